From an optimization exercise on the open Yosys and OpenROAD flow, aimed at a short achievable clock period and few clock cycles; shortcuts taken in it are not production practice.
The RTL was checked by simulation tests, not by an equivalence proof against the original design.
Runs are listed by start time; runs that overlapped did not see each other's results, and the first one shown may already differ from the original design.
Some runs may be left out. An edit can pass the tests and still lose a function that they never use.
No activity file was given, so power comes from the tool's default toggle rates.

<file path="flow/run.sh">
#!/bin/bash
# synth_recipe.tcl (not shown) runs the flow's synth.tcl, then flattens the netlist and writes it again
# the make line also repeats each setting of config.mk as NAME=value (left out here)
make -C /OpenROAD-flow-scripts/flow DESIGN_CONFIG=/design/flow/config.mk WORK_HOME=/design/flow/orfs CLKGATE_MAP_FILE= SYNTH_SCRIPT=/design/flow/synth_recipe.tcl finish
</file>
<file path="flow/config.mk">
export PLATFORM = sky130hd
export DESIGN_NAME = simplecore
export DESIGN_NICKNAME = simplecore
export VERILOG_FILES = /design/flow/design.v
export SDC_FILE = /design/flow/constraint.sdc
export NUM_CORES = 4
export LEC_CHECK = 0
export CAP_MARGIN = 20
export CORE_MARGIN = 2
export CORE_UTILIZATION = 40
export SLEW_MARGIN = 20
</file>
<file path="flow/constraint.sdc">
create_clock -name core_clock -period 11.5 [get_ports {clk}]
set_input_delay 2.3000 -clock core_clock [delete_from_list [all_inputs] [get_ports {clk}]]
set_output_delay 2.3000 -clock core_clock [all_outputs]
set_load 0.01 [all_outputs]
</file>
<file path="flow/design.v">
module	alu(
	aluAIn,
	aluBIn,
	aluCtl,
	aluOut,
	condFlag
);
input	[15:0]	aluAIn;    
input	[15:0]	aluBIn;    
input	[ 2:0]	aluCtl;    
output	[15:0]	aluOut;    
output	[ 3:0]	condFlag;  
reg	[15:0]	aluOut;
reg		aluCarry;
always @ (*)
begin
	casex(aluCtl)
		3'b000:  
			{aluCarry, aluOut} = {1'b0, aluAIn};
		3'b001:  
			{aluCarry, aluOut} = {1'b0, aluBIn};
		3'b010:  
			{aluCarry, aluOut} = {1'b0, aluAIn & aluBIn};
		3'b011:  
			{aluCarry, aluOut} = {1'b0, aluAIn | aluBIn};
		3'b10?:  
			{aluCarry, aluOut} = aluAIn + aluBIn;
		3'b11?:  
			{aluCarry, aluOut} = aluAIn - aluBIn;
	endcase
end
wire	aluOverflow;
assign	aluOverflow = (aluAIn[15] == aluBIn[15])&&(aluAIn[15] != aluOut[15]);
assign	condFlag[3] = aluOut[15];			 
assign	condFlag[2] = ~|aluOut;				 
assign	condFlag[1] = aluCtl[2] ? aluCarry    : 1'b0;	 
assign	condFlag[0] = aluCtl[2] ? aluOverflow : 1'b0;	 
endmodule
module	shifter(
	shiftIn,
	shiftAmt, 
	shiftCtl,
	shiftOut
);
input	[15:0]	shiftIn;   
input	[ 3:0]	shiftAmt;  
input	[ 2:0]	shiftCtl;  
output	[15:0]	shiftOut;  
reg	[15:0]	shiftOut;
always @ (*)
begin
	casex(shiftCtl)
		3'b0?? :  
			shiftOut = shiftIn << shiftAmt; 
		3'b100 :  
			shiftOut = shiftIn >> shiftAmt; 
		3'b101 :  
			shiftOut = ({16{shiftIn[15]}}<<(16-shiftAmt)) | (shiftIn >> shiftAmt); 
		3'b11? :  
			shiftOut = (shiftIn >> shiftAmt) | (shiftIn << (16-shiftAmt)); 
	endcase
end
endmodule
module	mul(
	mulAIn,
	mulBIn,
	mulOut
);
input	[15:0]	mulAIn;  
input	[15:0]	mulBIn;  
output	[15:0]	mulOut;  
assign	mulOut = mulAIn * mulBIn;
endmodule
module	incr (
	iAddr,
	incrOut
);
input	[15:0]	iAddr;
output	[15:0]	incrOut;
assign	incrOut = iAddr + 2;
endmodule
module	iAreg (
	clk,
	nreset,
	incrOut,
	aluOut,
	iAregCtl,
	iAddr
);
input		clk;
input		nreset;
input	[15:0]	incrOut;
input	[15:0]	aluOut;
input		iAregCtl;
output	[15:0]	iAddr;
reg	[15:0]	iAddr;
always@(posedge clk)
begin
	if(~nreset)
		iAddr <= 16'b0;
	else
		if(iAregCtl)
			iAddr <= aluOut;
		else
			iAddr <= incrOut;
end
endmodule
module	gpr (
	clk,
	wbEn,
	wbData,
	rdData
);
input		clk;
input		wbEn;
input	[15:0]	wbData;
output	[15:0]	rdData;
reg	[15:0]	rdData;
always	@(posedge clk)
	if(wbEn)
		rdData <= wbData;
endmodule
module	regSel (
	rdIdx,
	gpr0 , gpr1 , gpr2 , gpr3 , gpr4 , gpr5 , gpr6 , gpr7,
	gpr8 , gpr9 , gpr10, gpr11, gpr12, gpr13, gpr14, gpr15,
	rdData
);
input	[ 3:0]	rdIdx;
input	[15:0]	gpr0 , gpr1 , gpr2 , gpr3 , gpr4 , gpr5 , gpr6 , gpr7;
input	[15:0]	gpr8 , gpr9 , gpr10, gpr11, gpr12, gpr13, gpr14, gpr15;
output	[15:0]	rdData;
reg	[15:0]	rdData;
always @ (*)
begin
	case(rdIdx)
		4'd0 :	rdData = gpr0 ;
		4'd1 :	rdData = gpr1 ;
		4'd2 :	rdData = gpr2 ;
		4'd3 :	rdData = gpr3 ;
		4'd4 :	rdData = gpr4 ;
		4'd5 :	rdData = gpr5 ;
		4'd6 :	rdData = gpr6 ;
		4'd7 :	rdData = gpr7 ;
		4'd8 :	rdData = gpr8 ;
		4'd9 :	rdData = gpr9 ;
		4'd10:	rdData = gpr10;
		4'd11:	rdData = gpr11;
		4'd12:	rdData = gpr12;
		4'd13:	rdData = gpr13;
		4'd14:	rdData = gpr14;
		4'd15:	rdData = gpr15;
	endcase
end
endmodule
module	regFile (
	clk,
	rdAIdx,
	rdBIdx,
	rdAOEn,
	rdBOEn,
	wbIdx,
	wbData,
	wbEn,
	pc,
	rdAData,
	rdBData
);
input		clk;
input	[ 3:0]	rdAIdx;    
input	[ 3:0]	rdBIdx;    
input		rdAOEn;    
input		rdBOEn;    
input	[ 3:0]	wbIdx;     
input	[15:0]	wbData;    
input		wbEn;	   
input	[15:0]	pc;
output	[15:0]	rdAData;   
output	[15:0]	rdBData;   
wire	[15:0]	gpr0 , gpr1 , gpr2 , gpr3 , gpr4 , gpr5 , gpr6 , gpr7;
wire	[15:0]	gpr8 , gpr9 , gpr10, gpr11, gpr12, gpr13, gpr14;
wire	[15:0]	rdADataTmp, rdBDataTmp;
gpr	Igpr0 (.clk(clk), .wbEn(wbEn && wbIdx == 4'd0),  .wbData(wbData), .rdData(gpr0 ));
gpr	Igpr1 (.clk(clk), .wbEn(wbEn && wbIdx == 4'd1),  .wbData(wbData), .rdData(gpr1 ));
gpr	Igpr2 (.clk(clk), .wbEn(wbEn && wbIdx == 4'd2),  .wbData(wbData), .rdData(gpr2 ));
gpr	Igpr3 (.clk(clk), .wbEn(wbEn && wbIdx == 4'd3),  .wbData(wbData), .rdData(gpr3 ));
gpr	Igpr4 (.clk(clk), .wbEn(wbEn && wbIdx == 4'd4),  .wbData(wbData), .rdData(gpr4 ));
gpr	Igpr5 (.clk(clk), .wbEn(wbEn && wbIdx == 4'd5),  .wbData(wbData), .rdData(gpr5 ));
gpr	Igpr6 (.clk(clk), .wbEn(wbEn && wbIdx == 4'd6),  .wbData(wbData), .rdData(gpr6 ));
gpr	Igpr7 (.clk(clk), .wbEn(wbEn && wbIdx == 4'd7),  .wbData(wbData), .rdData(gpr7 ));
gpr	Igpr8 (.clk(clk), .wbEn(wbEn && wbIdx == 4'd8),  .wbData(wbData), .rdData(gpr8 ));
gpr	Igpr9 (.clk(clk), .wbEn(wbEn && wbIdx == 4'd9),  .wbData(wbData), .rdData(gpr9 ));
gpr	Igpr10(.clk(clk), .wbEn(wbEn && wbIdx == 4'd10), .wbData(wbData), .rdData(gpr10));
gpr	Igpr11(.clk(clk), .wbEn(wbEn && wbIdx == 4'd11), .wbData(wbData), .rdData(gpr11));
gpr	Igpr12(.clk(clk), .wbEn(wbEn && wbIdx == 4'd12), .wbData(wbData), .rdData(gpr12));
gpr	Igpr13(.clk(clk), .wbEn(wbEn && wbIdx == 4'd13), .wbData(wbData), .rdData(gpr13));
gpr	Igpr14(.clk(clk), .wbEn(wbEn && wbIdx == 4'd14), .wbData(wbData), .rdData(gpr14));
regSel	regASel (
	rdAIdx,
	gpr0 , gpr1 , gpr2 , gpr3 , gpr4 , gpr5 , gpr6 , gpr7,
	gpr8 , gpr9 , gpr10, gpr11, gpr12, gpr13, gpr14, pc,
	rdADataTmp
);
regSel	regBSel (
	rdBIdx,
	gpr0 , gpr1 , gpr2 , gpr3 , gpr4 , gpr5 , gpr6 , gpr7,
	gpr8 , gpr9 , gpr10, gpr11, gpr12, gpr13, gpr14, pc,
	rdBDataTmp
);
assign	rdAData = rdADataTmp;
assign	rdBData = rdBDataTmp;
endmodule
module sr (
	clk,
	nreset,
	condFlag,
	wbData,
	wbSel,
	srOEn,
	srWbEn,
	zFlag,
	rdData
);
input		clk;
input		nreset;
input	[ 3:0]	condFlag;
input	[ 3:0]	wbData;
input		wbSel;
input		srOEn;
input		srWbEn;
output		zFlag;
output	[ 3:0]	rdData;
reg	[3:0]	srData;
always@(posedge clk)
begin
	if(~nreset)
		srData <= 4'b0;
	else if(srWbEn == 1'b1)
		if(wbSel)
			srData <= condFlag;
		else
			srData <= wbData;
end
assign	zFlag = srData[2];
assign	rdData = srData;
endmodule
module	fetch (
	clk,
	dIn,
	fInst
	);
input		clk;	 
input	[15:0]	dIn;	 
output	[15:0]	fInst;	 
reg	[15:0]	fInst;
always@(posedge clk)
begin
	fInst <= dIn;
end
endmodule
module	decode (
	clk,
	nreset,
	fInst,
	flush,
	refill,
	instId,
	cond,
	opcode,
	shift,
	rs1Idx,
	rs2Idx,
	rdIdx,
	imm,
	immFlag,
	cmpFlag,
	branchFlag,
	exitFlag,
	srOEn,
	srWbEn
	);
input		clk;		 
input		nreset;		 
input	[15:0]	fInst;		 
input		flush;		 
output		refill;		 
output	[ 2:0]	instId;		 
output	[ 1:0]	cond;		 
output	[ 2:0]	opcode;		 
output	[ 1:0]	shift;		 
output	[ 3:0]	rs1Idx;		 
output	[ 3:0]	rs2Idx;		 
output	[ 3:0]	rdIdx;		 
output	[15:0]	imm;		 
output		immFlag;	 
output		cmpFlag;	 
output		branchFlag;	 
output		exitFlag;	 
output		srOEn, srWbEn;	 
reg	[ 2:0]	instId;
reg		refillTmp, refill;
reg	[ 1:0]	cond;
always@(posedge clk)
begin
	if(~nreset)
	begin
		refillTmp <= 1'b1;
		refill    <= 1'b1;
	end
	else
	begin
		if(flush)
		begin
			refillTmp <= 1'b1;
			refill    <= 1'b1;
		end
		else
		begin
			refillTmp <= 1'b0;
			refill    <= refillTmp;
		end
	end
end
always@(*)
begin
	instId = 3'd0;
	casex(fInst[15:12])
		4'b00?? : instId = 3'd0; 	 
		4'b01?? : instId = 3'd1; 	 
		4'b100? : instId = 3'd2; 	 
		4'b1010 : instId = 3'd3; 	 
		4'b1011 : instId = 3'd4; 	 
		4'b110? : instId = 3'd5; 	 
		4'b11?0 : instId = 3'd5; 	 
		4'b1111 : instId = 3'd6;		 
	endcase
end
always@(*)
begin
	casex({instId, refill})
	{3'd5, 1'b0} : cond = fInst[13:12];
	{      3'b???, 1'b0} : cond = 2'd2;
	default              : cond = 2'd2;
	endcase
end
assign	opcode     = fInst[13:11];
assign	shift      = fInst[12:11];
assign	rs1Idx     = fInst[ 3: 0];
assign	rs2Idx     = {1'b0, fInst[ 6: 4]};
assign	rdIdx      = fInst[10: 7];
assign	imm        = (instId == 3'd5) ? 
			{{4{fInst[11]}}, fInst[11:0]} :   
			{9'b0, fInst[6:0]};		  
assign	immFlag    = (instId == 3'd0);
assign	cmpFlag    = (fInst[15:11] == 5'b00101);
assign	branchFlag = (instId == 3'd5); 
assign	exitFlag   = (fInst[15:11] == 5'b00111);	  
assign	srWbEn     = (fInst[15:11] == 5'b00110) || (fInst[15:11] == 5'b00101);  
assign	srOEn      = (fInst[15:11] == 5'b00111);  
endmodule
module	execute (
	clk,
	instId,
	cond,
	opcode,
	shift,
	rs1Idx,
	rs2Idx,
	rdIdx,
	imm,
	immFlag,
	cmpFlag,
	srOEn,
	srWbEn,
	aluCtl,
	aluOEn,
	shiftCtl,
	shiftOEn,
	mulOEn,
	opAIdx,
	opBIdx,
	rdAOEn,
	rdBOEn,
	wbIdx,
	wbEn,
	immOEn,
	iAregCtl,
	dAregCtl,
	dInCtl,
	dOutCtl
	);
input		clk;		 
input	[ 2:0]	instId;		 
input	[ 1:0]	cond;		 
input	[ 2:0]	opcode;		 
input	[ 1:0]	shift;		 
input	[ 3:0]	rs1Idx;		 
input	[ 3:0]	rs2Idx;		 
input	[ 3:0]	rdIdx;		 
input	[15:0]	imm;		 
input		immFlag;	 
input		cmpFlag;	 
input		srOEn, srWbEn;	 
output	[ 2:0]	aluCtl;		 
output		aluOEn;		 
output	[ 2:0]	shiftCtl;	 
output		shiftOEn;	 
output		mulOEn;		 
output	[ 3:0]	opAIdx;		 
output	[ 3:0]	opBIdx;		 
output		rdAOEn;		 
output		rdBOEn;		 
output	[ 3:0]	wbIdx;		 
output		wbEn;		 
output		immOEn;		 
output		iAregCtl;	 
output		dAregCtl;	 
output		dInCtl;		 
output		dOutCtl;	 
reg	[16:0]	control;
reg	[ 2:0]	aluCtl;
reg	[ 2:0]	shiftCtl;
reg	[ 3:0]	opAIdx;
reg	[ 3:0]	opBIdx;
always@(*)
begin
	control = 17'b0;
	case(instId)
		3'd0   : control = { opcode,  1'b1,    1'b0,  1'b0,2'b00 ,2'b00 ,1'b1, 1'b0, 1'b0,  1'b0,   1'b0};
		3'd1   : control = { opcode,  1'b1,    1'b0,  1'b0,2'b01,2'b01,1'b1, 1'b0, 1'b0,  1'b0,   1'b0};
		3'd2   : control = {   3'b0,  1'b0,    1'b1,  1'b0,2'b01,2'b01,1'b1, 1'b0, 1'b0,  1'b0,   1'b0};
		3'd3   : control = {3'd0,  1'b0,    1'b0,  1'b0,2'b01,2'b00 ,1'b1, 1'b0, 1'b1,  1'b1,   1'b0};
		3'd4  : control = {3'd0,  1'b0,    1'b0,  1'b0,2'b01,2'b10 ,1'b0, 1'b0, 1'b1,  1'b0,   1'b1};
		3'd5 : control = {3'd1,  1'b1,    1'b0,  1'b0,2'b10 ,2'b00 ,1'b0, 1'b1, 1'b0,  1'b0,   1'b0};
		3'd6    : control = {   3'b0,  1'b0,    1'b0,  1'b1,2'b01,2'b01,1'b1, 1'b0, 1'b0,  1'b0,   1'b0};
	endcase
end
wire	[ 2:0]	opcodeTmp;
wire	[ 1:0]	opA;
wire	[ 1:0]	opB;
wire		wbEnTmp; 
assign	{opcodeTmp, aluOEn, shiftOEn, mulOEn, opA, opB, wbEnTmp, iAregCtl, dAregCtl,dInCtl, dOutCtl} = control;
assign	rdAOEn = ~srOEn;
assign	rdBOEn = (opB != 2'b00);
assign	wbEn   = (cmpFlag == 1'b0 && wbEnTmp == 1'b1);	 
assign	immOEn = (opB == 2'b00);
always@(*)
begin
	case(opA)
		2'b00   : opAIdx = rdIdx;
		2'b01  : opAIdx = rs1Idx;
		2'b10   : opAIdx = 4'b1111;
		default: opAIdx = 4'b0;
	endcase
end
always@(*)
begin
	case(opB)
		2'b00   : opBIdx = 4'b0;
		2'b01  : opBIdx = rs2Idx;
		2'b10   : opBIdx = rdIdx;
		default: opBIdx = 4'b0;
	endcase
end
assign	wbIdx = rdIdx;
always@(*)
begin
	casex({opcodeTmp, immFlag})
		{3'd0,1'b0}	: aluCtl = 3'b000;
		{3'd0,1'b1}	: aluCtl = 3'b001;
		{3'd1,1'b?}	: aluCtl = 3'b100;
		{3'd2,1'b?}	: aluCtl = 3'b110;
		{3'd3,1'b?}	: aluCtl = 3'b010;
		{3'd4 ,1'b?}	: aluCtl = 3'b011;
		{3'd5,1'b?}	: aluCtl = 3'b110;
		{3'd6,1'b?}	: aluCtl = 3'b000;
		{3'd7,1'b?}	: aluCtl = 3'b000;
	endcase
end
always@(*)
begin
	case(shift)
		2'd0	: shiftCtl = 3'b000;
		2'd1	: shiftCtl = 3'b100;
		2'd2	: shiftCtl = 3'b101;
		2'd3	: shiftCtl = 3'b110;
	endcase
end
endmodule
module	control (
	clk,
	nreset,
	dIn,
	zFlag,
	imm,
	cmpFlag,
	srOEn, 
	srWbEn,
	aluCtl,
	aluOEn,
	shiftCtl,
	shiftOEn,
	mulOEn,
	opAIdx,
	opBIdx,
	rdAOEn,
	rdBOEn,
	wbIdx,
	wbEn,
	immOEn,
	iAregCtl,
	dAregCtl,
	dInCtl,
	dOutCtl
);
input		clk;		 
input		nreset;		 
input	[15:0]	dIn;		 
input		zFlag; 		 
output	[15:0]	imm;		 
output		cmpFlag;	 
output		srOEn, srWbEn;	 
output	[ 2:0]	aluCtl;		 
output		aluOEn;		 
output	[ 2:0]	shiftCtl;	 
output		shiftOEn;	 
output		mulOEn;		 
output	[ 3:0]	opAIdx;		 
output	[ 3:0]	opBIdx;		 
output		rdAOEn;		 
output		rdBOEn;		 
output	[ 3:0]	wbIdx;		 
output		wbEn;		 
output		immOEn;		 
output		iAregCtl;	 
output		dAregCtl;	 
output		dInCtl;		 
output		dOutCtl;	 
wire	[15:0]	fInst;
fetch	Ifetch (
	.clk		(clk		),
	.dIn		(dIn		),
	.fInst		(fInst		)
	);
wire		flush;		 
wire		refill;		 
wire	[ 2:0]	dInstId;	 
wire	[ 1:0]	dCond;		 
wire	[ 2:0]	opcode;		 
wire	[ 1:0]	shift;		 
wire	[ 3:0]	rs1Idx;		 
wire	[ 3:0]	rs2Idx;		 
wire	[ 3:0]	rdIdx;		 
wire	[15:0]	dImm;		 
wire		immFlag;	 
wire		dCmpFlag;	 
wire		dBranchFlag;	 
wire		dExitFlag;	 
wire		dSrOEn, dSrWbEn; 
decode	Idecode (
	.clk		(clk		),
	.nreset		(nreset		),
	.fInst		(fInst		),
	.flush		(flush		),
	.refill		(refill		),
	.instId		(dInstId	),
	.cond		(dCond		),
	.opcode		(opcode		),
	.shift		(shift		),
	.rs1Idx		(rs1Idx		),
	.rs2Idx		(rs2Idx		),
	.rdIdx		(rdIdx		),
	.imm		(dImm		),
	.immFlag	(immFlag	),
	.cmpFlag	(dCmpFlag	),
	.branchFlag	(dBranchFlag	),
	.exitFlag	(dExitFlag	),
	.srOEn		(dSrOEn		),
	.srWbEn		(dSrWbEn	)	
	);
wire	[ 2:0]	dAluCtl;	 
wire		dAluOEn;	 
wire	[ 2:0]	dShiftCtl;	 
wire		dShiftOEn;	 
wire		dMulOEn;	 
wire	[ 3:0]	dOpAIdx;	 
wire	[ 3:0]	dOpBIdx;	 
wire		dRdAOEn;	 
wire		dRdBOEn;	 
wire	[ 3:0]	dWbIdx;		 
wire		dWbEn;		 
wire		dImmOEn;	 
wire		dIAregCtl;	 
wire		dDAregCtl;	 
wire		dDInCtl;	 
wire		dDOutCtl;	 
reg	[ 2:0]	instId;		 
reg	[ 1:0]	cond;		 
reg		cmpFlag;	 
reg		branchFlag;	 
reg		eExitFlag;
reg		srOEn, eSrWbEn;	 
reg	[ 2:0]	aluCtl;		 
reg		aluOEn;		 
reg	[ 2:0]	shiftCtl;	 
reg		shiftOEn;	 
reg		mulOEn;		 
reg	[ 3:0]	opAIdx;		 
reg	[ 3:0]	opBIdx;		 
reg		rdAOEn;		 
reg		rdBOEn;		 
reg	[ 3:0]	wbIdx;		 
reg		eWbEn;		 
reg	[15:0]	imm;		 
reg		immOEn;		 
reg		eIAregCtl;	 
reg		dAregCtl;	 
reg		dInCtl;		 
reg		eDOutCtl;	 
execute	Iexecute (
	.clk		(clk		),
	.instId		(dInstId	),
	.cond		(dCond		),
	.opcode		(opcode		),
	.shift		(shift		),
	.rs1Idx		(rs1Idx		),
	.rs2Idx		(rs2Idx		),
	.rdIdx		(rdIdx		),
	.imm		(dImm		),
	.immFlag	(immFlag	),
	.cmpFlag	(dCmpFlag	),
	.srOEn		(dSrOEn		),
	.srWbEn		(dSrWbEn	),
	.aluCtl		(dAluCtl	),
	.aluOEn		(dAluOEn	),
	.shiftCtl	(dShiftCtl	),
	.shiftOEn	(dShiftOEn	),
	.mulOEn		(dMulOEn	),
	.opAIdx		(dOpAIdx	),
	.opBIdx		(dOpBIdx	),
	.rdAOEn		(dRdAOEn	),
	.rdBOEn		(dRdBOEn	),
	.wbIdx		(dWbIdx		),
	.wbEn		(dWbEn		),
	.immOEn		(dImmOEn	),
	.iAregCtl	(dIAregCtl	),
	.dAregCtl	(dDAregCtl	),
	.dInCtl		(dDInCtl	),
	.dOutCtl	(dDOutCtl	)
	);
always@(posedge clk)
begin
	if(~nreset)
	begin
		cond		<= 2'b10;
		eSrWbEn		<= 1'b0;
		eWbEn		<= 1'b0;	
		eIAregCtl	<= 1'b0;
		branchFlag	<= 1'b0;
		eExitFlag	<= 1'b0;
	end
	else
	begin
		instId		<= dInstId;
		cond		<= dCond;
		cmpFlag		<= dCmpFlag;
		branchFlag	<= dBranchFlag;
		eExitFlag	<= dExitFlag;
		srOEn  		<= dSrOEn;
		eSrWbEn		<= dSrWbEn;
		aluCtl		<= dAluCtl;
		aluOEn		<= dAluOEn;
		shiftCtl	<= dShiftCtl;
		shiftOEn	<= dShiftOEn;
		mulOEn		<= dMulOEn;
		opAIdx		<= dOpAIdx;
		opBIdx		<= dOpBIdx;
		rdAOEn		<= dRdAOEn;
		rdBOEn		<= dRdBOEn;
		wbIdx		<= dWbIdx;
		eWbEn		<= dWbEn;
		immOEn		<= dImmOEn;
		imm		<= dImm;
		eIAregCtl	<= dIAregCtl;
		dAregCtl	<= dDAregCtl;
		dInCtl		<= dDInCtl;
		eDOutCtl	<= dDOutCtl;
	end
end
wire		execFlag;	 
assign	execFlag = (cond == 2'd2) || (cond == 2'd0 && zFlag) || (cond == 2'd1 && ~zFlag);
assign	flush    = branchFlag & execFlag & ~refill;
assign	wbEn     = (execFlag && ~refill) ? eWbEn    : 1'b0;
assign	srWbEn   = (execFlag && ~refill) ? eSrWbEn  : 1'b0;
assign	iAregCtl = (execFlag && ~refill) ? eIAregCtl: 1'b0;
assign	dOutCtl  = (execFlag && ~refill) ? eDOutCtl : 1'b0;
endmodule
module	datapath (
	clk,
	nreset,
	imm,
	cmpFlag,
	srOEn,
	srWbEn,
	aluCtl,
	shiftCtl,
	aluOEn,
	shiftOEn,
	mulOEn,
	opAIdx,
	opBIdx,
	rdAOEn,
	rdBOEn,
	immOEn,
	wbIdx,
	wbEn,
	iAregCtl,
	dAregCtl,
	dInCtl,
	dOutCtl,
	dIn,
	zFlag,
	iAddr,
	dAddr,
	dOut
);
input		clk;
input		nreset;
input	[15:0]	imm;		 
input		cmpFlag;	 
input		srOEn, srWbEn;	 
input	[ 2:0]	aluCtl;		 
input		aluOEn;		 
input	[ 2:0]	shiftCtl;	 
input		shiftOEn;	 
input		mulOEn;		 
input	[ 3:0]	opAIdx;		 
input	[ 3:0]	opBIdx;		 
input		rdAOEn;		 
input		rdBOEn;		 
input	[ 3:0]	wbIdx;		 
input		wbEn;		 
input		immOEn;		 
input		iAregCtl;	 
input		dAregCtl;	 
input		dInCtl;		 
input		dOutCtl;	 
input	[15:0]	dIn;
output		zFlag;     
output	[15:0]	iAddr;     
output	[15:0]	dAddr;     
output	[15:0]	dOut;
wire	[15:0]	busA, busB, busW;
wire	[15:0]	rdA, rdB;    
wire	[ 3:0]	srRd;        
wire	[15:0]	aluOut;    
wire	[ 3:0]	condFlag;  
wire	[15:0]	shiftOut;  
wire	[15:0]	mulOut;    
wire	[15:0]	incrOut;   
regFile	IregFile (
	.clk		(clk		),
	.rdAIdx		(opAIdx		),
	.rdBIdx		(opBIdx		),
	.rdAOEn		(rdAOEn		),
	.rdBOEn		(rdBOEn		),
	.wbIdx		(wbIdx		),
	.wbData		(busW		),
	.wbEn		(wbEn		),
	.pc		(iAddr		),
	.rdAData	(rdA		),
	.rdBData	(rdB		)
);
assign	busA = srOEn  ? {srRd, 12'b0} : rdA;
assign	busB = immOEn ? imm : rdB;
sr Isr(
	.clk		(clk		),
	.nreset		(nreset		),
	.condFlag	(condFlag	),
	.wbData		(busW[15:12]	),
	.wbSel		(cmpFlag	),
	.srOEn		(srOEn		),
	.srWbEn		(srWbEn		),
	.zFlag		(zFlag		),
	.rdData		(srRd		)
);
alu	Ialu(
	.aluAIn		(busA		),
	.aluBIn		(busB		),
	.aluCtl		(aluCtl		),
	.aluOut		(aluOut		),
	.condFlag	(condFlag	)
);
shifter	Ishifter(
	.shiftIn	(busA		),
	.shiftAmt	(busB[3:0]	), 
	.shiftCtl	(shiftCtl	),
	.shiftOut	(shiftOut	)
);
mul	Imul(
	.mulAIn		(busA		),
	.mulBIn		(busB		),
	.mulOut		(mulOut		)
);
incr	Iincr (
	.iAddr		(iAddr		),
	.incrOut	(incrOut	)
);
iAreg	IiAreg (
	.clk		(clk		),
	.nreset		(nreset		),
	.incrOut	(incrOut	),
	.aluOut		(aluOut		),
	.iAregCtl	(iAregCtl	),
	.iAddr		(iAddr		)
);
assign	dAddr = aluOut;
assign	dOut  = busB;
assign	busW = aluOEn   ? aluOut   :
	       shiftOEn ? shiftOut :
	       mulOEn   ? mulOut   :
	       dInCtl   ? dIn      : 16'b0;
endmodule
module	simplecore (
	clk,
	nreset,
	iAddr,
	iData,
	dAddr,
	dIn,
	dOut,
	nRW
);
input		clk;
input		nreset;
output	[15:0]	iAddr;     
input	[15:0]	iData;     
output	[15:0]	dAddr;     
input	[15:0]	dIn;       
output	[15:0]	dOut;      
output		nRW;
wire	[15:0]	imm;
wire		cmpFlag;	 
wire		srOEn, srWbEn;	 
wire	[ 2:0]	aluCtl;    
wire	[ 2:0]	shiftCtl;  
wire		aluOEn;
wire		shiftOEn;
wire		mulOEn;
wire	[ 3:0]	opAIdx;
wire	[ 3:0]	opBIdx;
wire		rdAOEn;
wire		rdBOEn;
wire	[ 3:0]	wbIdx;
wire		wbEn;
wire		immOEn;
wire		iAregCtl;
wire		dAregCtl;
wire		dInCtl;
wire		dOutCtl;
wire		zFlag;
control	Icontrol (
	clk,
	nreset,
	iData,
	zFlag,
	imm,
	cmpFlag,
	srOEn, 
	srWbEn,
	aluCtl,
	aluOEn,
	shiftCtl,
	shiftOEn,
	mulOEn,
	opAIdx,
	opBIdx,
	rdAOEn,
	rdBOEn,
	wbIdx,
	wbEn,
	immOEn,
	iAregCtl,
	dAregCtl,
	dInCtl,
	dOutCtl
);
assign	nRW = dOutCtl;
datapath Idatapath (
	clk,
	nreset,
	imm,
	cmpFlag,
	srOEn, 
	srWbEn,
	aluCtl,
	shiftCtl,
	aluOEn,
	shiftOEn,
	mulOEn,
	opAIdx,
	opBIdx,
	rdAOEn,
	rdBOEn,
	immOEn,
	wbIdx,
	wbEn,
	iAregCtl,
	dAregCtl,
	dInCtl,
	dOutCtl,
	dIn,
	zFlag,
	iAddr,
	dAddr,
	dOut
);
endmodule
</file>
==> results.toml, run 1 <==
[status]
outcome = "finished clean"

[power]
p_clk_share_pct = 21.5
p_switching_mw = 2.543
switching_share_pct = 44.56
p_leak_nw = 10.00
vdd_drop_max_mv = 0.7480
power_density_nw_per_um2 = 215.5
seqPwrFrac_pct = 24.9
combPwrFrac_pct = 53.5
p_int_mw = 3.163

[detailed_routing]
drc = 0
wirelength_um = 107300
drt_iter0_drc = 3208
vias = 21206
drtAntennaViolNets = 0
first_pass_iters = 8
wl_per_cell_um = 33.76
viasPerCell = 6.673

[floorplanning]
ios = 83
die_y_um = 246.6
rows = 88
core-area_um2 = 57920
die_w_um = 246.6
die-area_um2 = 60790
start_util_pct = 40.64

[worst_setup_path]
worstPathArrival_ns = 8.03
path_max_fanout = 30
cp-end-kind = "primary output"
cp-start-kind = "flop"
rr_startpoint = "Icontrol.opAIdx[1]$_DFFE_PP_"
reg2regPathDepth = 27
r2r_slack_ns = 1.65
crit_required_ns = 9.20
r2r-end = "Idatapath.IregFile.Igpr2.rdData[15]$_DFFE_PP_"
crit_type = "reg2out"

[run]
maxCapViolations = 0

[timing]
hold_viol = 0
min_period_over_period_pct = 89.82
skew_ns = 0.04493
tns_ns = 0
rsz0062_at_grt = "false"
finalMaxSlewViolations = 0
timing.fmax_mhz = 96.81
setup_viol = 0
fin_ws_ns = 1.171
slew_headroom_pct = 17.64
tightest_slew_ns = 1.230
period_minus_slack_ns = 10.33

[clock_network]
cts_setup_buffers = 0
h-tree-depth = 2
clkSlewWorstSetupHoldPaths_ns = 0.06
insertion_delay_ns = 0.59
cts_tree = "built"
clk_path_buf_depth = 3
ctsHoldBuffers = 0
numCtsBuffers = 37
clock-sinks = 322
cts-resized-gates = 0
cts_root_buf = "clkbuf_16"

[placed_design]
port_buffers = 82
hpwl_um = 79490
post-place-ws_ns = 1.875
globalplace.congestion = 1.050

[synthesis]
synth_top_flop_cell = "edfxtp_1"
yosys_warnings = 10
yosysTopAreaCell = "edfxtp_1"
synth_edf_count = 278
yosysSeqAreaShare_pct = 39.21
synth_nets = 2526
async_reset_ff_share_pct = 0
synthesis.area_um2 = 23540
synth_cell_types = 116
avgSynthCellArea_um2 = 10.07
ys_seq_elements = 322
synthTopCellsByArea = "edfxtp_1, fa_1, ha_1, dfxtp_1, nand2_1"
synth.top_cell.area_share_pct = 35.47
postSynthCellCount = 2336

[global_routing]
grt_overflow = 0
grt_pass1_vias = 19812
antenna_found_initial = 2
grt_pass1_wl_um = 150100
grt_max_degree = 65
grt_util_all_layers_pct = 34.89

[worst_hold_path]
whs_endpoint = "Icontrol.Idecode.refill$_SDFF_PP1_"
hp-class = "reg2reg"
min_from = "Icontrol.Idecode.refillTmp$_SDFF_PN1_"
whs_path_depth = 1

[final_layout]
syn_to_final_growth_pct = 12.49
drive_gt1_share_pct = 12.19
final_common_cell = "edfxtp_1"
final_cell_mix = "edfxtp_1, nand2_1, nor2_1, inv_1, a21oi_1"
nets = 2573
==> power by group through the flow <==
stage          logic (mW)  registers (mW)  clock network [mW]
3_3_place_gp         2.93            1.45                   0
2_1_floorplan        1.84            1.43                   0
6_report             3.05            1.42                1.23
3_5_place_dp         2.96            1.45                   0
5_1_grt              3.28            1.42                1.28
4_1_cts              2.97            1.42                1.23
==> cells by family after synthesis <==
kind of cell | count (synthesis) | share of synthesized area, %
buffers and inverters | 334 | 6.619
adder cells (fa/ha/maj) | 156 | 10.88
AND/OR/NAND/NOR | 720 | 15.05
multiplexers | 105 | 5.167
flip-flops | 322 | 39.21
XOR/XNOR | 83 | 3.631
AO/OA/AOI/OAI | 616 | 19.44
==> through the flow <==
stage | hold slack, ns | power, mW | instance area (um^2) | instances | util (%)
5_1_grt | 0.4523 | 5.980 | 26470 | 3177 | 45.71
3_5_place_dp | 0.4054 | 4.402 | 25240 | 3109 | 43.57
2_1_floorplan | 0.3925 | 3.270 | 23540 | 2336 | -
3_3_place_gp | 0.4028 | 4.377 | 25220 | 3108 | 43.54
6_report | 0.4259 | 5.706 | 26470 | 3178 | 45.71
4_1_cts | 0.4295 | 5.627 | 26470 | 3177 | 45.70
==> sequential cells by signal (all words and copies together) (netlist names), 12 cells and up <==
register and count:
Icontrol.Ifetch.fInst 16, Icontrol.imm 12, Idatapath.IiAreg.iAddr 16, Idatapath.IregFile.Igpr0.rdData 16
Idatapath.IregFile.Igpr1.rdData 16, Idatapath.IregFile.Igpr10.rdData 16, Idatapath.IregFile.Igpr11.rdData 16, Idatapath.IregFile.Igpr12.rdData 16
Idatapath.IregFile.Igpr13.rdData 16, Idatapath.IregFile.Igpr14.rdData 16, Idatapath.IregFile.Igpr2.rdData 16, Idatapath.IregFile.Igpr3.rdData 16
Idatapath.IregFile.Igpr4.rdData 16, Idatapath.IregFile.Igpr5.rdData 16, Idatapath.IregFile.Igpr6.rdData 16, Idatapath.IregFile.Igpr7.rdData 16
Idatapath.IregFile.Igpr8.rdData 16, Idatapath.IregFile.Igpr9.rdData 16
==> final cells by class <==
cell class / count / area (um^2)
Tap cell: 765 / 957.2
Fill cell: 5526 / 31440
Timing Repair Buffer: 170 / 1501
Multi-Input combinational cell: 1680 / 12900
Clock buffer: 48 / 987.2
Clock inverter: 20 / 246.5
Sequential cell: 322 / 9229
Inverter: 172 / 651.9
Antenna cell: 1 / 2.502
==> worst max-delay path by stage <==
| stage | cells past startpoint | to | startpoint | slack, ns |
|---|---|---|---|---|
| after floorplan | 28 | dAddr[14] | Icontrol.opBIdx[1]$_DFFE_PP_ | 3.00 |
| after CTS | 22 | dAddr[14] | Icontrol.opBIdx[1]$_DFFE_PP_ | 1.37 |
| after global routing | 22 | dAddr[14] | Icontrol.opBIdx[1]$_DFFE_PP_ | 0.78 |
| final | 22 | dAddr[14] | Icontrol.opBIdx[1]$_DFFE_PP_ | 1.17 |
| after detailed placement | 28 | Idatapath.IregFile.Igpr12.rdData[15]$_DFFE_PP_ | Icontrol.opBIdx[0]$_DFFE_PP_ | 1.87 |
| after global placement | 29 | Idatapath.IregFile.Igpr2.rdData[15]$_DFFE_PP_ | Icontrol.opAIdx[0]$_DFFE_PP_ | 1.91 |
==> Yosys cell counts, types with 15 or more instances <==
master / count
a21o_1: 15
a21oi_1: 98
a221oi_1: 50
a22o_1: 32
a22oi_1: 48
a31oi_1: 25
a32oi_1: 29
and2_1: 35
and3_1: 23
buf_2: 39
buf_4: 24
buf_6: 21
clkbuf_1: 71
dfxtp_1: 44
edfxtp_1: 278
fa_1: 81
ha_1: 75
inv_1: 157
mux2_2: 35
mux2i_1: 53
nand2_1: 216
nand2b_1: 32
nand3_1: 52
nor2_1: 192
nor2b_1: 47
nor3_1: 27
o211ai_1: 22
o21ai_0: 96
o31ai_1: 16
xnor2_1: 55
xor2_1: 19
==> metal layers <==
| metal | global-route usage, % | part of all wire, % | wire [um] |
|---|---|---|---|
| met5 | 0 | 0.011 | 12 |
| met1 | 51.03 | 42 | 45560 |
| met4 | 12.42 | 4.2 | 4496 |
| met2 | 49.00 | 41 | 43740 |
| met3 | 9.455 | 13 | 13480 |
==> critical path: stages (launching register included) <==
cell	delay, ns
edfxtp_1	0.79
buf_4	0.47
nor2b_1	0.63
a311oi_1	0.19
a21oi_1	0.26
o31a_1	0.34
clkinv_4	0.29
ha_1	0.76
a21oi_1	0.22
fa_1	0.48
a21o_1	0.18
a21oi_1	0.18
nand2b_1	0.17
a21oi_1	0.10
o21a_1	0.20
a311o_1	0.39
a21o_1	0.18
a21o_1	0.21
a31oi_1	0.26
xnor2_1	0.10
mux2i_1	0.34
inv_1	0.18
clkdlybuf4s50_1	0.52
Testbench counts, summed over its fixed seeds: cycles 54,356.
==> run 2: changes to the inputs <==
==> flow/design.v (replaced) <==
module	csa16 (
	x,
	y,
	z,
	s,
	c
);
input	[15:0]	x, y, z;
output	[15:0]	s, c;
wire	[15:0]	maj = (x & y) | (x & z) | (y & z);
assign	s = x ^ y ^ z;
assign	c = {maj[14:0], 1'b0};
endmodule
module	simplecore (
	clk,
	nreset,
	iAddr,
	iData,
	dAddr,
	dIn,
	dOut,
	nRW
);
input		clk;
input		nreset;
output	[15:0]	iAddr;     
input	[15:0]	iData;     
output	[15:0]	dAddr;     
input	[15:0]	dIn;       
output	[15:0]	dOut;      
output		nRW;
reg	[15:0]	pc;		 
reg	[15:0]	fInst;		 
reg		refillTmp, refill;
reg	[ 1:0]	cond;
reg		cmpFlag;
reg		branchFlag;
reg		srOEn, eSrWbEn;
reg	[ 2:0]	aluCtl;
reg		aluOEn;
reg	[ 2:0]	shiftCtl;
reg		shiftOEn;
reg		mulOEn;
reg	[ 3:0]	wbIdx;
reg		eWbEn;
reg		eIAregCtl;
reg		dInCtl;
reg		eDOutCtl;
reg	[15:0]	opA, opB;	 
reg	[ 3:0]	sr;		 
reg	[16*15-1:0]	rf;		 
wire	zFlag = sr[2];
wire	execFlag = (cond == 2'd2) || (cond == 2'd0 && zFlag) ||
		   (cond == 2'd1 && ~zFlag);
wire	live     = execFlag & ~refill;
wire	flush    = branchFlag & live;
wire	wbEn     = eWbEn & live;
wire	srWbEn   = eSrWbEn & live;
wire	iAregCtl = eIAregCtl & live;
wire	[15:0]	aluA = srOEn ? {sr, 12'b0} : opA;
reg	[15:0]	aluOut;
reg		aluCarry;
always @(*)
begin
	casex (aluCtl)
		3'b000:	{aluCarry, aluOut} = {1'b0, aluA};
		3'b001:	{aluCarry, aluOut} = {1'b0, opB};
		3'b010:	{aluCarry, aluOut} = {1'b0, aluA & opB};
		3'b011:	{aluCarry, aluOut} = {1'b0, aluA | opB};
		3'b10?:	{aluCarry, aluOut} = aluA + opB;
		default: {aluCarry, aluOut} = aluA - opB;
	endcase
end
wire	aluOverflow = (aluA[15] == opB[15]) && (aluA[15] != aluOut[15]);
wire	[ 3:0]	condFlag = {aluOut[15], ~|aluOut,
			    aluCtl[2] ? aluCarry : 1'b0,
			    aluCtl[2] ? aluOverflow : 1'b0};
wire	[ 3:0]	amt = opB[3:0];
wire	[31:0]	rot = {opA, opA} >> amt;
wire	[31:0]	asr = {{16{opA[15]}}, opA} >> amt;
reg	[15:0]	shiftOut;
always @(*)
begin
	casex (shiftCtl)
		3'b0??:	shiftOut = opA << amt;
		3'b100:	shiftOut = opA >> amt;
		3'b101:	shiftOut = asr[15:0];
		default: shiftOut = rot[15:0];
	endcase
end
wire	[15:0]	mulOut = opA * opB;
wire	[15:0]	busW = aluOEn   ? aluOut   :
		       shiftOEn ? shiftOut :
		       mulOEn   ? mulOut   :
		       dInCtl   ? dIn      : 16'b0;
assign	dAddr = opA;
assign	dOut  = opB;
assign	nRW   = eDOutCtl & live;
assign	iAddr = pc;
reg	[ 2:0]	instId;
always @(*)
begin
	casex (fInst[15:12])
		4'b00??: instId = 3'd0;
		4'b01??: instId = 3'd1;
		4'b100?: instId = 3'd2;
		4'b1010: instId = 3'd3;
		4'b1011: instId = 3'd4;
		4'b1111: instId = 3'd6;
		default: instId = 3'd5;
	endcase
end
wire	[ 2:0]	opcode = fInst[13:11];
wire	[ 3:0]	rs1Idx = fInst[ 3: 0];
wire	[ 3:0]	rs2Idx = {1'b0, fInst[ 6: 4]};
wire	[ 3:0]	rdIdx  = fInst[10: 7];
wire	isBranch = (instId == 3'd5);
wire	immFlag  = (instId == 3'd0);
wire	[15:0]	dImm = isBranch ? {{4{fInst[11]}}, fInst[11:0]} : {9'b0, fInst[6:0]};
wire	[ 1:0]	dCond = (isBranch && ~refill) ? fInst[13:12] : 2'd2;
wire	dCmpFlag = (fInst[15:11] == 5'b00101);
wire	dSrWbEn  = (fInst[15:11] == 5'b00110) || (fInst[15:11] == 5'b00101);
wire	dSrOEn   = (fInst[15:11] == 5'b00111);
reg	[ 2:0]	opTmp;
reg		dAluOEn, dShiftOEn, dMulOEn, dWbTmp, dIAreg, dDIn, dDOut;
always @(*)
begin
	{opTmp, dAluOEn, dShiftOEn, dMulOEn, dWbTmp, dIAreg, dDIn, dDOut} = 10'b0;
	case (instId)
		3'd0:   {opTmp, dAluOEn, dShiftOEn, dMulOEn, dWbTmp, dIAreg, dDIn, dDOut} = {opcode,  7'b1001000};
		3'd1:   {opTmp, dAluOEn, dShiftOEn, dMulOEn, dWbTmp, dIAreg, dDIn, dDOut} = {opcode,  7'b1001000};
		3'd2:   {opTmp, dAluOEn, dShiftOEn, dMulOEn, dWbTmp, dIAreg, dDIn, dDOut} = {3'b0,    7'b0101000};
		3'd3:   {opTmp, dAluOEn, dShiftOEn, dMulOEn, dWbTmp, dIAreg, dDIn, dDOut} = {3'd0, 7'b0001010};
		3'd4:  {opTmp, dAluOEn, dShiftOEn, dMulOEn, dWbTmp, dIAreg, dDIn, dDOut} = {3'd0, 7'b0000001};
		3'd5: {opTmp, dAluOEn, dShiftOEn, dMulOEn, dWbTmp, dIAreg, dDIn, dDOut} = {3'd1, 7'b1000100};
		3'd6:    {opTmp, dAluOEn, dShiftOEn, dMulOEn, dWbTmp, dIAreg, dDIn, dDOut} = {3'b0,    7'b0011000};
		default: ;
	endcase
end
reg	[ 2:0]	dAluCtl;
always @(*)
begin
	case (opTmp)
		3'd0: dAluCtl = immFlag ? 3'b001 : 3'b000;
		3'd1: dAluCtl = 3'b100;
		3'd2: dAluCtl = 3'b110;
		3'd3: dAluCtl = 3'b010;
		3'd4:  dAluCtl = 3'b011;
		3'd5: dAluCtl = 3'b110;
		default: dAluCtl = 3'b000;
	endcase
end
reg	[ 2:0]	dShiftCtl;
always @(*)
begin
	case (fInst[12:11])
		2'd0: dShiftCtl = 3'b000;
		2'd1: dShiftCtl = 3'b100;
		2'd2: dShiftCtl = 3'b101;
		default: dShiftCtl = 3'b110;
	endcase
end
wire	[ 3:0]	aIdx = immFlag ? rdIdx : (isBranch ? 4'd15 : rs1Idx);
wire	immOEn = immFlag | isBranch | (instId == 3'd3);
wire	[ 3:0]	bIdx = (instId == 3'd4) ? rdIdx : rs2Idx;
wire	[15:0]	pcInc = pc + 16'd2;
reg	[15:0]	rfA, rfB;
integer	k;
always @(*)
begin
	rfA = pcInc;
	rfB = pcInc;
	for (k = 0; k < 15; k = k + 1)
	begin
		if (aIdx == k)
			rfA = rf[k*16 +: 16];
		if (bIdx == k)
			rfB = rf[k*16 +: 16];
	end
end
wire	fwdA = wbEn && (wbIdx == aIdx) && (aIdx != 4'd15);
wire	fwdB = wbEn && (wbIdx == bIdx) && (bIdx != 4'd15);
wire	[15:0]	dOpA = fwdA ? busW : rfA;
wire	[15:0]	dOpB = immOEn ? dImm : (fwdB ? busW : rfB);
always @(posedge clk)
	fInst <= iData;
always @(posedge clk)
begin
	if (~nreset)
	begin
		pc		<= 16'b0;
		refillTmp	<= 1'b1;
		refill		<= 1'b1;
		cond		<= 2'd2;
		eSrWbEn		<= 1'b0;
		eWbEn		<= 1'b0;
		eIAregCtl	<= 1'b0;
		branchFlag	<= 1'b0;
		eDOutCtl	<= 1'b0;
		sr		<= 4'b0;
	end
	else
	begin
		pc <= iAregCtl ? aluOut : pcInc;
		if (flush)
		begin
			refillTmp <= 1'b1;
			refill    <= 1'b1;
		end
		else
		begin
			refillTmp <= 1'b0;
			refill    <= refillTmp;
		end
		cond		<= dCond;
		cmpFlag		<= dCmpFlag;
		branchFlag	<= isBranch;
		srOEn		<= dSrOEn;
		eSrWbEn		<= dSrWbEn;
		aluCtl		<= dAluCtl;
		aluOEn		<= dAluOEn;
		shiftCtl	<= dShiftCtl;
		shiftOEn	<= dShiftOEn;
		mulOEn		<= dMulOEn;
		wbIdx		<= rdIdx;
		eWbEn		<= dWbTmp & ~dCmpFlag;
		eIAregCtl	<= dIAreg;
		dInCtl		<= dDIn;
		eDOutCtl	<= dDOut;
		opA		<= dOpA;
		opB		<= dOpB;
		if (srWbEn)
			sr <= cmpFlag ? condFlag : busW[15:12];
	end
end
integer	w;
always @(posedge clk)
	for (w = 0; w < 15; w = w + 1)
		if (wbEn && wbIdx == w)
			rf[w*16 +: 16] <= busW;
endmodule
==> run 2 against run 1 <==
Effect of this change: still clean; clock skew is 0.022 ns lower; first-iteration DRC count shrank 7.5%; sequential power increased by 7%; combinational power rose by 4%; register-to-register slack better by 2.4 ns; synthesized cell count increased by 7.1%; cell area grew 2.3%; largest cell class unchanged; largest power group unchanged; highest routed layer unchanged.
==> results.toml, run 2 <==
[final_layout]
multi_input_area_um2 = 13290
regMostFlops = "rf"
syn_to_final_growth_pct = 12.83
regArea_um2 = 9530
n_fill_cell = 5658
final_cell_mix = "edfxtp_1, nand2_1, nor2_1, a21oi_1, inv_1"
diodes = 0
nets = 2719
final_common_cell = "edfxtp_1"
largest_reg_flops = 240
final_cell_area_um2 = 27090
drive_gt1_share_pct = 9.208

[floorplanning]
die-area_um2 = 62010
die_w_um = 249.0
core-area_um2 = 59240
die_y_um = 249.0
rows = 89
ios = 83
start_util_pct = 40.54

[worst_setup_path]
critPathTopFamily = "adder cells"
reg2regPathDepth = 20
worstPathArrival_ns = 7.77
slowest_stage = "edfxtp_1"
path_max_fanout = 21
critPathMostFrequentCell = "fa_1"
crit_buf_inv = 5
cp-start-kind = "flop"
cp-end-kind = "flop"
crit_chain = "and2_1 > fa_1 > inv_1 > fa_1 > fa_1 > fa_1 > inv_1 > fa_1 > inv_1 > fa_1 > inv_1 > ha_1 > nand2_1 > a21boi_0 > a31oi_1 > a21oi_1 > xnor2_1 > a2111oi_0 > a21oi_1 > inv_1"
crit_required_ns = 11.81
cp.depth = 20
critPathMaxStageDelay_ns = 1.04
crit_type = "reg2reg"

[global_routing]
grt_max_degree = 58
grt_util_all_layers_pct = 32.86
grt_pass1_wl_um = 150800
antenna_found_initial = 2
grt_pass1_vias = 20976
grt_overflow = 0

[power]
p_leak_nw = 9.997
power_density_nw_per_um2 = 220.6
vdd_drop_max_mv = 0.2917

[detailed_routing]
wirelength_um = 104300
vias = 22103
first_pass_iters = 6
drc = 0
drtAntennaViolNets = 0
drt_iter0_drc = 2968
wl_per_cell_um = 31.26
viasPerCell = 6.626

[timing]
slew_headroom_pct = 21.64
hold_viol = 0
setup_viol = 0
timing.fmax_mhz = 134.0
skew_ns = 0.02320
tns_ns = 0
rsz0062_at_grt = "false"
tightest_slew_ns = 1.146
period_minus_slack_ns = 7.463
min_period_over_period_pct = 64.90
finalMaxSlewViolations = 0

[placed_design]
placedInstanceArea_um2 = 25820
globalplace.congestion = 0.9855
hpwl_um = 73180
port_buffers = 82

[clock_network]
cts_root_buf = "clkbuf_16"
cts-resized-gates = 0
clock-sinks = 332
h-tree-depth = 2
clkSlewWorstSetupHoldPaths_ns = 0.06
insertion_delay_ns = 0.59
clk_path_buf_depth = 3
numCtsBuffers = 38
cts_setup_buffers = 0
cts_tree = "built"
ctsHoldBuffers = 0

[synthesis]
synthesis.area_um2 = 24010
synth_cell_types = 94
synth_edf_count = 288
yosysSeqAreaShare_pct = 39.68
ys_seq_elements = 332
yosys-top-cells-count = "edfxtp_1, nand2_1, nor2_1, a21oi_1, inv_1"
avgSynthCellArea_um2 = 9.594
synth_nets = 2688
synth.top_cell.area_share_pct = 36.01
synth_top_flop_cell = "edfxtp_1"
synthMostInstantiatedCell = "edfxtp_1"
synthTopCellsByArea = "edfxtp_1, fa_1, nand2_1, dfxtp_1, ha_1"
async_reset_ff_share_pct = 0
postSynthCellCount = 2503
yosys_warnings = 1
yosysTopAreaCell = "edfxtp_1"

[worst_hold_path]
whs_path_depth = 1
hp-class = "reg2reg"

[run]
maxCapViolations = 0

[status]
outcome = "finished clean"
## run 2: cells by family (layout without fill, tap and decap cells)
logic type | Yosys count | count (layout) | share of synthesized area [%]
and+or+nand+nor | 786 | 786 | 15.45
adders and majority gates | 151 | 151 | 10.40
DFF | 332 | 332 | 39.68
muxes | 100 | 100 | 5.617
buffers and inverters | 325 | 385 | 5.570
AOI/OAI and AO/OA | 728 | 728 | 20.27
xor gates and xnor gates | 81 | 81 | 3.011
## run 2: path summary, 6_finish.rpt
| kind | startpoint | to | slack [ns] |
|---|---|---|---|
| max | opA[5]$_DFFE_PP_ | rf[143]$_DFFE_PP_ | 4.04 |
| min | refillTmp$_SDFF_PN1_ | refill$_SDFF_PP1_ | 0.41 |
| max reg2reg | opA[5]$_DFFE_PP_ | rf[143]$_DFFE_PP_ | 4.04 |
| min reg2reg | refillTmp$_SDFF_PN1_ | refill$_SDFF_PP1_ | 0.41 |
## run 2: final cells by class
| cell class | instances | area share, % |
|---|---|---|
| inverter | 149 | 2.064 |
| sequential | 332 | 35.17 |
| clock inverter | 18 | 0.9651 |
| tap | 773 | 3.570 |
| multi-input combinational | 1846 | 49.03 |
| timing repair buffer | 167 | 5.440 |
| clock buffer | 51 | 3.754 |
## run 2: report_power, final
group | switching (mW) | leakage [nW] | internal, mW
logic | 1.93 | 6.37 | 1.25
clock network | 0.536 | 0.614 | 0.741
registers | 0.0793 | 3.01 | 1.44
total | 2.54 | 10.0 | 3.43
## run 2: through the flow
step / std cells / util [%] / hold slack (ns) / worst slack, ns / total power [mW]
after CTS: 3336 / 45.74 / 0.4101 / 4.087 / 5.945
after detailed placement: 3267 / 43.58 / 0.3972 / 4.111 / 4.668
after global placement: 3266 / 43.51 / 0.3944 / 4.314 / 4.639
after global routing: 3336 / 45.74 / 0.4253 / 3.789 / 6.358
final: 3336 / 45.74 / 0.4084 / 4.037 / 5.976
after floorplan: 2503 / - / 0.3863 / 4.903 / 3.662
## run 2: metal layers
metal  routed length, um  track usage, %  vias to the layer above
met2               45750           49.91                     1514
met3               11650           6.928                      265
met1               42290           45.79                    11020
met5                 141           1.390                        -
met4                4437           12.77                        6
li1                    -               -                     9298
## run 2: worst reg2reg max path, stage by stage (launching register included)
cell and delay [ns]:
edfxtp_1 1.04, and2_1 0.26, fa_1 0.40, inv_1 0.08, fa_1 0.43, fa_1 0.51, fa_1 0.55, inv_1 0.06
fa_1 0.49, inv_1 0.05, fa_1 0.48, inv_1 0.04, ha_1 0.33, nand2_1 0.10, a21boi_0 0.08, a31oi_1 0.23
a21oi_1 0.13, xnor2_1 0.15, a2111oi_0 1.01, a21oi_1 0.28, inv_1 0.48
Testbench counts for the RTL of run 2, summed over its fixed seeds: cycles 54,356.
==> run 3: changes to the inputs <==
--- a/flow/design.v
+++ b/flow/design.v
@@ -10,6 +10,50 @@
 wire	[15:0]	maj = (x & y) | (x & z) | (y & z);
 assign	s = x ^ y ^ z;
 assign	c = {maj[14:0], 1'b0};
+endmodule
+module	mul (
+	mulAIn,
+	mulBIn,
+	mulOut
+);
+input	[15:0]	mulAIn;	 
+input	[15:0]	mulBIn;	 
+output	[15:0]	mulOut;
+wire	[16:0]	b = {mulBIn, 1'b0};
+wire	[15:0]	row [0:7];
+wire	[ 7:0]	neg;
+genvar	k, i;
+generate
+	for (k = 0; k < 8; k = k + 1) begin : gbooth
+		wire	one = b[2*k+1] ^ b[2*k];
+		wire	two = (b[2*k+2] & ~b[2*k+1] & ~b[2*k]) |
+			      (~b[2*k+2] & b[2*k+1] & b[2*k]);
+		assign	neg[k] = b[2*k+2];
+		for (i = 0; i < 16; i = i + 1) begin : gbit
+			if (i < 2*k) begin : glo
+				assign row[k][i] = (k > 0 && i == 2*k-2) ? neg[k-1] : 1'b0;
+			end else if (i == 2*k) begin : gfirst
+				assign row[k][i] = (one & mulAIn[0]) ^ neg[k];
+			end else begin : grest
+				assign row[k][i] = ((one & mulAIn[i-2*k]) |
+						    (two & mulAIn[i-2*k-1])) ^ neg[k];
+			end
+		end
+	end
+endgenerate
+wire	[15:0]	row8 = {1'b0, neg[7], 14'b0};
+wire	[15:0]	a0, a1, a2, a3, a4, a5;
+csa16	Ia0 (row[0], row[1], row[2], a0, a1);
+csa16	Ia1 (row[3], row[4], row[5], a2, a3);
+csa16	Ia2 (row[6], row[7], row8,   a4, a5);
+wire	[15:0]	b0, b1, b2, b3;
+csa16	Ib0 (a0, a1, a2, b0, b1);
+csa16	Ib1 (a3, a4, a5, b2, b3);
+wire	[15:0]	c0, c1;
+csa16	Ic0 (b0, b1, b2, c0, c1);
+wire	[15:0]	d0, d1;
+csa16	Id0 (c0, c1, b3, d0, d1);
+assign	mulOut = d0 + d1;
 endmodule
 module	simplecore (
 	clk,
@@ -47,6 +91,12 @@
 reg		dInCtl;
 reg		eDOutCtl;
 reg	[15:0]	opA, opB;	 
+reg	[15:0]	mulA, mulB;	 
+reg	[15:0]	dAddrR, dOutR;	 
+reg		nRWR;
+reg		wEn;
+reg	[ 3:0]	wIdx;
+reg	[15:0]	wVal;
 reg	[ 3:0]	sr;		 
 reg	[16*15-1:0]	rf;		 
 wire	zFlag = sr[2];
@@ -88,14 +138,19 @@
 		default: shiftOut = rot[15:0];
 	endcase
 end
-wire	[15:0]	mulOut = opA * opB;
-wire	[15:0]	busW = aluOEn   ? aluOut   :
-		       shiftOEn ? shiftOut :
-		       mulOEn   ? mulOut   :
-		       dInCtl   ? dIn      : 16'b0;
-assign	dAddr = opA;
-assign	dOut  = opB;
-assign	nRW   = eDOutCtl & live;
+wire	[15:0]	mulOut;
+mul	Imul (
+	.mulAIn		(mulA		),
+	.mulBIn		(mulB		),
+	.mulOut		(mulOut		)
+);
+wire	[15:0]	busW = (aluOEn   ? aluOut   : 16'b0) |
+		       (shiftOEn ? shiftOut : 16'b0) |
+		       mulOut |
+		       (dInCtl   ? dIn      : 16'b0);
+assign	dAddr = dAddrR;
+assign	dOut  = dOutR;
+assign	nRW   = nRWR;
 assign	iAddr = pc;
 reg	[ 2:0]	instId;
 always @(*)
@@ -178,12 +233,37 @@
 			rfB = rf[k*16 +: 16];
 	end
 end
-wire	fwdA = wbEn && (wbIdx == aIdx) && (aIdx != 4'd15);
-wire	fwdB = wbEn && (wbIdx == bIdx) && (bIdx != 4'd15);
-wire	[15:0]	dOpA = fwdA ? busW : rfA;
-wire	[15:0]	dOpB = immOEn ? dImm : (fwdB ? busW : rfB);
+wire	fwdA  = wbEn && (wbIdx == aIdx) && (aIdx != 4'd15);
+wire	fwdB  = wbEn && (wbIdx == bIdx) && (bIdx != 4'd15);
+wire	fwdWA = wEn && (wIdx == aIdx);
+wire	fwdWB = wEn && (wIdx == bIdx);
+wire	[15:0]	regA = fwdWA ? wVal : rfA;
+wire	[15:0]	regB = fwdWB ? wVal : rfB;
+wire	[15:0]	dOpA = fwdA ? busW : regA;
+wire	[15:0]	dOpB = immOEn ? dImm : (fwdB ? busW : regB);
+wire	isMem  = (instId == 3'd3) || (instId == 3'd4);
 always @(posedge clk)
-	fInst <= iData;
+begin
+	fInst	<= iData;
+	opA	<= dOpA;
+	opB	<= dOpB;
+	mulA	<= dMulOEn ? dOpA : 16'b0;
+	mulB	<= dMulOEn ? dOpB : 16'b0;
+	dAddrR	<= isMem ? dOpA : 16'b0;
+	dOutR	<= isMem ? dOpB : 16'b0;
+	wEn	<= wbEn && (wbIdx != 4'd15);
+	wIdx	<= wbIdx;
+	wVal	<= busW;
+	cmpFlag	<= dCmpFlag;
+	srOEn	<= dSrOEn;
+	aluCtl	<= dAluCtl;
+	aluOEn	<= dAluOEn;
+	shiftCtl <= dShiftCtl;
+	shiftOEn <= dShiftOEn;
+	mulOEn	<= dMulOEn;
+	wbIdx	<= rdIdx;
+	dInCtl	<= dDIn;
+end
 always @(posedge clk)
 begin
 	if (~nreset)
@@ -197,6 +277,7 @@
 		eIAregCtl	<= 1'b0;
 		branchFlag	<= 1'b0;
 		eDOutCtl	<= 1'b0;
+		nRWR		<= 1'b0;
 		sr		<= 4'b0;
 	end
 	else
@@ -213,22 +294,12 @@
 			refill    <= refillTmp;
 		end
 		cond		<= dCond;
-		cmpFlag		<= dCmpFlag;
 		branchFlag	<= isBranch;
-		srOEn		<= dSrOEn;
 		eSrWbEn		<= dSrWbEn;
-		aluCtl		<= dAluCtl;
-		aluOEn		<= dAluOEn;
-		shiftCtl	<= dShiftCtl;
-		shiftOEn	<= dShiftOEn;
-		mulOEn		<= dMulOEn;
-		wbIdx		<= rdIdx;
 		eWbEn		<= dWbTmp & ~dCmpFlag;
 		eIAregCtl	<= dIAreg;
-		dInCtl		<= dDIn;
 		eDOutCtl	<= dDOut;
-		opA		<= dOpA;
-		opB		<= dOpB;
+		nRWR		<= dDOut & ~flush & ~refillTmp;
 		if (srWbEn)
 			sr <= cmpFlag ? condFlag : busW[15:12];
 	end
@@ -236,6 +307,6 @@
 integer	w;
 always @(posedge clk)
 	for (w = 0; w < 15; w = w + 1)
-		if (wbEn && wbIdx == w)
-			rf[w*16 +: 16] <= busW;
+		if (wEn && wIdx == w)
+			rf[w*16 +: 16] <= wVal;
 endmodule
==> run 3 against run 2 <==
Effect of this change: synthesized cell count is 20% higher; non-clock buffer count is 4 higher; utilization is 0.39 points lower.
==> results.toml, run 3 <==
[global_routing]
met2_usage_pct = 53.30
grt_pass1_vias = 23929
grt_pass1_wl_um = 173200
grt_util_all_layers_pct = 33.72
grt_overflow = 0
grt_util_met1_pct = 43.52
grt_max_degree = 73
busiest_layer = "met2"
antenna_found_initial = 2
use_met3_pct = 7.078

[clock_network]
clk_path_buf_depth = 3
cts-resized-gates = 0
cts_root_buf = "clkbuf_16"
clock-sinks = 416
cts_setup_buffers = 0
h-tree-depth = 2
cts_tree = "built"
ctsHoldBuffers = 0
clkSlewWorstSetupHoldPaths_ns = 0.07
insertion_delay_ns = 0.61
numCtsBuffers = 45

[synthesis]
synth_nets = 3141
synthesis.area_um2 = 27230
synth_top_flop_cell = "edfxtp_1"
postSynthCellCount = 3013
ys_seq_elements = 416
yosys-top-cells-count = "nand2_1, edfxtp_1, nor2_1, a21oi_1, o21ai_0"
async_reset_ff_share_pct = 0
synthTopCellsByArea = "edfxtp_1, dfxtp_1, nand2_1, a21oi_1, o21ai_0"
synthMostInstantiatedCell = "nand2_1"
synth_cell_types = 106
yosysTopAreaCell = "edfxtp_1"
avgSynthCellArea_um2 = 9.038
synth_edf_count = 240
yosys_warnings = 2
yosysSeqAreaShare_pct = 39.40
synth.top_cell.area_share_pct = 26.46

[run]
maxCapViolations = 0

[final_layout]
drive_gt1_share_pct = 9.142
largest_reg_flops = 240
final_cells = 3915
regMostFlops = "rf"
regArea_um2 = 10740
multi_input_area_um2 = 15140
post-route-util_pct = 45.35
final_cell_mix = "nand2_1, edfxtp_1, nor2_1, a21oi_1, o21ai_0"
final_common_cell = "nand2_1"
nets = 3132
n_fill_cell = 6510
syn_to_final_growth_pct = 12.03

[timing]
rsz0062_at_grt = "false"
fin_ws_ns = 5.367
hold_viol = 0
period_minus_slack_ns = 6.133
timing.fmax_mhz = 163.1
setup_viol = 0
finalMaxSlewViolations = 0
skew_ns = 0.02880
tightest_slew_ns = 1.387
min_period_over_period_pct = 53.33
slew_headroom_pct = 7.508
tns_ns = 0

[worst_setup_path]
slowest_stage = "fa_1"
crit_chain = "buf_4 > clkinv_1 > nand2_1 > o21ai_0 > nand2_1 > o221ai_1 > fa_1 > fa_1 > fa_1 > inv_1 > fa_1 > xnor2_1 > xnor3_1 > xnor3_1 > xnor2_1 > xnor3_1 > xor2_1 > a211o_1 > o21ai_1 > o21ai_1"
cp-start-kind = "flop"
crit_required_ns = 11.98
reg2regPathDepth = 20
worstPathArrival_ns = 6.61
r2r_slack_ns = 5.37
critPathMaxStageDelay_ns = 0.60
critPathMostFrequentCell = "fa_1"
path_max_fanout = 54
crit_type = "reg2reg"
cp-end-kind = "flop"

[floorplanning]
core-area_um2 = 67280
ios = 83
start_util_pct = 40.48
die-area_um2 = 70190
rows = 95
die_y_um = 264.9
die_w_um = 264.9

[detailed_routing]
first_pass_iters = 8
wl_per_cell_um = 31.01
viasPerCell = 6.527
vias = 25555
wirelength_um = 121400
drtAntennaViolNets = 0
drc = 0
drt_iter0_drc = 3626

[placed_design]
dp.cells = 3829
hpwl_um = 87390
post-place-ws_ns = 5.439
port_buffers = 82
globalplace.congestion = 1.012

[power]
power_density_nw_per_um2 = 163.2
p_leak_nw = 10.90
vdd_drop_max_mv = 0.1140

[status]
outcome = "finished clean"

[worst_hold_path]
hp-class = "reg2reg"
whs_path_depth = 0
==> run 3: cell types whose count changed in the layout (fill, tap and decap cells not counted), sizes merged, moves of 52 or more <==
cell | previous run | this run
dfxtp | 44 | 176
o21ai | 157 | 239
nand2 | 286 | 364
nor2 | 176 | 240
a21oi | 167 | 220
and2 | 76 | 24
==> run 3: final cells by class <==
type	instances	share of cell area, %
multi-input cells	2259	49.64
flip-flops and latches	416	35.21
repair buffers	171	4.917
clock buffers	51	3.937
well taps	873	3.580
inverters	111	1.366
clock inverters	33	1.341
diodes	1	0.008202
==> run 3: layer usage <==
| metal | up-vias | part of all wire [%] |
|---|---|---|
| li1 | 11123 | - |
| met1 | 12607 | 39 |
| met2 | 1526 | 45 |
| met3 | 297 | 9.4 |
| met4 | 2 | 6.0 |
| met5 | - | 0.011 |
==> run 3: cells by family after synthesis <==
family / Yosys count / synth area share (%)
AO/OA/AOI/OAI: 931 / 22.45
XOR/XNOR: 105 / 3.529
adder cells (fa/ha/maj): 132 / 6.763
buffers and inverters: 338 / 5.196
flip-flops: 416 / 39.40
multiplexers: 116 / 5.665
AND/OR/NAND/NOR: 975 / 16.99
==> run 3: critical path: cells and delay by family (launching register included) <==
family                     cells  cell delay [ns]
AOI/OAI and AO/OA              5             0.89
xor gates and xnor gates       6             1.62
adders and majority gates      4             1.89
buffers and inverters          3             0.97
DFF                            1             0.31
and+or+nand+nor                2             0.29
==> run 3: where the power goes <==
group,leakage (nW),internal (mW),total (mW),switching (mW)
sequential,3.62,1.75,1.99,0.235
clock,0.784,0.922,1.59,0.666
combinational,6.49,0.463,1.41,0.943
==> run 3: metrics by stage <==
step	cell area, um^2	hold WS [ns]	total power [mW]
5_1_grt	30510	0.4165	5.112
3_5_place_dp	28880	0.4107	3.369
2_1_floorplan	27230	0.3559	2.693
3_3_place_gp	28860	0.4024	3.352
4_1_cts	30490	0.4137	4.936
6_report	30510	0.4141	4.979
==> run 3: final timing paths <==
| kind | startpoint | to |
|---|---|---|
| setup / recovery | mulB[5]$_SDFF_PP0_ | opB[15]$_DFF_P_ |
| hold / removal | wbIdx[2]$_DFF_P_ | wIdx[2]$_DFF_P_ |
| setup reg to reg | mulB[5]$_SDFF_PP0_ | opB[15]$_DFF_P_ |
| hold reg to reg | wbIdx[2]$_DFF_P_ | wIdx[2]$_DFF_P_ |
Testbench counts for the RTL of run 3, summed over its fixed seeds: cycles 54,356.
==> run 4: changes to the inputs <==
--- a/flow/config.mk
+++ b/flow/config.mk
@@ -5,7 +5,9 @@
 export SDC_FILE = /design/flow/constraint.sdc
 export NUM_CORES = 4
 export LEC_CHECK = 0
+export ABC_CLOCK_PERIOD_IN_PS = 3000
 export CAP_MARGIN = 20
 export CORE_MARGIN = 2
 export CORE_UTILIZATION = 40
+export SETUP_SLACK_MARGIN = 5
 export SLEW_MARGIN = 20
==> run 4 against run 3 <==
Effect of this change: non-clock buffer count did not move; setup slack improved by 0.079 ns; maximum frequency rose by 1.3%; cell area barely moved; synthesized cell count did not move; sequential power barely moved; sequential share of layout area barely moved; utilization barely moved; clock power barely moved; combinational power barely moved; worst hold slack improved by 0.0034 ns; critical endpoint is now opB[14]$_DFF_P_; largest cell class unchanged; highest routed layer unchanged.
==> results.toml, run 4 <==
[power]
power_mw = 4.984
power_density_nw_per_um2 = 163.3
p_int_mw = 3.136
combPwrFrac_pct = 28.3
p_leak_nw = 10.90
p_clk_share_pct = 31.9
vdd_drop_max_mv = 0.1145
seqPwrFrac_pct = 39.9
switching_share_pct = 37.08
p_switching_mw = 1.848

[placed_design]
port_buffers = 82
placedInstanceArea_um2 = 28880
globalplace.congestion = 1.012
hpwl_um = 87390
post-place-ws_ns = 5.439

[synthesis]
synth_top_family_by_area = "compound AO/OA/AOI/OAI gates"
synth_edf_count = 240
muxShareOfSynthArea_pct = 5.665
postSynthCellCount = 3013
ys_seq_elements = 416
synthTopCellsByArea = "edfxtp_1, dfxtp_1, nand2_1, a21oi_1, o21ai_0"
synthesis.area_um2 = 27230
synthAdderAreaFrac_pct = 6.763
synth_compound_area_share_pct = 22.45
yosys-top-cells-count = "nand2_1, edfxtp_1, nor2_1, a21oi_1, o21ai_0"
synth_nets = 3141
synth_xor_area_share_pct = 3.529
synthMostInstantiatedCell = "nand2_1"
synth_top_flop_cell = "edfxtp_1"
yosysSeqAreaShare_pct = 39.40
avgSynthCellArea_um2 = 9.038
async_reset_ff_share_pct = 0
yosysTopAreaCell = "edfxtp_1"
yosys_warnings = 2
synth.top_cell.area_share_pct = 26.46
synth_simple_gate_area_share_pct = 16.99
synth_cell_types = 106

[worst_setup_path]
r2r-end = "opB[14]$_DFF_P_"
cp-end-kind = "flop"
path_max_fanout = 38
r2r_slack_ns = 5.45
reg2regPathDepth = 18
cp-start-kind = "flop"
crit_type = "reg2reg"
worstPathArrival_ns = 6.53
crit_required_ns = 11.98
rr_startpoint = "mulB[1]$_SDFF_PP0_"

[timing]
fin_ws_ns = 5.446
finalMaxSlewViolations = 0
period_minus_slack_ns = 6.054
tightest_slew_ns = 1.295
min_period_over_period_pct = 52.64
setup_viol = 0
hold_viol = 0
timing.fmax_mhz = 165.2
slew_headroom_pct = 13.68
skew_ns = 0.02884
tns_ns = 0
rsz0062_at_grt = "false"

[clock_network]
clkSlewWorstSetupHoldPaths_ns = 0.07
clk_path_buf_depth = 3
cts_tree = "built"
clock-sinks = 416
numCtsBuffers = 45
insertion_delay_ns = 0.61
h-tree-depth = 2
cts_root_buf = "clkbuf_16"
ctsHoldBuffers = 0

[run]
maxCapViolations = 0

[floorplanning]
die_w_um = 264.9
ios = 83
start_util_pct = 40.48
rows = 95
die-area_um2 = 70190
die_y_um = 264.9
core-area_um2 = 67280

[final_layout]
syn_to_final_growth_pct = 12.06
post-route-util_pct = 45.36
drive_gt1_share_pct = 9.207
final_cell_mix = "nand2_1, edfxtp_1, nor2_1, a21oi_1, o21ai_0"
largest_reg_flops = 240
final_common_cell = "nand2_1"
final_cell_area_um2 = 30520
nets = 3132
diodes = 0
regMostFlops = "rf"

[global_routing]
grt_max_degree = 73
grt_pass1_vias = 23929
grt_pass1_wl_um = 173200
grt_util_all_layers_pct = 33.72
grt_overflow = 0
antenna_found_initial = 2

[detailed_routing]
drc = 0
first_pass_iters = 7
viasPerCell = 6.501
wirelength_um = 121500
drtAntennaViolNets = 0
wl_per_cell_um = 31.03
drt_iter0_drc = 3689
vias = 25443

[status]
outcome = "finished clean"

[worst_hold_path]
whs_path_depth = 0
hp-class = "reg2reg"
min_from = "wbIdx[2]$_DFF_P_"
whs_endpoint = "wIdx[2]$_DFF_P_"
[run 4: power by group through the flow]
| stage | Sequential (mW) | Combinational (mW) | Clock, mW |
|---|---|---|---|
| after global placement | 2.00 | 1.35 | 0 |
| after floorplan | 1.88 | 0.815 | 0 |
| after global routing | 1.99 | 1.47 | 1.66 |
| after detailed placement | 2.01 | 1.36 | 0 |
| after CTS | 1.97 | 1.37 | 1.59 |
| final | 1.99 | 1.41 | 1.59 |
[run 4: kinds of logic after synthesis]
kind of cell / after synthesis
xor+xnor: 105
fa+ha+maj: 132
simple gates: 975
mux: 116
flops: 416
buf+inv: 338
compound gates: 931
[run 4: layout make-up]
cell class | count | area [um^2]
well taps | 873 | 1092
inverters | 111 | 420.4
flip-flops and latches | 416 | 10740
clock buffers | 51 | 1201
multi-input cells | 2259 | 15150
fillers | 6508 | 36760
repair buffers | 171 | 1500
clock inverters | 33 | 409.1
[run 4: metal layers]
metal / GRT usage [%] / up-vias / part of all wire [%]
li1: - / 11125 / -
met1: 43.52 / 12548 / 40
met2: 53.30 / 1458 / 45
met3: 7.078 / 310 / 9.2
met4: 17.58 / 2 / 6.0
met5: 0 / - / 0.011
[run 4: metrics by stage]
stage	instances	hold WS [ns]
2_1_floorplan	3013	0.3559
3_3_place_gp	3828	0.4024
4_1_cts	3913	0.4137
5_1_grt	3914	0.4165
6_report	3914	0.4175
3_5_place_dp	3829	0.4107
[run 4: worst max-delay path by stage]
stage,startpoint,cells after the start,end
2_1_floorplan,mulB[1]$_SDFF_PP0_,19,opB[15]$_DFF_P_
3_3_place_gp,mulB[5]$_SDFF_PP0_,20,mulB[15]$_SDFF_PP0_
3_5_place_dp,mulB[9]$_SDFF_PP0_,19,opB[15]$_DFF_P_
4_1_cts,mulB[9]$_SDFF_PP0_,19,opB[15]$_DFF_P_
5_1_grt,mulB[5]$_SDFF_PP0_,20,opB[15]$_DFF_P_
6_report,mulB[1]$_SDFF_PP0_,18,opB[14]$_DFF_P_
[run 4: critical path: stages (launching register included)]
cell and delay, ns:
dfxtp_2 0.82, buf_4 0.48, maj3_1 0.23, o22ai_1 0.08, a21oi_1 0.21, fa_1 0.47
fa_1 0.54, fa_1 0.43, ha_1 0.30, ha_1 0.38, o21a_1 0.16, a21oi_1 0.09
o31ai_1 0.39, a21oi_1 0.13, a31oi_1 0.17, a221oi_1 0.09, a311o_1 0.42, a221oi_2 0.41
o21ai_1 0.11
[run 4: what timing repair did]
item	CTS	global route
setup buffers	0	0
setup endpoints to repair	0	2
gates resized for setup	0	2
endpoints found under the hold margin	0	0
==> run 5: changes to the inputs <==
==> flow/flow/run.sh (new file) <==
#!/bin/bash
# The standard layout (standard.sh: the standard synthesis and the
# ORFS steps) with timing repair aimed well below the clock period: every
# repair_timing step works until the setup slack is SETUP_SLACK_MARGIN ns.
# The clock, constraints and all other settings are the design's.
set -euo pipefail
bash standard.sh SETUP_SLACK_MARGIN=8 finish > standard.log 2>&1
==> flow/standard.sh (new file) <==
#!/bin/bash
# synth_recipe.tcl (not shown) runs the flow's synth.tcl, then flattens the netlist and writes it again
# the make line also repeats each setting of config.mk as NAME=value (left out here)
make -C /OpenROAD-flow-scripts/flow DESIGN_CONFIG=/design/flow/config.mk WORK_HOME=/design/flow/orfs CLKGATE_MAP_FILE= SYNTH_SCRIPT=/design/flow/synth_recipe.tcl "${@:-finish}"
removed: flow/run.sh
==> run 5 against run 4 <==
Effect of this change: global-route usage up 2.4 points; critical path depth is 2 higher; sequential cell count unchanged; worst hold slack lost 0.0053 ns; combinational power rose by 29%; critical endpoint is now dOutR[14]$_SDFF_PN0_; largest cell class unchanged.
==> results.toml, run 5 <==
[clock_network]
ctsHoldBuffers = 0
clk_path_buf_depth = 3
clkSlewWorstSetupHoldPaths_ns = 0.07
insertion_delay_ns = 0.60
clock-sinks = 416
cts_tree = "built"
numCtsBuffers = 46
cts_root_buf = "clkbuf_16"
h-tree-depth = 2

[worst_setup_path]
cp.depth = 20
cp-end-kind = "flop"
slowest_stage = "fa_1"
crit_type = "reg2reg"
crit_required_ns = 11.94
cp-start-kind = "flop"
crit_path_start = "mulB[3]$_SDFF_PP0_"
r2r_slack_ns = 6.39
reg2regPathDepth = 20
critPathTopFamily = "adder cells"
path_max_fanout = 7
worstPathArrival_ns = 5.56
crit_buf_inv = 6
critPathMostFrequentCell = "fa_1"
rr_startpoint = "mulB[3]$_SDFF_PP0_"
critPathMaxStageDelay_ns = 0.55
crit_chain = "buf_12 > buf_16 > buf_8 > buf_6 > o22ai_2 > a21oi_2 > fa_1 > inv_2 > fa_2 > fa_1 > fa_1 > inv_2 > ha_4 > a2111oi_4 > a21oi_1 > a31oi_1 > a221oi_2 > a311o_1 > a221oi_2 > nor3_1"

[timing]
timing.fmax_mhz = 195.5
period_minus_slack_ns = 5.114
setup_viol = 0
skew_ns = 0.02957
min_period_over_period_pct = 44.47
slew_headroom_pct = 15.00
tns_ns = 0
hold_viol = 0
finalMaxSlewViolations = 0
rsz0062_at_grt = "true"
tightest_slew_ns = 1.272

[synthesis]
yosys_warnings = 2
postSynthCellCount = 3013
synth_top_flop_cell = "edfxtp_1"
ys_seq_elements = 416
avgSynthCellArea_um2 = 9.038
synth_nets = 3141
synth_edf_count = 240
synthesis.area_um2 = 27230
synth_cell_types = 106
synthTopCellsByArea = "edfxtp_1, dfxtp_1, nand2_1, a21oi_1, o21ai_0"
yosysTopAreaCell = "edfxtp_1"
yosys-top-cells-count = "nand2_1, edfxtp_1, nor2_1, a21oi_1, o21ai_0"
yosysSeqAreaShare_pct = 39.40
synth.top_cell.area_share_pct = 26.46
synthMostInstantiatedCell = "nand2_1"
async_reset_ff_share_pct = 0

[final_layout]
nets = 3328
largest_reg_flops = 240
final_cell_mix = "nand2_1, edfxtp_1, nor2_1, a21oi_1, o21ai_0"
syn_to_final_growth_pct = 28.79
diodes = 0
drive_gt1_share_pct = 26.43
n_fill_cell = 5954
final_common_cell = "nand2_1"
regMostFlops = "rf"

[placed_design]
globalplace.congestion = 1.019
hpwl_um = 87080
port_buffers = 82

[global_routing]
grt_util_all_layers_pct = 36.16
antenna_found_initial = 3
grt_pass1_wl_um = 185600
grt_pass1_vias = 25644
grt_max_degree = 48
grt_overflow = 0

[floorplanning]
core-area_um2 = 67280
die_w_um = 264.9
start_util_pct = 40.48
die_y_um = 264.9
rows = 95
die-area_um2 = 70190
ios = 83

[power]
switching_share_pct = 37.84
power_mw = 5.340
seqPwrFrac_pct = 38.0
p_int_mw = 3.320
combPwrFrac_pct = 34.1
power_density_nw_per_um2 = 152.3
p_clk_share_pct = 27.9
p_switching_mw = 2.020
p_leak_nw = 12.62
vdd_drop_max_mv = 0.1084

[worst_hold_path]
hp-class = "reg2reg"
min_from = "wbIdx[3]$_DFF_P_"
whs_path_depth = 0

[status]
outcome = "finished clean"

[run]
maxCapViolations = 0

[detailed_routing]
viasPerCell = 6.677
wirelength_um = 132700
drtAntennaViolNets = 0
drc = 0
drt_iter0_drc = 3812
vias = 27429
wl_per_cell_um = 32.30
first_pass_iters = 6
run 5: area by class of cell:
cell class | instances | area, um^2 | area share, %
repair buffers | 364 | 4084 | 11.64
clock buffers | 58 | 1291 | 3.682
inverters | 111 | 470.5 | 1.341
flip-flops and latches | 416 | 10910 | 31.11
multi-input cells | 2260 | 17030 | 48.54
repair inverters | 1 | 5.005 | 0.01427
well taps | 873 | 1092 | 3.114
clock inverters | 25 | 193.9 | 0.5529
run 5: cell families after synthesis:
kind of cell | share of synthesized area (%)
AO/OA/AOI/OAI | 22.45
XOR/XNOR | 3.529
adder cells (fa/ha/maj) | 6.763
buffers and inverters | 5.196
flip-flops | 39.40
multiplexers | 5.665
AND/OR/NAND/NOR | 16.99
run 5: path summary, 6_finish.rpt:
kind / to
setup reg to reg: dOutR[14]$_SDFF_PN0_
setup / recovery: dOutR[14]$_SDFF_PN0_
hold / removal: wIdx[3]$_DFF_P_
hold reg to reg: wIdx[3]$_DFF_P_
run 5: timing repair:
item,CTS,global route
buffers inserted,111,63
pin swaps,119,99
hold endpoints to repair,0,0
gates cloned,23,4
resized for setup,575,175
endpoints found under the setup margin,176,127
run 5: per-stage QoR:
step	hold WS, ns	instances	util, %	cell area (um^2)	worst slack [ns]
2_1_floorplan	0.3559	3013	-	27610	6.629
5_1_grt	0.4347	4108	52.13	35070	6.266
4_1_cts	0.4125	4040	50.28	33820	6.499
6_report	0.4122	4108	52.13	35070	6.386
3_5_place_dp	0.4091	3823	43.17	29040	5.437
3_3_place_gp	0.3993	3823	43.15	29030	5.536
run 5: power groups by stage:
stage | sequential, mW | combinational [mW] | clock, mW
3_3_place_gp | 2.04 | 1.33 | 0
2_1_floorplan | 1.88 | 0.833 | 0
3_5_place_dp | 2.04 | 1.34 | 0
5_1_grt | 2.02 | 1.88 | 1.55
6_report | 2.03 | 1.82 | 1.49
4_1_cts | 2.01 | 1.64 | 1.49
run 5: routing by layer:
metal	vias to the layer above	wire length (um)	share of wire (%)	track usage, %
li1	11554	-	-	-
met1	13591	50310	38	46.87
met3	428	14020	11	7.144
met4	6	9776	7.4	21.18
met2	1850	58570	44	56.19
met5	-	30	0.023	0
==> run 6: changes to the inputs <==
--- a/flow/flow/run.sh
+++ b/flow/flow/run.sh
@@ -4,4 +4,4 @@
 # repair_timing step works until the setup slack is SETUP_SLACK_MARGIN ns.
 # The clock, constraints and all other settings are the design's.
 set -euo pipefail
-bash standard.sh SETUP_SLACK_MARGIN=8 finish > standard.log 2>&1
+bash standard.sh SETUP_SLACK_MARGIN=10 finish > standard.log 2>&1
==> flow/config.mk (replaced) <==
export PLATFORM = sky130hd
export DESIGN_NAME = simplecore
export DESIGN_NICKNAME = simplecore
export VERILOG_FILES = /design/flow/design.v
export SDC_FILE = /design/flow/constraint.sdc
export NUM_CORES = 4
export LEC_CHECK = 0
export ABC_CLOCK_PERIOD_IN_PS = 2000
export CAP_MARGIN = 20
export CORE_MARGIN = 2
export CORE_UTILIZATION = 55
export SLEW_MARGIN = 20
==> run 6 against run 5 <==
Effect of this change: cell area rose by 4.1%; global-route usage rose by 14 points; still clean; clock power barely moved; via count rose by 9.0%; power rose by 5.4%; register-to-register slack got worse by 0.25 ns; sequential share of layout area fell by 1.0 points; critical endpoint is now mulA[13]$_SDFF_PP0_; cell count fell by 3.2%; first-iteration DRC count rose by 52%; sequential cell count did not move; utilization rose by 22 points; largest power group is now combinational logic.
==> results.toml, run 6 <==
[status]
outcome = "finished clean"

[worst_setup_path]
worstPathArrival_ns = 5.82
cp-start-kind = "flop"
crit_type = "reg2reg"
r2r_slack_ns = 6.13
r2r-end = "mulA[13]$_SDFF_PP0_"
crit_path_start = "mulB[3]$_SDFF_PP0_"
rr_startpoint = "mulB[3]$_SDFF_PP0_"
crit_required_ns = 11.95
path_max_fanout = 5
reg2regPathDepth = 21
cp-end-kind = "flop"
worstSetupEndpoint = "mulA[13]$_SDFF_PP0_"

[clock_network]
insertion_delay_ns = 0.63
cts_tree = "built"
numCtsBuffers = 45
h-tree-depth = 2
cts_root_buf = "clkbuf_16"
clk_path_buf_depth = 3
clkSlewWorstSetupHoldPaths_ns = 0.07
clock-sinks = 416

[timing]
tightest_slew_ns = 1.274
period_minus_slack_ns = 5.367
min_period_over_period_pct = 46.67
tns_ns = 0
finalMaxSlewViolations = 0
hold_viol = 0
timing.fmax_mhz = 186.3
rsz0062_at_grt = "true"
slew_headroom_pct = 14.84
skew_ns = 0.02813
setup_viol = 0

[global_routing]
grt_overflow = 0
grt_util_all_layers_pct = 50.64
antenna_found_initial = 10
grt_max_degree = 51
grt_pass1_wl_um = 187200
grt_pass1_vias = 27321

[synthesis]
ys_seq_elements = 416
synthMostInstantiatedCell = "nand2_1"
synth_nets = 3141
synthTopCellsByArea = "edfxtp_1, dfxtp_1, nand2_1, a21oi_1, o21ai_0"
postSynthCellCount = 3013
synth_cell_types = 106
synth.top_cell.area_share_pct = 26.46
avgSynthCellArea_um2 = 9.038
yosys_warnings = 2
synth_edf_count = 240
async_reset_ff_share_pct = 0
synth_top_flop_cell = "edfxtp_1"
yosysSeqAreaShare_pct = 39.40
synthesis.area_um2 = 27230
yosysTopAreaCell = "edfxtp_1"
yosys-top-cells-count = "nand2_1, edfxtp_1, nor2_1, a21oi_1, o21ai_0"

[final_layout]
final_cell_mix = "nand2_1, edfxtp_1, buf_4, nor2_1, a21oi_1"
largest_reg_flops = 240
final_common_cell = "nand2_1"
regMostFlops = "rf"
drive_gt1_share_pct = 31.53
nets = 3398
final_cells = 3975
syn_to_final_growth_pct = 34.04

[placed_design]
globalplace.congestion = 1.022
hpwl_um = 80860
port_buffers = 82
dp.cells = 3596

[power]
p_leak_nw = 13.35
seqPwrFrac_pct = 36.5
p_clk_share_pct = 26.5
power_density_nw_per_um2 = 154.2
switching_share_pct = 39.21
vdd_drop_max_mv = 0.1429
p_int_mw = 3.422
power_mw = 5.630
combPwrFrac_pct = 37.1
p_switching_mw = 2.207

[floorplanning]
core-area_um2 = 48950
die-area_um2 = 51310
rows = 81
start_util_pct = 55.63
ios = 83
die_y_um = 226.5
die_w_um = 226.5

[detailed_routing]
drtAntennaViolNets = 0
vias = 29888
wl_per_cell_um = 35.24
viasPerCell = 7.519
drc = 0
drt_iter0_drc = 5803
wirelength_um = 140100
first_pass_iters = 10

[run]
maxCapViolations = 0

[worst_hold_path]
hp-class = "reg2reg"
## run 6: final cells by class
class	instances	area, um^2
Clock buffer	59	1261
Multi-Input combinational cell	2263	17650
Clock inverter	23	196.4
Fill cell	3218	12450
Timing Repair inverter	1	5.005
Timing Repair Buffer	432	5082
Sequential cell	416	10980
Inverter	111	479.2
Tap cell	664	830.8
Antenna cell	6	15.01
## run 6: worst min path at each step
stage                           from               end  slack (ns)  cells past startpoint
floorplan           fInst[9]$_DFF_P_  wbIdx[2]$_DFF_P_        0.36                      0
global placement    wbIdx[1]$_DFF_P_   wIdx[1]$_DFF_P_        0.41                      0
CTS                 wbIdx[3]$_DFF_P_   wIdx[3]$_DFF_P_        0.42                      0
detailed placement  wbIdx[2]$_DFF_P_   wIdx[2]$_DFF_P_        0.41                      0
finish              wbIdx[2]$_DFF_P_   wIdx[2]$_DFF_P_        0.43                      0
global route        wbIdx[2]$_DFF_P_   wIdx[2]$_DFF_P_        0.42                      0
## run 6: what timing repair did
action | CTS | global route
hold buffers | 0 | 0
pin swaps | 118 | 131
endpoints found under the setup margin | 447 | 305
resized for setup | 722 | 243
gates cloned | 29 | 7
buffers inserted | 165 | 90
## run 6: power groups by stage
| stage | Combinational, mW | Clock, mW | Sequential (mW) |
|---|---|---|---|
| CTS | 1.67 | 1.46 | 2.01 |
| global route | 2.11 | 1.53 | 2.03 |
| floorplan | 0.869 | 0 | 1.88 |
| global placement | 1.29 | 0 | 2.04 |
| finish | 2.09 | 1.49 | 2.05 |
| detailed placement | 1.31 | 0 | 2.04 |
## run 6: metal layers
metal,vias to the layer above,routed length (um),track usage [%],share of wire (%)
met4,2,16060,39.43,11
li1,11725,-,-,-
met3,1090,21200,16.42,15
met1,14037,43850,58.76,31
met2,3034,58950,77.57,42
met5,-,13,0,0.0093
## run 6: critical path, cell delays in order (launching register included)
cell and delay (ns):
dfxtp_4 0.40, buf_4 0.16, buf_16 0.13, maj3_2 0.30, o22ai_2 0.18, a21oi_2 0.06, fa_1 0.55, inv_1 0.05
fa_1 0.49, inv_2 0.06, fa_2 0.56, ha_4 0.21, ha_4 0.29, a21oi_1 0.09, nor2_2 0.20, nor2_1 0.08
a211o_1 0.31, xor2_2 0.23, nand3_2 0.14, a31o_4 0.33, o22ai_4 0.23, nor3_1 0.12
## run 6: metrics by stage
| step | area, um^2 | setup WS, ns | hold slack (ns) | utilization [%] |
|---|---|---|---|---|
| after global routing | 36490 | 6.079 | 0.4247 | 74.55 |
| after global placement | 29000 | 5.575 | 0.4076 | 59.24 |
| after detailed placement | 29000 | 5.361 | 0.4144 | 59.24 |
| after floorplan | 28160 | 6.629 | 0.3559 | - |
| final | 36500 | 6.133 | 0.4264 | 74.57 |
| after CTS | 34540 | 6.430 | 0.4239 | 70.55 |
## run 6: cells by family after synthesis
| family | Yosys count | synth area share, % |
|---|---|---|
| compound gates | 931 | 22.45 |
| xor+xnor | 105 | 3.529 |
| fa+ha+maj | 132 | 6.763 |
| buf+inv | 338 | 5.196 |
| flops | 416 | 39.40 |
| mux | 116 | 5.665 |
| simple gates | 975 | 16.99 |
==> run 7: changes to the inputs <==
--- a/flow/design.v
+++ b/flow/design.v
@@ -11,32 +11,51 @@
 assign	s = x ^ y ^ z;
 assign	c = {maj[14:0], 1'b0};
 endmodule
+module	boothDigits (
+	b,
+	digits
+);
+input	[15:0]	b;
+output	[23:0]	digits;
+wire	[16:0]	bx = {b, 1'b0};
+genvar	k;
+generate
+	for (k = 0; k < 8; k = k + 1) begin : gdig
+		assign	digits[3*k]   = bx[2*k+1] ^ bx[2*k];
+		assign	digits[3*k+1] = (bx[2*k+2] & ~bx[2*k+1] & ~bx[2*k]) |
+					(~bx[2*k+2] & bx[2*k+1] & bx[2*k]);
+		assign	digits[3*k+2] = bx[2*k+2];
+	end
+endgenerate
+endmodule
 module	mul (
-	mulAIn,
-	mulBIn,
+	aL,
+	aH,
+	dL,
+	dH,
 	mulOut
 );
-input	[15:0]	mulAIn;	 
-input	[15:0]	mulBIn;	 
+input	[15:0]	aL;
+input	[ 7:0]	aH;
+input	[11:0]	dL;
+input	[23:0]	dH;
 output	[15:0]	mulOut;
-wire	[16:0]	b = {mulBIn, 1'b0};
 wire	[15:0]	row [0:7];
-wire	[ 7:0]	neg;
+wire	[ 7:0]	neg = {dH[23], dH[20], dH[17], dH[14], dH[11], dH[8], dH[5], dH[2]};
 genvar	k, i;
 generate
 	for (k = 0; k < 8; k = k + 1) begin : gbooth
-		wire	one = b[2*k+1] ^ b[2*k];
-		wire	two = (b[2*k+2] & ~b[2*k+1] & ~b[2*k]) |
-			      (~b[2*k+2] & b[2*k+1] & b[2*k]);
-		assign	neg[k] = b[2*k+2];
 		for (i = 0; i < 16; i = i + 1) begin : gbit
+			wire	one = (i < 8 && k < 4) ? dL[3*k]   : dH[3*k];
+			wire	two = (i < 8 && k < 4) ? dL[3*k+1] : dH[3*k+1];
+			wire	ng  = (i < 8 && k < 4) ? dL[3*k+2] : dH[3*k+2];
 			if (i < 2*k) begin : glo
 				assign row[k][i] = (k > 0 && i == 2*k-2) ? neg[k-1] : 1'b0;
 			end else if (i == 2*k) begin : gfirst
-				assign row[k][i] = (one & mulAIn[0]) ^ neg[k];
+				assign row[k][i] = (one & (k < 4 ? aL[0] : aH[0])) ^ ng;
 			end else begin : grest
-				assign row[k][i] = ((one & mulAIn[i-2*k]) |
-						    (two & mulAIn[i-2*k-1])) ^ neg[k];
+				assign row[k][i] = ((one & (k < 4 ? aL[i-2*k] : aH[(i-2*k) % 8])) |
+						    (two & (k < 4 ? aL[i-2*k-1] : aH[(i-2*k-1) % 8]))) ^ ng;
 			end
 		end
 	end
@@ -91,7 +110,10 @@
 reg		dInCtl;
 reg		eDOutCtl;
 reg	[15:0]	opA, opB;	 
-reg	[15:0]	mulA, mulB;	 
+reg	[15:0]	mulAL;
+reg	[ 7:0]	mulAH;
+reg	[11:0]	digL;
+reg	[23:0]	digH;
 reg	[15:0]	dAddrR, dOutR;	 
 reg		nRWR;
 reg		wEn;
@@ -140,14 +162,16 @@
 end
 wire	[15:0]	mulOut;
 mul	Imul (
-	.mulAIn		(mulA		),
-	.mulBIn		(mulB		),
+	.aL		(mulAL		),
+	.aH		(mulAH		),
+	.dL		(digL		),
+	.dH		(digH		),
 	.mulOut		(mulOut		)
 );
-wire	[15:0]	busW = (aluOEn   ? aluOut   : 16'b0) |
-		       (shiftOEn ? shiftOut : 16'b0) |
-		       mulOut |
-		       (dInCtl   ? dIn      : 16'b0);
+wire	[15:0]	busWo = (aluOEn   ? aluOut   : 16'b0) |
+			(shiftOEn ? shiftOut : 16'b0) |
+			(dInCtl   ? dIn      : 16'b0);
+wire	[15:0]	busW = busWo | mulOut;
 assign	dAddr = dAddrR;
 assign	dOut  = dOutR;
 assign	nRW   = nRWR;
@@ -239,16 +263,23 @@
 wire	fwdWB = wEn && (wIdx == bIdx);
 wire	[15:0]	regA = fwdWA ? wVal : rfA;
 wire	[15:0]	regB = fwdWB ? wVal : rfB;
-wire	[15:0]	dOpA = fwdA ? busW : regA;
-wire	[15:0]	dOpB = immOEn ? dImm : (fwdB ? busW : regB);
+wire	[15:0]	dOpAo = fwdA ? busWo : regA;
+wire	[15:0]	dOpBo = immOEn ? dImm : (fwdB ? busWo : regB);
+wire	[15:0]	dOpA = (fwdA & mulOEn) ? mulOut : dOpAo;
+wire	[15:0]	dOpB = (fwdB & mulOEn & ~immOEn) ? mulOut : dOpBo;
+wire	[23:0]	dDig;
+boothDigits	IboothDigits (
+	.b		(dMulOEn ? dOpB : 16'b0),
+	.digits		(dDig		)
+);
 wire	isMem  = (instId == 3'd3) || (instId == 3'd4);
 always @(posedge clk)
 begin
 	fInst	<= iData;
 	opA	<= dOpA;
 	opB	<= dOpB;
-	mulA	<= dMulOEn ? dOpA : 16'b0;
-	mulB	<= dMulOEn ? dOpB : 16'b0;
+	mulAL	<= dMulOEn ? dOpA : 16'b0;
+	digL	<= dDig[11:0];
 	dAddrR	<= isMem ? dOpA : 16'b0;
 	dOutR	<= isMem ? dOpB : 16'b0;
 	wEn	<= wbEn && (wbIdx != 4'd15);
@@ -279,6 +310,8 @@
 		eDOutCtl	<= 1'b0;
 		nRWR		<= 1'b0;
 		sr		<= 4'b0;
+		mulAH		<= 8'b0;
+		digH		<= 24'b0;
 	end
 	else
 	begin
@@ -300,6 +333,8 @@
 		eIAregCtl	<= dIAreg;
 		eDOutCtl	<= dDOut;
 		nRWR		<= dDOut & ~flush & ~refillTmp;
+		mulAH		<= dMulOEn ? dOpA[7:0] : 8'b0;
+		digH		<= dDig;
 		if (srWbEn)
 			sr <= cmpFlag ? condFlag : busW[15:12];
 	end
--- a/flow/flow/run.sh
+++ b/flow/flow/run.sh
@@ -4,4 +4,4 @@
 # repair_timing step works until the setup slack is SETUP_SLACK_MARGIN ns.
 # The clock, constraints and all other settings are the design's.
 set -euo pipefail
-bash standard.sh SETUP_SLACK_MARGIN=10 finish > standard.log 2>&1
+bash standard.sh SETUP_SLACK_MARGIN=8 finish > standard.log 2>&1
--- a/flow/config.mk
+++ b/flow/config.mk
@@ -5,8 +5,9 @@
 export SDC_FILE = /design/flow/constraint.sdc
 export NUM_CORES = 4
 export LEC_CHECK = 0
-export ABC_CLOCK_PERIOD_IN_PS = 2000
+export ABC_CLOCK_PERIOD_IN_PS = 3000
 export CAP_MARGIN = 20
 export CORE_MARGIN = 2
-export CORE_UTILIZATION = 55
+export CORE_UTILIZATION = 40
+export SETUP_SLACK_MARGIN = 5
 export SLEW_MARGIN = 20
==> run 7 against run 6 <==
Effect of this change: sequential share of layout area rose by 2.4 points; critical path depth decreased by 1; setup slack improved by 0.15 ns; cell count rose by 1.1%; maximum frequency rose by 2.8%; wire length up 1.8%; area after synthesis shrank 0.61%; clock power increased by 9%; clock skew up 0.012 ns; cell area fell by 3.0%; first-iteration DRC count is 27% lower.
==> results.toml, run 7 <==
[power]
p_clk_share_pct = 27.8
power_mw = 5.843
seqPwrFrac_pct = 35.9
vdd_drop_max_mv = 0.1169
p_switching_mw = 2.235
p_leak_nw = 13.19
switching_share_pct = 38.25
p_int_mw = 3.608
combPwrFrac_pct = 36.3
power_density_nw_per_um2 = 165.1

[final_layout]
multi_input_area_um2 = 16710
n_fill_cell = 6154
regArea_um2 = 11510
final_cell_mix = "edfxtp_1, nor2_1, buf_4, nand2_1, a21oi_1"
top_regs = "rf (240), digH (24)"
largest_reg_flops = 240
final_common_cell = "edfxtp_1"
syn_to_final_growth_pct = 30.76
drive_gt1_share_pct = 28.71
nets = 3230
regMostFlops = "rf"
post-route-util_pct = 52.80

[floorplanning]
ios = 83
die_y_um = 264.1
core-area_um2 = 67040
rows = 95
start_util_pct = 40.38
die_w_um = 264.1
die-area_um2 = 69760

[synthesis]
ys_seq_elements = 445
synthMostInstantiatedCell = "nor2_1"
synth.top_cell.area_share_pct = 26.63
postSynthCellCount = 2832
synth_nets = 2961
avgSynthCellArea_um2 = 9.558
yosys-top-cells-count = "nor2_1, edfxtp_1, nand2_1, dfxtp_1, a21oi_1"
yosys_warnings = 2
synthTopCellsByArea = "edfxtp_1, dfxtp_1, nor2_1, xnor2_1, mux2i_1"
synth_top_flop_cell = "edfxtp_1"
synthesis.area_um2 = 27070
yosysSeqAreaShare_pct = 41.79
async_reset_ff_share_pct = 0
synth_cell_types = 108
synth_edf_count = 240
yosysTopAreaCell = "edfxtp_1"

[worst_setup_path]
r2r_slack_ns = 6.28
crit_chain = "buf_4 > a22oi_2 > xor2_1 > fa_1 > fa_1 > inv_1 > fa_1 > ha_4 > ha_4 > and3_4 > a2111o_1 > buf_4 > buf_6 > a21oi_4 > or3_4 > nand2_4 > o2bb2ai_4 > buf_4 > nor3b_2 > o21ba_2"
crit_type = "reg2reg"
crit_required_ns = 12.00
cp-end-kind = "flop"
path_max_fanout = 6
crit_buf_inv = 5
critPathTopFamily = "adder cells"
cp-start-kind = "flop"
r2r-end = "digH[22]$_SDFF_PN0_"
rr_startpoint = "digH[12]$_SDFF_PN0_"
reg2regPathDepth = 20
worstPathArrival_ns = 5.73
critPathMaxStageDelay_ns = 0.56
slowest_stage = "fa_1"

[clock_network]
clk_path_buf_depth = 3
cts_root_buf = "clkbuf_16"
numCtsBuffers = 51
cts_tree = "built"
insertion_delay_ns = 0.64
clkSlewWorstSetupHoldPaths_ns = 0.06
clock-sinks = 445
ctsHoldBuffers = 0
h-tree-depth = 2

[placed_design]
globalplace.congestion = 1.024
port_buffers = 82
post-place-ws_ns = 5.986
hpwl_um = 97990

[timing]
tightest_slew_ns = 1.269
slew_headroom_pct = 14.91
tns_ns = 0
fin_ws_ns = 6.278
min_period_over_period_pct = 45.41
skew_ns = 0.04037
rsz0062_at_grt = "true"
timing.fmax_mhz = 191.5
period_minus_slack_ns = 5.222
hold_viol = 0
finalMaxSlewViolations = 0
setup_viol = 0

[detailed_routing]
drtAntennaViolNets = 0
drc = 0
viasPerCell = 6.738
vias = 27082
wirelength_um = 142600
first_pass_iters = 7
drt_iter0_drc = 4239
wl_per_cell_um = 35.48

[worst_hold_path]
whs_endpoint = "wIdx[3]$_DFF_P_"
min_from = "wbIdx[3]$_DFF_P_"
hp-class = "reg2reg"
whs_path_depth = 0

[global_routing]
antenna_found_initial = 7
grt_pass1_vias = 25247
grt_max_degree = 49
grt_overflow = 0
grt_pass1_wl_um = 194200
grt_util_all_layers_pct = 38.84

[status]
outcome = "finished clean"

[run]
maxCapViolations = 0
-- run 7: per-layer routing --
layer	track usage (%)	vias to the layer above	share of wire (%)	wire length, um
met5	0	-	0.013	19
met4	15.99	4	5.3	7527
met3	11.36	421	13	18050
met2	56.59	1953	42	59380
met1	53.75	13553	40	57610
li1	-	11151	-	-
-- run 7: kinds of logic (layout without fill, tap and decap cells) --
| family | count (synthesis) | count (layout) | share of synthesized area (%) |
|---|---|---|---|
| multiplexers | 147 | 148 | 6.555 |
| flip-flops | 445 | 445 | 41.79 |
| adder cells (fa/ha/maj) | 95 | 95 | 5.473 |
| buffers and inverters | 301 | 609 | 4.609 |
| other | 0 | 4 | 0 |
| AND/OR/NAND/NOR | 881 | 881 | 15.87 |
| AO/OA/AOI/OAI | 812 | 813 | 20.77 |
| XOR/XNOR | 151 | 151 | 4.937 |
-- run 7: cell type report --
type	instances	share of cell area, %
Timing Repair Buffer	397	11.16
Tap cell	873	3.086
Inverter	118	1.372
Antenna cell	4	0.02828
Multi-Input combinational cell	2088	47.23
Clock buffer	76	4.097
Sequential cell	445	32.52
Clock inverter	18	0.5091
-- run 7: worst max-delay path by stage --
| stage | startpoint | to | slack (ns) | cells after the start |
|---|---|---|---|---|
| floorplan | mulAL[7]$_SDFF_PN0_ | digH[19]$_SDFF_PN0_ | 6.75 | 18 |
| finish | digH[12]$_SDFF_PN0_ | digH[22]$_SDFF_PN0_ | 6.28 | 20 |
| detailed placement | mulAL[7]$_SDFF_PN0_ | digH[22]$_SDFF_PN0_ | 5.99 | 18 |
| global placement | fInst[14]$_DFF_P_ | dAddrR[8]$_SDFF_PN0_ | 5.92 | 9 |
| global route | mulAH[3]$_SDFF_PN0_ | digH[22]$_SDFF_PN0_ | 6.18 | 21 |
| CTS | mulAH[1]$_SDFF_PN0_ | digH[22]$_SDFF_PN0_ | 6.41 | 20 |
-- run 7: power groups by stage --
stage	clock network, mW	registers [mW]	logic (mW)
2_1_floorplan	0	2.00	0.904
3_3_place_gp	0	2.11	1.55
3_5_place_dp	0	2.11	1.55
4_1_cts	1.63	2.08	1.84
5_1_grt	1.69	2.09	2.18
6_report	1.63	2.10	2.12
-- run 7: repair_timing --
item,CTS,global route
setup endpoints to repair,209,153
gates cloned,12,9
pin swaps,82,81
setup buffers,122,98
gates resized for setup,570,200
-- run 7: stage by stage --
step	instance area (um^2)	hold slack, ns	cells
after CTS	33640	0.4241	3908
after floorplan	27540	0.3686	2832
final	35390	0.4287	4019
after global routing	35390	0.4361	4018
after global placement	29210	0.4176	3679
after detailed placement	29230	0.4159	3680
Testbench counts for the RTL of run 7, summed over its fixed seeds: cycles 54,356.
==> run 8: changes to the inputs <==
--- a/flow/design.v
+++ b/flow/design.v
@@ -1,16 +1,3 @@
-module	csa16 (
-	x,
-	y,
-	z,
-	s,
-	c
-);
-input	[15:0]	x, y, z;
-output	[15:0]	s, c;
-wire	[15:0]	maj = (x & y) | (x & z) | (y & z);
-assign	s = x ^ y ^ z;
-assign	c = {maj[14:0], 1'b0};
-endmodule
 module	boothDigits (
 	b,
 	digits
@@ -28,6 +15,24 @@
 	end
 endgenerate
 endmodule
+module	cmp42 (
+	x1,
+	x2,
+	x3,
+	x4,
+	s,
+	c
+);
+input	[15:0]	x1, x2, x3, x4;
+output	[15:0]	s, c;
+wire	[15:0]	p12 = x1 ^ x2;
+wire	[15:0]	p   = p12 ^ (x3 ^ x4);
+wire	[15:0]	co  = (p12 & x3) | (~p12 & x1);
+wire	[15:0]	ci  = {co[14:0], 1'b0};
+wire	[15:0]	cc  = (p & ci) | (~p & x4);
+assign	s = p ^ ci;
+assign	c = {cc[14:0], 1'b0};
+endmodule
 module	mul (
 	aL,
 	aH,
@@ -44,7 +49,7 @@
 wire	[ 7:0]	neg = {dH[23], dH[20], dH[17], dH[14], dH[11], dH[8], dH[5], dH[2]};
 genvar	k, i;
 generate
-	for (k = 0; k < 8; k = k + 1) begin : gbooth
+	for (k = 0; k < 7; k = k + 1) begin : gbooth
 		for (i = 0; i < 16; i = i + 1) begin : gbit
 			wire	one = (i < 8 && k < 4) ? dL[3*k]   : dH[3*k];
 			wire	two = (i < 8 && k < 4) ? dL[3*k+1] : dH[3*k+1];
@@ -60,19 +65,15 @@
 		end
 	end
 endgenerate
-wire	[15:0]	row8 = {1'b0, neg[7], 14'b0};
-wire	[15:0]	a0, a1, a2, a3, a4, a5;
-csa16	Ia0 (row[0], row[1], row[2], a0, a1);
-csa16	Ia1 (row[3], row[4], row[5], a2, a3);
-csa16	Ia2 (row[6], row[7], row8,   a4, a5);
-wire	[15:0]	b0, b1, b2, b3;
-csa16	Ib0 (a0, a1, a2, b0, b1);
-csa16	Ib1 (a3, a4, a5, b2, b3);
-wire	[15:0]	c0, c1;
-csa16	Ic0 (b0, b1, b2, c0, c1);
-wire	[15:0]	d0, d1;
-csa16	Id0 (c0, c1, b3, d0, d1);
-assign	mulOut = d0 + d1;
+wire	m0 = dH[21] & aH[0];
+wire	m1 = (dH[21] & aH[1]) | (dH[22] & aH[0]);
+assign	row[7] = {m1 ^ (dH[23] & m0), m0, 1'b0, neg[6], 12'b0};
+wire	[15:0]	s0, c0, s1, c1;
+cmp42	Ic0 (row[0], row[1], row[2], row[3], s0, c0);
+cmp42	Ic1 (row[4], row[5], row[6], row[7], s1, c1);
+wire	[15:0]	s2, c2;
+cmp42	Ic2 (s0, c0, s1, c1, s2, c2);
+assign	mulOut = s2 + c2;
 endmodule
 module	simplecore (
 	clk,
@@ -336,7 +337,7 @@
 		mulAH		<= dMulOEn ? dOpA[7:0] : 8'b0;
 		digH		<= dDig;
 		if (srWbEn)
-			sr <= cmpFlag ? condFlag : busW[15:12];
+			sr <= cmpFlag ? condFlag : aluOut[15:12];
 	end
 end
 integer	w;
==> run 8 against run 7 <==
Effect of this change: cell count up 0.60%; clock-buffer cell count shrank 14; maximum frequency rose by 16%; power rose by 0.91%; sequential power is 2% lower; synthesized cell count is 0.42% lower; clock skew rose by 0.0016 ns; via count hardly changed; sequential cell count unchanged; non-clock buffer count up 44; critical endpoint unchanged.
==> results.toml, run 8 <==
[final_layout]
regMostFlops = "rf"
largest_reg_flops = 240
drive_gt1_share_pct = 33.10
final_cell_area_um2 = 36110
top_regs = "rf (240), digH (24)"
syn_to_final_growth_pct = 36.79
final_cell_mix = "nor2_1, buf_4, nand2_1, edfxtp_1, a21oi_1"
final_common_cell = "nor2_1"
final_cells = 4043
nets = 3225

[worst_hold_path]
whs_endpoint = "wIdx[3]$_DFF_P_"
whs_path_depth = 0
hp-class = "reg2reg"
min_from = "wbIdx[3]$_DFF_P_"

[clock_network]
cts_root_buf = "clkbuf_16"
clock-sinks = 445
clkSlewWorstSetupHoldPaths_ns = 0.07
insertion_delay_ns = 0.63
ctsHoldBuffers = 0
cts_tree = "built"
clk_path_buf_depth = 3
numCtsBuffers = 51
h-tree-depth = 2

[placed_design]
placedInstanceArea_um2 = 28580
port_buffers = 82
hpwl_um = 88760
globalplace.congestion = 1.074
dp.cells = 3653

[worst_setup_path]
crit_chain = "a22oi_2 > xnor2_2 > maj3_2 > xnor2_2 > xnor2_2 > xnor2_2 > ha_4 > ha_4 > a31oi_4 > o21bai_4 > a21oi_2 > o21bai_2 > a21oi_2 > o2bb2ai_2 > xor2_2 > and2_1 > a2111o_1 > inv_2 > buf_6 > nand3_1 > mux2i_1"
worstPathArrival_ns = 5.01
crit_required_ns = 12.02
r2r_slack_ns = 7.01
crit_type = "reg2reg"
r2r-end = "digH[22]$_SDFF_PN0_"
reg2regPathDepth = 21
crit_path_start = "mulAL[5]$_SDFF_PN0_"
slowest_stage = "a2111o_1"
critPathMaxStageDelay_ns = 0.47
rr_startpoint = "mulAL[5]$_SDFF_PN0_"
critPathMostFrequentCell = "xnor2_2"
cp-end-kind = "flop"
cp-start-kind = "flop"
path_max_fanout = 8

[detailed_routing]
first_pass_iters = 10
viasPerCell = 6.701
vias = 27094
drc = 0
wl_per_cell_um = 32.90
drtAntennaViolNets = 0
drt_iter0_drc = 4543
wirelength_um = 133000

[floorplanning]
start_util_pct = 40.30
ios = 83
core-area_um2 = 65510
die-area_um2 = 68070
rows = 94
die_w_um = 260.9
die_y_um = 260.9

[timing]
period_minus_slack_ns = 4.491
tightest_slew_ns = 1.181
min_period_over_period_pct = 39.06
hold_viol = 0
slew_headroom_pct = 21.09
setup_viol = 0
timing.fmax_mhz = 222.6
skew_ns = 0.04192
rsz0062_at_grt = "true"
tns_ns = 0
finalMaxSlewViolations = 0

[synthesis]
synthMostInstantiatedCell = "nor2_1"
synth_nets = 2908
synthesis.area_um2 = 26400
postSynthCellCount = 2820
synth_edf_count = 240
yosysSeqAreaShare_pct = 42.84
yosysTopAreaCell = "edfxtp_1"
synth.top_cell.area_share_pct = 27.30
synth_top_flop_cell = "edfxtp_1"
synthTopCellsByArea = "edfxtp_1, dfxtp_1, xnor2_1, nor2_1, nand2_1"
yosys-top-cells-count = "nor2_1, nand2_1, edfxtp_1, dfxtp_1, xnor2_1"
avgSynthCellArea_um2 = 9.362
yosys_warnings = 2
synth_cell_types = 100
async_reset_ff_share_pct = 0
ys_seq_elements = 445

[power]
power_density_nw_per_um2 = 163.3
p_clk_share_pct = 28.4
vdd_drop_max_mv = 0.1405
power_mw = 5.896
combPwrFrac_pct = 36.7
p_switching_mw = 2.213
p_leak_nw = 13.20
p_int_mw = 3.682
seqPwrFrac_pct = 34.9
switching_share_pct = 37.54

[global_routing]
grt_max_degree = 40
antenna_found_initial = 2
grt_util_all_layers_pct = 37.04
grt_pass1_vias = 24843
grt_pass1_wl_um = 181700
grt_overflow = 0

[run]
maxCapViolations = 0

[status]
outcome = "finished clean"
-- run 8: layout make-up --
cell class / count / area [um^2]
clock buffer: 62 / 1384
timing repair buffer: 441 / 4478
fill: 5620 / 29400
sequential: 445 / 11510
timing repair inverter: 2 / 10.01
tap: 864 / 1081
clock inverter: 32 / 314.1
multi-input combinational: 2128 / 17040
antenna: 1 / 2.502
inverter: 68 / 290.3
-- run 8: critical path: cells and delay by family, from the launching register on --
family,cells,cell delay [ns]
compound gates,8,1.66
xor+xnor,5,0.82
fa+ha+maj,3,0.83
buf+inv,2,0.25
flops,1,0.38
mux,1,0.17
simple gates,2,0.27
-- run 8: kinds of logic (layout without fill, tap and decap cells) --
group,count (synthesis),count (layout),synth area share [%]
muxes,125,125,5.986
AOI/OAI and AO/OA,823,823,21.08
other,0,1,0
DFF,445,445,42.84
and+or+nand+nor,870,871,15.17
xor gates and xnor gates,226,226,7.498
buffers and inverters,248,605,3.744
adders and majority gates,83,83,3.687
-- run 8: worst max path at each step --
stage	endpoint	slack, ns	depth (start not counted)
2_1_floorplan	digH[19]$_SDFF_PN0_	7.47	18
3_5_place_dp	digH[16]$_SDFF_PN0_	5.87	15
5_1_grt	digH[22]$_SDFF_PN0_	6.93	21
3_3_place_gp	digL[10]$_DFF_P_	5.54	10
4_1_cts	digH[19]$_SDFF_PN0_	7.17	20
6_report	digH[22]$_SDFF_PN0_	7.01	21
-- run 8: metrics by stage --
step           setup WS (ns)  util [%]  hold WS [ns]
3_3_place_gp           5.536     43.59        0.4059
4_1_cts                7.173     51.20        0.3979
5_1_grt                6.928     55.12        0.4158
6_report               7.009     55.12        0.4123
3_5_place_dp           5.872     43.63        0.4050
2_1_floorplan          7.473         -        0.3290
-- run 8: layer usage --
metal	track usage [%]	wire (um)	vias to the layer above
met4	17.95	8344	2
met3	9.645	17460	518
li1	-	-	11117
met1	50.33	51060	13335
met2	54.68	56120	2122
met5	0	31	-
-- run 8: repair_timing --
item	in CTS	in global routing
pin swaps	114	134
cloned	17	5
endpoints found under the setup margin	209	153
resized for setup	584	319
setup buffers	139	134
-- run 8: power by group through the flow --
stage / Clock (mW) / Sequential [mW] / Combinational [mW]
floorplan: 0 / 1.99 / 0.865
global placement: 0 / 2.08 / 1.45
detailed placement: 0 / 2.08 / 1.45
CTS: 1.68 / 2.05 / 1.82
global route: 1.74 / 2.05 / 2.22
finish: 1.67 / 2.06 / 2.17
Testbench counts for the RTL of run 8, summed over its fixed seeds: cycles 54,356.
==> run 9: changes to the inputs <==
--- a/flow/design.v
+++ b/flow/design.v
@@ -33,18 +33,19 @@
 assign	s = p ^ ci;
 assign	c = {cc[14:0], 1'b0};
 endmodule
-module	mul (
+module	boothTree (
 	aL,
 	aH,
 	dL,
 	dH,
-	mulOut
+	s,
+	c
 );
 input	[15:0]	aL;
 input	[ 7:0]	aH;
 input	[11:0]	dL;
 input	[23:0]	dH;
-output	[15:0]	mulOut;
+output	[15:0]	s, c;
 wire	[15:0]	row [0:7];
 wire	[ 7:0]	neg = {dH[23], dH[20], dH[17], dH[14], dH[11], dH[8], dH[5], dH[2]};
 genvar	k, i;
@@ -73,7 +74,29 @@
 cmp42	Ic1 (row[4], row[5], row[6], row[7], s1, c1);
 wire	[15:0]	s2, c2;
 cmp42	Ic2 (s0, c0, s1, c1, s2, c2);
-assign	mulOut = s2 + c2;
+assign	s = s2;
+assign	c = c2;
+endmodule
+module	sqTree (
+	x,
+	s,
+	c
+);
+input	[15:0]	x;
+output	[15:0]	s, c;
+wire	[15:0]	q0, q1, q2, q3, q4, q5, q6, q7;
+assign	q0 = {(x[0] & x[14]), x[7], (x[0] & x[12]), x[6], (x[0] & x[10]), x[5], (x[0] & x[8]), x[4], (x[0] & x[6]), x[3], (x[0] & x[4]), x[2], (x[0] & x[2]), x[1], 1'b0, x[0]};
+assign	q1 = {(x[1] & x[13]), (x[0] & x[13]), (x[1] & x[11]), (x[0] & x[11]), (x[1] & x[9]), (x[0] & x[9]), (x[1] & x[7]), (x[0] & x[7]), (x[1] & x[5]), (x[0] & x[5]), (x[1] & x[3]), (x[0] & x[3]), 1'b0, (x[0] & x[1]), 1'b0, 1'b0};
+assign	q2 = {(x[2] & x[12]), (x[1] & x[12]), (x[2] & x[10]), (x[1] & x[10]), (x[2] & x[8]), (x[1] & x[8]), (x[2] & x[6]), (x[1] & x[6]), (x[2] & x[4]), (x[1] & x[4]), 1'b0, (x[1] & x[2]), 1'b0, 1'b0, 1'b0, 1'b0};
+assign	q3 = {(x[3] & x[11]), (x[2] & x[11]), (x[3] & x[9]), (x[2] & x[9]), (x[3] & x[7]), (x[2] & x[7]), (x[3] & x[5]), (x[2] & x[5]), 1'b0, (x[2] & x[3]), 1'b0, 1'b0, 1'b0, 1'b0, 1'b0, 1'b0};
+assign	q4 = {(x[4] & x[10]), (x[3] & x[10]), (x[4] & x[8]), (x[3] & x[8]), (x[4] & x[6]), (x[3] & x[6]), 1'b0, (x[3] & x[4]), 1'b0, 1'b0, 1'b0, 1'b0, 1'b0, 1'b0, 1'b0, 1'b0};
+assign	q5 = {(x[5] & x[9]), (x[4] & x[9]), (x[5] & x[7]), (x[4] & x[7]), 1'b0, (x[4] & x[5]), 1'b0, 1'b0, 1'b0, 1'b0, 1'b0, 1'b0, 1'b0, 1'b0, 1'b0, 1'b0};
+assign	q6 = {(x[6] & x[8]), (x[5] & x[8]), 1'b0, (x[5] & x[6]), 1'b0, 1'b0, 1'b0, 1'b0, 1'b0, 1'b0, 1'b0, 1'b0, 1'b0, 1'b0, 1'b0, 1'b0};
+assign	q7 = {1'b0, (x[6] & x[7]), 1'b0, 1'b0, 1'b0, 1'b0, 1'b0, 1'b0, 1'b0, 1'b0, 1'b0, 1'b0, 1'b0, 1'b0, 1'b0, 1'b0};
+wire	[15:0]	s0, c0, s1, c1;
+cmp42	Ic0 (q0, q1, q2, q3, s0, c0);
+cmp42	Ic1 (q4, q5, q6, q7, s1, c1);
+cmp42	Ic2 (s0, c0, s1, c1, s, c);
 endmodule
 module	simplecore (
 	clk,
@@ -116,6 +139,10 @@
 reg	[11:0]	digL;
 reg	[23:0]	digH;
 reg	[15:0]	dAddrR, dOutR;	 
+reg	[15:0]	mulRes;
+reg		selMA, selMB;
+reg		mcSel, sqSel;
+reg		wMul;		 
 reg		nRWR;
 reg		wEn;
 reg	[ 3:0]	wIdx;
@@ -130,51 +157,59 @@
 wire	wbEn     = eWbEn & live;
 wire	srWbEn   = eSrWbEn & live;
 wire	iAregCtl = eIAregCtl & live;
-wire	[15:0]	aluA = srOEn ? {sr, 12'b0} : opA;
+wire	[15:0]	A = selMA ? mulRes : opA;
+wire	[15:0]	B = selMB ? mulRes : opB;
+wire	[15:0]	aluA = srOEn ? {sr, 12'b0} : A;
 reg	[15:0]	aluOut;
 reg		aluCarry;
 always @(*)
 begin
 	casex (aluCtl)
 		3'b000:	{aluCarry, aluOut} = {1'b0, aluA};
-		3'b001:	{aluCarry, aluOut} = {1'b0, opB};
-		3'b010:	{aluCarry, aluOut} = {1'b0, aluA & opB};
-		3'b011:	{aluCarry, aluOut} = {1'b0, aluA | opB};
-		3'b10?:	{aluCarry, aluOut} = aluA + opB;
-		default: {aluCarry, aluOut} = aluA - opB;
+		3'b001:	{aluCarry, aluOut} = {1'b0, B};
+		3'b010:	{aluCarry, aluOut} = {1'b0, aluA & B};
+		3'b011:	{aluCarry, aluOut} = {1'b0, aluA | B};
+		3'b10?:	{aluCarry, aluOut} = aluA + B;
+		default: {aluCarry, aluOut} = aluA - B;
 	endcase
 end
-wire	aluOverflow = (aluA[15] == opB[15]) && (aluA[15] != aluOut[15]);
+wire	aluOverflow = (aluA[15] == B[15]) && (aluA[15] != aluOut[15]);
 wire	[ 3:0]	condFlag = {aluOut[15], ~|aluOut,
 			    aluCtl[2] ? aluCarry : 1'b0,
 			    aluCtl[2] ? aluOverflow : 1'b0};
-wire	[ 3:0]	amt = opB[3:0];
-wire	[31:0]	rot = {opA, opA} >> amt;
-wire	[31:0]	asr = {{16{opA[15]}}, opA} >> amt;
+wire	[ 3:0]	amt = B[3:0];
+wire	[31:0]	rot = {A, A} >> amt;
+wire	[31:0]	asr = {{16{A[15]}}, A} >> amt;
 reg	[15:0]	shiftOut;
 always @(*)
 begin
 	casex (shiftCtl)
-		3'b0??:	shiftOut = opA << amt;
-		3'b100:	shiftOut = opA >> amt;
+		3'b0??:	shiftOut = A << amt;
+		3'b100:	shiftOut = A >> amt;
 		3'b101:	shiftOut = asr[15:0];
 		default: shiftOut = rot[15:0];
 	endcase
 end
-wire	[15:0]	mulOut;
-mul	Imul (
-	.aL		(mulAL		),
-	.aH		(mulAH		),
+wire	[15:0]	bS, bC, qS, qC;
+boothTree	IboothTree (
+	.aL		(mcSel ? mulRes : mulAL),
+	.aH		(mcSel ? mulRes[7:0] : mulAH),
 	.dL		(digL		),
 	.dH		(digH		),
-	.mulOut		(mulOut		)
+	.s		(bS		),
+	.c		(bC		)
+);
+sqTree	IsqTree (
+	.x		(mulRes		),
+	.s		(qS		),
+	.c		(qC		)
 );
+wire	[15:0]	mulOut = (sqSel ? qS : bS) + (sqSel ? qC : bC);
 wire	[15:0]	busWo = (aluOEn   ? aluOut   : 16'b0) |
 			(shiftOEn ? shiftOut : 16'b0) |
 			(dInCtl   ? dIn      : 16'b0);
-wire	[15:0]	busW = busWo | mulOut;
-assign	dAddr = dAddrR;
-assign	dOut  = dOutR;
+assign	dAddr = selMA ? mulRes : dAddrR;
+assign	dOut  = selMB ? mulRes : dOutR;
 assign	nRW   = nRWR;
 assign	iAddr = pc;
 reg	[ 2:0]	instId;
@@ -262,15 +297,16 @@
 wire	fwdB  = wbEn && (wbIdx == bIdx) && (bIdx != 4'd15);
 wire	fwdWA = wEn && (wIdx == aIdx);
 wire	fwdWB = wEn && (wIdx == bIdx);
-wire	[15:0]	regA = fwdWA ? wVal : rfA;
-wire	[15:0]	regB = fwdWB ? wVal : rfB;
-wire	[15:0]	dOpAo = fwdA ? busWo : regA;
-wire	[15:0]	dOpBo = immOEn ? dImm : (fwdB ? busWo : regB);
-wire	[15:0]	dOpA = (fwdA & mulOEn) ? mulOut : dOpAo;
-wire	[15:0]	dOpB = (fwdB & mulOEn & ~immOEn) ? mulOut : dOpBo;
+wire	[15:0]	wV   = wMul ? mulRes : wVal;
+wire	[15:0]	regA = fwdWA ? wV : rfA;
+wire	[15:0]	regB = fwdWB ? wV : rfB;
+wire	fwdMA = fwdA & mulOEn;
+wire	fwdMB = fwdB & mulOEn & ~immOEn;
+wire	[15:0]	dOpA = (fwdA & ~mulOEn) ? busWo : regA;
+wire	[15:0]	dOpB = immOEn ? dImm : ((fwdB & ~mulOEn) ? busWo : regB);
 wire	[23:0]	dDig;
 boothDigits	IboothDigits (
-	.b		(dMulOEn ? dOpB : 16'b0),
+	.b		(dMulOEn ? ((fwdMB & ~fwdMA) ? dOpA : dOpB) : 16'b0),
 	.digits		(dDig		)
 );
 wire	isMem  = (instId == 3'd3) || (instId == 3'd4);
@@ -285,7 +321,13 @@
 	dOutR	<= isMem ? dOpB : 16'b0;
 	wEn	<= wbEn && (wbIdx != 4'd15);
 	wIdx	<= wbIdx;
-	wVal	<= busW;
+	wVal	<= busWo;
+	wMul	<= mulOEn;
+	mulRes	<= mulOut;
+	selMA	<= fwdMA;
+	selMB	<= fwdMB;
+	mcSel	<= dMulOEn & (fwdMA | fwdMB);
+	sqSel	<= dMulOEn & fwdMA & fwdMB;
 	cmpFlag	<= dCmpFlag;
 	srOEn	<= dSrOEn;
 	aluCtl	<= dAluCtl;
@@ -344,5 +386,5 @@
 always @(posedge clk)
 	for (w = 0; w < 15; w = w + 1)
 		if (wEn && wIdx == w)
-			rf[w*16 +: 16] <= wVal;
+			rf[w*16 +: 16] <= wV;
 endmodule
==> run 9 against run 8 <==
Effect of this change: via count is 12% higher; largest power group unchanged; area after synthesis rose by 15%; non-clock buffer count rose by 146.
==> results.toml, run 9 <==
[timing]
setup_viol = 0
timing.fmax_mhz = 221.3
period_minus_slack_ns = 4.518
hold_viol = 0
tightest_slew_ns = 1.075
tns_ns = 0
slew_headroom_pct = 28.08
rsz0062_at_grt = "true"
min_period_over_period_pct = 39.29
skew_ns = 0.04993
finalMaxSlewViolations = 0

[global_routing]
use_met3_pct = 8.123
busiest_layer = "met2"
grt_util_met1_pct = 44.92
grt_util_all_layers_pct = 34.82
grt_overflow = 0
grt_max_degree = 53
antenna_found_initial = 5
grt_pass1_wl_um = 199900
met2_usage_pct = 52.83
grt_pass1_vias = 28369

[placed_design]
globalplace.congestion = 1.032
port_buffers = 82
dp.cells = 4130
hpwl_um = 92580

[power]
p_switching_mw = 2.466
seqPwrFrac_pct = 30.3
vdd_drop_max_mv = 0.1151
switching_share_pct = 37.36
combPwrFrac_pct = 41.6
power_mw = 6.600
p_clk_share_pct = 28.2
power_density_nw_per_um2 = 158.1
p_leak_nw = 15.65
p_int_mw = 4.134

[synthesis]
synthTopCellsByArea = "edfxtp_1, dfxtp_1, xnor2_1, mux2i_1, nand2_1"
synthesis.area_um2 = 30390
synthMostInstantiatedCell = "nand2_1"
yosys-top-cells-count = "nand2_1, nor2_1, edfxtp_1, xnor2_1, dfxtp_1"
synth_nets = 3309
synth_cell_types = 120
ys_seq_elements = 466
synth_edf_count = 241
async_reset_ff_share_pct = 0
synth.top_cell.area_share_pct = 23.81
yosysSeqAreaShare_pct = 38.63
postSynthCellCount = 3198
yosys_warnings = 2
avgSynthCellArea_um2 = 9.503
yosysTopAreaCell = "edfxtp_1"
synth_top_flop_cell = "edfxtp_1"

[run]
maxCapViolations = 0

[final_layout]
drive_gt1_share_pct = 34.73
top_regs = "rf (240), digH (24)"
largest_reg_flops = 240
final_cell_mix = "buf_4, nand2_1, edfxtp_1, nor2_1, xnor2_1"
nets = 3747
regMostFlops = "rf"
final_common_cell = "buf_4"
syn_to_final_growth_pct = 37.32
final_cells = 4660

[worst_setup_path]
critPathMaxStageDelay_ns = 0.53
r2r-end = "opB[15]$_DFF_P_"
reg2regPathDepth = 24
slowest_stage = "mux2i_2"
cp-start-kind = "flop"
r2r_slack_ns = 6.98
rr_startpoint = "selMB$_DFF_P_"
worstPathArrival_ns = 5.08
critPathMostFrequentCell = "buf_6"
crit_type = "reg2reg"
cp.depth = 24
crit_chain = "buf_12 > buf_8 > buf_4 > mux2i_2 > and3_4 > and3_4 > nor2_4 > xnor2_1 > ha_1 > a21o_1 > a21o_1 > a21oi_2 > o2111ai_1 > nand2_1 > xnor2_2 > a211o_1 > o22ai_2 > buf_4 > buf_4 > buf_6 > buf_6 > buf_6 > buf_6 > nor2_2"
path_max_fanout = 7
crit_buf_inv = 9
critPathTopFamily = "buffers and inverters"
crit_required_ns = 12.07
crit_path_start = "selMB$_DFF_P_"
cp-end-kind = "flop"

[clock_network]
h-tree-depth = 2
clock-sinks = 466
cts_tree = "built"
insertion_delay_ns = 0.64
clk_path_buf_depth = 3
cts_root_buf = "clkbuf_16"
clkSlewWorstSetupHoldPaths_ns = 0.07
ctsHoldBuffers = 0
numCtsBuffers = 53

[worst_hold_path]
min_from = "wbIdx[1]$_DFF_P_"
whs_endpoint = "wIdx[1]$_DFF_P_"
whs_path_depth = 0
hp-class = "reg2reg"

[floorplanning]
ios = 83
die-area_um2 = 78200
core-area_um2 = 75570
rows = 101
start_util_pct = 40.22
die_y_um = 279.6
die_w_um = 279.6

[detailed_routing]
wirelength_um = 143300
drc = 0
vias = 30244
drt_iter0_drc = 4528
wl_per_cell_um = 30.76
first_pass_iters = 9
drtAntennaViolNets = 0
viasPerCell = 6.490

[status]
outcome = "finished clean"
-- run 9: per-stage QoR --
stage	util [%]	worst slack (ns)	hold slack, ns	cell area, um^2
floorplan	-	7.222	0.3258	31030
global placement	43.20	5.840	0.4071	32650
detailed placement	43.20	5.794	0.4034	32650
CTS	52.62	7.104	0.4130	39760
global route	55.22	6.886	0.4317	41730
finish	55.22	6.982	0.4116	41730
-- run 9: final cells by class --
cell class	instances	area (um^2)
timing repair buffer	587	5816
sequential	466	11840
antenna	2	5.005
multi-input combinational	2426	20530
clock inverter	33	431.7
tap	978	1224
inverter	100	416.7
clock buffer	66	1446
timing repair inverter	2	17.52
fill	6425	33840
-- run 9: worst max path at each step --
stage,end
global route,digH[19]$_SDFF_PN0_
CTS,digH[22]$_SDFF_PN0_
detailed placement,digH[19]$_SDFF_PN0_
global placement,digH[19]$_SDFF_PN0_
finish,opB[15]$_DFF_P_
floorplan,digH[22]$_SDFF_PN0_
-- run 9: kinds of logic after synthesis --
logic type	after synthesis	share of synthesized area, %
simple gates	903	14.09
compound gates	855	20.09
flops	466	38.63
buf+inv	310	4.570
xor+xnor	294	8.847
mux	244	8.946
fa+ha+maj	126	4.829
-- run 9: routing by layer --
metal  up-vias  wire, um
li1      12800         -
met2      2247     61110
met3       575     16680
met5         -        13
met1     14620     53980
met4         2     11540
-- run 9: power groups by stage --
| stage | registers, mW | logic (mW) | clock network [mW] |
|---|---|---|---|
| 3_5_place_dp | 2.02 | 1.68 | 0 |
| 5_1_grt | 2.00 | 2.79 | 1.92 |
| 6_report | 2.00 | 2.74 | 1.86 |
| 2_1_floorplan | 1.99 | 1.03 | 0 |
| 3_3_place_gp | 2.02 | 1.69 | 0 |
| 4_1_cts | 1.99 | 2.31 | 1.85 |
-- run 9: repair_timing --
action,CTS,global route
gates resized for setup,784,225
endpoints found under the setup margin,219,185
pin swaps,162,90
cloned,22,1
setup buffers,287,119
-- run 9: worst reg2reg max path: cells and delay by family, from the launching register on --
| kind | cells | cell delay [ns] |
|---|---|---|
| AO/OA/AOI/OAI | 6 | 1.09 |
| buffers and inverters | 9 | 1.14 |
| adder cells (fa/ha/maj) | 1 | 0.32 |
| AND/OR/NAND/NOR | 5 | 0.75 |
| XOR/XNOR | 2 | 0.27 |
| flip-flops | 1 | 0.36 |
| multiplexers | 1 | 0.53 |
Testbench counts for the RTL of run 9, summed over its fixed seeds: cycles 54,356.
==> run 10: changes to the inputs <==
--- a/flow/design.v
+++ b/flow/design.v
@@ -136,12 +136,16 @@
 reg	[15:0]	opA, opB;	 
 reg	[15:0]	mulAL;
 reg	[ 7:0]	mulAH;
-reg	[11:0]	digL;
-reg	[23:0]	digH;
+reg	[ 7:0]	mulBL;		 
+reg	[15:0]	mulBH;
 reg	[15:0]	dAddrR, dOutR;	 
 reg	[15:0]	mulRes;
 reg		selMA, selMB;
-reg		mcSel, sqSel;
+reg		sqSel;
+reg	[15:0]	shA;
+reg	[ 3:0]	shB;
+reg		shSelA, shSelB;
+reg		memSelA, memSelB;
 reg		wMul;		 
 reg		nRWR;
 reg		wEn;
@@ -177,30 +181,40 @@
 wire	[ 3:0]	condFlag = {aluOut[15], ~|aluOut,
 			    aluCtl[2] ? aluCarry : 1'b0,
 			    aluCtl[2] ? aluOverflow : 1'b0};
-wire	[ 3:0]	amt = B[3:0];
-wire	[31:0]	rot = {A, A} >> amt;
-wire	[31:0]	asr = {{16{A[15]}}, A} >> amt;
+wire	[15:0]	shIn = shSelA ? mulRes : shA;
+wire	[ 3:0]	amt  = shSelB ? mulRes[3:0] : shB;
+wire	[31:0]	rot = {shIn, shIn} >> amt;
+wire	[31:0]	asr = {{16{shIn[15]}}, shIn} >> amt;
 reg	[15:0]	shiftOut;
 always @(*)
 begin
 	casex (shiftCtl)
-		3'b0??:	shiftOut = A << amt;
-		3'b100:	shiftOut = A >> amt;
+		3'b0??:	shiftOut = shIn << amt;
+		3'b100:	shiftOut = shIn >> amt;
 		3'b101:	shiftOut = asr[15:0];
 		default: shiftOut = rot[15:0];
 	endcase
 end
+wire	[23:0]	digL, digH;
+boothDigits	IdigL (
+	.b		({8'b0, mulBL}	),
+	.digits		(digL		)
+);
+boothDigits	IdigH (
+	.b		(mulBH		),
+	.digits		(digH		)
+);
 wire	[15:0]	bS, bC, qS, qC;
 boothTree	IboothTree (
-	.aL		(mcSel ? mulRes : mulAL),
-	.aH		(mcSel ? mulRes[7:0] : mulAH),
-	.dL		(digL		),
+	.aL		(mulAL		),
+	.aH		(mulAH		),
+	.dL		(digL[11:0]	),
 	.dH		(digH		),
 	.s		(bS		),
 	.c		(bC		)
 );
 sqTree	IsqTree (
-	.x		(mulRes		),
+	.x		(mulAL		),
 	.s		(qS		),
 	.c		(qC		)
 );
@@ -208,8 +222,8 @@
 wire	[15:0]	busWo = (aluOEn   ? aluOut   : 16'b0) |
 			(shiftOEn ? shiftOut : 16'b0) |
 			(dInCtl   ? dIn      : 16'b0);
-assign	dAddr = selMA ? mulRes : dAddrR;
-assign	dOut  = selMB ? mulRes : dOutR;
+assign	dAddr = memSelA ? mulRes : dAddrR;
+assign	dOut  = memSelB ? mulRes : dOutR;
 assign	nRW   = nRWR;
 assign	iAddr = pc;
 reg	[ 2:0]	instId;
@@ -304,19 +318,16 @@
 wire	fwdMB = fwdB & mulOEn & ~immOEn;
 wire	[15:0]	dOpA = (fwdA & ~mulOEn) ? busWo : regA;
 wire	[15:0]	dOpB = immOEn ? dImm : ((fwdB & ~mulOEn) ? busWo : regB);
-wire	[23:0]	dDig;
-boothDigits	IboothDigits (
-	.b		(dMulOEn ? ((fwdMB & ~fwdMA) ? dOpA : dOpB) : 16'b0),
-	.digits		(dDig		)
-);
+wire	mcSelD = dMulOEn & (fwdMA | fwdMB);
+wire	[15:0]	dMulB = dMulOEn ? ((fwdMB & ~fwdMA) ? dOpA : dOpB) : 16'b0;
 wire	isMem  = (instId == 3'd3) || (instId == 3'd4);
 always @(posedge clk)
 begin
 	fInst	<= iData;
 	opA	<= dOpA;
 	opB	<= dOpB;
-	mulAL	<= dMulOEn ? dOpA : 16'b0;
-	digL	<= dDig[11:0];
+	mulAL	<= mcSelD ? mulOut : (dMulOEn ? dOpA : 16'b0);
+	mulBL	<= dMulB[7:0];
 	dAddrR	<= isMem ? dOpA : 16'b0;
 	dOutR	<= isMem ? dOpB : 16'b0;
 	wEn	<= wbEn && (wbIdx != 4'd15);
@@ -326,7 +337,12 @@
 	mulRes	<= mulOut;
 	selMA	<= fwdMA;
 	selMB	<= fwdMB;
-	mcSel	<= dMulOEn & (fwdMA | fwdMB);
+	shA	<= dShiftOEn ? dOpA : 16'b0;
+	shB	<= dShiftOEn ? dOpB[3:0] : 4'b0;
+	shSelA	<= dShiftOEn & fwdMA;
+	shSelB	<= dShiftOEn & fwdMB;
+	memSelA	<= isMem & fwdMA;
+	memSelB	<= isMem & fwdMB;
 	sqSel	<= dMulOEn & fwdMA & fwdMB;
 	cmpFlag	<= dCmpFlag;
 	srOEn	<= dSrOEn;
@@ -354,7 +370,7 @@
 		nRWR		<= 1'b0;
 		sr		<= 4'b0;
 		mulAH		<= 8'b0;
-		digH		<= 24'b0;
+		mulBH		<= 16'b0;
 	end
 	else
 	begin
@@ -376,8 +392,8 @@
 		eIAregCtl	<= dIAreg;
 		eDOutCtl	<= dDOut;
 		nRWR		<= dDOut & ~flush & ~refillTmp;
-		mulAH		<= dMulOEn ? dOpA[7:0] : 8'b0;
-		digH		<= dDig;
+		mulAH		<= mcSelD ? mulOut[7:0] : (dMulOEn ? dOpA[7:0] : 8'b0);
+		mulBH		<= dMulB;
 		if (srWbEn)
 			sr <= cmpFlag ? condFlag : aluOut[15:12];
 	end
==> run 10 against run 9 <==
Effect of this change: largest cell class unchanged; first-iteration DRC count fell by 1.1%; sequential share of layout area rose by 1.5 points; still clean on timing, DRC and antenna; clock skew fell by 0.022 ns.
==> results.toml, run 10 <==
[status]
outcome = "finished clean"

[timing]
hold_viol = 0
setup_viol = 0
period_minus_slack_ns = 4.476
tns_ns = 0
skew_ns = 0.02763
timing.fmax_mhz = 223.4
slew_headroom_pct = 25.31
finalMaxSlewViolations = 0
tightest_slew_ns = 1.119
min_period_over_period_pct = 38.92
whs_ns = 0.4188
rsz0062_at_grt = "true"

[global_routing]
grt_util_all_layers_pct = 31.28
antenna_found_initial = 3
grt_overflow = 0
grt_max_degree = 43
grt_pass1_wl_um = 185100
grt_pass1_vias = 27731

[floorplanning]
die_w_um = 281.9
ios = 83
rows = 101
start_util_pct = 40.53
core-area_um2 = 76200
die-area_um2 = 79450
die_y_um = 281.9

[synthesis]
synth_nets = 3536
synthesis.area_um2 = 30890
yosys_warnings = 2
yosys-top-cells-count = "nor2_1, nand2_1, a21oi_1, edfxtp_1, dfxtp_1"
synth.top_cell.area_share_pct = 23.33
postSynthCellCount = 3429
synth_cell_types = 105
synth_top_flop_cell = "edfxtp_1"
synthTopCellsByArea = "edfxtp_1, dfxtp_1, xnor2_1, nor2_1, nand2_1"
yosysSeqAreaShare_pct = 38.70
ys_seq_elements = 477
synth_edf_count = 240
synthMostInstantiatedCell = "nor2_1"
yosysTopAreaCell = "edfxtp_1"
async_reset_ff_share_pct = 0
avgSynthCellArea_um2 = 9.007

[detailed_routing]
first_pass_iters = 9
vias = 30355
wl_met2_um = 58250
maxUsedRoutingLayer = "met4"
met1_length_um = 49970
drt_iter0_drc = 4479
drtAntennaViolNets = 0
viasPerCell = 6.346
wl_per_cell_um = 27.47
wl_met3_um = 14110
wirelength_um = 131400
drc = 0

[final_layout]
final_cell_mix = "nand2_1, nor2_1, edfxtp_1, buf_4, a21oi_1"
diodes = 0
final_common_cell = "nand2_1"
final_cells = 4783
syn_to_final_growth_pct = 31.45
nets = 3822
drive_gt1_share_pct = 31.73
largest_reg_flops = 240
regMostFlops = "rf"

[power]
vdd_drop_max_mv = 0.1027
power_mw = 5.663
p_leak_nw = 14.82
power_density_nw_per_um2 = 139.5

[placed_design]
port_buffers = 82
globalplace.congestion = 1.039
dp.cells = 4370
hpwl_um = 84940

[worst_setup_path]
cp-start-kind = "flop"
slowest_stage = "dfxtp_4"
cp-end-kind = "flop"
worstPathArrival_ns = 5.03
crit_chain = "inv_1 > nor2_4 > a221o_1 > xor2_1 > xnor2_1 > or2_4 > nand2_4 > xnor2_4 > xnor2_2 > xnor2_1 > ha_1 > mux2_4 > ha_4 > inv_2 > nor2_1 > nor2_2 > o21ai_2 > a21o_1 > a21oi_2 > o21ai_2 > xnor2_1 > xnor2_1 > nand2_1 > a21oi_1"
path_max_fanout = 7
crit_type = "reg2reg"
crit_required_ns = 12.05
critPathMaxStageDelay_ns = 0.42
critPathMostFrequentCell = "xnor2_1"

[worst_hold_path]
hp-class = "reg2reg"

[run]
maxCapViolations = 0

[clock_network]
cts_tree = "built"
insertion_delay_ns = 0.63
h-tree-depth = 2
clk_path_buf_depth = 3
numCtsBuffers = 50
clkSlewWorstSetupHoldPaths_ns = 0.07
clock-sinks = 477
cts_root_buf = "clkbuf_16"
==> run 10: timing repair <==
action                                  CTS  global route
endpoints found under the hold margin     0             0
resized for setup                       773           313
buffers inserted                        228            81
gates cloned                             10             4
pin swaps                               134           154
hold buffers                              0             0
endpoints found under the setup margin  230           193
==> run 10: worst paths after layout <==
path | startpoint | endpoint | slack (ns) | cells past startpoint
max | mulBH[3]$_SDFF_PN0_ | mulAL[15]$_DFF_P_ | 7.02 | 24
min | wbIdx[3]$_DFF_P_ | wIdx[3]$_DFF_P_ | 0.42 | 0
max reg2reg | mulBH[3]$_SDFF_PN0_ | mulAL[15]$_DFF_P_ | 7.02 | 24
min reg2reg | wbIdx[3]$_DFF_P_ | wIdx[3]$_DFF_P_ | 0.42 | 0
==> run 10: cells by family after synthesis <==
family / Yosys count / synth area share [%]
mux: 235 / 9.095
xor+xnor: 245 / 7.215
compound gates: 981 / 20.48
buf+inv: 326 / 4.476
simple gates: 1031 / 15.06
fa+ha+maj: 134 / 4.975
flops: 477 / 38.70
==> run 10: layout make-up <==
class                      count  area [um^2]
fill                        6564        35600
multi-input combinational   2628        20500
sequential                   477        12130
timing repair buffer         471         4637
clock buffer                  62         1358
tap                         1030         1289
inverter                      87        364.1
clock inverter                28        322.8
==> run 10: metrics by stage <==
step | cell area [um^2] | util [%] | worst slack, ns
after floorplan | 31340 | - | 7.170
after global placement | 32810 | 43.05 | 6.131
after detailed placement | 32810 | 43.05 | 6.081
after CTS | 38630 | 50.69 | 7.142
after global routing | 40600 | 53.28 | 6.857
final | 40600 | 53.28 | 7.024
==> run 10: where the power goes <==
part / switching [mW] / internal, mW / total (mW)
combinational: 1.16 / 0.770 / 1.93
clock: 0.723 / 0.976 / 1.70
sequential: 0.0869 / 1.95 / 2.04
total: 1.97 / 3.69 / 5.66
==> run 10: worst max-delay path, delay by kind of cell, from the launching register on <==
family                   cells  cell delay (ns)
XOR/XNOR                     7             1.24
AND/OR/NAND/NOR              6             0.62
adder cells (fa/ha/maj)      2             0.52
multiplexers                 1             0.29
buffers and inverters        2             0.32
flip-flops                   1             0.42
AO/OA/AOI/OAI                6             0.97
==> run 10: per-layer routing <==
layer | track usage (%) | up-vias
met1 | 40.03 | 14598
li1 | - | 13155
met2 | 49.47 | 2076
met4 | 16.54 | 0
met5 | 0.06105 | -
met3 | 6.679 | 526
Testbench counts for the RTL of run 10, summed over its fixed seeds: cycles 54,356.
==> run 11: changes to the inputs <==
--- a/flow/design.v
+++ b/flow/design.v
@@ -122,16 +122,13 @@
 reg	[ 1:0]	cond;
 reg		cmpFlag;
 reg		branchFlag;
-reg		srOEn, eSrWbEn;
-reg	[ 2:0]	aluCtl;
-reg		aluOEn;
+reg		eSrWbEn;
+reg		rAdd, rSub, rAnd, rOr, rMovA, rMovB, rMrs, rSh, rLd;
 reg	[ 2:0]	shiftCtl;
-reg		shiftOEn;
 reg		mulOEn;
 reg	[ 3:0]	wbIdx;
 reg		eWbEn;
 reg		eIAregCtl;
-reg		dInCtl;
 reg		eDOutCtl;
 reg	[15:0]	opA, opB;	 
 reg	[15:0]	mulAL;
@@ -163,24 +160,10 @@
 wire	iAregCtl = eIAregCtl & live;
 wire	[15:0]	A = selMA ? mulRes : opA;
 wire	[15:0]	B = selMB ? mulRes : opB;
-wire	[15:0]	aluA = srOEn ? {sr, 12'b0} : A;
-reg	[15:0]	aluOut;
-reg		aluCarry;
-always @(*)
-begin
-	casex (aluCtl)
-		3'b000:	{aluCarry, aluOut} = {1'b0, aluA};
-		3'b001:	{aluCarry, aluOut} = {1'b0, B};
-		3'b010:	{aluCarry, aluOut} = {1'b0, aluA & B};
-		3'b011:	{aluCarry, aluOut} = {1'b0, aluA | B};
-		3'b10?:	{aluCarry, aluOut} = aluA + B;
-		default: {aluCarry, aluOut} = aluA - B;
-	endcase
-end
-wire	aluOverflow = (aluA[15] == B[15]) && (aluA[15] != aluOut[15]);
-wire	[ 3:0]	condFlag = {aluOut[15], ~|aluOut,
-			    aluCtl[2] ? aluCarry : 1'b0,
-			    aluCtl[2] ? aluOverflow : 1'b0};
+wire	[15:0]	sum = A + B;
+wire	[16:0]	dif = {1'b0, A} - {1'b0, B};
+wire	[ 3:0]	condFlag = {dif[15], ~|dif[15:0], dif[16],
+			    (A[15] == B[15]) && (A[15] != dif[15])};
 wire	[15:0]	shIn = shSelA ? mulRes : shA;
 wire	[ 3:0]	amt  = shSelB ? mulRes[3:0] : shB;
 wire	[31:0]	rot = {shIn, shIn} >> amt;
@@ -219,9 +202,15 @@
 	.c		(qC		)
 );
 wire	[15:0]	mulOut = (sqSel ? qS : bS) + (sqSel ? qC : bC);
-wire	[15:0]	busWo = (aluOEn   ? aluOut   : 16'b0) |
-			(shiftOEn ? shiftOut : 16'b0) |
-			(dInCtl   ? dIn      : 16'b0);
+wire	[15:0]	busWo = ({16{rAdd}}  & sum)        |
+			({16{rSub}}  & dif[15:0])  |
+			({16{rAnd}}  & (A & B))    |
+			({16{rOr}}   & (A | B))    |
+			({16{rMovA}} & A)          |
+			({16{rMovB}} & B)          |
+			({16{rMrs}}  & {sr, 12'b0}) |
+			({16{rSh}}   & shiftOut)   |
+			({16{rLd}}   & dIn);
 assign	dAddr = memSelA ? mulRes : dAddrR;
 assign	dOut  = memSelB ? mulRes : dOutR;
 assign	nRW   = nRWR;
@@ -316,20 +305,26 @@
 wire	[15:0]	regB = fwdWB ? wV : rfB;
 wire	fwdMA = fwdA & mulOEn;
 wire	fwdMB = fwdB & mulOEn & ~immOEn;
-wire	[15:0]	dOpA = (fwdA & ~mulOEn) ? busWo : regA;
-wire	[15:0]	dOpB = immOEn ? dImm : ((fwdB & ~mulOEn) ? busWo : regB);
+wire	fwdOA = fwdA & ~mulOEn;
+wire	fwdOB = fwdB & ~mulOEn & ~immOEn;
+wire	[15:0]	earlyB = immOEn ? dImm : regB;
+wire	[15:0]	dOpA = fwdOA ? busWo : regA;
+wire	[15:0]	dOpB = fwdOB ? busWo : earlyB;
 wire	mcSelD = dMulOEn & (fwdMA | fwdMB);
-wire	[15:0]	dMulB = dMulOEn ? ((fwdMB & ~fwdMA) ? dOpA : dOpB) : 16'b0;
+wire	mbSwap = fwdMB & ~fwdMA;
+wire	mbFwd  = dMulOEn & (mbSwap ? fwdOA : fwdOB);
+wire	[15:0]	dMulB = mbFwd ? busWo : (dMulOEn ? (mbSwap ? regA : earlyB) : 16'b0);
+wire	[15:0]	dMulA = (dMulOEn & fwdOA) ? busWo : (dMulOEn ? regA : 16'b0);
 wire	isMem  = (instId == 3'd3) || (instId == 3'd4);
 always @(posedge clk)
 begin
 	fInst	<= iData;
 	opA	<= dOpA;
 	opB	<= dOpB;
-	mulAL	<= mcSelD ? mulOut : (dMulOEn ? dOpA : 16'b0);
+	mulAL	<= mcSelD ? mulOut : dMulA;
 	mulBL	<= dMulB[7:0];
-	dAddrR	<= isMem ? dOpA : 16'b0;
-	dOutR	<= isMem ? dOpB : 16'b0;
+	dAddrR	<= (isMem & fwdOA) ? busWo : (isMem ? regA : 16'b0);
+	dOutR	<= (isMem & fwdOB) ? busWo : (isMem ? earlyB : 16'b0);
 	wEn	<= wbEn && (wbIdx != 4'd15);
 	wIdx	<= wbIdx;
 	wVal	<= busWo;
@@ -337,22 +332,26 @@
 	mulRes	<= mulOut;
 	selMA	<= fwdMA;
 	selMB	<= fwdMB;
-	shA	<= dShiftOEn ? dOpA : 16'b0;
-	shB	<= dShiftOEn ? dOpB[3:0] : 4'b0;
+	shA	<= (dShiftOEn & fwdOA) ? busWo : (dShiftOEn ? regA : 16'b0);
+	shB	<= (dShiftOEn & fwdOB) ? busWo[3:0] : (dShiftOEn ? earlyB[3:0] : 4'b0);
 	shSelA	<= dShiftOEn & fwdMA;
 	shSelB	<= dShiftOEn & fwdMB;
 	memSelA	<= isMem & fwdMA;
 	memSelB	<= isMem & fwdMB;
 	sqSel	<= dMulOEn & fwdMA & fwdMB;
 	cmpFlag	<= dCmpFlag;
-	srOEn	<= dSrOEn;
-	aluCtl	<= dAluCtl;
-	aluOEn	<= dAluOEn;
+	rAdd	<= dAluOEn & (dAluCtl[2:1] == 2'b10);
+	rSub	<= dAluOEn & (dAluCtl[2:1] == 2'b11);
+	rAnd	<= dAluOEn & (dAluCtl == 3'b010);
+	rOr	<= dAluOEn & (dAluCtl == 3'b011);
+	rMovA	<= dAluOEn & (dAluCtl == 3'b000) & ~dSrOEn;
+	rMovB	<= dAluOEn & (dAluCtl == 3'b001);
+	rMrs	<= dAluOEn & (dAluCtl == 3'b000) & dSrOEn;
+	rSh	<= dShiftOEn;
+	rLd	<= dDIn;
 	shiftCtl <= dShiftCtl;
-	shiftOEn <= dShiftOEn;
 	mulOEn	<= dMulOEn;
 	wbIdx	<= rdIdx;
-	dInCtl	<= dDIn;
 end
 always @(posedge clk)
 begin
@@ -374,7 +373,7 @@
 	end
 	else
 	begin
-		pc <= iAregCtl ? aluOut : pcInc;
+		pc <= iAregCtl ? sum : pcInc;
 		if (flush)
 		begin
 			refillTmp <= 1'b1;
@@ -392,10 +391,10 @@
 		eIAregCtl	<= dIAreg;
 		eDOutCtl	<= dDOut;
 		nRWR		<= dDOut & ~flush & ~refillTmp;
-		mulAH		<= mcSelD ? mulOut[7:0] : (dMulOEn ? dOpA[7:0] : 8'b0);
+		mulAH		<= mcSelD ? mulOut[7:0] : dMulA[7:0];
 		mulBH		<= dMulB;
 		if (srWbEn)
-			sr <= cmpFlag ? condFlag : aluOut[15:12];
+			sr <= cmpFlag ? condFlag : A[15:12];
 	end
 end
 integer	w;
==> run 11 against run 10 <==
Effect of this change: critical path depth shrank 4; power up 4.3%; register-to-register slack better by 0.09 ns; still clean; setup slack improved by 0.089 ns; critical path type unchanged; sequential cell count up 2; sequential share of layout area decreased by 1.7 points; worst hold slack worse by 0.0051 ns.
==> results.toml, run 11 <==
[status]
outcome = "finished clean"

[worst_hold_path]
hp-class = "reg2reg"

[worst_setup_path]
cp-start-kind = "flop"
crit_required_ns = 12.06
slowest_stage = "xnor3_1"
crit_type = "reg2reg"
path_max_fanout = 7
cp-end-kind = "flop"
worstPathArrival_ns = 4.95
critPathMostFrequentCell = "a21oi_2"
crit_buf_inv = 1
critPathTopFamily = "XOR/XNOR gates"
critPathMaxStageDelay_ns = 0.45
crit_chain = "buf_6 > nor2_4 > a21oi_2 > o21ai_2 > xnor3_1 > maj3_2 > xor3_1 > ha_1 > mux2_4 > ha_4 > nand2_4 > o21ai_4 > o21ai_2 > nand2b_1 > a21oi_2 > o21a_1 > nor2_1 > a211oi_2 > xor3_2 > a21oi_2"
r2r_slack_ns = 7.11

[timing]
period_minus_slack_ns = 4.387
tightest_slew_ns = 0.9457
whs_ns = 0.4137
hold_viol = 0
skew_ns = 0.05041
slew_headroom_pct = 36.87
setup_viol = 0
min_period_over_period_pct = 38.15
rsz0062_at_grt = "true"
finalMaxSlewViolations = 0
timing.fmax_mhz = 227.9
tns_ns = 0

[floorplanning]
ios = 83
core-area_um2 = 81980
rows = 105
die_w_um = 291.8
die_y_um = 291.8
die-area_um2 = 85130
start_util_pct = 40.41

[clock_network]
ctsHoldBuffers = 0
h-tree-depth = 2
insertion_delay_ns = 0.65
clkSlewWorstSetupHoldPaths_ns = 0.07
clk_path_buf_depth = 3
clock-sinks = 479
numCtsBuffers = 50
cts_root_buf = "clkbuf_16"
cts_tree = "built"

[synthesis]
postSynthCellCount = 3779
synth_top_flop_cell = "edfxtp_1"
synthMostInstantiatedCell = "nand2_1"
synth.top_cell.area_share_pct = 21.76
synthesis.area_um2 = 33130
avgSynthCellArea_um2 = 8.766
yosys_warnings = 2
yosys-top-cells-count = "nand2_1, nor2_1, a21oi_1, edfxtp_1, dfxtp_1"
synthTopCellsByArea = "edfxtp_1, dfxtp_1, nand2_1, a21oi_1, mux2_2"
synth_edf_count = 240
yosysTopAreaCell = "edfxtp_1"
yosysSeqAreaShare_pct = 36.20
synth_nets = 3915
ys_seq_elements = 479
async_reset_ff_share_pct = 0
synth_cell_types = 115

[final_layout]
largest_reg_flops = 240
final_common_cell = "nand2_1"
n_fill_cell = 7288
final_cell_mix = "nand2_1, nor2_1, buf_4, a21oi_1, edfxtp_1"
drive_gt1_share_pct = 30.02
syn_to_final_growth_pct = 30.28
regMostFlops = "rf"
final_cells = 5145
nets = 4168

[placed_design]
hpwl_um = 95240
port_buffers = 82
dp.cells = 4732
globalplace.congestion = 1.021

[detailed_routing]
viasPerCell = 6.508
wl_per_cell_um = 28.79
drc = 0
vias = 33483
first_pass_iters = 10
drtAntennaViolNets = 0
drt_iter0_drc = 5540
wirelength_um = 148100

[power]
vdd_drop_max_mv = 0.1313
p_leak_nw = 16.11
power_density_nw_per_um2 = 136.9

[global_routing]
antenna_found_initial = 4
grt_pass1_wl_um = 206700
grt_max_degree = 68
grt_overflow = 0
grt_pass1_vias = 30458
grt_util_all_layers_pct = 32.28

[run]
maxCapViolations = 0
-- run 11: cell types whose count changed after synthesis, moves of 28 or more --
cell / previous run / this run
nand3_1: 56 / 87
nor2_1: 376 / 340
ha_1: 72 / 100
a21oi_1: 247 / 300
buf_2: 55 / 105
mux2_2: 97 / 126
inv_1: 80 / 123
nand2_1: 354 / 429
-- run 11: what timing repair did --
| item | 4_1_cts | 5_1_grt |
|---|---|---|
| endpoints found under the setup margin | 225 | 178 |
| pin swaps | 114 | 161 |
| buffers inserted | 186 | 103 |
| gates resized for setup | 759 | 340 |
| cloned | 16 | 13 |
-- run 11: metrics by stage --
step / area (um^2) / util, % / setup WS [ns] / power [mW]
6_report: 43160 / 52.64 / 7.113 / 5.907
5_1_grt: 43150 / 52.64 / 6.908 / 6.027
4_1_cts: 40470 / 49.37 / 7.067 / 5.534
3_5_place_dp: 34890 / 42.56 / 5.637 / 3.551
3_3_place_gp: 34890 / 42.56 / 5.613 / 3.564
2_1_floorplan: 33560 / - / 7.377 / 2.944
-- run 11: kinds of logic after synthesis --
group / Yosys count / synth area share (%)
AND/OR/NAND/NOR: 1127 / 15.38
AO/OA/AOI/OAI: 1120 / 22.03
adder cells (fa/ha/maj): 156 / 5.556
multiplexers: 243 / 8.313
XOR/XNOR: 246 / 7.018
flip-flops: 479 / 36.20
buffers and inverters: 408 / 5.496
-- run 11: power by group --
group	total (mW)	leakage (nW)	switching [mW]	internal, mW
Sequential	2.05	4.18	0.0773	1.97
Clock	1.67	0.803	0.749	0.917
Combinational	2.19	11.1	1.38	0.813
-- run 11: path summary, 6_finish.rpt --
| path | start | endpoint | cells past startpoint |
|---|---|---|---|
| max | mulBL[3]$_DFF_P_ | mulAL[15]$_DFF_P_ | 20 |
| min | fInst[7]$_DFF_P_ | wbIdx[0]$_DFF_P_ | 0 |
| min reg2reg | fInst[7]$_DFF_P_ | wbIdx[0]$_DFF_P_ | 0 |
| max reg2reg | mulBL[3]$_DFF_P_ | mulAL[15]$_DFF_P_ | 20 |
-- run 11: final cells by class --
type                       count  area (um^2)  share of cell area, %
tap                         1070         1339                  3.102
inverter                     128        494.2                  1.145
clock buffer                  70         1461                  3.386
antenna                        1        2.502               0.005798
timing repair buffer         475         4957                  11.49
clock inverter                24        197.7                 0.4581
sequential                   479        12160                  28.17
multi-input combinational   2898        22550                  52.24
-- run 11: metal layers --
layer  track usage, %  up-vias  part of all wire [%]
li1                 -    14385                     -
met1            42.17    15926                    38
met2            49.23     2511                    43
met3            7.901      655                    13
met4            17.05        6                   6.9
met5           0.1702        -                  0.13
Testbench counts for the RTL of run 11, summed over its fixed seeds: cycles 54,356.
==> run 12: changes to the inputs <==
--- a/flow/design.v
+++ b/flow/design.v
@@ -33,11 +33,12 @@
 assign	s = p ^ ci;
 assign	c = {cc[14:0], 1'b0};
 endmodule
-module	boothTree (
+module	mulTree (
 	aL,
 	aH,
 	dL,
 	dH,
+	sq,
 	s,
 	c
 );
@@ -45,6 +46,7 @@
 input	[ 7:0]	aH;
 input	[11:0]	dL;
 input	[23:0]	dH;
+input		sq;	 
 output	[15:0]	s, c;
 wire	[15:0]	row [0:7];
 wire	[ 7:0]	neg = {dH[23], dH[20], dH[17], dH[14], dH[11], dH[8], dH[5], dH[2]};
@@ -69,22 +71,23 @@
 wire	m0 = dH[21] & aH[0];
 wire	m1 = (dH[21] & aH[1]) | (dH[22] & aH[0]);
 assign	row[7] = {m1 ^ (dH[23] & m0), m0, 1'b0, neg[6], 12'b0};
+wire	[15:0]	q0, q1, q2, q3, q4, q5, q6, q7;
+sqRows	IsqRows (
+	.x	(aL & {16{sq}}),
+	.q0	(q0), .q1 (q1), .q2 (q2), .q3 (q3),
+	.q4	(q4), .q5 (q5), .q6 (q6), .q7 (q7)
+);
 wire	[15:0]	s0, c0, s1, c1;
-cmp42	Ic0 (row[0], row[1], row[2], row[3], s0, c0);
-cmp42	Ic1 (row[4], row[5], row[6], row[7], s1, c1);
-wire	[15:0]	s2, c2;
-cmp42	Ic2 (s0, c0, s1, c1, s2, c2);
-assign	s = s2;
-assign	c = c2;
+cmp42	Ic0 (row[0] | q0, row[1] | q1, row[2] | q2, row[3] | q3, s0, c0);
+cmp42	Ic1 (row[4] | q4, row[5] | q5, row[6] | q6, row[7] | q7, s1, c1);
+cmp42	Ic2 (s0, c0, s1, c1, s, c);
 endmodule
-module	sqTree (
+module	sqRows (
 	x,
-	s,
-	c
+	q0, q1, q2, q3, q4, q5, q6, q7
 );
 input	[15:0]	x;
-output	[15:0]	s, c;
-wire	[15:0]	q0, q1, q2, q3, q4, q5, q6, q7;
+output	[15:0]	q0, q1, q2, q3, q4, q5, q6, q7;
 assign	q0 = {(x[0] & x[14]), x[7], (x[0] & x[12]), x[6], (x[0] & x[10]), x[5], (x[0] & x[8]), x[4], (x[0] & x[6]), x[3], (x[0] & x[4]), x[2], (x[0] & x[2]), x[1], 1'b0, x[0]};
 assign	q1 = {(x[1] & x[13]), (x[0] & x[13]), (x[1] & x[11]), (x[0] & x[11]), (x[1] & x[9]), (x[0] & x[9]), (x[1] & x[7]), (x[0] & x[7]), (x[1] & x[5]), (x[0] & x[5]), (x[1] & x[3]), (x[0] & x[3]), 1'b0, (x[0] & x[1]), 1'b0, 1'b0};
 assign	q2 = {(x[2] & x[12]), (x[1] & x[12]), (x[2] & x[10]), (x[1] & x[10]), (x[2] & x[8]), (x[1] & x[8]), (x[2] & x[6]), (x[1] & x[6]), (x[2] & x[4]), (x[1] & x[4]), 1'b0, (x[1] & x[2]), 1'b0, 1'b0, 1'b0, 1'b0};
@@ -93,10 +96,6 @@
 assign	q5 = {(x[5] & x[9]), (x[4] & x[9]), (x[5] & x[7]), (x[4] & x[7]), 1'b0, (x[4] & x[5]), 1'b0, 1'b0, 1'b0, 1'b0, 1'b0, 1'b0, 1'b0, 1'b0, 1'b0, 1'b0};
 assign	q6 = {(x[6] & x[8]), (x[5] & x[8]), 1'b0, (x[5] & x[6]), 1'b0, 1'b0, 1'b0, 1'b0, 1'b0, 1'b0, 1'b0, 1'b0, 1'b0, 1'b0, 1'b0, 1'b0};
 assign	q7 = {1'b0, (x[6] & x[7]), 1'b0, 1'b0, 1'b0, 1'b0, 1'b0, 1'b0, 1'b0, 1'b0, 1'b0, 1'b0, 1'b0, 1'b0, 1'b0, 1'b0};
-wire	[15:0]	s0, c0, s1, c1;
-cmp42	Ic0 (q0, q1, q2, q3, s0, c0);
-cmp42	Ic1 (q4, q5, q6, q7, s1, c1);
-cmp42	Ic2 (s0, c0, s1, c1, s, c);
 endmodule
 module	simplecore (
 	clk,
@@ -133,8 +132,8 @@
 reg	[15:0]	opA, opB;	 
 reg	[15:0]	mulAL;
 reg	[ 7:0]	mulAH;
-reg	[ 7:0]	mulBL;		 
-reg	[15:0]	mulBH;
+reg	[11:0]	digL;		 
+reg	[23:0]	digH;
 reg	[15:0]	dAddrR, dOutR;	 
 reg	[15:0]	mulRes;
 reg		selMA, selMB;
@@ -178,30 +177,17 @@
 		default: shiftOut = rot[15:0];
 	endcase
 end
-wire	[23:0]	digL, digH;
-boothDigits	IdigL (
-	.b		({8'b0, mulBL}	),
-	.digits		(digL		)
-);
-boothDigits	IdigH (
-	.b		(mulBH		),
-	.digits		(digH		)
-);
-wire	[15:0]	bS, bC, qS, qC;
-boothTree	IboothTree (
+wire	[15:0]	mS, mC;
+mulTree	ImulTree (
 	.aL		(mulAL		),
 	.aH		(mulAH		),
-	.dL		(digL[11:0]	),
+	.dL		(digL		),
 	.dH		(digH		),
-	.s		(bS		),
-	.c		(bC		)
-);
-sqTree	IsqTree (
-	.x		(mulAL		),
-	.s		(qS		),
-	.c		(qC		)
+	.sq		(sqSel		),
+	.s		(mS		),
+	.c		(mC		)
 );
-wire	[15:0]	mulOut = (sqSel ? qS : bS) + (sqSel ? qC : bC);
+wire	[15:0]	mulOut = mS + mC;
 wire	[15:0]	busWo = ({16{rAdd}}  & sum)        |
 			({16{rSub}}  & dif[15:0])  |
 			({16{rAnd}}  & (A & B))    |
@@ -313,7 +299,14 @@
 wire	mcSelD = dMulOEn & (fwdMA | fwdMB);
 wire	mbSwap = fwdMB & ~fwdMA;
 wire	mbFwd  = dMulOEn & (mbSwap ? fwdOA : fwdOB);
-wire	[15:0]	dMulB = mbFwd ? busWo : (dMulOEn ? (mbSwap ? regA : earlyB) : 16'b0);
+wire	sqSelD = dMulOEn & fwdMA & fwdMB;
+wire	[15:0]	dMulB = (mbFwd & ~sqSelD) ? busWo :
+			((dMulOEn & ~sqSelD) ? (mbSwap ? regA : earlyB) : 16'b0);
+wire	[23:0]	dDig;
+boothDigits	IboothDigits (
+	.b		(dMulB		),
+	.digits		(dDig		)
+);
 wire	[15:0]	dMulA = (dMulOEn & fwdOA) ? busWo : (dMulOEn ? regA : 16'b0);
 wire	isMem  = (instId == 3'd3) || (instId == 3'd4);
 always @(posedge clk)
@@ -322,7 +315,7 @@
 	opA	<= dOpA;
 	opB	<= dOpB;
 	mulAL	<= mcSelD ? mulOut : dMulA;
-	mulBL	<= dMulB[7:0];
+	digL	<= dDig[11:0];
 	dAddrR	<= (isMem & fwdOA) ? busWo : (isMem ? regA : 16'b0);
 	dOutR	<= (isMem & fwdOB) ? busWo : (isMem ? earlyB : 16'b0);
 	wEn	<= wbEn && (wbIdx != 4'd15);
@@ -338,7 +331,7 @@
 	shSelB	<= dShiftOEn & fwdMB;
 	memSelA	<= isMem & fwdMA;
 	memSelB	<= isMem & fwdMB;
-	sqSel	<= dMulOEn & fwdMA & fwdMB;
+	sqSel	<= sqSelD;
 	cmpFlag	<= dCmpFlag;
 	rAdd	<= dAluOEn & (dAluCtl[2:1] == 2'b10);
 	rSub	<= dAluOEn & (dAluCtl[2:1] == 2'b11);
@@ -369,7 +362,7 @@
 		nRWR		<= 1'b0;
 		sr		<= 4'b0;
 		mulAH		<= 8'b0;
-		mulBH		<= 16'b0;
+		digH		<= 24'b0;
 	end
 	else
 	begin
@@ -392,7 +385,7 @@
 		eDOutCtl	<= dDOut;
 		nRWR		<= dDOut & ~flush & ~refillTmp;
 		mulAH		<= mcSelD ? mulOut[7:0] : dMulA[7:0];
-		mulBH		<= dMulB;
+		digH		<= dDig;
 		if (srWbEn)
 			sr <= cmpFlag ? condFlag : A[15:12];
 	end
==> run 12 against run 11 <==
Effect of this change: synthesized cell count is 11% lower; non-clock buffer count is 30 higher; power is 5.9% higher; setup slack better by 0.12 ns; critical path type is now in2reg; clock-buffer cell count is 4 lower; die area is 6.3% lower; sequential power is 2% higher.
==> results.toml, run 12 <==
[clock_network]
insertion_delay_ns = 0.64
clk_path_buf_depth = 3
clock-sinks = 491
h-tree-depth = 2
clkSlewWorstSetupHoldPaths_ns = 0.07
cts_tree = "built"
numCtsBuffers = 51
cts_root_buf = "clkbuf_16"

[detailed_routing]
maxUsedRoutingLayer = "met5"
wl_met3_um = 17290
drtAntennaViolNets = 0
drc = 0
drt_iter0_drc = 4588
wl_met2_um = 61260
first_pass_iters = 7
met1_length_um = 54430
viasPerCell = 6.562
wirelength_um = 144100
vias = 31327
wl_per_cell_um = 30.18

[synthesis]
yosysSeqAreaShare_pct = 39.46
synthTopCellsByArea = "edfxtp_1, dfxtp_1, xnor2_1, mux2_2, a21oi_1"
synthMostInstantiatedCell = "nand2_1"
synth_top_flop_cell = "dfxtp_1"
synth_nets = 3479
async_reset_ff_share_pct = 0
synth_cell_types = 102
yosysTopAreaCell = "edfxtp_1"
synth.top_cell.area_share_pct = 23.25
postSynthCellCount = 3363
yosys-top-cells-count = "nand2_1, nor2_1, dfxtp_1, edfxtp_1, a21oi_1"
synthesis.area_um2 = 31000
synth_edf_count = 240
ys_seq_elements = 491
avgSynthCellArea_um2 = 9.217
yosys_warnings = 2

[floorplanning]
rows = 102
die-area_um2 = 79740
die_y_um = 282.4
die_w_um = 282.4
ios = 83
core-area_um2 = 77080
start_util_pct = 40.21

[worst_setup_path]
worstPathArrival_ns = 4.80
cp-end-kind = "flop"
cp-start-kind = "input pin"
path_max_fanout = 4
crit_required_ns = 12.03
crit_type = "in2reg"

[power]
switching_share_pct = 36.37
combPwrFrac_pct = 37.5
power_density_nw_per_um2 = 150.2
seqPwrFrac_pct = 33.4
p_int_mw = 3.979
p_leak_nw = 15.34
power_mw = 6.253
vdd_drop_max_mv = 0.1310
p_clk_share_pct = 29.1
p_switching_mw = 2.274

[timing]
tns_ns = 0
min_period_over_period_pct = 37.14
setup_viol = 0
skew_ns = 0.04384
timing.fmax_mhz = 234.1
finalMaxSlewViolations = 0
hold_viol = 0
slew_headroom_pct = 7.011
rsz0062_at_grt = "true"
tightest_slew_ns = 1.395
period_minus_slack_ns = 4.271

[global_routing]
antenna_found_initial = 6
grt_max_degree = 44
grt_util_all_layers_pct = 34.19
grt_pass1_vias = 28464
grt_overflow = 0
grt_pass1_wl_um = 199600

[final_layout]
nets = 3809
drive_gt1_share_pct = 33.08
regMostFlops = "rf"
syn_to_final_growth_pct = 34.30
top_regs = "rf (240), digH (24)"
final_common_cell = "nand2_1"
n_fill_cell = 6795
largest_reg_flops = 240
final_cell_mix = "nand2_1, buf_4, edfxtp_1, nor2_1, dfxtp_1"

[worst_hold_path]
hp-class = "reg2reg"

[placed_design]
globalplace.congestion = 1.066
hpwl_um = 94550
port_buffers = 82

[status]
outcome = "finished clean"

[run]
maxCapViolations = 0
==> run 12: cell types whose count changed in the layout (fill, tap and decap cells not counted), moves of 24 or more <==
cell and delta:
a22oi_1 +44, maj3_1 -24, a21oi_1 -75, nand2_1 -102, o21ai_0 -43, ha_1 -26, nor2_1 -76, o21ai_1 -28
buf_4 +26, xor2_1 -37
==> run 12: kinds of logic after synthesis <==
logic type	Yosys count	synth area share [%]
mux	253	9.558
buf+inv	363	4.896
simple gates	947	14.24
compound gates	1011	22.02
fa+ha+maj	104	4.069
xor+xnor	194	5.756
flops	491	39.46
==> run 12: metal layers <==
layer	GRT usage, %	up-vias
li1	-	13213
met1	44.32	15151
met2	52.12	2330
met3	8.260	629
met4	19.36	4
met5	0	-
==> run 12: worst max-delay path, cell delays in order <==
cell	delay, ns
buf_6	0.09
a221o_1	0.32
a2111oi_4	0.21
nand2_2	0.12
a311oi_2	0.24
or4b_4	0.50
a211o_4	0.32
o2bb2ai_4	0.14
or3b_1	0.39
a21oi_1	0.15
==> run 12: worst paths after layout <==
| path | startpoint | to | slack (ns) | cells past startpoint |
|---|---|---|---|---|
| hold reg to reg | wbIdx[3]$_DFF_P_ | wIdx[3]$_DFF_P_ | 0.38 | 0 |
| setup reg to reg | sqSel$_DFF_P_ | mulAL[15]$_DFF_P_ | 7.27 | 23 |
| setup / recovery | dIn[15] | digH[22]$_SDFF_PN0_ | 7.23 | 10 |
| hold / removal | wbIdx[3]$_DFF_P_ | wIdx[3]$_DFF_P_ | 0.38 | 0 |
==> run 12: power by group through the flow <==
stage,combinational [mW],sequential [mW],clock (mW)
3_5_place_dp,1.50,2.13,0
3_3_place_gp,1.50,2.13,0
6_report,2.34,2.09,1.82
4_1_cts,1.92,2.08,1.81
2_1_floorplan,0.927,2.07,0
5_1_grt,2.38,2.09,1.89
==> run 12: through the flow <==
| stage | instance area [um^2] | hold WS, ns | worst slack (ns) | cells | utilization, % |
|---|---|---|---|---|---|
| 4_1_cts | 38860 | 0.3787 | 7.113 | 4627 | 50.41 |
| 3_3_place_gp | 33170 | 0.3744 | 6.181 | 4328 | 43.03 |
| 2_1_floorplan | 31560 | 0.3258 | 7.100 | 3363 | - |
| 5_1_grt | 41630 | 0.3872 | 7.053 | 4773 | 54.00 |
| 3_5_place_dp | 33170 | 0.3670 | 6.098 | 4328 | 43.03 |
| 6_report | 41630 | 0.3822 | 7.229 | 4774 | 54.00 |
==> run 12: area by class of cell <==
type | instances | area [um^2] | share of cell area [%]
multi-input cells | 2515 | 20580 | 49.45
flip-flops and latches | 491 | 12390 | 29.75
repair buffers | 505 | 5060 | 12.15
clock buffers | 66 | 1446 | 3.475
well taps | 1040 | 1301 | 3.126
inverters | 129 | 496.7 | 1.193
clock inverters | 27 | 351.6 | 0.8446
diodes | 1 | 2.502 | 0.006011
==> run 12: timing repair <==
| action | in CTS | in global routing |
|---|---|---|
| gates resized for setup | 767 | 336 |
| hold buffers | 0 | 0 |
| endpoints found under the setup margin | 244 | 174 |
| pin swaps | 112 | 164 |
| buffers inserted | 193 | 139 |
| cloned | 13 | 7 |
Testbench counts for the RTL of run 12, summed over its fixed seeds: cycles 54,356.
==> run 13: changes to the inputs <==
--- a/flow/flow/run.sh
+++ b/flow/flow/run.sh
@@ -4,4 +4,4 @@
 # repair_timing step works until the setup slack is SETUP_SLACK_MARGIN ns.
 # The clock, constraints and all other settings are the design's.
 set -euo pipefail
-bash standard.sh SETUP_SLACK_MARGIN=8 finish > standard.log 2>&1
+bash standard.sh SETUP_SLACK_MARGIN=7.5 finish > standard.log 2>&1
--- a/flow/config.mk
+++ b/flow/config.mk
@@ -8,6 +8,6 @@
 export ABC_CLOCK_PERIOD_IN_PS = 3000
 export CAP_MARGIN = 20
 export CORE_MARGIN = 2
-export CORE_UTILIZATION = 40
-export SETUP_SLACK_MARGIN = 5
+export CORE_UTILIZATION = 30
+export PLACE_DENSITY = 0.5
 export SLEW_MARGIN = 20
==> run 13 against run 12 <==
Effect of this change: clock power is essentially flat; critical path type is now reg2reg; highest routed layer unchanged; cell count up 3.6%; combinational power fell by 17%; clock skew increased by 0.0036 ns.
==> results.toml, run 13 <==
[synthesis]
synthMostInstantiatedCell = "nand2_1"
synthesis.area_um2 = 31000
async_reset_ff_share_pct = 0
synth_edf_count = 240
yosysSeqAreaShare_pct = 39.46
synth.top_cell.area_share_pct = 23.25
synth_top_flop_cell = "dfxtp_1"
synthTopCellsByArea = "edfxtp_1, dfxtp_1, xnor2_1, mux2_2, a21oi_1"
synth_nets = 3479
yosys-top-cells-count = "nand2_1, nor2_1, dfxtp_1, edfxtp_1, a21oi_1"
yosysTopAreaCell = "edfxtp_1"
postSynthCellCount = 3363
ys_seq_elements = 491
yosys_warnings = 2
synth_cell_types = 102
avgSynthCellArea_um2 = 9.217

[final_layout]
post-route-util_pct = 38.11
regMostFlops = "rf"
top_regs = "rf (240), digH (24)"
largest_reg_flops = 240
drive_gt1_share_pct = 25.31
n_fill_cell = 10340
final_common_cell = "nand2_1"
nets = 3648
syn_to_final_growth_pct = 25.64
final_cell_mix = "nand2_1, nor2_1, edfxtp_1, buf_4, a21oi_1"

[timing]
tns_ns = 0
rsz0062_at_grt = "true"
finalMaxSlewViolations = 0
timing.fmax_mhz = 229.4
slew_headroom_pct = 22.28
tightest_slew_ns = 1.157
min_period_over_period_pct = 37.90
hold_viol = 0
whs_ns = 0.3824
setup_viol = 0
skew_ns = 0.04739
period_minus_slack_ns = 4.359

[worst_hold_path]
whs_path_depth = 0
whs_endpoint = "wIdx[3]$_DFF_P_"
min_from = "wbIdx[3]$_DFF_P_"
hp-class = "reg2reg"

[floorplanning]
core-area_um2 = 102200
start_util_pct = 30.34
die_w_um = 325.4
die-area_um2 = 105900
rows = 117
die_y_um = 325.4
ios = 83

[detailed_routing]
drt_iter0_drc = 3992
vias = 29792
viasPerCell = 6.023
wirelength_um = 144800
wl_per_cell_um = 29.28
first_pass_iters = 8
drc = 0
drtAntennaViolNets = 0

[worst_setup_path]
path_max_fanout = 34
worstPathArrival_ns = 4.90
r2r_slack_ns = 7.14
cp-start-kind = "flop"
r2r-end = "digH[22]$_SDFF_PN0_"
reg2regPathDepth = 12
crit_type = "reg2reg"
rr_startpoint = "fInst[9]$_DFF_P_"
cp-end-kind = "flop"
crit_required_ns = 12.04

[power]
seqPwrFrac_pct = 35.8
p_leak_nw = 14.15
power_density_nw_per_um2 = 149.5
p_switching_mw = 2.132
vdd_drop_max_mv = 0.09861
power_mw = 5.823
p_int_mw = 3.691
combPwrFrac_pct = 33.3
switching_share_pct = 36.62
p_clk_share_pct = 30.9

[clock_network]
cts_tree = "built"
clk_path_buf_depth = 3
h-tree-depth = 2
numCtsBuffers = 53
insertion_delay_ns = 0.65
cts_root_buf = "clkbuf_16"
clkSlewWorstSetupHoldPaths_ns = 0.06
ctsHoldBuffers = 0
clock-sinks = 491

[status]
outcome = "finished clean"

[global_routing]
grt_util_all_layers_pct = 25.69
grt_overflow = 0
grt_pass1_vias = 27306
antenna_found_initial = 1
grt_pass1_wl_um = 201700
grt_max_degree = 60

[placed_design]
globalplace.congestion = 1.002
hpwl_um = 101200
port_buffers = 82

[run]
maxCapViolations = 0
run 13: cells by family after synthesis:
kind of cell	share of synthesized area, %
compound gates	22.02
xor+xnor	5.756
fa+ha+maj	4.069
buf+inv	4.896
flops	39.46
mux	9.558
simple gates	14.24
run 13: area by class of cell:
cell class | count | area (um^2) | area share [%]
Clock inverter | 35 | 357.8 | 0.9189
Clock buffer | 64 | 1430 | 3.672
Multi-Input combinational cell | 2513 | 19300 | 49.55
Inverter | 129 | 501.7 | 1.288
Tap cell | 1368 | 1712 | 4.395
Sequential cell | 491 | 12360 | 31.74
Timing Repair Buffer | 344 | 3281 | 8.424
Antenna cell | 2 | 5.005 | 0.01285
run 13: power groups by stage:
stage	Combinational [mW]	Clock [mW]	Sequential [mW]
final	1.94	1.80	2.08
after global routing	1.99	1.88	2.09
after CTS	1.67	1.81	2.08
after detailed placement	1.52	0	2.12
after global placement	1.53	0	2.12
after floorplan	0.900	0	2.07
run 13: worst max path at each step:
stage,end,start
after global placement,digH[22]$_SDFF_PN0_,fInst[15]$_DFF_P_
final,digH[22]$_SDFF_PN0_,fInst[9]$_DFF_P_
after detailed placement,digH[7]$_SDFF_PN0_,fInst[15]$_DFF_P_
after global routing,mulAL[15]$_DFF_P_,mulAL[1]$_DFF_P_
after CTS,digH[22]$_SDFF_PN0_,dIn[15]
after floorplan,digH[22]$_SDFF_PN0_,dIn[15]
run 13: metrics by stage:
stage	instance area, um^2	std cells	setup WS, ns
2_1_floorplan	31180	3363	7.100
3_3_place_gp	33360	4665	5.959
3_5_place_dp	33370	4665	5.910
4_1_cts	37170	4867	7.066
5_1_grt	38940	4944	7.146
6_report	38940	4946	7.141
run 13: what timing repair did:
action | in CTS | in global routing
setup buffers | 96 | 71
setup endpoints to repair | 209 | 119
gates cloned | 7 | 6
gates resized for setup | 424 | 271
pin swaps | 82 | 105
run 13: critical path: stages (launching register included):
cell	delay, ns
dfxtp_1	0.33
buf_6	0.30
inv_1	0.36
nand4_1	0.49
o21ai_0	0.16
a21oi_1	0.64
o2111ai_1	0.46
nand2_1	0.28
a22oi_1	0.19
a22oi_1	0.34
o21ai_4	0.12
or3b_4	0.41
a21oi_2	0.13
run 13: per-layer routing:
layer / vias to the layer above / global-route usage [%] / part of all wire, %
met2: 1869 / 39.79 / 44
met3: 372 / 4.439 / 9.6
met4: 2 / 10.75 / 5.1
li1: 12889 / - / -
met5: - / 0 / 0.011
met1: 14660 / 35.22 / 41
==> run 14: changes to the inputs <==
--- a/flow/flow/run.sh
+++ b/flow/flow/run.sh
@@ -4,4 +4,4 @@
 # repair_timing step works until the setup slack is SETUP_SLACK_MARGIN ns.
 # The clock, constraints and all other settings are the design's.
 set -euo pipefail
-bash standard.sh SETUP_SLACK_MARGIN=7.5 finish > standard.log 2>&1
+bash standard.sh SETUP_SLACK_MARGIN=8 finish > standard.log 2>&1
--- a/flow/config.mk
+++ b/flow/config.mk
@@ -8,6 +8,6 @@
 export ABC_CLOCK_PERIOD_IN_PS = 3000
 export CAP_MARGIN = 20
 export CORE_MARGIN = 2
-export CORE_UTILIZATION = 30
-export PLACE_DENSITY = 0.5
+export CORE_UTILIZATION = 40
+export PLACE_DENSITY = 0.75
 export SLEW_MARGIN = 20
==> run 14 against run 13 <==
Effect of this change: still clean; critical path depth increased by 10; area after synthesis unchanged; power increased by 6.8%; utilization increased by 16 points; highest routed layer unchanged.
==> results.toml, run 14 <==
[final_layout]
final_common_cell = "nand2_1"
final_cell_mix = "nand2_1, buf_4, edfxtp_1, nor2_1, dfxtp_1"
top_regs = "rf (240), digH (24)"
final_cells = 4792
regMostFlops = "rf"
final_cell_area_um2 = 41740
nets = 3828
post-route-util_pct = 54.14
drive_gt1_share_pct = 33.49
syn_to_final_growth_pct = 34.65
largest_reg_flops = 240

[worst_setup_path]
cp-end-kind = "flop"
critPathMaxStageDelay_ns = 0.36
worstSetupEndpoint = "mulAL[15]$_DFF_P_"
rr_startpoint = "sqSel$_DFF_P_"
r2r_slack_ns = 7.16
crit_chain = "buf_12 > and2_4 > a21o_1 > a32oi_1 > o21ai_1 > xnor2_1 > xor2_1 > xnor2_2 > ha_4 > ha_4 > ha_4 > inv_2 > o21bai_1 > a21o_1 > a21o_1 > a21oi_2 > o21a_1 > o21ai_2 > xnor2_2 > nand4_1 > nand3_2 > a21oi_2"
cp.depth = 22
cp-start-kind = "flop"
path_max_fanout = 6
crit_required_ns = 11.99
crit_buf_inv = 2
crit_type = "reg2reg"
slowest_stage = "dfxtp_4"
worstPathArrival_ns = 4.83
r2r-end = "mulAL[15]$_DFF_P_"
reg2regPathDepth = 22
critPathTopFamily = "compound AO/OA/AOI/OAI gates"
crit_path_start = "sqSel$_DFF_P_"

[placed_design]
dp.cells = 4330
hpwl_um = 94810
port_buffers = 82
globalplace.congestion = 1.051
placedInstanceArea_um2 = 33200

[clock_network]
cts_tree = "built"
clk_path_buf_depth = 3
ctsHoldBuffers = 0
h-tree-depth = 2
cts_root_buf = "clkbuf_16"
insertion_delay_ns = 0.64
clkSlewWorstSetupHoldPaths_ns = 0.06
numCtsBuffers = 51
clock-sinks = 491

[synthesis]
yosysTopAreaCell = "edfxtp_1"
async_reset_ff_share_pct = 0
avgSynthCellArea_um2 = 9.217
synthTopCellsByArea = "edfxtp_1, dfxtp_1, xnor2_1, mux2_2, a21oi_1"
synth_cell_types = 102
yosys-top-cells-count = "nand2_1, nor2_1, dfxtp_1, edfxtp_1, a21oi_1"
synth_top_flop_cell = "dfxtp_1"
yosysSeqAreaShare_pct = 39.46
synthMostInstantiatedCell = "nand2_1"
synth_nets = 3479
synthesis.area_um2 = 31000
synth_edf_count = 240
ys_seq_elements = 491
synth.top_cell.area_share_pct = 23.25
postSynthCellCount = 3363
yosys_warnings = 2

[detailed_routing]
wl_per_cell_um = 31.19
drc = 0
first_pass_iters = 9
wirelength_um = 149400
drt_iter0_drc = 5473
viasPerCell = 6.801
drtAntennaViolNets = 0
vias = 32591

[global_routing]
grt_overflow = 0
grt_pass1_wl_um = 201400
grt_util_all_layers_pct = 34.30
grt_pass1_vias = 29371
grt_max_degree = 44
antenna_found_initial = 8

[timing]
skew_ns = 0.03247
slew_headroom_pct = 15.30
hold_viol = 0
tightest_slew_ns = 1.271
tns_ns = 0
timing.fmax_mhz = 230.6
period_minus_slack_ns = 4.337
min_period_over_period_pct = 37.71
finalMaxSlewViolations = 0
rsz0062_at_grt = "true"
setup_viol = 0

[worst_hold_path]
hp-class = "reg2reg"

[floorplanning]
core-area_um2 = 77080
die_y_um = 282.4
rows = 102
ios = 83
die-area_um2 = 79740
die_w_um = 282.4
start_util_pct = 40.21

[power]
power_mw = 6.222
power_density_nw_per_um2 = 149.1
vdd_drop_max_mv = 0.1503
p_leak_nw = 15.34

[run]
maxCapViolations = 0

[status]
outcome = "finished clean"
==> run 14: power breakdown <==
part | switching [mW] | internal [mW]
clock network | 0.760 | 0.963
registers | 0.0765 | 2.01
logic | 1.50 | 0.908
==> run 14: stage by stage <==
stage	worst slack, ns	hold slack (ns)
floorplan	7.100	0.3258
global placement	6.151	0.3668
detailed placement	6.070	0.3727
CTS	7.178	0.3795
global route	6.983	0.3973
finish	7.163	0.3831
==> run 14: kinds of logic after synthesis <==
kind of cell	Yosys count	synth area share, %
compound gates	1011	22.02
xor+xnor	194	5.756
fa+ha+maj	104	4.069
buf+inv	363	4.896
flops	491	39.46
mux	253	9.558
simple gates	947	14.24
==> run 14: area by class of cell <==
| class | count | area [um^2] |
|---|---|---|
| Multi-Input combinational cell | 2516 | 20640 |
| Clock inverter | 28 | 304.0 |
| Inverter | 129 | 508.0 |
| Clock buffer | 63 | 1373 |
| Tap cell | 1040 | 1301 |
| Sequential cell | 491 | 12390 |
| Timing Repair Buffer | 523 | 5218 |
| Fill cell | 6487 | 35350 |
| Antenna cell | 2 | 5.005 |
==> run 14: worst min-delay path by stage <==
| stage | slack, ns | start | endpoint | cells after the start |
|---|---|---|---|---|
| floorplan | 0.33 | fInst[8]$_DFF_P_ | wbIdx[1]$_DFF_P_ | 0 |
| global placement | 0.37 | wbIdx[3]$_DFF_P_ | wIdx[3]$_DFF_P_ | 0 |
| detailed placement | 0.37 | wbIdx[3]$_DFF_P_ | wIdx[3]$_DFF_P_ | 0 |
| CTS | 0.38 | wbIdx[3]$_DFF_P_ | wIdx[3]$_DFF_P_ | 0 |
| global route | 0.40 | wbIdx[3]$_DFF_P_ | wIdx[3]$_DFF_P_ | 0 |
| finish | 0.38 | wbIdx[3]$_DFF_P_ | wIdx[3]$_DFF_P_ | 0 |
==> run 14: timing repair <==
| action | CTS | global route |
|---|---|---|
| pin swaps | 142 | 155 |
| buffers inserted | 221 | 127 |
| setup endpoints to repair | 237 | 182 |
| gates cloned | 15 | 5 |
| endpoints found under the hold margin | 0 | 0 |
| resized for setup | 744 | 364 |
==> run 14: per-layer routing <==
layer | global-route usage, % | routed length [um] | share of wire [%]
met5 | 0.1221 | 42 | 0.028
met4 | 22.03 | 13550 | 9.1
met3 | 9.366 | 21470 | 14
met2 | 51.34 | 61740 | 41
met1 | 43.55 | 52660 | 35
==> run 14: worst reg2reg max path, cell delays in order (launching register included) <==
cell	delay [ns]
dfxtp_4	0.36
buf_12	0.13
and2_4	0.14
a21o_1	0.17
a32oi_1	0.16
o21ai_1	0.15
xnor2_1	0.27
xor2_1	0.15
xnor2_2	0.34
ha_4	0.27
ha_4	0.27
ha_4	0.20
inv_2	0.06
o21bai_1	0.07
a21o_1	0.21
a21o_1	0.20
a21oi_2	0.15
o21a_1	0.19
o21ai_2	0.09
xnor2_2	0.15
nand4_1	0.25
nand3_2	0.16
a21oi_2	0.07
==> run 15: changes to the inputs <==
--- a/flow/design.v
+++ b/flow/design.v
@@ -188,15 +188,15 @@
 	.c		(mC		)
 );
 wire	[15:0]	mulOut = mS + mC;
-wire	[15:0]	busWo = ({16{rAdd}}  & sum)        |
+wire	[15:0]	busWn = ({16{rAdd}}  & sum)        |
 			({16{rSub}}  & dif[15:0])  |
 			({16{rAnd}}  & (A & B))    |
 			({16{rOr}}   & (A | B))    |
 			({16{rMovA}} & A)          |
 			({16{rMovB}} & B)          |
 			({16{rMrs}}  & {sr, 12'b0}) |
-			({16{rSh}}   & shiftOut)   |
-			({16{rLd}}   & dIn);
+			({16{rSh}}   & shiftOut);
+wire	[15:0]	busWo = busWn | ({16{rLd}} & dIn);
 assign	dAddr = memSelA ? mulRes : dAddrR;
 assign	dOut  = memSelB ? mulRes : dOutR;
 assign	nRW   = nRWR;
@@ -296,25 +296,30 @@
 wire	[15:0]	earlyB = immOEn ? dImm : regB;
 wire	[15:0]	dOpA = fwdOA ? busWo : regA;
 wire	[15:0]	dOpB = fwdOB ? busWo : earlyB;
-wire	mcSelD = dMulOEn & (fwdMA | fwdMB);
-wire	mbSwap = fwdMB & ~fwdMA;
+wire	lateA  = fwdMA | (fwdOA & rLd);
+wire	lateB  = fwdMB | (fwdOB & rLd);
+wire	mcSelD = dMulOEn & (lateA | lateB);
+wire	mcMul  = mcSelD & mulOEn;
+wire	mcLd   = mcSelD & rLd;
+wire	mbSwap = lateB & ~lateA;
 wire	mbFwd  = dMulOEn & (mbSwap ? fwdOA : fwdOB);
-wire	sqSelD = dMulOEn & fwdMA & fwdMB;
-wire	[15:0]	dMulB = (mbFwd & ~sqSelD) ? busWo :
+wire	sqSelD = dMulOEn & lateA & lateB;
+wire	[15:0]	dMulB = (mbFwd & ~sqSelD) ? busWn :
 			((dMulOEn & ~sqSelD) ? (mbSwap ? regA : earlyB) : 16'b0);
 wire	[23:0]	dDig;
 boothDigits	IboothDigits (
 	.b		(dMulB		),
 	.digits		(dDig		)
 );
-wire	[15:0]	dMulA = (dMulOEn & fwdOA) ? busWo : (dMulOEn ? regA : 16'b0);
+wire	[15:0]	dMulA = mcLd ? dIn :
+			((dMulOEn & fwdOA) ? busWn : (dMulOEn ? regA : 16'b0));
 wire	isMem  = (instId == 3'd3) || (instId == 3'd4);
 always @(posedge clk)
 begin
 	fInst	<= iData;
 	opA	<= dOpA;
 	opB	<= dOpB;
-	mulAL	<= mcSelD ? mulOut : dMulA;
+	mulAL	<= mcMul ? mulOut : dMulA;
 	digL	<= dDig[11:0];
 	dAddrR	<= (isMem & fwdOA) ? busWo : (isMem ? regA : 16'b0);
 	dOutR	<= (isMem & fwdOB) ? busWo : (isMem ? earlyB : 16'b0);
@@ -384,7 +389,7 @@
 		eIAregCtl	<= dIAreg;
 		eDOutCtl	<= dDOut;
 		nRWR		<= dDOut & ~flush & ~refillTmp;
-		mulAH		<= mcSelD ? mulOut[7:0] : dMulA[7:0];
+		mulAH		<= mcMul ? mulOut[7:0] : dMulA[7:0];
 		digH		<= dDig;
 		if (srWbEn)
 			sr <= cmpFlag ? condFlag : A[15:12];
--- a/flow/config.mk
+++ b/flow/config.mk
@@ -9,5 +9,5 @@
 export CAP_MARGIN = 20
 export CORE_MARGIN = 2
 export CORE_UTILIZATION = 40
-export PLACE_DENSITY = 0.75
+export SETUP_SLACK_MARGIN = 5
 export SLEW_MARGIN = 20
==> run 15 against run 14 <==
Effect of this change: setup slack better by 0.22 ns; clock power is 3% higher; cell area is 0.79% lower; non-clock buffer count is 30 lower; area after synthesis is 0.90% higher; register-to-register slack better by 0.22 ns; combinational power is about 10% lower; sequential cell count stayed put; via count is 3.4% lower; clock skew is 0.0024 ns higher; clock-buffer cell count is 9 higher.
==> results.toml, run 15 <==
[synthesis]
synthMostInstantiatedCell = "nand2_1"
avgSynthCellArea_um2 = 9.201
ys_seq_elements = 491
synth_edf_count = 240
synth_nets = 3515
synthesis.area_um2 = 31270
yosysTopAreaCell = "edfxtp_1"
yosysSeqAreaShare_pct = 39.11
async_reset_ff_share_pct = 0
synth_cell_types = 107
synth.top_cell.area_share_pct = 23.04
synthTopCellsByArea = "edfxtp_1, dfxtp_1, xnor2_1, mux2_2, mux2i_1"
yosys-top-cells-count = "nand2_1, dfxtp_1, a21oi_1, edfxtp_1, nor2_1"
synth_top_flop_cell = "dfxtp_1"
yosys_warnings = 2
postSynthCellCount = 3399

[worst_setup_path]
critPathMostFrequentCell = "ha_4"
r2r-end = "mulAL[15]$_DFF_P_"
crit_path_start = "digL[1]$_DFF_P_"
worstPathArrival_ns = 4.62
slowest_stage = "dfxtp_4"
cp.depth = 22
crit_buf_inv = 2
crit_type = "reg2reg"
rr_startpoint = "digL[1]$_DFF_P_"
critPathTopFamily = "compound AO/OA/AOI/OAI gates"
cp-end-kind = "flop"
r2r_slack_ns = 7.38
critPathMaxStageDelay_ns = 0.38
cp-start-kind = "flop"
reg2regPathDepth = 22
worstSetupEndpoint = "mulAL[15]$_DFF_P_"
crit_chain = "a22oi_2 > xnor2_1 > nor2_1 > buf_4 > maj3_2 > and2_4 > nor2_1 > xnor2_1 > ha_4 > ha_4 > ha_4 > inv_2 > o21bai_4 > a21oi_4 > o21bai_1 > a21oi_2 > o21ai_2 > a21o_1 > a21oi_2 > xnor2_2 > xnor2_2 > o21a_1"
crit_required_ns = 12.01
path_max_fanout = 8

[final_layout]
regMostFlops = "rf"
drive_gt1_share_pct = 32.27
syn_to_final_growth_pct = 32.40
top_regs = "rf (240), digH (24)"
n_fill_cell = 6895
post-route-util_pct = 53.45
multi_input_area_um2 = 20750
final_cells = 4791
final_cell_mix = "nand2_1, buf_4, edfxtp_1, nor2_1, a21oi_1"
final_common_cell = "nand2_1"
regArea_um2 = 12410
largest_reg_flops = 240
nets = 3824

[floorplanning]
start_util_pct = 40.37
die_w_um = 283.6
die-area_um2 = 80440
die_y_um = 283.6
ios = 83
rows = 102
core-area_um2 = 77470

[clock_network]
clk_path_buf_depth = 3
cts_tree = "built"
clkSlewWorstSetupHoldPaths_ns = 0.06
numCtsBuffers = 52
cts_root_buf = "clkbuf_16"
ctsHoldBuffers = 0
insertion_delay_ns = 0.63
clock-sinks = 491
h-tree-depth = 2

[placed_design]
port_buffers = 82
globalplace.congestion = 1.051
dp.cells = 4362
hpwl_um = 101900

[timing]
period_minus_slack_ns = 4.117
skew_ns = 0.03483
hold_viol = 0
whs_ns = 0.4166
tightest_slew_ns = 1.134
timing.fmax_mhz = 242.9
min_period_over_period_pct = 35.80
finalMaxSlewViolations = 0
slew_headroom_pct = 24.15
setup_viol = 0
tns_ns = 0
rsz0062_at_grt = "true"

[power]
vdd_drop_max_mv = 0.1227
p_leak_nw = 15.34
power_density_nw_per_um2 = 145.1

[worst_hold_path]
hp-class = "reg2reg"

[detailed_routing]
wirelength_um = 149800
drtAntennaViolNets = 0
vias = 31493
first_pass_iters = 8
drt_iter0_drc = 4443
wl_per_cell_um = 31.28
viasPerCell = 6.573
drc = 0

[global_routing]
antenna_found_initial = 3
grt_util_all_layers_pct = 35.04
grt_pass1_wl_um = 207400
grt_pass1_vias = 29192
grt_max_degree = 61
grt_overflow = 0

[run]
maxCapViolations = 0

[status]
outcome = "finished clean"
==> run 15: changes by cell type after synthesis, moves of 9 or more <==
| cell | delta |
|---|---|
| nand3_1 | -35 |
| nor2_1 | -29 |
| clkbuf_1 | +18 |
| a21oi_1 | +16 |
| o21ai_0 | +14 |
| o221ai_1 | +12 |
| a31oi_1 | -11 |
| and2_1 | +11 |
| mux2i_1 | +11 |
| mux2_2 | +9 |
==> run 15: kinds of logic (layout without fill, tap and decap cells) <==
family | count (synthesis) | after routing | share of synthesized area [%]
AO/OA/AOI/OAI | 1061 | 1061 | 22.90
XOR/XNOR | 203 | 203 | 5.865
adder cells (fa/ha/maj) | 109 | 109 | 4.193
buffers and inverters | 360 | 706 | 4.573
flip-flops | 491 | 491 | 39.11
multiplexers | 267 | 268 | 9.762
other | 0 | 1 | 0
AND/OR/NAND/NOR | 908 | 912 | 13.60
==> run 15: how the worst min path moves through the flow <==
stage | start | endpoint | slack [ns] | cells past startpoint
detailed placement | wbIdx[3]$_DFF_P_ | wIdx[3]$_DFF_P_ | 0.40 | 0
CTS | wbIdx[3]$_DFF_P_ | wIdx[3]$_DFF_P_ | 0.41 | 0
floorplan | fInst[7]$_DFF_P_ | wbIdx[0]$_DFF_P_ | 0.33 | 0
global placement | wbIdx[3]$_DFF_P_ | wIdx[3]$_DFF_P_ | 0.40 | 0
finish | wbIdx[3]$_DFF_P_ | wIdx[3]$_DFF_P_ | 0.42 | 0
global route | wbIdx[2]$_DFF_P_ | wIdx[2]$_DFF_P_ | 0.43 | 0
==> run 15: final cells by class <==
type,count,area share (%)
Clock buffer,72,3.596
Inverter,117,1.085
Antenna cell,1,0.006043
Timing Repair Buffer,493,11.36
Multi-Input combinational cell,2553,50.10
Clock inverter,24,0.7343
Tap cell,1040,3.142
Sequential cell,491,29.97
==> run 15: stage by stage <==
stage | worst slack (ns) | power [mW] | cell area [um^2]
after floorplan | 7.649 | 2.940 | 31740
after global placement | 6.010 | 3.546 | 33460
after detailed placement | 6.017 | 3.542 | 33470
after CTS | 7.440 | 5.686 | 39260
after global routing | 7.194 | 6.128 | 41410
final | 7.383 | 6.010 | 41410
==> run 15: timing repair <==
action,CTS,global route
setup buffers,204,114
endpoints found under the setup margin,238,197
endpoints found under the hold margin,0,0
pin swaps,126,151
gates resized for setup,766,270
gates cloned,10,4
==> run 15: report_power, final <==
group          total [mW]  internal (mW)  switching [mW]  leakage, nW
Combinational        2.16          0.828            1.33         10.2
Sequential           2.07           1.99          0.0794         4.28
Clock                1.78           1.04           0.739        0.873
==> run 15: layer usage <==
layer	routed length [um]	global-route usage, %	vias to the layer above	part of all wire, %
li1	-	-	13288	-
met3	16950	8.609	629	11
met1	56190	44.32	15346	37
met4	12180	22.46	2	8.1
met5	13	0	-	0.0087
met2	64510	53.47	2228	43
Testbench counts for the RTL of run 15, summed over its fixed seeds: cycles 54,356.
==> run 16: changes to the inputs <==
--- a/flow/flow/run.sh
+++ b/flow/flow/run.sh
@@ -4,4 +4,4 @@
 # repair_timing step works until the setup slack is SETUP_SLACK_MARGIN ns.
 # The clock, constraints and all other settings are the design's.
 set -euo pipefail
-bash standard.sh SETUP_SLACK_MARGIN=8 finish > standard.log 2>&1
+bash standard.sh SETUP_SLACK_MARGIN=7 finish > standard.log 2>&1
==> run 16 against run 15 <==
Effect of this change: still clean; cell area decreased by 13%; power decreased by 6.7%; cell count decreased by 6.0%; non-clock buffer count decreased by 293; clock skew decreased by 0.0020 ns; setup slack got worse by 0.47 ns.
==> results.toml, run 16 <==
[power]
power_mw = 5.610
combPwrFrac_pct = 27.4
seqPwrFrac_pct = 36.9
p_switching_mw = 1.943
switching_share_pct = 34.64
p_leak_nw = 12.97
power_density_nw_per_um2 = 155.5
p_clk_share_pct = 35.7
vdd_drop_max_mv = 0.1248
p_int_mw = 3.667

[clock_network]
clkSlewWorstSetupHoldPaths_ns = 0.06
insertion_delay_ns = 0.64
clock-sinks = 491
h-tree-depth = 2
cts_tree = "built"
clk_path_buf_depth = 3
cts_root_buf = "clkbuf_16"
numCtsBuffers = 55
ctsHoldBuffers = 0

[synthesis]
synth_simple_gate_area_share_pct = 13.60
synth_top_flop_cell = "dfxtp_1"
synth_cell_types = 107
synthAdderAreaFrac_pct = 4.193
synthTopCellsByArea = "edfxtp_1, dfxtp_1, xnor2_1, mux2_2, mux2i_1"
synthMostInstantiatedCell = "nand2_1"
yosys_warnings = 2
synthesis.area_um2 = 31270
yosys-top-cells-count = "nand2_1, dfxtp_1, a21oi_1, edfxtp_1, nor2_1"
postSynthCellCount = 3399
async_reset_ff_share_pct = 0
synth_top_family_by_area = "compound AO/OA/AOI/OAI gates"
yosysSeqAreaShare_pct = 39.11
muxShareOfSynthArea_pct = 9.762
synth_edf_count = 240
synth_nets = 3515
ys_seq_elements = 491
yosysTopAreaCell = "edfxtp_1"
synth_xor_area_share_pct = 5.865
avgSynthCellArea_um2 = 9.201
synth.top_cell.area_share_pct = 23.04
synth_compound_area_share_pct = 22.90

[detailed_routing]
drc = 0
drtAntennaViolNets = 0
first_pass_iters = 8
wirelength_um = 140600
vias = 29710
drt_iter0_drc = 4299
viasPerCell = 6.596
wl_per_cell_um = 31.22

[worst_setup_path]
critPathMaxStageDelay_ns = 0.83
crit_chain = "buf_4 > buf_6 > a22oi_1 > buf_4 > nand2_4 > buf_6 > a211oi_1 > o211ai_1 > o211ai_1 > a21oi_2 > o22a_1 > mux2i_1 > nor2_1"
crit_required_ns = 11.99
critPathTopFamily = "compound AO/OA/AOI/OAI gates"
cp-start-kind = "flop"
cp-end-kind = "flop"
slowest_stage = "o211ai_1"
path_max_fanout = 36
crit_buf_inv = 4
worstPathArrival_ns = 5.08
crit_type = "reg2reg"

[final_layout]
syn_to_final_growth_pct = 15.37
largest_reg_flops = 240
final_common_cell = "nand2_1"
top_regs = "rf (240), digH (24)"
drive_gt1_share_pct = 15.37
n_fill_cell = 7359
nets = 3530
regMostFlops = "rf"
final_cell_mix = "nand2_1, edfxtp_1, a21oi_1, nor2_1, dfxtp_1"
final_cells = 4504

[placed_design]
post-place-ws_ns = 6.002
globalplace.congestion = 1.051
port_buffers = 82
dp.cells = 4366
hpwl_um = 100200

[timing]
min_period_over_period_pct = 39.88
fin_ws_ns = 6.914
timing.fmax_mhz = 218.0
slew_headroom_pct = 20.89
rsz0062_at_grt = "true"
hold_viol = 0
tns_ns = 0
setup_viol = 0
period_minus_slack_ns = 4.586
tightest_slew_ns = 1.176
finalMaxSlewViolations = 0
skew_ns = 0.03279

[floorplanning]
core-area_um2 = 77470
start_util_pct = 40.37
die_w_um = 283.6
die_y_um = 283.6
ios = 83
rows = 102
die-area_um2 = 80440

[global_routing]
antenna_found_initial = 5
grt_overflow = 0
grt_max_degree = 44
grt_pass1_vias = 27831
grt_pass1_wl_um = 197800
grt_util_all_layers_pct = 33.39

[run]
maxCapViolations = 0

[status]
outcome = "finished clean"

[worst_hold_path]
hp-class = "reg2reg"
[run 16: power by group through the flow]
stage / Combinational (mW) / Sequential (mW) / Clock [mW]
floorplan: 0.842 / 2.05 / 0
global placement: 1.39 / 2.10 / 0
detailed placement: 1.38 / 2.10 / 0
CTS: 1.42 / 2.07 / 2.01
global route: 1.57 / 2.07 / 2.08
finish: 1.54 / 2.07 / 2.00
[run 16: cell type report]
class	count	area, um^2	share of cell area (%)
antenna	3	7.507	0.02081
clock buffer	67	1483	4.109
clock inverter	37	553.0	1.533
inverter	117	439.2	1.217
multi-input combinational	2549	18230	50.52
sequential	491	12310	34.10
tap	1040	1301	3.606
timing repair buffer	200	1765	4.893
[run 16: through the flow]
stage          instance area [um^2]  hold WS (ns)  util, %
4_1_cts                       35590        0.4249    45.94
2_1_floorplan                 31280        0.3258        -
6_report                      36080        0.4252    46.58
3_5_place_dp                  33180        0.4112    42.83
3_3_place_gp                  33170        0.4071    42.82
5_1_grt                       36080        0.4434    46.57
[run 16: path summary, 6_finish.rpt]
check | startpoint | endpoint | slack, ns | depth (start not counted)
min reg2reg | refillTmp$_SDFF_PN1_ | refill$_SDFF_PP1_ | 0.43 | 1
min | refillTmp$_SDFF_PN1_ | refill$_SDFF_PP1_ | 0.43 | 1
max reg2reg | fInst[7]$_DFF_P_ | dAddrR[8]$_DFF_P_ | 6.91 | 13
max | fInst[7]$_DFF_P_ | dAddrR[8]$_DFF_P_ | 6.91 | 13
[run 16: worst reg2reg max path, cell delays in order, from the launching register on]
cell	delay (ns)
dfxtp_2	0.31
buf_4	0.27
buf_6	0.28
a22oi_1	0.18
buf_4	0.29
nand2_4	0.29
buf_6	0.33
a211oi_1	0.33
o211ai_1	0.10
o211ai_1	0.83
a21oi_2	0.22
o22a_1	0.39
mux2i_1	0.54
nor2_1	0.11
[run 16: what timing repair did]
item,4_1_cts,5_1_grt
endpoints found under the setup margin,173,96
pin swaps,6,12
gates resized for setup,86,84
buffers inserted,14,15
gates cloned,0,1
[run 16: routing by layer]
metal,GRT usage (%),share of wire [%],vias up
met5,0,0.014,-
met1,41.89,38,14320
met3,9.035,11,581
li1,-,-,12714
met2,50.16,42,2093
met4,22.57,8.2,2
[run 16: cells by family after synthesis]
kind of cell | Yosys count
multiplexers | 267
buffers and inverters | 360
flip-flops | 491
AO/OA/AOI/OAI | 1061
XOR/XNOR | 203
adder cells (fa/ha/maj) | 109
AND/OR/NAND/NOR | 908
==> run 17: changes to the inputs <==
--- a/flow/flow/run.sh
+++ b/flow/flow/run.sh
@@ -4,4 +4,4 @@
 # repair_timing step works until the setup slack is SETUP_SLACK_MARGIN ns.
 # The clock, constraints and all other settings are the design's.
 set -euo pipefail
-bash standard.sh SETUP_SLACK_MARGIN=7 finish > standard.log 2>&1
+bash standard.sh SETUP_SLACK_MARGIN=10 finish > standard.log 2>&1
==> run 17 against run 16 <==
Effect of this change: die area unchanged; utilization increased by 12 points; maximum frequency increased by 5.3%; clock power about the same; largest power group is now combinational logic; largest cell class unchanged; first-iteration DRC count up 25%; still clean on timing, DRC and antenna; sequential share of layout area decreased by 6.8 points; clock-buffer cell count unchanged; combinational power grew 71%; synthesized cell count did not move.
==> results.toml, run 17 <==
[status]
outcome = "finished clean"

[clock_network]
clock-sinks = 491
insertion_delay_ns = 0.69
cts_tree = "built"
numCtsBuffers = 54
clkSlewWorstSetupHoldPaths_ns = 0.07
cts_root_buf = "clkbuf_16"
h-tree-depth = 2
ctsHoldBuffers = 0
clk_path_buf_depth = 3

[floorplanning]
rows = 102
die_w_um = 283.6
start_util_pct = 40.37
ios = 83
core-area_um2 = 77470
die-area_um2 = 80440
die_y_um = 283.6

[final_layout]
largest_reg_flops = 240
final_common_cell = "buf_4"
final_cells = 4969
regMostFlops = "rf"
syn_to_final_growth_pct = 45.79
final_cell_area_um2 = 45600
drive_gt1_share_pct = 41.11
nets = 3996
top_regs = "rf (240), digH (24)"
n_fill_cell = 6299
final_cell_mix = "buf_4, nand2_1, edfxtp_1, buf_6, nor2_1"

[timing]
period_minus_slack_ns = 4.354
slew_headroom_pct = 16.66
finalMaxSlewViolations = 0
fin_ws_ns = 7.146
setup_viol = 0
tns_ns = 0
rsz0062_at_grt = "true"
skew_ns = 0.05576
timing.fmax_mhz = 229.7
min_period_over_period_pct = 37.86
hold_viol = 0
tightest_slew_ns = 1.248

[global_routing]
grt_max_degree = 36
antenna_found_initial = 7
grt_util_all_layers_pct = 36.87
grt_pass1_wl_um = 218000
grt_overflow = 0
grt_pass1_vias = 30746

[detailed_routing]
drtAntennaViolNets = 0
drc = 0
drt_iter0_drc = 5354
wl_per_cell_um = 31.91
first_pass_iters = 9
wirelength_um = 158600
vias = 33119
viasPerCell = 6.665

[synthesis]
synthMostInstantiatedCell = "nand2_1"
postSynthCellCount = 3399
synth_nets = 3515
synth.top_cell.area_share_pct = 23.04
yosysSeqAreaShare_pct = 39.11
synthesis.area_um2 = 31270
synthTopCellsByArea = "edfxtp_1, dfxtp_1, xnor2_1, mux2_2, mux2i_1"
yosys_warnings = 2
async_reset_ff_share_pct = 0
ys_seq_elements = 491
yosysTopAreaCell = "edfxtp_1"
synth_cell_types = 107
synth_edf_count = 240
yosys-top-cells-count = "nand2_1, dfxtp_1, a21oi_1, edfxtp_1, nor2_1"
avgSynthCellArea_um2 = 9.201
synth_top_flop_cell = "dfxtp_1"

[run]
maxCapViolations = 0

[worst_setup_path]
crit_type = "reg2reg"
crit_required_ns = 12.09
cp-start-kind = "flop"
rr_startpoint = "fInst[14]$_DFF_P_"
path_max_fanout = 11
crit_chain = "buf_6 > nor2_4 > buf_12 > a22oi_2 > nand2_4 > nor2_4 > a2bb2oi_1 > a221oi_1 > o221a_2 > o22ai_2 > o21a_2 > or3_1 > a21oi_1"
critPathMostFrequentCell = "nor2_4"
crit_path_start = "fInst[14]$_DFF_P_"
critPathMaxStageDelay_ns = 0.97
cp-end-kind = "flop"
worstPathArrival_ns = 4.94
slowest_stage = "a221oi_1"

[worst_hold_path]
hp-class = "reg2reg"
min_from = "wbIdx[3]$_DFF_P_"

[power]
power_mw = 6.672
vdd_drop_max_mv = 0.1366
power_density_nw_per_um2 = 146.3
p_leak_nw = 16.93

[placed_design]
placedInstanceArea_um2 = 34200
dp.cells = 4344
globalplace.congestion = 1.073
post-place-ws_ns = 6.521
hpwl_um = 101500
port_buffers = 82
run 17: final cells by class:
cell class	instances	area [um^2]	share of cell area [%]
Multi-Input combinational cell	2556	22430	49.19
Sequential cell	491	12450	27.30
Timing Repair Buffer	660	6903	15.14
Clock buffer	67	1481	3.249
Tap cell	1040	1301	2.854
Clock inverter	35	520.5	1.142
Inverter	117	504.2	1.106
Antenna cell	3	7.507	0.01646
run 17: path summary, 6_finish.rpt:
check                              to  slack, ns  depth (start not counted)
setup / recovery  digH[16]$_SDFF_PN0_       7.15                         13
hold / removal        wIdx[3]$_DFF_P_       0.39                          0
setup reg to reg  digH[16]$_SDFF_PN0_       7.15                         13
hold reg to reg       wIdx[3]$_DFF_P_       0.39                          0
run 17: critical path: cells and delay by family (launching register included):
| family | cells | cell delay [ns] |
|---|---|---|
| compound gates | 7 | 2.55 |
| flops | 1 | 0.37 |
| simple gates | 4 | 1.08 |
| buf+inv | 2 | 0.24 |
run 17: cell families (layout without fill, tap and decap cells):
group                      count (synthesis)  count (layout)  share of synthesized area, %
muxes                                    267             269                         9.762
xor gates and xnor gates                 203             203                         5.865
adders and majority gates                109             109                         4.193
buffers and inverters                    360             879                         4.573
DFF                                      491             491                         39.11
AOI/OAI and AO/OA                       1061            1062                         22.90
other                                      0               3                             0
and+or+nand+nor                          908             913                         13.60
run 17: through the flow:
stage	hold slack [ns]	utilization [%]
after floorplan	0.3258	-
after global placement	0.4068	44.15
after detailed placement	0.4056	44.15
after CTS	0.3832	55.83
after global routing	0.3986	58.85
final	0.3903	58.86
run 17: layer usage:
metal	global-route usage (%)	vias up	part of all wire, %
li1	-	13674	-
met1	45.77	15966	36
met2	55.74	2661	42
met3	10.31	816	12
met4	24.96	2	9.1
met5	0	-	0.010
run 17: power by group:
part | internal, mW | leakage (nW) | switching, mW
logic | 1.11 | 11.7 | 1.53
registers | 1.99 | 4.29 | 0.0845
clock network | 1.16 | 0.973 | 0.810
run 17: timing repair:
item | 4_1_cts | 5_1_grt
resized for setup | 1070 | 273
setup endpoints to repair | 681 | 508
setup buffers | 373 | 125
pin swaps | 245 | 168
cloned | 21 | 1
==> run 18: changes to the inputs <==
--- a/flow/flow/run.sh
+++ b/flow/flow/run.sh
@@ -4,4 +4,4 @@
 # repair_timing step works until the setup slack is SETUP_SLACK_MARGIN ns.
 # The clock, constraints and all other settings are the design's.
 set -euo pipefail
-bash standard.sh SETUP_SLACK_MARGIN=10 finish > standard.log 2>&1
+bash standard.sh SETUP_SLACK_MARGIN=9 finish > standard.log 2>&1
==> run 18 against run 17 <==
Effect of this change: still clean; sequential cell count did not move; utilization rose by 0.13 points; setup slack improved by 0.20 ns; sequential power barely moved; critical path depth rose by 10; global-route usage rose by 0.29 points; cell area rose by 0.23%; combinational power barely moved; wire length fell by 0.34%.
==> results.toml, run 18 <==
[status]
outcome = "finished clean"

[floorplanning]
ios = 83
die_w_um = 283.6
start_util_pct = 40.37
rows = 102
core-area_um2 = 77470
die-area_um2 = 80440
die_y_um = 283.6

[worst_setup_path]
worstPathArrival_ns = 4.66
reg2regPathDepth = 23
worstSetupEndpoint = "mulAL[15]$_DFF_P_"
critPathTopFamily = "compound AO/OA/AOI/OAI gates"
crit_required_ns = 12.00
crit_buf_inv = 2
critPathMaxStageDelay_ns = 0.37
rr_startpoint = "mulAL[1]$_DFF_P_"
cp-end-kind = "flop"
slowest_stage = "dfxtp_4"
path_max_fanout = 6
r2r-end = "mulAL[15]$_DFF_P_"
r2r_slack_ns = 7.34
crit_type = "reg2reg"
cp.depth = 23
cp-start-kind = "flop"
crit_path_start = "mulAL[1]$_DFF_P_"
crit_chain = "buf_4 > nand2_1 > nand3_1 > o21ai_0 > a21oi_2 > maj3_2 > and2_1 > nor2_1 > xnor2_2 > ha_4 > ha_4 > ha_4 > inv_1 > o21bai_2 > a21oi_4 > o21bai_1 > a21oi_2 > o21ai_2 > a21o_1 > a21oi_2 > xnor2_1 > xnor2_1 > o21a_1"

[timing]
hold_viol = 0
min_period_over_period_pct = 36.14
whs_ns = 0.4260
slew_headroom_pct = 20.26
rsz0062_at_grt = "true"
timing.fmax_mhz = 240.6
skew_ns = 0.03640
period_minus_slack_ns = 4.156
tns_ns = 0
tightest_slew_ns = 1.192
finalMaxSlewViolations = 0
setup_viol = 0

[final_layout]
nets = 4041
top_regs = "rf (240), digH (24)"
regMostFlops = "rf"
syn_to_final_growth_pct = 46.12
final_common_cell = "buf_4"
post-route-util_pct = 58.99
largest_reg_flops = 240
final_cell_mix = "buf_4, nand2_1, edfxtp_1, buf_6, nor2_1"
drive_gt1_share_pct = 41.71

[synthesis]
yosysTopAreaCell = "edfxtp_1"
synth_edf_count = 240
synthTopCellsByArea = "edfxtp_1, dfxtp_1, xnor2_1, mux2_2, mux2i_1"
synth_nets = 3515
synth_top_flop_cell = "dfxtp_1"
yosys-top-cells-count = "nand2_1, dfxtp_1, a21oi_1, edfxtp_1, nor2_1"
yosys_warnings = 2
synthMostInstantiatedCell = "nand2_1"
postSynthCellCount = 3399
synth.top_cell.area_share_pct = 23.04
yosysSeqAreaShare_pct = 39.11
ys_seq_elements = 491
synthesis.area_um2 = 31270
async_reset_ff_share_pct = 0
synth_cell_types = 107
avgSynthCellArea_um2 = 9.201

[detailed_routing]
drt_iter0_drc = 5061
maxUsedRoutingLayer = "met5"
met1_length_um = 57790
drtAntennaViolNets = 0
wl_met2_um = 66740
drc = 0
vias = 33271
first_pass_iters = 9
wl_per_cell_um = 31.52
viasPerCell = 6.636
wirelength_um = 158000
wl_met3_um = 19150

[power]
power_density_nw_per_um2 = 142.1
p_leak_nw = 17.04
vdd_drop_max_mv = 0.1237

[placed_design]
globalplace.congestion = 1.036
port_buffers = 82
hpwl_um = 102300

[clock_network]
cts_tree = "built"
ctsHoldBuffers = 0
cts_root_buf = "clkbuf_16"
numCtsBuffers = 54
insertion_delay_ns = 0.64
clock-sinks = 491
clkSlewWorstSetupHoldPaths_ns = 0.06
h-tree-depth = 2
clk_path_buf_depth = 3

[global_routing]
grt_util_all_layers_pct = 37.16
grt_max_degree = 32
grt_pass1_vias = 30992
antenna_found_initial = 7
grt_pass1_wl_um = 220200
grt_overflow = 0

[worst_hold_path]
hp-class = "reg2reg"

[run]
maxCapViolations = 0
## run 18: worst register-to-register path, delay by kind of cell, from the launching register on
family	cells	cell delay, ns
xor gates and xnor gates	3	0.48
and+or+nand+nor	4	0.50
adders and majority gates	4	1.10
DFF	1	0.37
AOI/OAI and AO/OA	10	1.38
buffers and inverters	2	0.23
## run 18: worst min path at each step
| stage | from | to | slack [ns] | depth (start not counted) |
|---|---|---|---|---|
| 3_5_place_dp | wbIdx[3]$_DFF_P_ | wIdx[3]$_DFF_P_ | 0.41 | 0 |
| 5_1_grt | wbIdx[3]$_DFF_P_ | wIdx[3]$_DFF_P_ | 0.43 | 0 |
| 2_1_floorplan | fInst[7]$_DFF_P_ | wbIdx[0]$_DFF_P_ | 0.33 | 0 |
| 4_1_cts | wbIdx[3]$_DFF_P_ | wIdx[3]$_DFF_P_ | 0.41 | 0 |
| 3_3_place_gp | wbIdx[3]$_DFF_P_ | wIdx[3]$_DFF_P_ | 0.41 | 0 |
| 6_report | wbIdx[3]$_DFF_P_ | wIdx[3]$_DFF_P_ | 0.43 | 0 |
## run 18: area by class of cell
class / instances / area [um^2]
Inverter: 117 / 489.2
Sequential cell: 491 / 12430
Multi-Input combinational cell: 2554 / 22580
Antenna cell: 4 / 10.01
Clock inverter: 32 / 332.8
Tap cell: 1040 / 1301
Fill cell: 6251 / 31770
Timing Repair Buffer: 707 / 7043
Clock buffer: 69 / 1509
## run 18: power breakdown
| group | internal [mW] | leakage, nW | switching (mW) |
|---|---|---|---|
| clock network | 1.03 | 0.877 | 0.770 |
| logic | 1.10 | 11.9 | 1.53 |
| registers | 1.99 | 4.29 | 0.0794 |
## run 18: routing by layer
metal | up-vias | track usage [%]
li1 | 13753 | -
met1 | 15993 | 45.98
met2 | 2736 | 55.99
met3 | 783 | 10.90
met4 | 6 | 25.07
met5 | - | 0
## run 18: timing repair
item / 4_1_cts / 5_1_grt
resized for setup: 1052 / 283
cloned: 21 / 0
endpoints found under the setup margin: 273 / 248
pin swaps: 235 / 183
buffers inserted: 421 / 116
## run 18: metrics by stage
stage	setup slack, ns	instances	power [mW]	instance area (um^2)
after detailed placement	6.262	4351	3.613	34110
after global placement	6.182	4350	3.615	34100
after global routing	7.196	5010	6.600	45690
final	7.344	5014	6.495	45700
after floorplan	7.649	3399	3.004	32810
after CTS	7.468	4894	6.059	43520
## run 18: logic make-up (layout without fill, tap and decap cells)
kind of cell,count (synthesis),in the layout,synth area share (%)
other cells,0,4,0
simple gates,908,912,13.60
flops,491,491,39.11
mux,267,269,9.762
fa+ha+maj,109,109,4.193
buf+inv,360,925,4.573
compound gates,1061,1061,22.90
xor+xnor,203,203,5.865

-- separate check: timing with driven ports --
No port has a modelled driver above. Below, the same layouts with a new extraction and two added sets of constraints. Step 1 assumes that a clkbuf_16 drives the clock port and a buf_2 every other input. Step 2, shift: input delay + t, output delay - t, t = (earliest + latest rising clock arrival at the registers) / 2. This alone moves slack from input paths to output paths. Slacks: ideal / step 1 / step 2; pairs: ideal / step 1.
run | t, ns | slack for setup (ns) | worst setup path after step 2 | worst slew at a driven data input, ns | pins driven straight from the clock port
run 1 | 0.621 | 1.171 / 1.114 / 1.654 | register to register | 0.05 | 1
run 2 | 0.633 | 4.037 / 4.037 / 4.037 | register to register | 0.05 | 1
run 3 | 0.654 | 5.367 / 5.367 / 5.367 | register to register | 0.05 | 1
run 4 | 0.657 | 5.446 / 5.446 / 5.446 | register to register | 0.05 | 1
run 5 | 0.639 | 6.386 / 6.386 / 6.386 | register to register | 0.05 | 1
run 6 | 0.679 | 6.133 / 6.133 / 6.133 | register to register | 0.07 | 1
run 7 | 0.681 | 6.278 / 6.278 / 6.278 | register to register | 0.08 | 1
run 8 | 0.672 | 7.009 / 7.009 / 7.009 | register to register | 0.10 | 1
run 9 | 0.677 | 6.982 / 6.982 / 6.866 | input to register | 0.06 | 1
run 10 | 0.689 | 7.024 / 7.024 / 7.024 | register to register | 0.04 | 1
run 11 | 0.697 | 7.113 / 7.113 / 6.981 | input to register | 0.05 | 1
run 12 | 0.691 | 7.229 / 7.266 / 6.576 | input to register | 0.05 | 1
run 13 | 0.696 | 7.141 / 7.141 / 6.575 | input to register | 0.04 | 1
run 14 | 0.696 | 7.163 / 7.163 / 6.600 | input to register | 0.08 | 1
run 15 | 0.675 | 7.383 / 7.383 / 7.379 | input to register | 0.06 | 1
run 16 | 0.696 | 6.914 / 6.914 / 6.637 | input to register | 0.04 | 1
run 17 | 0.725 | 7.146 / 7.146 / 7.146 | register to register | 0.06 | 1
run 18 | 0.691 | 7.344 / 7.344 / 7.344 | register to register | 0.15 | 1
After both steps every run listed still meets setup and hold. The setup slack of run 12, which loses most, moves by +0.037 ns with the drivers and by -0.653 ns with both steps.
